From an optimization exercise on the open Yosys and OpenROAD flow, aimed at small area; shortcuts taken in it are not production practice. Only simulation tests tie the RTL to the original design; equivalence was not proved. Runs are listed by start time; runs that overlapped did not see each other's results, and the first one shown may already differ from the original design. Not every run is shown, and edits may drop behaviour that the tests do not exercise. Power is estimated from default activity; no workload was simulated.

$ cat flow/design.v
`timescale      1ns/1ns
module buf0 (
	input	[0:0]	D,
	input		CLK,
	input		CE,
	output	[0:0]	Q
);
reg	[639:0]	sr;
always @(posedge CLK) begin
	if (CE)
		sr <= {sr[638:0], D};
end
assign Q = sr[639];
endmodule
`timescale 1 ps / 1 ps
module line_buffer (
	clken,
	clock,
	shiftin,
	shiftout,
	taps0x,
	taps1x,
	taps2x);
	input	  clken;
	input	  clock;
	input	[0:0]  shiftin;
	output	[0:0]  shiftout;
	output	[0:0]  taps0x;
	output	[0:0]  taps1x;
	output	[0:0]  taps2x;
buf0 l0 (
.D(shiftin),       
.CLK(clock),   
.CE(clken),     
.Q(taps0x)       
);
buf0 l1 (
.D(taps0x),       
.CLK(clock),   
.CE(clken),     
.Q(taps1x)       
);
buf0 l2 (
.D(taps1x),       
.CLK(clock),   
.CE(clken),     
.Q(taps2x)       
);
assign shiftout = taps2x;
endmodule
`timescale      1ns/1ns
module  RGB2Ycbcr(
        input                   s_rst_n                 ,       
        input                   sclk                    ,       
        input           [7:0]   rgb_r                   ,
        input           [7:0]   rgb_g                   ,
        input           [7:0]   rgb_b                   ,
        input                   vsync_i                 ,
        input                   hsync_i                 ,
        input           [7:0]   data_1_up               ,
        input           [7:0]   data_1_down             ,
        input           [7:0]   data_2_up               ,
        input           [7:0]   data_2_down             ,
        output  reg             vsync_o                 ,       
        output  reg             hsync_o                 ,       
        output  wire    [7:0]   data_o                  
);
localparam              cb_up   =       8'd255   ;
localparam              cb_down =       8'd180   ;
localparam              cr_up   =       8'd128   ;
localparam              cr_down =       8'd80    ;
reg             [15:0]          Y_sum           ;
reg             [15:0]          Cb_sum          ;
reg             [15:0]          Cr_sum          ;
reg             [7:0]           Y_data          ;
reg             [7:0]           Cb_data         ;
reg             [7:0]           Cr_data         ;
reg                             vsync_i_r0      ;
reg                             hsync_i_r0      ;
reg             [7:0]           state           ;
always  @(posedge sclk or negedge s_rst_n) begin
        if(s_rst_n == 1'b0)
                Y_sum <= 16'd0;
        else
                Y_sum <= 8'd77 * rgb_r + 8'd150 * rgb_g + 8'd29 * rgb_b; 
end
always  @(posedge sclk or negedge s_rst_n) begin
        if(s_rst_n == 1'b0)
                Cb_sum <= 16'd0;
        else
                Cb_sum <= -8'd43 * rgb_r - 8'd85 * rgb_g + 8'd128 * rgb_b; 
end
always  @(posedge sclk or negedge s_rst_n) begin
        if(s_rst_n == 1'b0)
                Cr_sum <= 16'd0;
        else
                Cr_sum <= 8'd128 * rgb_r - 8'd107 * rgb_g - 8'd21 * rgb_b; 
end
always  @(posedge sclk or negedge s_rst_n) begin
        if(s_rst_n == 1'b0)
                Y_data <= 8'd0;
        else
                Y_data <=  Y_sum[15:8];
end
always  @(posedge sclk or negedge s_rst_n) begin
        if(s_rst_n == 1'b0)
                Cb_data <= 8'd0;
        else
                Cb_data <=  Cb_sum[15:8] + 8'd128;
end
always  @(posedge sclk or negedge s_rst_n) begin
        if(s_rst_n == 1'b0)
                Cr_data <= 8'd0;
        else
                Cr_data <=  Cr_sum[15:8] +8'd128;
end
always  @(posedge sclk ) begin
        hsync_i_r0 <= hsync_i;
        hsync_o <= hsync_i_r0;
end
always  @(posedge sclk ) begin
        vsync_i_r0 <= vsync_i;
        vsync_o <= vsync_i_r0;
end
 assign  data_o = (Cb_data > cb_down && Cb_data < cb_up 
 		&& Cr_data > cr_down && Cr_data < cr_up) ? 8'hff : 8'h00 ;  
endmodule
`timescale      1ns/1ns
module Cor_alg (
	input						sclk		, 
	input						s_rst_n		,
	input						vsync_i		,
	input						hsync_i		,
	input						data_en_i	,
	input			[15:0]		Cor_data_i	,
	output	reg					vsync_o		,
	output	reg					hsync_o		,
	output	reg					data_en_o	,
	output	wire	[15:0]		Cor_data_o
);
reg							line1_1			;
reg							line1_2			;
reg							line1_3			;
reg							line2_1			; 
reg							line2_2			;
reg							line2_3			;
reg							line3_1			; 
reg							line3_2			;
reg							line3_3			;
reg							data_flag		;
reg							data_en_r0		;
reg							data_en_r1		;
reg							data_en_r2		;
reg                     	vsync_i_r0      ;
reg                     	vsync_i_r1      ;
reg                     	vsync_i_r2      ;
reg                     	hsync_i_r0      ;
reg                     	hsync_i_r1      ;
reg                     	hsync_i_r2      ;
wire						line1			;
wire						line2			;
wire						line3			;
line_buffer	cor_buffer_inst (
	.clock 			( sclk 			),
	.clken			( data_en_i		),
	.shiftin 		( Cor_data_i[0]	),
	.shiftout 		( 		 		),
	.taps0x 		( line1 		),
	.taps1x 		( line2 		),
	.taps2x 		( line3 		)
	);
always @ (posedge sclk ) begin
		line1_1	<= line1;
		line1_2 <= line1_1;
		line1_3 <= line1_2;
end
always @ (posedge sclk ) begin
		line2_1	<= line2;
		line2_2 <= line2_1;
		line2_3 <= line2_2;
end
always @ (posedge sclk ) begin
		line3_1	<= line3;
		line3_2 <= line3_1;
		line3_3 <= line3_2;
end
always @ (posedge sclk or negedge s_rst_n) begin
	if(s_rst_n == 1'b0)
		data_flag <= 1'b0;	
	else if((line1_1 ==1'b1 || line1_2 ==1'b1 || line1_3 ==1'b1  ||
			 line2_1 ==1'b1 || line2_2 ==1'b1 || line2_3 ==1'b1  ||
			 line3_1 ==1'b1 || line3_2 ==1'b1 || line3_3 ==1'b1 ) && data_en_r2) 
		data_flag <= 1'b1;
	else 
	    data_flag <= 1'b0;   
end
always @ (posedge sclk ) begin	
        data_en_r0 <= data_en_i;
		data_en_r1 <= data_en_r0;
		data_en_r2 <= data_en_r1;
		data_en_o <= data_en_r2;
end
always  @(posedge sclk ) begin
        hsync_i_r0 <= hsync_i;
        hsync_i_r1 <= hsync_i_r0;
        hsync_i_r2 <= hsync_i_r1;
        hsync_o <= hsync_i_r2;
end
always  @(posedge sclk ) begin
        vsync_i_r0 <= vsync_i;
        vsync_i_r1 <= vsync_i_r0;
        vsync_i_r2 <= vsync_i_r1;
        vsync_o <= vsync_i_r2;
end
assign Cor_data_o = data_flag == 1'b1 ? 16'hffff : 16'd0;
endmodule
`timescale      1ns/1ns
module Exp_alg (
	input						sclk		, 
	input						s_rst_n		,
	input						vsync_i		,
	input						hsync_i		,
	input						data_en_i	,
	input			[15:0]		Exp_data_i	,
	output	reg					vsync_o		,
	output	reg					hsync_o		,
	output	reg					data_en_o	,
	output	wire	[15:0]		Exp_data_o
);
reg							line1_1			;
reg							line1_2			;
reg							line1_3			;
reg							line2_1			; 
reg							line2_2			;
reg							line2_3			;
reg							line3_1			; 
reg							line3_2			;
reg							line3_3			;
reg							data_flag		;
reg							data_en_r0		;
reg							data_en_r1		;
reg							data_en_r2		;
reg                     	vsync_i_r0      ;
reg                     	vsync_i_r1      ;
reg                     	vsync_i_r2      ;
reg                     	hsync_i_r0      ;
reg                     	hsync_i_r1      ;
reg                     	hsync_i_r2      ;
wire						line1			;
wire						line2			;
wire						line3			;
line_buffer	exp_buffer_inst (
	.clock 			( sclk 			),
	.clken			( data_en_i		),
	.shiftin 		( Exp_data_i[0]	),
	.shiftout 		( 		 		),
	.taps0x 		( line1 		),
	.taps1x 		( line2 		),
	.taps2x 		( line3 		)
	);
always @ (posedge sclk ) begin
		line1_1	<= line1;
		line1_2 <= line1_1;
		line1_3 <= line1_2;
end
always @ (posedge sclk ) begin
		line2_1	<= line2;
		line2_2 <= line2_1;
		line2_3 <= line2_2;
end
always @ (posedge sclk ) begin
		line3_1	<= line3;
		line3_2 <= line3_1;
		line3_3 <= line3_2;
end
always @ (posedge sclk or negedge s_rst_n) begin
	if(s_rst_n == 1'b0)
		data_flag <= 1'b0;	
	else if((line1_1 ==1'b0 || line1_2 ==1'b0 || line1_3 ==1'b0  ||
			 line2_1 ==1'b0 || line2_2 ==1'b0 || line2_3 ==1'b0  ||
			 line3_1 ==1'b0 || line3_2 ==1'b0 || line3_3 ==1'b0 ) && data_en_r2) 
		data_flag <= 1'b0;
	else 
	    data_flag <= 1'b1;   
end
always @ (posedge sclk ) begin	
        data_en_r0 <= data_en_i;
		data_en_r1 <= data_en_r0;
		data_en_r2 <= data_en_r1;
		data_en_o <= data_en_r2;
end
always  @(posedge sclk ) begin
        hsync_i_r0 <= hsync_i;
        hsync_i_r1 <= hsync_i_r0;
        hsync_i_r2 <= hsync_i_r1;
        hsync_o <= hsync_i_r2;
end
always  @(posedge sclk ) begin
        vsync_i_r0 <= vsync_i;
        vsync_i_r1 <= vsync_i_r0;
        vsync_i_r2 <= vsync_i_r1;
        vsync_o <= vsync_i_r2;
end
assign Exp_data_o = data_flag == 1'b0 ? 16'h0 : 16'hffff;
endmodule
`timescale      1ns/1ns
module Boundary_extraction (
	input					sclk			, 
	input					s_rst_n			,
	input					vsync_i			,
	input					hsync_i			,
	input					data_en_i		,
	input					bound_data_i	,
	output wire [15:0] valid_num,
	output	wire	[31:0]	x_coor			,
	output	wire	[31:0]	y_coor			,
	output	wire			coor_valid_flag	
);
reg 						data_en_i_pos	;
reg 						data_en_i_r1	;
reg 						vsync_i_pos		;
reg 						vsync_i_neg		;
reg 						vsync_i_r1		;
reg 			[15:0]		valid_num_cnt	;
reg 						valid_flag		;
reg				[31:0]		x_coor_all		;
reg				[31:0]		y_coor_all		;
reg 			[9:0]		row_cnt			;
reg 			[9:0]		col_cnt			;
always @ (posedge sclk) begin	
	data_en_i_r1 <= data_en_i;
end
always @ (posedge sclk or negedge s_rst_n) begin
	if(s_rst_n == 1'b0)
		data_en_i_pos <= 1'b0;
	else if (~data_en_i_r1 && data_en_i)
	    data_en_i_pos <= 1'b1;    
	else	
        data_en_i_pos <= 1'b0;
end
always @ (posedge sclk) begin	
	vsync_i_r1 <= vsync_i;
end
always @ (posedge sclk or negedge s_rst_n) begin
	if(s_rst_n == 1'b0)
		vsync_i_pos <= 1'b0;
	else if (~vsync_i_r1 && vsync_i)
	    vsync_i_pos <= 1'b1;    
	else	
        vsync_i_pos <= 1'b0;
end
always @ (posedge sclk or negedge s_rst_n) begin
	if(s_rst_n == 1'b0)
		vsync_i_neg <= 1'b0;
	else if (vsync_i_r1 && ~vsync_i)
	    vsync_i_neg <= 1'b1;    
	else	
        vsync_i_neg <= 1'b0;
end
always @ (posedge sclk or negedge s_rst_n) begin
	if(s_rst_n == 1'b0)
		row_cnt <= 10'd0;
	else if (vsync_i_neg == 1'b1)        	
		row_cnt <= 10'd0; 	
	else if (data_en_i_pos == 1'b1 )
		row_cnt <= row_cnt + 1'b1;   
end
 always @ (posedge sclk or negedge s_rst_n) begin
 	if(s_rst_n == 1'b0)
 		col_cnt <= 10'd0;
 	else if (data_en_i == 1'b1)
 		col_cnt <= col_cnt + 1'b1;
 	else	
         col_cnt <= 10'd0;
 end
always @ (posedge sclk or negedge s_rst_n) begin
	if(s_rst_n == 1'b0)
		valid_num_cnt <= 16'd0;
	else if (vsync_i_neg == 1'b1)
		valid_num_cnt <= 16'd0;   
	else if (data_en_i == 1'b1 && bound_data_i == 1'b1)
		valid_num_cnt <= valid_num_cnt + 1'b1;   
end
always @ (posedge sclk or negedge s_rst_n) begin
	if(s_rst_n == 1'b0)
		valid_flag <= 1'b0;
	else if (vsync_i_neg == 1'b1)
		valid_flag <= 1'b0;	        
	else if (valid_num_cnt >= 16'd1500)
		valid_flag <= 1'b1;      
end
always @ (posedge sclk or negedge s_rst_n) begin
	if(s_rst_n == 1'b0)
		x_coor_all <= 32'd0;
	else if (data_en_i == 1'b1 && bound_data_i == 1'b1)
	    x_coor_all <=  x_coor_all +  col_cnt;  
	else if (vsync_i_neg == 1'b1)
	    x_coor_all <= 32'd0;    	   
end
always @ (posedge sclk or negedge s_rst_n) begin
	if(s_rst_n == 1'b0)
		y_coor_all <= 32'd0;
	else if (data_en_i == 1'b1 && bound_data_i == 1'b1)
	    y_coor_all <=  y_coor_all +  row_cnt;  
	else if (vsync_i_neg == 1'b1)
	    y_coor_all <= 32'd0;    	   
end
assign x_coor =  (vsync_i == 1'b1 ) ? x_coor_all : 32'd0;
assign y_coor =  (vsync_i == 1'b1 ) ? y_coor_all : 32'd0;
assign valid_num =  (vsync_i == 1'b1 ) ? valid_num_cnt : 16'd0;
assign coor_valid_flag = vsync_i && valid_flag;
endmodule
`timescale      1ns/1ns
module  algo_top(
        input                   sclk                    ,       
        input                   s_rst_n                 ,   
        input                   vsync_i                 ,       
        input                   hsync_i                 ,       
	    input	[15 : 0]		data_i		            ,	
        input                   [1 : 0]sel              ,
        input                   data_en                 ,       
        output  reg             vsync_o                 ,       
        output  reg             hsync_o                 ,       
        output  [15 : 0] rgb565 ,
	    output  wire    [15 : 0]   valid_num            ,
        output  wire    [31 : 0]   x_coor               ,
        output  wire    [31 : 0]   y_coor               ,
        output  wire            coor_valid_flag        
);
reg     [17:0] rgb_data_o;
assign rgb565 ={rgb_data_o[17 : 13], rgb_data_o[11 : 6], rgb_data_o[5 : 1]};
localparam              RGB             = 2'b00         ;
localparam              YCBCR           = 2'b01         ;
localparam              CORRO           = 2'b10         ;
localparam              EXP             = 2'b11         ;
reg             [1:0]           state                   ;
reg             [17:0]          rgb_data_i0             ;
wire            [7:0]           rgb_r                   ;
wire            [7:0]           rgb_g                   ;
wire            [7:0]           rgb_b                   ;
wire		[7:0]           Ycbcr_data_o            ;
wire            [15:0]          Cor_data_o              ;
wire            [15:0]          Exp_data_o              ;
wire                            cor_vsync_o             ;
wire                            cor_hsync_o             ;
wire                            exp_vsync_o             ;
wire                            exp_hsync_o             ;
wire                            ycbcr_vsync_o           ;
wire                            ycbcr_hsync_o           ;
wire            [7:0]           data_1_up               ;
wire            [7:0]           data_1_down             ;
wire            [7:0]           data_2_up               ;
wire            [7:0]           data_2_down             ;
wire                            cor_data_en_o           ;
wire                            exp_data_en_o           ;
always  @(posedge sclk or negedge s_rst_n) begin
        if(s_rst_n == 1'b0)
                state <= RGB;
        else state <= sel;
end
always  @(posedge sclk ) begin
          rgb_data_i0 <= {data_i[15 : 11], 1'b0, data_i[10 : 5], data_i[4 : 0], 1'b0};              
end
always  @(posedge sclk ) begin
        if(state == RGB) begin
                rgb_data_o <= rgb_data_i0;
                vsync_o <= vsync_i; 
                hsync_o <= hsync_i; 
                end
        else if(state == YCBCR) begin
                rgb_data_o <= {Ycbcr_data_o,Ycbcr_data_o,Ycbcr_data_o[1:0]};
                vsync_o <= ycbcr_vsync_o;
                hsync_o <= ycbcr_hsync_o;
                end
        else if(state == CORRO) begin
                rgb_data_o <= {Cor_data_o,Cor_data_o[1:0]}; 
                vsync_o <= cor_vsync_o;
                hsync_o <= cor_hsync_o;
                end
        else if(state == EXP) begin
                rgb_data_o <= {Exp_data_o,Exp_data_o[1:0]}; 
                vsync_o <= exp_vsync_o;
                hsync_o <= exp_hsync_o;
                end                
end
assign  rgb_r = {data_i[15 : 11], 3'b0};
assign  rgb_g = {data_i[10 : 5] , 2'b0};
assign  rgb_b = {data_i[4 : 0]  , 3'b0};
RGB2Ycbcr       RGB2Ycbcr_inst(
        .s_rst_n                (s_rst_n                ),
        .sclk                   (sclk                   ),
        .rgb_r                  (rgb_r                  ),
        .rgb_g                  (rgb_g                  ),
        .rgb_b                  (rgb_b                  ),
        .vsync_i                (vsync_i                ),
        .hsync_i                (hsync_i                ),
        .data_1_up              (8'b0              ),
        .data_1_down            (8'b0            ),
        .data_2_up              (8'b0              ),
        .data_2_down            (8'b0            ),
        .vsync_o                (ycbcr_vsync_o          ),
        .hsync_o                (ycbcr_hsync_o          ),
        .data_o                 (Ycbcr_data_o           )
);
Cor_alg 			Cor_alg_inst(
        .sclk                   (sclk                   ), 
        .s_rst_n                (s_rst_n                ),
        .vsync_i                (ycbcr_vsync_o          ),
        .hsync_i                (ycbcr_hsync_o          ),
        .data_en_i              (data_en                ),
        .Cor_data_i             ({Ycbcr_data_o,Ycbcr_data_o}  ),
        .vsync_o                (cor_vsync_o            ),
        .hsync_o                (cor_hsync_o            ),
        .data_en_o              (cor_data_en_o          ),
        .Cor_data_o             (Cor_data_o             )
);
Exp_alg                         Exp_alg_inst(
        .sclk                   (sclk                   ), 
        .s_rst_n                (s_rst_n                ),
        .vsync_i                (cor_vsync_o            ),
        .hsync_i                (cor_hsync_o            ),
        .data_en_i              (cor_data_en_o          ),
        .Exp_data_i             (Cor_data_o             ),
        .vsync_o                (exp_vsync_o            ),
        .hsync_o                (exp_hsync_o            ),
        .data_en_o              (exp_data_en_o          ),
        .Exp_data_o             (Exp_data_o             )
);
Boundary_extraction             Boundary_extraction_inst(
        .sclk                   (sclk                   ), 
        .s_rst_n                (s_rst_n                ),
        .vsync_i                (cor_vsync_o            ),
        .hsync_i                (cor_hsync_o            ),
        .data_en_i              (cor_data_en_o          ),
        .bound_data_i           (Cor_data_o[0:0]        ),
        .valid_num              (valid_num              ),
        .x_coor                 (x_coor                 ),
        .y_coor                 (y_coor                 ),
        .coor_valid_flag        (coor_valid_flag        )
);
endmodule
$ cat flow/run.sh
#!/bin/bash
# synth_recipe.tcl (not shown) runs the flow's synth.tcl, then flattens the netlist and writes it again
# the make line also repeats each setting of config.mk as NAME=value (left out here)
make -C /OpenROAD-flow-scripts/flow DESIGN_CONFIG=/design/flow/config.mk WORK_HOME=/design/flow/orfs CLKGATE_MAP_FILE= SYNTH_SCRIPT=/design/flow/synth_recipe.tcl finish
$ cat flow/config.mk
export PLATFORM = sky130hd
export DESIGN_NAME = algo_top
export DESIGN_NICKNAME = algo_top
export VERILOG_FILES = /design/flow/design.v
export SDC_FILE = /design/flow/constraint.sdc
export NUM_CORES = 4
export LEC_CHECK = 0
export CAP_MARGIN = 20
export CORE_MARGIN = 2
export CORE_UTILIZATION = 40
export SLEW_MARGIN = 20
$ cat flow/constraint.sdc
create_clock -name core_clock -period 10.0 [get_ports {sclk}]
set_input_delay 2.0000 -clock core_clock [delete_from_list [all_inputs] [get_ports {sclk}]]
set_output_delay 2.0000 -clock core_clock [all_outputs]
set_load 0.01 [all_outputs]
==> qor.json, run 1 <==
{
  "outcome": {"value": "timing/DRC/antenna clean"},
  "clock_power_share": {"value": 0.396},
  "die_width": {"value": 570.4, "unit": "microns"},
  "grt_max_degree": {"value": 228},
  "final_critical_path_required_period": {"value": 6861, "unit": "ps"},
  "dieHeight": {"value": 570.4, "unit": "microns"},
  "synth_most_common_cell": {"value": "sky130_fd_sc_hd__edfxtp_1"},
  "rows": {"value": 207},
  "totalWireLength": {"value": 167400, "unit": "microns"},
  "gr-usage-all-layers": {"value": 0.1012},
  "cts_tree": {"value": "done"},
  "ys_seq_elements": {"value": 4058},
  "cts_hold_repair.buffers": {"value": 0},
  "grt_pass1_vias": {"value": 45140},
  "rsz0062_at_grt": {"value": "false"},
  "worst_hold_path_type": {"value": "flip-flop to flip-flop"},
  "worst_skew_pair.late_latency": {"value": 890, "unit": "ps"},
  "die_area": {"value": 325300, "unit": "sq um"},
  "power.share.combinational": {"value": 0.043},
  "seqPwrFrac": {"value": 0.560},
  "path_delay_family": {"value": "adder cells"},
  "syn-mean-instance-area": {"value": 25.11, "unit": "sq um"},
  "critical-path-max-stage-delay": {"value": 780, "unit": "ps"},
  "yosysUniqueCellTypes": {"value": 71},
  "max-slew-margin-rel": {"value": 0.2091},
  "yosys.area.top_type_share": {"value": 0.9029},
  "cp-start-kind": {"value": "input pin"},
  "cp_num_cells": {"value": 17},
  "power_leakage": {"value": 0.05069, "unit": "uW"},
  "synth_top_cells_by_area": {"value": "sky130_fd_sc_hd__edfxtp_1 90%, sky130_fd_sc_hd__dfrtp_1 2.7%, sky130_fd_sc_hd__ha_1 1.3%, sky130_fd_sc_hd__dfxtp_1 0.95%, sky130_fd_sc_hd__fa_1 0.56%"},
  "floorplan.io_pins": {"value": 122},
  "report.final.slew_viol_count": {"value": 0},
  "drive_above_1_share": {"value": 0.1041},
  "grt_antenna_before_repair": {"value": 5},
  "dp_hpwl": {"value": 80400, "unit": "microns"},
  "totalPowerFinal": {"value": 35780, "unit": "uW"},
  "drt_iter0_markers": {"value": 4151},
  "crit_fanout": {"value": 5},
  "worst_r2r_path_depth": {"value": 4},
  "clock_tree.root_cell": {"value": "sky130_fd_sc_hd__clkbuf_16"},
  "synth.top_cells.by_count": {"value": "3,858 x sky130_fd_sc_hd__edfxtp_1, 139 x sky130_fd_sc_hd__dfrtp_1, 133 x sky130_fd_sc_hd__ha_1, 107 x sky130_fd_sc_hd__inv_1, 94 x sky130_fd_sc_hd__and2_1"},
  "synthesis.instances": {"value": 5109},
  "cts.repair.resized": {"value": 0},
  "initial_util": {"value": 0.4028},
  "power.internal": {"value": 28400, "unit": "uW"},
  "cts.sinks": {"value": 4058},
  "core-area": {"value": 318600, "unit": "sq um"},
  "worst_ir_drop_vdd": {"value": 172.8, "unit": "uV"},
  "postRouteAntennaNets": {"value": 0},
  "synthToLayoutAreaGrowth": {"value": 15.11, "unit": "%"},
  "power_switching_share": {"value": 0.2061},
  "final.setup.worst_slack": {"value": 3139, "unit": "ps"},
  "critical_path.slowest_cell": {"value": "sky130_fd_sc_hd__a2111oi_0"},
  "final_report_setup_violation_count": {"value": 0},
  "crit_buf_inv": {"value": 2},
  "crit_arrival": {"value": 7620, "unit": "ps"},
  "dr.pass1.iters": {"value": 5},
  "critical_path.reg2reg.startpoint": {"value": "Cor_alg_inst.data_en_o"},
  "crit_path_end": {"value": "RGB2Ycbcr_inst.Cb_sum[15]"},
  "final_min_period_over_clock_period": {"value": 0.6861},
  "num_vias": {"value": 45990},
  "grt_pass1_wl": {"value": 265000, "unit": "microns"},
  "startpoint": {"value": "data_i[8]"},
  "cp-end-kind": {"value": "flip-flop"},
  "cp_cell_sequence": {"value": "clkdlybuf4s50_1 -> ha_1 -> ha_1 -> fa_1 -> inv_1 -> fa_1 -> nor2b_1 -> o21ai_0 -> a21boi_0 -> o41a_1 -> nor4_1 -> a2111oi_0 -> fa_1 -> ha_1 -> a21o_1 -> a31o_2 -> xnor2_1"},
  "fmax": {"value": 145.8, "unit": "MHz"},
  "most_frequently_used_flop_master_after_synthesis": {"value": "sky130_fd_sc_hd__edfxtp_1"},
  "portBuffers": {"value": 121},
  "post_drt_via_cell_ratio": {"value": 4.538},
  "gpl.final_weighted_congestion": {"value": 0.7371},
  "worst-slew-pin-transition": {"value": 1186, "unit": "ps"},
  "cts_made_buffers": {"value": 389},
  "pre_cts_ws": {"value": 2178, "unit": "ps"},
  "crit-reg2reg-capture": {"value": "Exp_alg_inst.exp_buffer_inst.l0.sr[91]"},
  "globalRouteOverflowTotal": {"value": 0},
  "netlist_area": {"value": 128300, "unit": "sq um"},
  "setup_slack_of_the_most_critical_reg_to_reg_path": {"value": 6040, "unit": "ps"},
  "power_switching": {"value": 7372, "unit": "uW"},
  "synth-seq-area-share": {"value": 0.9395},
  "cts-htree-levels": {"value": 5},
  "clock_path_buffers": {"value": 4},
  "path_class": {"value": "input pin to flip-flop"},
  "finalClockSkew": {"value": 59.55, "unit": "ps"},
  "synth_async_sr_flop_share": {"value": 0.03425},
  "reported_max_cap_violation_count": {"value": 0},
  "synth_enable_flop_cells": {"value": 3858},
  "postCtsSetupBuffers": {"value": 0},
  "final-hold-violation-count": {"value": 0},
  "final_nets": {"value": 5833},
  "drc_errors": {"value": 0},
  "power_density_over_the_cells": {"value": 242.2, "unit": "nW/um^2"},
  "clock_pin_slew_of_the_registers_on_the_worst_case_setup_and_hold_paths": {"value": 60, "unit": "ps"},
  "synthDominantAreaCellType": {"value": "sky130_fd_sc_hd__edfxtp_1"},
  "cp_data_required_time": {"value": 10760, "unit": "ps"},
  "synth-warning-count": {"value": 6},
  "route.detailed.wl_per_inst": {"value": 16.52, "unit": "microns"}
}
-- worst min path at each step --
| stage | start | to | slack [ps] | depth (start not counted) |
|---|---|---|---|---|
| 2_1_floorplan | Cor_alg_inst.data_en_r0 | Cor_alg_inst.data_en_r1 | 310 | 0 |
| 3_3_place_gp | Cor_alg_inst.vsync_i_r2 | Cor_alg_inst.vsync_o | 310 | 0 |
| 3_5_place_dp | Exp_alg_inst.hsync_i_r0 | Exp_alg_inst.hsync_i_r1 | 310 | 0 |
| 4_1_cts | Exp_alg_inst.hsync_i_r0 | Exp_alg_inst.hsync_i_r1 | 280 | 0 |
| 5_1_grt | Exp_alg_inst.hsync_i_r0 | Exp_alg_inst.hsync_i_r1 | 280 | 0 |
| 6_report | Exp_alg_inst.hsync_i_r0 | Exp_alg_inst.hsync_i_r1 | 290 | 0 |
-- logic make-up (layout without fill, tap and decap cells) --
group,count (synthesis),in the layout,synth area share
AO/OA/AOI/OAI,214,214,0.01170
XOR/XNOR,83,83,0.005665
adder cells (fa/ha/maj),169,169,0.01859
buffers and inverters,146,973,0.004417
flip-flops,4058,4058,0.9395
multiplexers,30,30,0.002535
other,1,19,0.00002923
AND/OR/NAND/NOR,408,408,0.01754
-- sequential cells by signal (all words and copies together), names as in the netlist, 16 cells and up --
name,cells
Cor_alg_inst.cor_buffer_inst.l0.sr,640
Boundary_extraction_inst.y_coor_all,32
Cor_alg_inst.cor_buffer_inst.l2.sr,640
Cor_alg_inst.cor_buffer_inst.l1.sr,640
Boundary_extraction_inst.x_coor_all,32
rgb_data_i0,16
Exp_alg_inst.exp_buffer_inst.l2.sr,640
Boundary_extraction_inst.valid_num_cnt,16
Exp_alg_inst.exp_buffer_inst.l1.sr,640
rgb_data_o,16
Exp_alg_inst.exp_buffer_inst.l0.sr,640
-- layer usage --
metal | part of all wire | GRT usage | wire length, microns
met1 | 0.52 | 0.1644 | 87340
met4 | 0.030 | 0.03538 | 4955
met2 | 0.41 | 0.1343 | 68640
met3 | 0.039 | 0.01960 | 6467
met5 | 0 | 0 | 0
-- power groups by stage --
stage | sequential (uW) | combinational [uW] | clock, uW
finish | 20000 | 1550 | 14200
global route | 20100 | 1770 | 15300
CTS | 20100 | 1580 | 14700
detailed placement | 20400 | 1570 | 0
global placement | 20400 | 1520 | 0
floorplan | 20500 | 916 | 0
-- cell usage in the layout (no fill, tap or decap), types with 25 or more instances in the layout --
master                            instances
sky130_fd_sc_hd__dfrtp_1                139
sky130_fd_sc_hd__nand3_1                 44
sky130_fd_sc_hd__clkdlybuf4s50_1        119
sky130_fd_sc_hd__a21oi_1                 37
sky130_fd_sc_hd__a21o_1                  38
sky130_fd_sc_hd__clkbuf_16              395
sky130_fd_sc_hd__buf_4                   25
sky130_fd_sc_hd__o21ai_0                 31
sky130_fd_sc_hd__mux2i_1                 28
sky130_fd_sc_hd__nor3_1                  26
sky130_fd_sc_hd__dfxtp_1                 59
sky130_fd_sc_hd__clkinv_1                87
sky130_fd_sc_hd__inv_1                  107
sky130_fd_sc_hd__and2_1                  94
sky130_fd_sc_hd__clkinv_2                71
sky130_fd_sc_hd__xnor2_1                 46
sky130_fd_sc_hd__ha_1                   133
sky130_fd_sc_hd__bufinv_16               31
sky130_fd_sc_hd__fa_1                    36
sky130_fd_sc_hd__clkbuf_1                68
sky130_fd_sc_hd__nand2_1                 80
sky130_fd_sc_hd__xor2_1                  36
sky130_fd_sc_hd__edfxtp_1              3858
sky130_fd_sc_hd__nor2_1                  55
-- per-stage QoR --
step                std cells  instance area (sq um)  setup TNS, ps  hold WS (ps)  utilization
floorplan                5126                 128400       -8191580         309.6            -
global placement         9427                 135200              0         311.5       0.4243
detailed placement       9427                 135200              0         313.5       0.4243
CTS                     10130                 147600              0         278.3       0.4634
global route            10130                 147700              0         276.4       0.4637
finish                  10130                 147700              0         288.9       0.4637
-- cell type report --
| class | count | area (sq um) |
|---|---|---|
| clock inverters | 237 | 2270 |
| flip-flops and latches | 4058 | 120600 |
| inverters | 107 | 401.6 |
| clock buffers | 466 | 10180 |
| multi-input cells | 922 | 7292 |
| well taps | 4180 | 5230 |
| repair buffers | 163 | 1772 |
| fillers | 25740 | 170900 |
| diodes | 1 | 2.502 |
==> inputs of run 2 (changes only) <==
==> flow/design.v (replaced) <==
`timescale      1ns/1ns
module buf0 #(
	parameter W     = 2,
	parameter DEPTH = 640
) (
	input	[W-1:0]	D,
	input		CLK,
	input		CE,
	output	[W-1:0]	Q
);
reg	[W*DEPTH-1:0]	sr;
always @(posedge CLK) begin
	if (CE)
		sr <= {sr[W*DEPTH-W-1:0], D};
end
assign Q = sr[W*DEPTH-1 -: W];
endmodule
`timescale      1ns/1ns
module line_buffer (
	input	clken,
	input	clock,
	input	shiftin,
	output	vor
);
wire	[1:0]	head;
wire	[1:0]	nxt;
assign nxt[1] = ~shiftin & (head[1] ^ head[0]);
assign nxt[0] =  shiftin | (head[1] & ~head[0]);
buf0 #(.W(2), .DEPTH(640)) ring (
	.D	(nxt	),
	.CLK	(clock	),
	.CE	(clken	),
	.Q	(head	)
);
assign vor = head[1] | head[0];
endmodule
`timescale      1ns/1ns
module RGB2Ycbcr (
	input	[15:0]	pix,
	output		mask
);
wire	[4:0]	R = pix[15:11];
wire	[5:0]	G = pix[10:5];
wire	[4:0]	B = pix[4:0];
wire	signed	[14:0]	r15 = {10'd0, R};
wire	signed	[14:0]	g15 = {9'd0, G};
wire	signed	[14:0]	b15 = {10'd0, B};
wire	signed	[14:0]	cb  = (b15 <<< 8) - r15 * 15'sd86 - g15 * 15'sd85;
wire	signed	[14:0]	cr  = g15 * 15'sd107 + b15 * 15'sd42 - (r15 <<< 8);
assign mask = (cb >= 15'sd3392) && (cr >= 15'sd1) && (cr <= 15'sd3008);
endmodule
`timescale      1ns/1ns
module Cor_alg (
	input		sclk,
	input		s_rst_n,
	input		en0,
	input		en3,
	input		x,
	output	reg	flag
);
wire	v;
reg	v1, v2, v3;
line_buffer cor_buffer_inst (
	.clken		(en0	),
	.clock		(sclk	),
	.shiftin	(x	),
	.vor		(v	)
);
always @(posedge sclk) begin
	v1 <= v;
	v2 <= v1;
	v3 <= v2;
end
always @(posedge sclk or negedge s_rst_n) begin
	if (s_rst_n == 1'b0)
		flag <= 1'b0;
	else
		flag <= en3 & (v1 | v2 | v3);
end
endmodule
`timescale      1ns/1ns
module Exp_alg (
	input		sclk,
	input		s_rst_n,
	input		en0,
	input		en3,
	input		x,
	output	reg	flag
);
wire	z;
reg	z1, z2, z3;
line_buffer exp_buffer_inst (
	.clken		(en0	),
	.clock		(sclk	),
	.shiftin	(~x	),
	.vor		(z	)
);
always @(posedge sclk) begin
	z1 <= z;
	z2 <= z1;
	z3 <= z2;
end
always @(posedge sclk or negedge s_rst_n) begin
	if (s_rst_n == 1'b0)
		flag <= 1'b0;
	else
		flag <= ~(en3 & (z1 | z2 | z3));
end
endmodule
`timescale      1ns/1ns
module Boundary_extraction (
	input			sclk,
	input			s_rst_n,
	input			vsync_i,
	input			vsync_i_r1,
	input			data_en_i,
	input			data_en_i_r1,
	input			bound_data_i,
	output	wire	[15:0]	valid_num,
	output	wire	[31:0]	x_coor,
	output	wire	[31:0]	y_coor,
	output	wire		coor_valid_flag
);
reg			data_en_i_pos;
reg			vsync_i_neg;
reg	[15:0]		valid_num_cnt;
reg			valid_flag;
reg	[26:0]		x_coor_all;
reg	[26:0]		y_coor_all;
reg	[8:0]		row_cnt;
reg	[9:0]		col_cnt;
wire	hit = data_en_i & bound_data_i;
always @(posedge sclk or negedge s_rst_n) begin
	if (s_rst_n == 1'b0) begin
		data_en_i_pos <= 1'b0;
		vsync_i_neg   <= 1'b0;
	end else begin
		data_en_i_pos <= ~data_en_i_r1 & data_en_i;
		vsync_i_neg   <= vsync_i_r1 & ~vsync_i;
	end
end
always @(posedge sclk or negedge s_rst_n) begin
	if (s_rst_n == 1'b0)
		row_cnt <= 9'd0;
	else if (vsync_i_neg)
		row_cnt <= 9'd0;
	else if (data_en_i_pos)
		row_cnt <= row_cnt + 1'b1;
end
always @(posedge sclk or negedge s_rst_n) begin
	if (s_rst_n == 1'b0)
		col_cnt <= 10'd0;
	else if (data_en_i)
		col_cnt <= col_cnt + 1'b1;
	else
		col_cnt <= 10'd0;
end
always @(posedge sclk or negedge s_rst_n) begin
	if (s_rst_n == 1'b0)
		valid_num_cnt <= 16'd0;
	else if (vsync_i_neg)
		valid_num_cnt <= 16'd0;
	else if (hit)
		valid_num_cnt <= valid_num_cnt + 1'b1;
end
always @(posedge sclk or negedge s_rst_n) begin
	if (s_rst_n == 1'b0)
		valid_flag <= 1'b0;
	else if (vsync_i_neg)
		valid_flag <= 1'b0;
	else if (valid_num_cnt >= 16'd1500)
		valid_flag <= 1'b1;
end
always @(posedge sclk or negedge s_rst_n) begin
	if (s_rst_n == 1'b0)
		x_coor_all <= 27'd0;
	else if (hit)
		x_coor_all <= x_coor_all + col_cnt;
	else if (vsync_i_neg)
		x_coor_all <= 27'd0;
end
always @(posedge sclk or negedge s_rst_n) begin
	if (s_rst_n == 1'b0)
		y_coor_all <= 27'd0;
	else if (hit)
		y_coor_all <= y_coor_all + row_cnt;
	else if (vsync_i_neg)
		y_coor_all <= 27'd0;
end
assign x_coor    = vsync_i ? {5'd0, x_coor_all} : 32'd0;
assign y_coor    = vsync_i ? {5'd0, y_coor_all} : 32'd0;
assign valid_num = vsync_i ? valid_num_cnt : 16'd0;
assign coor_valid_flag = vsync_i & valid_flag;
endmodule
`timescale      1ns/1ns
module  algo_top(
        input                   sclk                    ,
        input                   s_rst_n                 ,
        input                   vsync_i                 ,
        input                   hsync_i                 ,
        input   [15 : 0]        data_i                  ,
        input   [1 : 0]         sel                     ,
        input                   data_en                 ,
        output  reg             vsync_o                 ,
        output  reg             hsync_o                 ,
        output  wire [15 : 0]   rgb565                  ,
        output  wire    [15 : 0]   valid_num            ,
        output  wire    [31 : 0]   x_coor               ,
        output  wire    [31 : 0]   y_coor               ,
        output  wire            coor_valid_flag
);
reg     [1:0]   state;
reg     [15:0]  out_r;           
assign  rgb565 = out_r;
reg     [15:0]  pix_r;           
reg             mask_r;          
reg     [10:1]  vd;              
reg     [10:1]  hd;              
reg     [7:1]   ed;              
wire            mask;
wire            cor_flag;
wire            exp_flag;
always @(posedge sclk or negedge s_rst_n) begin
        if (s_rst_n == 1'b0)
                state <= 2'b00;
        else
                state <= sel;
end
always @(posedge sclk) begin
        pix_r  <= data_i;
        mask_r <= mask;
        vd     <= {vd[9:1], vsync_i};
        hd     <= {hd[9:1], hsync_i};
        ed     <= {ed[6:1], data_en};
end
RGB2Ycbcr RGB2Ycbcr_inst (
        .pix    (pix_r  ),
        .mask   (mask   )
);
Cor_alg Cor_alg_inst (
        .sclk   (sclk           ),
        .s_rst_n(s_rst_n        ),
        .en0    (data_en        ),
        .en3    (ed[3]          ),
        .x      (mask_r         ),
        .flag   (cor_flag       )
);
Exp_alg Exp_alg_inst (
        .sclk   (sclk           ),
        .s_rst_n(s_rst_n        ),
        .en0    (ed[4]          ),
        .en3    (ed[7]          ),
        .x      (cor_flag       ),
        .flag   (exp_flag       )
);
Boundary_extraction Boundary_extraction_inst (
        .sclk           (sclk           ),
        .s_rst_n        (s_rst_n        ),
        .vsync_i        (vd[6]          ),
        .vsync_i_r1     (vd[7]          ),
        .data_en_i      (ed[4]          ),
        .data_en_i_r1   (ed[5]          ),
        .bound_data_i   (cor_flag       ),
        .valid_num      (valid_num      ),
        .x_coor         (x_coor         ),
        .y_coor         (y_coor         ),
        .coor_valid_flag(coor_valid_flag)
);
wire    bit_sel = (state == 2'b01) ? mask_r :
                  (state == 2'b10) ? cor_flag : exp_flag;
always @(posedge sclk) begin
        case (state)
        2'b00: begin out_r <= pix_r;         vsync_o <= vsync_i; hsync_o <= hsync_i; end
        2'b01: begin out_r <= {16{bit_sel}}; vsync_o <= vd[2];   hsync_o <= hd[2];   end
        2'b10: begin out_r <= {16{bit_sel}}; vsync_o <= vd[6];   hsync_o <= hd[6];   end
        default: begin out_r <= {16{bit_sel}}; vsync_o <= vd[10]; hsync_o <= hd[10]; end
        endcase
end
endmodule
==> run 2 against run 1 <==
Effect of this change:
- sequential share of layout area is 2.2 points lower
- clock skew is 20 ps higher
- sequential power is 33% lower
- largest cell class unchanged
==> qor.json, run 2 <==
{
  "outcome": {"value": "timing/DRC/antenna clean"},
  "sequential_cell_area": {"value": 80640, "unit": "sq um", "change": "-33%"},
  "final_min_period_over_clock_period": {"value": 0.5422, "change": "-0.1439"},
  "cp_data_required_time": {"value": 10760, "unit": "ps", "change": "about the same"},
  "dr.pass1.iters": {"value": 5, "change": "unchanged"},
  "fmax": {"value": 184.4, "unit": "MHz", "change": "+27%"},
  "drt_iter0_markers": {"value": 2783, "change": "-33%"},
  "rows": {"value": 171, "change": "-17%"},
  "gpl.final_weighted_congestion": {"value": 0.7652, "change": "+3.8%"},
  "reported_max_cap_violation_count": {"value": 0, "change": "unchanged"},
  "post_drt_via_cell_ratio": {"value": 4.551, "change": "+0.28%"},
  "power_density_over_the_cells": {"value": 245.3, "unit": "nW/um^2", "change": "+1.3%"},
  "report.final.slew_viol_count": {"value": 0, "change": "unchanged"},
  "die_area": {"value": 223000, "unit": "sq um", "change": "-31%"},
  "path_delay_family": {"value": "adder cells"},
  "gr-usage-all-layers": {"value": 0.1029, "change": "+0.001687"},
  "worst_r2r_path_depth": {"value": 19, "change": "+15"},
  "max-slew-margin-rel": {"value": 0.2586, "change": "+0.04949"},
  "final_report_setup_violation_count": {"value": 0, "change": "unchanged"},
  "min_delay_path_depth": {"value": 0, "change": "unchanged"},
  "globalRouteOverflowTotal": {"value": 0, "change": "unchanged"},
  "cts_hold_repair.buffers": {"value": 0, "change": "unchanged"},
  "worst_hold_path_type": {"value": "flip-flop to flip-flop"},
  "floorplan.io_pins": {"value": 122, "change": "unchanged"},
  "postCtsSetupBuffers": {"value": 0, "change": "unchanged"},
  "route.detailed.wl_per_inst": {"value": 16.17, "unit": "microns", "change": "-2.1%"},
  "synth_async_sr_flop_share": {"value": 0.03524, "change": "+0.0009890"},
  "clock_pin_slew_of_the_registers_on_the_worst_case_setup_and_hold_paths": {"value": 60, "unit": "ps", "change": "about the same"},
  "syn-mean-instance-area": {"value": 23.79, "unit": "sq um", "change": "-5.3%"},
  "final-hold-violation-count": {"value": 0, "change": "unchanged"},
  "drive_above_1_share": {"value": 0.1039, "change": "-0.0002107"},
  "portBuffers": {"value": 111, "change": "-8.3%"},
  "place_inst": {"value": 6647, "change": "-29%"},
  "synthesis.instances": {"value": 3686, "change": "-28%"},
  "postRouteAntennaNets": {"value": 0, "change": "unchanged"},
  "setup_slack_of_the_most_critical_reg_to_reg_path": {"value": 4580, "unit": "ps", "change": "-1460 ps"},
  "cts.repair.resized": {"value": 0, "change": "unchanged"},
  "ys_seq_elements": {"value": 2724, "change": "-33%"},
  "synth.top_cells.by_count": {"value": "2,560 x sky130_fd_sc_hd__edfxtp_1, 141 x sky130_fd_sc_hd__ha_1, 104 x sky130_fd_sc_hd__inv_1, 96 x sky130_fd_sc_hd__dfrtp_1, 85 x sky130_fd_sc_hd__and2_1"},
  "seqPwrFrac": {"value": 0.538, "change": "-0.022"},
  "number_of_filler_instances_in_the_final_layout": {"value": 17610, "change": "-32%"},
  "cts_made_buffers": {"value": 290, "change": "-25%"},
  "crit_fanout": {"value": 5, "change": "unchanged"},
  "crit_buf_inv": {"value": 2, "change": "unchanged"},
  "synth_most_common_cell": {"value": "sky130_fd_sc_hd__edfxtp_1"},
  "worst_ir_drop_vdd": {"value": 147.0, "unit": "uV", "change": "-15%"},
  "totalWireLength": {"value": 115600, "unit": "microns", "change": "-31%"},
  "synth-seq-area-share": {"value": 0.9197, "change": "-0.01985"},
  "crit-reg2reg-capture": {"value": "mask_r"},
  "critical_path.slowest_cell": {"value": "sky130_fd_sc_hd__fa_1"},
  "dp_hpwl": {"value": 54500, "unit": "microns", "change": "-32%"},
  "cp_cell_sequence": {"value": "ha_1 -> ha_1 -> inv_1 -> fa_1 -> inv_1 -> fa_1 -> a21o_1 -> a21oi_1 -> xnor2_1 -> fa_1 -> ha_1 -> a2111o_1 -> o22ai_2 -> nand2b_1 -> a21o_1 -> a2111oi_2 -> a21oi_1 -> o2111a_1 -> nor4_2"},
  "most_common_library_cell_in_the_layout_ignoring_fill_and_taps": {"value": "sky130_fd_sc_hd__edfxtp_1"},
  "die_width": {"value": 472.2, "unit": "microns", "change": "-17%"},
  "cp-end-kind": {"value": "flip-flop"},
  "path_class": {"value": "flip-flop to flip-flop"},
  "worst-slew-pin-transition": {"value": 1112, "unit": "ps", "change": "-74.23 ps"},
  "dieHeight": {"value": 472.2, "unit": "microns", "change": "-17%"},
  "cts-htree-levels": {"value": 5, "change": "unchanged"},
  "power_leakage": {"value": 0.03553, "unit": "uW", "change": "-30%"},
  "grt_antenna_before_repair": {"value": 1, "change": "-4"},
  "finish.utilization": {"value": 0.4665, "change": "+0.002812"},
  "yosysUniqueCellTypes": {"value": 61, "change": "-14%"},
  "clock_tree.root_cell": {"value": "sky130_fd_sc_hd__clkbuf_16"},
  "power_switching_share": {"value": 0.2098, "change": "+0.003707"},
  "final.setup.worst_slack": {"value": 4578, "unit": "ps", "change": "+1439 ps"},
  "grt_pass1_wl": {"value": 184100, "unit": "microns", "change": "-31%"},
  "final_cell_mix": {"value": "2,560 x sky130_fd_sc_hd__edfxtp_1, 295 x sky130_fd_sc_hd__clkbuf_16, 141 x sky130_fd_sc_hd__ha_1, 109 x sky130_fd_sc_hd__clkdlybuf4s50_1, 104 x sky130_fd_sc_hd__inv_1"},
  "tns": {"value": 0, "unit": "ps", "change": "unchanged"},
  "holdCritStartpoint": {"value": "ed[3]"},
  "cp-start-kind": {"value": "flip-flop"},
  "critical-path-max-stage-delay": {"value": 500, "unit": "ps", "change": "-280 ps"},
  "pre_cts_ws": {"value": 4637, "unit": "ps", "change": "+2459 ps"},
  "clock_path_buffers": {"value": 4, "change": "unchanged"},
  "core-area": {"value": 217600, "unit": "sq um", "change": "-32%"},
  "most_frequently_used_flop_master_after_synthesis": {"value": "sky130_fd_sc_hd__edfxtp_1"},
  "crit_arrival": {"value": 6190, "unit": "ps", "change": "-1430 ps"},
  "multi_input_area": {"value": 6545, "unit": "sq um", "change": "-10%"},
  "reg_top3": {"value": "Cor_alg_inst.cor_buffer_inst.ring.sr: 1280 flops, Exp_alg_inst.exp_buffer_inst.ring.sr: 1280 flops"},
  "drc_errors": {"value": 0, "change": "unchanged"},
  "clock_power_share": {"value": 0.405, "change": "+0.009"},
  "yosys.area.top_type_share": {"value": 0.8767, "change": "-0.02615"},
  "critical_path.reg2reg.startpoint": {"value": "pix_r[8]"},
  "synth_enable_flop_cells": {"value": 2560, "change": "-34%"},
  "netlist_area": {"value": 87680, "unit": "sq um", "change": "-32%"},
  "power.share.combinational": {"value": 0.057, "change": "+0.014"},
  "finalClockSkew": {"value": 79.67, "unit": "ps", "change": "+20.12 ps"},
  "grt_max_degree": {"value": 222, "change": "-2.6%"},
  "rsz0062_at_grt": {"value": "false"},
  "power_switching": {"value": 5222, "unit": "uW", "change": "-29%"},
  "postLayoutCellArea": {"value": 101500, "unit": "sq um", "change": "-31%"},
  "power.internal": {"value": 19670, "unit": "uW", "change": "-31%"},
  "worst_skew_pair.late_latency": {"value": 910, "unit": "ps", "change": "+20 ps"},
  "final_critical_path_required_period": {"value": 5422, "unit": "ps", "change": "-1439 ps"},
  "cp_num_cells": {"value": 19, "change": "+2"},
  "cts.sinks": {"value": 2724, "change": "-33%"},
  "initial_util": {"value": 0.4030, "change": "about the same"},
  "synthToLayoutAreaGrowth": {"value": 15.76, "unit": "%"},
  "finalNonFillerCells": {"value": 7147, "change": "-29%"},
  "dpl-instance-area": {"value": 92570, "unit": "sq um", "change": "-32%"},
  "synth-warning-count": {"value": 5, "change": "-1"},
  "worstHoldEndpoint": {"value": "ed[4]"},
  "synth_top_cells_by_area": {"value": "sky130_fd_sc_hd__edfxtp_1 88%, sky130_fd_sc_hd__dfrtp_1 2.7%, sky130_fd_sc_hd__ha_1 2.0%, sky130_fd_sc_hd__dfxtp_1 1.6%, sky130_fd_sc_hd__fa_1 0.66%"},
  "synthDominantAreaCellType": {"value": "sky130_fd_sc_hd__edfxtp_1"},
  "cts_tree": {"value": "done"},
  "num_vias": {"value": 32520, "change": "-29%"},
  "final_nets": {"value": 4279, "change": "-27%"},
  "grt_pass1_vias": {"value": 32230, "change": "-29%"}
}
run 2: changes by cell type in the layout (fill, tap and decap cells not counted), sizes merged, moves of 27 or more:
cell    previous run  this run
clkinv           177       112
o21ai             32        59
dfrtp            139        96
edfxtp          3858      2560
clkbuf           466       350
run 2: cell type report:
type,count,share of cell area
timing repair buffer,136,0.01429
inverter,104,0.003846
tap,2854,0.03518
clock buffer,350,0.07496
clock inverter,147,0.01267
multi-input combinational,830,0.06448
antenna,2,0.00004931
sequential,2724,0.7945
run 2: cell families after synthesis:
group | after synthesis | share of synthesized area
flops | 2724 | 0.9197
simple gates | 339 | 0.02098
compound gates | 203 | 0.01463
fa+ha+maj | 171 | 0.02686
buf+inv | 141 | 0.006464
xor+xnor | 81 | 0.008091
mux | 26 | 0.003268
other cells | 1 | 0.00004277
run 2: per-layer routing:
| layer | global-route usage | vias to the layer above | wire [microns] |
|---|---|---|---|
| li1 | - | 15170 | - |
| met1 | 0.1620 | 16590 | 59710 |
| met2 | 0.1352 | 459 | 47840 |
| met3 | 0.02464 | 307 | 4294 |
| met4 | 0.04329 | 0 | 3747 |
| met5 | 0 | - | 0 |
run 2: per-stage QoR:
step	hold WS, ps	total power [uW]
6_report	323.2	24890
5_1_grt	324.3	25910
4_1_cts	325.8	25270
3_5_place_dp	312.8	15020
3_3_place_gp	310.9	14980
2_1_floorplan	309.6	14610
run 2: worst max-delay path by stage:
stage               slack (ps)      start                                       to
floorplan                -1540      ed[4]  Boundary_extraction_inst.x_coor_all[23]
global placement          4700   pix_r[8]                                   mask_r
detailed placement        4640  pix_r[10]                                   mask_r
CTS                       4610  pix_r[10]                                   mask_r
global route              4200  pix_r[10]                                   mask_r
finish                    4580   pix_r[8]                                   mask_r
run 2: power by group through the flow:
stage / Clock (uW) / Combinational (uW) / Sequential [uW]
2_1_floorplan: 0 / 926 / 13700
3_3_place_gp: 0 / 1360 / 13600
3_5_place_dp: 0 / 1400 / 13600
4_1_cts: 10400 / 1410 / 13400
5_1_grt: 10900 / 1570 / 13500
6_report: 10100 / 1420 / 13400
==> inputs of run 3 (changes only) <==
--- a/flow/config.mk
+++ b/flow/config.mk
@@ -10,2 +10,4 @@
 export CORE_UTILIZATION = 40
+export CTS_BUF_LIST = sky130_fd_sc_hd__clkbuf_4 sky130_fd_sc_hd__clkbuf_8
+export CTS_CLUSTER_SIZE = 20
 export SLEW_MARGIN = 20
==> run 3 against run 2 <==
Effect of this change:
- global-route usage increased by 0.19 points
- largest power group unchanged
- clock power decreased by 11%
- sequential power about the same
==> qor.json, run 3 <==
{
  "power.share.combinational": {"value": 0.059, "change": "+0.002"},
  "clock_pin_slew_of_the_registers_on_the_worst_case_setup_and_hold_paths": {"value": 60, "unit": "ps", "change": "about the same"},
  "cts_tree": {"value": "done"},
  "synth_top_cells_by_area": {"value": "sky130_fd_sc_hd__edfxtp_1 88%, sky130_fd_sc_hd__dfrtp_1 2.7%, sky130_fd_sc_hd__ha_1 2.0%, sky130_fd_sc_hd__dfxtp_1 1.6%, sky130_fd_sc_hd__fa_1 0.66%"},
  "yosysUniqueCellTypes": {"value": 61, "change": "unchanged"},
  "netlist_area": {"value": 87680, "unit": "sq um", "change": "unchanged"},
  "dr.pass1.iters": {"value": 6, "change": "+1"},
  "power.internal": {"value": 18610, "unit": "uW", "change": "-5.4%"},
  "cp_data_required_time": {"value": 10890, "unit": "ps", "change": "+130 ps"},
  "final_critical_path_required_period": {"value": 5416, "unit": "ps", "change": "-6.480 ps"},
  "portBuffers": {"value": 111, "change": "unchanged"},
  "most_frequently_used_flop_master_after_synthesis": {"value": "sky130_fd_sc_hd__edfxtp_1"},
  "cts_hold_repair.buffers": {"value": 0, "change": "unchanged"},
  "gr-usage-all-layers": {"value": 0.1048, "change": "+0.001923"},
  "synthDominantAreaCellType": {"value": "sky130_fd_sc_hd__edfxtp_1"},
  "drive_above_1_share": {"value": 0.1538, "change": "+0.04987"},
  "max-slew-margin-rel": {"value": 0.2372, "change": "-0.02140"},
  "globalRouteOverflowTotal": {"value": 0, "change": "unchanged"},
  "grt_max_degree": {"value": 222, "change": "unchanged"},
  "crit_fanout": {"value": 5, "change": "unchanged"},
  "cts_made_buffers": {"value": 428, "change": "+48%"},
  "synth-seq-area-share": {"value": 0.9197, "change": "unchanged"},
  "fmax": {"value": 184.6, "unit": "MHz", "change": "+0.12%"},
  "grt_pass1_wl": {"value": 188000, "unit": "microns", "change": "+2.1%"},
  "rsz0062_at_grt": {"value": "false"},
  "synthToLayoutAreaGrowth": {"value": 14.92, "unit": "%"},
  "final-hold-violation-count": {"value": 0, "change": "unchanged"},
  "most_common_library_cell_in_the_layout_ignoring_fill_and_taps": {"value": "sky130_fd_sc_hd__edfxtp_1"},
  "cp-start-kind": {"value": "flip-flop"},
  "power_switching": {"value": 5162, "unit": "uW", "change": "-1.1%"},
  "clock_power_share": {"value": 0.377, "change": "-0.028"},
  "die_width": {"value": 472.2, "unit": "microns", "change": "unchanged"},
  "crit_arrival": {"value": 6310, "unit": "ps", "change": "+120 ps"},
  "drt_iter0_markers": {"value": 2948, "change": "+5.9%"},
  "synth_simple_gate_area_share": {"value": 0.02098, "change": "unchanged"},
  "rows": {"value": 171, "change": "unchanged"},
  "dp_hpwl": {"value": 54500, "unit": "microns", "change": "unchanged"},
  "core-area": {"value": 217600, "unit": "sq um", "change": "unchanged"},
  "totalPowerFinal": {"value": 23770, "unit": "uW", "change": "-4.5%"},
  "dpl-instance-area": {"value": 92570, "unit": "sq um", "change": "unchanged"},
  "drc_errors": {"value": 0, "change": "unchanged"},
  "seqPwrFrac": {"value": 0.564, "change": "+0.026"},
  "worst_hold_path_type": {"value": "flip-flop to flip-flop"},
  "worst_ir_drop_vdd": {"value": 135.1, "unit": "uV", "change": "-8.1%"},
  "synth_adder_area_share": {"value": 0.02686, "change": "unchanged"},
  "report.final.slew_viol_count": {"value": 0, "change": "unchanged"},
  "path_class": {"value": "flip-flop to flip-flop"},
  "synthesis.instances": {"value": 3686, "change": "unchanged"},
  "cp-end-kind": {"value": "flip-flop"},
  "clock_path_buffers": {"value": 4, "change": "unchanged"},
  "postLayoutCellArea": {"value": 100800, "unit": "sq um", "change": "-0.72%"},
  "postRouteAntennaNets": {"value": 0, "change": "unchanged"},
  "final_min_period_over_clock_period": {"value": 0.5416, "change": "-0.0006480"},
  "finalClockSkew": {"value": 88.84, "unit": "ps", "change": "+9.178 ps"},
  "synth.top_cells.by_count": {"value": "2,560 x sky130_fd_sc_hd__edfxtp_1, 141 x sky130_fd_sc_hd__ha_1, 104 x sky130_fd_sc_hd__inv_1, 96 x sky130_fd_sc_hd__dfrtp_1, 85 x sky130_fd_sc_hd__and2_1"},
  "power_leakage": {"value": 0.03550, "unit": "uW", "change": "about the same"},
  "route.detailed.wl_per_inst": {"value": 15.90, "unit": "microns", "change": "-1.7%"},
  "power_density_over_the_cells": {"value": 235.9, "unit": "nW/um^2", "change": "-3.8%"},
  "postCtsSetupBuffers": {"value": 0, "change": "unchanged"},
  "outcome": {"value": "timing/DRC/antenna clean"},
  "synth-warning-count": {"value": 5, "change": "unchanged"},
  "die_area": {"value": 223000, "unit": "sq um", "change": "unchanged"},
  "cts.repair.resized": {"value": 0, "change": "unchanged"},
  "final_report_setup_violation_count": {"value": 0, "change": "unchanged"},
  "synth_enable_flop_cells": {"value": 2560, "change": "unchanged"},
  "yosys-mux-area-fraction": {"value": 0.003268, "change": "unchanged"},
  "number_of_filler_instances_in_the_final_layout": {"value": 17750, "change": "+0.78%"},
  "syn-mean-instance-area": {"value": 23.79, "unit": "sq um", "change": "unchanged"},
  "synth_compound_area_frac": {"value": 0.01463, "change": "unchanged"},
  "ys_seq_elements": {"value": 2724, "change": "unchanged"},
  "worst-slew-pin-transition": {"value": 1144, "unit": "ps", "change": "+32.09 ps"},
  "grt_antenna_before_repair": {"value": 3, "change": "+2"},
  "synth_most_common_cell": {"value": "sky130_fd_sc_hd__edfxtp_1"},
  "finish.utilization": {"value": 0.4631, "change": "-0.003370"},
  "floorplan.io_pins": {"value": 122, "change": "unchanged"},
  "cts-htree-levels": {"value": 5, "change": "unchanged"},
  "num_vias": {"value": 33230, "change": "+2.2%"},
  "final_nets": {"value": 4417, "change": "+3.2%"},
  "final_cell_mix": {"value": "2,560 x sky130_fd_sc_hd__edfxtp_1, 438 x sky130_fd_sc_hd__clkbuf_8, 141 x sky130_fd_sc_hd__ha_1, 140 x sky130_fd_sc_hd__clkbuf_4, 109 x sky130_fd_sc_hd__clkdlybuf4s50_1"},
  "clock_tree.root_cell": {"value": "sky130_fd_sc_hd__clkbuf_8"},
  "power_switching_share": {"value": 0.2172, "change": "+0.007417"},
  "initial_util": {"value": 0.4030, "change": "unchanged"},
  "reg_top3": {"value": "Cor_alg_inst.cor_buffer_inst.ring.sr: 1280 flops, Exp_alg_inst.exp_buffer_inst.ring.sr: 1280 flops"},
  "cts.sinks": {"value": 2724, "change": "unchanged"},
  "gpl.final_weighted_congestion": {"value": 0.7652, "change": "unchanged"},
  "grt_pass1_vias": {"value": 33640, "change": "+4.4%"},
  "reported_max_cap_violation_count": {"value": 0, "change": "unchanged"},
  "post_synth_xor_area_fraction": {"value": 0.008091, "change": "unchanged"},
  "post_drt_via_cell_ratio": {"value": 4.486, "change": "-1.4%"},
  "synth_top_family_by_area": {"value": "adder cells"},
  "totalWireLength": {"value": 117800, "unit": "microns", "change": "+1.9%"},
  "synth_async_sr_flop_share": {"value": 0.03524, "change": "unchanged"},
  "dieHeight": {"value": 472.2, "unit": "microns", "change": "unchanged"},
  "worst_skew_pair.late_latency": {"value": 1050, "unit": "ps", "change": "+140 ps"},
  "yosys.area.top_type_share": {"value": 0.8767, "change": "unchanged"}
}
==> run 3: cell counts after synthesis <==
No cell type changed its count.
==> run 3: path summary, 6_finish.rpt <==
path | endpoint | cells after the start | from | slack (ps)
setup / recovery | mask_r | 19 | pix_r[10] | 4580
hold / removal | hd[5] | 0 | hd[4] | 320
setup reg to reg | mask_r | 19 | pix_r[10] | 4580
hold reg to reg | hd[5] | 0 | hd[4] | 320
max in group asynchronous | Boundary_extraction_inst.col_cnt[4] | 2 | s_rst_n | 7780
min in group asynchronous | Boundary_extraction_inst.y_coor_all[23] | 1 | s_rst_n | 1010
==> run 3: per-layer routing <==
| layer | up-vias | part of all wire | global-route usage |
|---|---|---|---|
| met2 | 554 | 0.41 | 0.1366 |
| met3 | 324 | 0.042 | 0.02663 |
| met4 | 0 | 0.032 | 0.04970 |
| met1 | 16850 | 0.51 | 0.1627 |
| li1 | 15510 | - | - |
| met5 | - | 0 | 0 |
==> run 3: cell type report <==
| cell class | count | area [sq um] | area share |
|---|---|---|---|
| clock buffers | 578 | 7079 | 0.07026 |
| multi-input cells | 830 | 6545 | 0.06495 |
| clock inverters | 179 | 1080 | 0.01072 |
| inverters | 104 | 390.4 | 0.003874 |
| diodes | 3 | 7.507 | 0.00007450 |
| well taps | 2854 | 3571 | 0.03544 |
| flip-flops and latches | 2724 | 80640 | 0.8003 |
| repair buffers | 136 | 1450 | 0.01439 |
==> run 3: metrics by stage <==
step | TNS, ps | instances | hold slack [ps] | setup WS (ps)
detailed placement | 0 | 6647 | 312.8 | 4637
global route | 0 | 7407 | 331.3 | 4196
global placement | 0 | 6647 | 310.9 | 4705
floorplan | -86700 | 3695 | 309.6 | -1540
finish | 0 | 7408 | 323.6 | 4584
CTS | 0 | 7404 | 328.5 | 4606
==> run 3: power by group through the flow <==
stage	registers (uW)	clock network, uW	logic [uW]
CTS	13400	9350	1410
finish	13400	8960	1410
detailed placement	13600	0	1400
global route	13500	9820	1570
floorplan	13700	0	926
global placement	13600	0	1360
==> run 3: cell families (layout without fill, tap and decap cells) <==
group,count (synthesis),in the layout
DFF,2724,2724
and+or+nand+nor,339,339
AOI/OAI and AO/OA,203,203
adders and majority gates,171,171
buffers and inverters,141,997
xor gates and xnor gates,81,81
muxes,26,26
other,1,13
==> run 3: critical path: stages (launching register included) <==
cell and delay, ps:
sky130_fd_sc_hd__dfxtp_1 440, sky130_fd_sc_hd__ha_1 340, sky130_fd_sc_hd__ha_1 350, sky130_fd_sc_hd__inv_1 70, sky130_fd_sc_hd__fa_1 500, sky130_fd_sc_hd__inv_1 70
sky130_fd_sc_hd__fa_1 460, sky130_fd_sc_hd__a21o_1 200, sky130_fd_sc_hd__a21oi_1 240, sky130_fd_sc_hd__xnor2_1 170, sky130_fd_sc_hd__fa_1 440, sky130_fd_sc_hd__ha_1 260
sky130_fd_sc_hd__a2111o_1 330, sky130_fd_sc_hd__o22ai_2 250, sky130_fd_sc_hd__nand2b_1 80, sky130_fd_sc_hd__a21o_1 200, sky130_fd_sc_hd__a2111oi_2 350, sky130_fd_sc_hd__a21oi_1 90
sky130_fd_sc_hd__o2111a_1 280, sky130_fd_sc_hd__nor4_2 190
==> inputs of run 4 (changes only) <==
--- a/flow/config.mk
+++ b/flow/config.mk
@@ -9,5 +9,5 @@
 export CORE_MARGIN = 2
-export CORE_UTILIZATION = 40
-export CTS_BUF_LIST = sky130_fd_sc_hd__clkbuf_4 sky130_fd_sc_hd__clkbuf_8
-export CTS_CLUSTER_SIZE = 20
+export CORE_UTILIZATION = 60
+export CTS_BUF_LIST = sky130_fd_sc_hd__clkbuf_8
+export CTS_CLUSTER_SIZE = 30
 export SLEW_MARGIN = 20
==> run 4 against run 3 <==
Effect of this change:
- still clean
- sequential power about the same
- cell count down 13%
- critical path depth unchanged
- global-route usage up 5.2 points
- non-clock buffer count up 1
- register-to-register slack worse by 70 ps
- sequential share of layout area up 1.5 points
==> qor.json, run 4 <==
{
  "outcome": {"value": "timing/DRC/antenna clean"},
  "path_delay_family": {"value": "adder cells"},
  "num_vias": {"value": 33310, "change": "+0.23%"},
  "clock_power_share": {"value": 0.358, "change": "-0.019"},
  "finalNonFillerCells": {"value": 6451, "change": "-13%"},
  "setup_slack_of_the_most_critical_reg_to_reg_path": {"value": 4520, "unit": "ps", "change": "-70 ps"},
  "grt_pass1_vias": {"value": 33500, "change": "-0.41%"},
  "dr.pass1.iters": {"value": 5, "change": "-1"},
  "report.final.slew_viol_count": {"value": 0, "change": "unchanged"},
  "worstHoldEndpoint": {"value": "hd[9]"},
  "final_nets": {"value": 4408, "change": "-0.20%"},
  "grt_pass1_wl": {"value": 184400, "unit": "microns", "change": "-1.9%"},
  "rows": {"value": 140, "change": "-18%"},
  "tns": {"value": 0, "unit": "ps", "change": "unchanged"},
  "globalRouteOverflowTotal": {"value": 0, "change": "unchanged"},
  "postCtsSetupBuffers": {"value": 0, "change": "unchanged"},
  "final_critical_path_required_period": {"value": 5483, "unit": "ps", "change": "+66.67 ps"},
  "synth-warning-count": {"value": 5, "change": "unchanged"},
  "cts_hold_repair.buffers": {"value": 0, "change": "unchanged"},
  "synthToLayoutAreaGrowth": {"value": 12.88, "unit": "%"},
  "final_report_setup_violation_count": {"value": 0, "change": "unchanged"},
  "synth_async_sr_flop_share": {"value": 0.03524, "change": "unchanged"},
  "synth_most_common_cell": {"value": "sky130_fd_sc_hd__edfxtp_1"},
  "reported_max_cap_violation_count": {"value": 0, "change": "unchanged"},
  "clock_tree.root_cell": {"value": "sky130_fd_sc_hd__clkbuf_8"},
  "worst-slew-pin-transition": {"value": 1152, "unit": "ps", "change": "+7.441 ps"},
  "die_area": {"value": 149200, "unit": "sq um", "change": "-33%"},
  "seqPwrFrac": {"value": 0.580, "change": "+0.016"},
  "die_width": {"value": 386.3, "unit": "microns", "change": "-18%"},
  "cts_made_buffers": {"value": 418, "change": "-2.3%"},
  "postRouteAntennaNets": {"value": 0, "change": "unchanged"},
  "final-hold-violation-count": {"value": 0, "change": "unchanged"},
  "min_delay_path_depth": {"value": 0, "change": "unchanged"},
  "crit_arrival": {"value": 6340, "unit": "ps", "change": "+30 ps"},
  "critical_path.reg2reg.startpoint": {"value": "pix_r[10]"},
  "power.share.combinational": {"value": 0.062, "change": "+0.003"},
  "synth_top_cells_by_area": {"value": "sky130_fd_sc_hd__edfxtp_1 88%, sky130_fd_sc_hd__dfrtp_1 2.7%, sky130_fd_sc_hd__ha_1 2.0%, sky130_fd_sc_hd__dfxtp_1 1.6%, sky130_fd_sc_hd__fa_1 0.66%"},
  "final_cell_mix": {"value": "2,560 x sky130_fd_sc_hd__edfxtp_1, 441 x sky130_fd_sc_hd__clkbuf_8, 252 x sky130_fd_sc_hd__inv_1, 141 x sky130_fd_sc_hd__ha_1, 109 x sky130_fd_sc_hd__clkdlybuf4s50_1"},
  "dpl-instance-area": {"value": 91380, "unit": "sq um", "change": "-1.3%"},
  "finish.utilization": {"value": 0.6807, "change": "+0.2176"},
  "most_frequently_used_flop_master_after_synthesis": {"value": "sky130_fd_sc_hd__edfxtp_1"},
  "drc_errors": {"value": 0, "change": "unchanged"},
  "synthDominantAreaCellType": {"value": "sky130_fd_sc_hd__edfxtp_1"},
  "postLayoutCellArea": {"value": 98970, "unit": "sq um", "change": "-1.8%"},
  "path_class": {"value": "flip-flop to flip-flop"},
  "cts.sinks": {"value": 2724, "change": "unchanged"},
  "worst_r2r_path_depth": {"value": 19, "change": "unchanged"},
  "dp_hpwl": {"value": 53970, "unit": "microns", "change": "-0.96%"},
  "gr-usage-all-layers": {"value": 0.1572, "change": "+0.05240"},
  "drt_iter0_markers": {"value": 2544, "change": "-14%"},
  "cp-end-kind": {"value": "flip-flop"},
  "totalWireLength": {"value": 116300, "unit": "microns", "change": "-1.3%"},
  "final_min_period_over_clock_period": {"value": 0.5483, "change": "+0.006667"},
  "crit_buf_inv": {"value": 2, "change": "unchanged"},
  "critical_path.slowest_cell": {"value": "sky130_fd_sc_hd__fa_1"},
  "max-slew-margin-rel": {"value": 0.2322, "change": "-0.004960"},
  "startpoint": {"value": "pix_r[10]"},
  "crit_fanout": {"value": 5, "change": "unchanged"},
  "cts.repair.resized": {"value": 0, "change": "unchanged"},
  "power_leakage": {"value": 0.03558, "unit": "uW", "change": "+0.22%"},
  "power_switching": {"value": 5087, "unit": "uW", "change": "-1.5%"},
  "yosysUniqueCellTypes": {"value": 61, "change": "unchanged"},
  "yosys.area.top_type_share": {"value": 0.8767, "change": "unchanged"},
  "cp-start-kind": {"value": "flip-flop"},
  "core-area": {"value": 145400, "unit": "sq um", "change": "-33%"},
  "grt_antenna_before_repair": {"value": 5, "change": "+2"},
  "fmax": {"value": 182.4, "unit": "MHz", "change": "-1.2%"},
  "synth_enable_flop_cells": {"value": 2560, "change": "unchanged"},
  "worst_skew_pair.late_latency": {"value": 1020, "unit": "ps", "change": "-30 ps"},
  "syn-mean-instance-area": {"value": 23.79, "unit": "sq um", "change": "unchanged"},
  "post_drt_via_cell_ratio": {"value": 5.164, "change": "+15%"},
  "worst_hold_path_type": {"value": "flip-flop to flip-flop"},
  "finalClockSkew": {"value": 69.92, "unit": "ps", "change": "-18.92 ps"},
  "dieHeight": {"value": 386.3, "unit": "microns", "change": "-18%"},
  "cp_cell_sequence": {"value": "ha_1 -> ha_1 -> inv_1 -> fa_1 -> inv_1 -> fa_1 -> a21o_1 -> a21oi_1 -> xnor2_1 -> fa_1 -> ha_1 -> o21a_1 -> o22ai_2 -> or2_2 -> nor3b_1 -> a2111oi_2 -> a21oi_1 -> o2111a_1 -> nor4_2"},
  "power_switching_share": {"value": 0.2202, "change": "+0.003010"},
  "reg_top3": {"value": "Cor_alg_inst.cor_buffer_inst.ring.sr: 1280 flops, Exp_alg_inst.exp_buffer_inst.ring.sr: 1280 flops"},
  "most_common_library_cell_in_the_layout_ignoring_fill_and_taps": {"value": "sky130_fd_sc_hd__edfxtp_1"},
  "power_density_over_the_cells": {"value": 233.4, "unit": "nW/um^2", "change": "-1.1%"},
  "route.detailed.wl_per_inst": {"value": 18.02, "unit": "microns", "change": "+13%"},
  "initial_util": {"value": 0.6031, "change": "+0.2001"},
  "cp_data_required_time": {"value": 10850, "unit": "ps", "change": "-40 ps"},
  "holdCritStartpoint": {"value": "hd[8]"},
  "ys_seq_elements": {"value": 2724, "change": "unchanged"},
  "grt_max_degree": {"value": 228, "change": "+2.7%"},
  "worst_ir_drop_vdd": {"value": 147.0, "unit": "uV", "change": "+8.9%"},
  "synth.top_cells.by_count": {"value": "2,560 x sky130_fd_sc_hd__edfxtp_1, 141 x sky130_fd_sc_hd__ha_1, 104 x sky130_fd_sc_hd__inv_1, 96 x sky130_fd_sc_hd__dfrtp_1, 85 x sky130_fd_sc_hd__and2_1"},
  "drive_above_1_share": {"value": 0.1233, "change": "-0.03047"},
  "power.internal": {"value": 18010, "unit": "uW", "change": "-3.2%"},
  "netlist_area": {"value": 87680, "unit": "sq um", "change": "unchanged"},
  "final.hold.worst_slack": {"value": 324.2, "unit": "ps", "change": "+0.5710 ps"},
  "portBuffers": {"value": 111, "change": "unchanged"},
  "critical-path-max-stage-delay": {"value": 510, "unit": "ps", "change": "about the same"},
  "synthesis.instances": {"value": 3686, "change": "unchanged"},
  "cts_tree": {"value": "done"},
  "crit-reg2reg-capture": {"value": "mask_r"},
  "clock_path_buffers": {"value": 4, "change": "unchanged"},
  "cts-htree-levels": {"value": 5, "change": "unchanged"},
  "rsz0062_at_grt": {"value": "false"},
  "clock_pin_slew_of_the_registers_on_the_worst_case_setup_and_hold_paths": {"value": 70, "unit": "ps", "change": "about the same"},
  "floorplan.io_pins": {"value": 122, "change": "unchanged"},
  "place_inst": {"value": 5709, "change": "-14%"},
  "synth-seq-area-share": {"value": 0.9197, "change": "unchanged"},
  "gpl.final_weighted_congestion": {"value": 0.8052, "change": "+5.2%"}
}
==> run 4: cell counts after synthesis <==
Identical to the previous run, type by type.
==> run 4: cell type report <==
class                           count  area [sq um]
Timing Repair Buffer              137          1489
Sequential cell                  2724         80640
Fill cell                        9014         46420
Antenna cell                        2         5.005
Clock buffer                      441          6070
Tap cell                         1917          2399
Clock inverter                    296          1430
Inverter                          104         390.4
Multi-Input combinational cell    830          6545
==> run 4: kinds of logic after synthesis <==
family,share of synthesized area
AO/OA/AOI/OAI,0.01463
XOR/XNOR,0.008091
adder cells (fa/ha/maj),0.02686
buffers and inverters,0.006464
flip-flops,0.9197
multiplexers,0.003268
other,0.00004277
AND/OR/NAND/NOR,0.02098
==> run 4: per-stage QoR <==
step / power, uW / worst slack, ps
6_report: 23100 / 4517
5_1_grt: 24150 / 4172
4_1_cts: 23450 / 4510
3_5_place_dp: 15040 / 4539
3_3_place_gp: 15000 / 4638
2_1_floorplan: 14610 / -1540
==> run 4: worst reg2reg max path: cells and delay by family, from the launching register on <==
kind | cells | cell delay, ps
DFF | 1 | 460
xor gates and xnor gates | 1 | 180
adders and majority gates | 6 | 2540
buffers and inverters | 2 | 140
AOI/OAI and AO/OA | 7 | 1400
and+or+nand+nor | 3 | 670
==> run 4: power groups by stage <==
stage / Clock (uW) / Combinational, uW / Sequential, uW
floorplan: 0 / 926 / 13700
global placement: 0 / 1370 / 13600
detailed placement: 0 / 1420 / 13600
CTS: 8600 / 1430 / 13400
global route: 9090 / 1600 / 13500
finish: 8270 / 1430 / 13400
==> run 4: layer usage <==
metal	routed length, microns	track usage	vias up
met5	13	0	-
met4	2242	0.05469	2
met3	6458	0.04563	227
met2	47240	0.1960	761
met1	60310	0.2638	16830
li1	-	-	15490
==> run 4: worst max path at each step <==
| stage | endpoint | slack (ps) | cells after the start |
|---|---|---|---|
| global placement | mask_r | 4640 | 19 |
| global route | mask_r | 4170 | 19 |
| CTS | mask_r | 4510 | 19 |
| floorplan | Boundary_extraction_inst.x_coor_all[23] | -1540 | 5 |
| finish | mask_r | 4520 | 19 |
| detailed placement | mask_r | 4540 | 19 |
==> inputs of run 5 (changes only) <==
==> flow/design.v (replaced) <==
`timescale      1ns/1ns
module buf0 #(
	parameter W     = 2,
	parameter DEPTH = 640
) (
	input		CLK,
	input		en,
	input		en_n,
	input	[W-1:0]	D,
	output	[W-1:0]	Q0,
	output	[W-1:0]	Q1
);
reg	[W*DEPTH-1:0]	sr;
wire	[W*DEPTH-1:0]	prev = {sr[W*DEPTH-W-1:0], D};
always @(posedge CLK) begin
	sr <= ~((prev | {W*DEPTH{en_n}}) & (sr | {W*DEPTH{en}}));
end
assign Q0 = sr[W*DEPTH-1 -: W];
assign Q1 = sr[W*DEPTH-W-1 -: W];
endmodule
`timescale      1ns/1ns
module line_buffer (
	input	clock,
	input	clken,
	input	clken_n,
	input	p,
	input	shiftin,
	output	vor,
	output	vor_next
);
wire	[1:0]	q0, q1;
wire	[1:0]	head = q0 ^ {p, p};
reg	[1:0]	aged;
wire	[1:0]	nxt = shiftin ? 2'b01 : aged;
always @(*) begin
	case (head)
	2'b01:   aged = 2'b10;
	2'b10:   aged = 2'b11;
	default: aged = 2'b00;
	endcase
end
buf0 #(.W(2), .DEPTH(640)) ring (
	.CLK	(clock		),
	.en	(clken		),
	.en_n	(clken_n	),
	.D	(nxt ^ {p, p}	),
	.Q0	(q0		),
	.Q1	(q1		)
);
assign vor      = |(q0 ^ {p, p});
assign vor_next = |(q1 ^ {p, p});
endmodule
`timescale      1ns/1ns
module RGB2Ycbcr (
	input	[15:0]	pix,
	output		mask
);
wire	[4:0]	R = pix[15:11];
wire	[5:0]	G = pix[10:5];
wire	[4:0]	B = pix[4:0];
wire	[8:0]	a = {3'b0, B, 1'b0} + {4'b0, B} - {4'b0, R} - {3'b0, G} - 9'd40;
wire	[8:0]	t = {1'b0, G, 2'b0} + {3'b0, G} + {3'b0, B, 1'b0} - {1'b0, R, 3'b0} - {2'b0, R, 2'b0} - 9'd1;
assign mask = ~a[8] && (t <= 9'd140);
endmodule
`timescale      1ns/1ns
module Cor_alg (
	input		sclk,
	input		p,
	input		en1,
	input		en1_n,
	input		en3,
	input		x1,
	output	reg	flag
);
wire	vh, vn;
wire	v = en1 ? vn : vh;
reg	v1, v2, v3;
line_buffer cor_buffer_inst (
	.clock		(sclk	),
	.clken		(en1	),
	.clken_n	(en1_n	),
	.p		(p	),
	.shiftin	(x1	),
	.vor		(vh	),
	.vor_next	(vn	)
);
always @(posedge sclk) begin
	v1 <= v;
	v2 <= v1;
	v3 <= v2;
end
always @(posedge sclk) begin
	flag <= en3 & (v1 | v2 | v3);
end
endmodule
`timescale      1ns/1ns
module Exp_alg (
	input		sclk,
	input		p,
	input		en0,
	input		en0_n,
	input		en3,
	input		x,
	output	reg	flag
);
wire	z;
reg	z1, z2, z3;
line_buffer exp_buffer_inst (
	.clock		(sclk	),
	.clken		(en0	),
	.clken_n	(en0_n	),
	.p		(p	),
	.shiftin	(~x	),
	.vor		(z	),
	.vor_next	(	)
);
always @(posedge sclk) begin
	z1 <= z;
	z2 <= z1;
	z3 <= z2;
end
always @(posedge sclk) begin
	flag <= ~(en3 & (z1 | z2 | z3));
end
endmodule
`timescale      1ns/1ns
module Boundary_extraction (
	input			sclk,
	input			vsync_i,
	input			vsync_i_nx,
	input			data_en_i,
	input			data_en_i_r1,
	input			bound_data_i,
	output	wire	[15:0]	valid_num,
	output	wire	[31:0]	x_coor,
	output	wire	[31:0]	y_coor,
	output	wire		coor_valid_flag
);
reg			data_en_i_pos;
reg	[15:0]		valid_num_cnt;
reg			valid_flag;
reg	[26:0]		x_coor_all;
reg	[26:0]		y_coor_all;
reg	[8:0]		row_cnt;
reg	[9:0]		col_cnt;
wire	hit = data_en_i & bound_data_i;
wire	clr = vsync_i & ~vsync_i_nx;
always @(posedge sclk) begin
	data_en_i_pos <= ~data_en_i_r1 & data_en_i;
end
always @(posedge sclk) begin
	row_cnt       <= (row_cnt + data_en_i_pos) & {9{~clr}};
	col_cnt       <= (col_cnt + 1'b1) & {10{data_en_i}};
	valid_num_cnt <= (valid_num_cnt + hit) & {16{~clr}};
	valid_flag    <= (valid_flag | (valid_num_cnt >= 16'd1500)) & ~clr;
	x_coor_all    <= (x_coor_all + (col_cnt & {10{hit}})) & {27{~clr}};
	y_coor_all    <= (y_coor_all + (row_cnt & {9{hit}})) & {27{~clr}};
end
assign x_coor    = {5'd0, x_coor_all};
assign y_coor    = {5'd0, y_coor_all};
assign valid_num = valid_num_cnt;
assign coor_valid_flag = valid_flag;
endmodule
`timescale      1ns/1ns
module  algo_top(
        input                   sclk                    ,
        input                   s_rst_n                 ,
        input                   vsync_i                 ,
        input                   hsync_i                 ,
        input   [15 : 0]        data_i                  ,
        input   [1 : 0]         sel                     ,
        input                   data_en                 ,
        output  reg             vsync_o                 ,
        output  reg             hsync_o                 ,
        output  wire [15 : 0]   rgb565                  ,
        output  wire    [15 : 0]   valid_num            ,
        output  wire    [31 : 0]   x_coor               ,
        output  wire    [31 : 0]   y_coor               ,
        output  wire            coor_valid_flag
);
reg     [1:0]   state;
reg     [15:0]  out_r;           
assign  rgb565 = out_r;
reg     [15:0]  pix_r;           
reg             mask_r;          
reg             mask_r2;         
reg             ed1_n;           
reg             ed4_n;           
reg             pol;             
reg     [10:1]  vd;              
reg     [10:1]  hd;              
reg     [7:1]   ed;              
wire            mask;
wire            cor_flag;
wire            exp_flag;
always @(posedge sclk) begin
        state <= sel;
end
always @(posedge sclk) begin
        pix_r  <= data_i;
        mask_r <= mask;
        mask_r2 <= mask_r;
        ed1_n  <= ~data_en;
        ed4_n  <= ~ed[3];
        vd     <= {vd[9:1], vsync_i};
        hd     <= {hd[9:1], hsync_i};
        ed     <= {ed[6:1], data_en};
end
always @(posedge sclk or negedge s_rst_n) begin
        if (s_rst_n == 1'b0)
                pol <= 1'b0;
        else
                pol <= ~pol;
end
RGB2Ycbcr RGB2Ycbcr_inst (
        .pix    (pix_r  ),
        .mask   (mask   )
);
Cor_alg Cor_alg_inst (
        .sclk   (sclk           ),
        .p      (pol            ),
        .en1    (ed[1]          ),
        .en1_n  (ed1_n          ),
        .en3    (ed[3]          ),
        .x1     (mask_r2        ),
        .flag   (cor_flag       )
);
Exp_alg Exp_alg_inst (
        .sclk   (sclk           ),
        .p      (pol            ),
        .en0    (ed[4]          ),
        .en0_n  (ed4_n          ),
        .en3    (ed[7]          ),
        .x      (cor_flag       ),
        .flag   (exp_flag       )
);
Boundary_extraction Boundary_extraction_inst (
        .sclk           (sclk           ),
        .vsync_i        (vd[6]          ),
        .vsync_i_nx     (vd[5]          ),
        .data_en_i      (ed[4]          ),
        .data_en_i_r1   (ed[5]          ),
        .bound_data_i   (cor_flag       ),
        .valid_num      (valid_num      ),
        .x_coor         (x_coor         ),
        .y_coor         (y_coor         ),
        .coor_valid_flag(coor_valid_flag)
);
wire    bit_sel = (state == 2'b01) ? mask_r :
                  (state == 2'b10) ? cor_flag : exp_flag;
always @(posedge sclk) begin
        case (state)
        2'b00: begin out_r <= pix_r;         vsync_o <= vsync_i; hsync_o <= hsync_i; end
        2'b01: begin out_r <= {16{bit_sel}}; vsync_o <= vd[2];   hsync_o <= hd[2];   end
        2'b10: begin out_r <= {16{bit_sel}}; vsync_o <= vd[6];   hsync_o <= hd[6];   end
        default: begin out_r <= {16{bit_sel}}; vsync_o <= vd[10]; hsync_o <= hd[10]; end
        endcase
end
endmodule
==> flow/flow/run.sh (new file) <==
#!/bin/bash
# Own flow: the standard layout (standard.sh, unchanged synthesis,
# floorplan, power grid, placement and routing) with two settings passed
# to ORFS through its own variables:
#  - port buffers made of the smallest buffer cell (every input and
#    output port still gets its own buffer).
# Each tool's full output is in the ORFS logs under orfs/logs/; make's own
# output goes to standard.log in this folder.
set -euo pipefail
export CTS_ARGS="-sink_clustering_enable -repair_clock_nets -dont_use_dummy_load -sink_clustering_size 18 -sink_clustering_max_diameter 60 -buf_list sky130_fd_sc_hd__clkbuf_8"
export BUFFER_PORTS_ARGS="-buffer_cell sky130_fd_sc_hd__buf_1"
bash standard.sh > standard.log 2>&1
==> flow/standard.sh (new file) <==
#!/bin/bash
# synth_recipe.tcl (not shown) runs the flow's synth.tcl, then flattens the netlist and writes it again
# the make line also repeats each setting of config.mk as NAME=value (left out here)
make -C /OpenROAD-flow-scripts/flow DESIGN_CONFIG=/design/flow/config.mk WORK_HOME=/design/flow/orfs CLKGATE_MAP_FILE= SYNTH_SCRIPT=/design/flow/synth_recipe.tcl "${@:-finish}"
--- a/flow/config.mk
+++ b/flow/config.mk
@@ -9,5 +9,6 @@
 export CORE_MARGIN = 2
-export CORE_UTILIZATION = 60
+export CORE_UTILIZATION = 70
 export CTS_BUF_LIST = sky130_fd_sc_hd__clkbuf_8
-export CTS_CLUSTER_SIZE = 30
+export CTS_CLUSTER_DIAMETER = 60
+export CTS_CLUSTER_SIZE = 20
 export SLEW_MARGIN = 20
removed: flow/run.sh
==> run 5 against run 4 <==
Effect of this change:
- cell count is 18% higher
- die area is 24% lower
- flip-flop and latch count is 3 higher
- clock power is 46% lower
- sequential share of layout area is 13 points lower
- total power is 16% lower
- fmax is 39% higher
- largest cell class unchanged
- highest routed layer is now met4
==> qor.json, run 5 <==
{
  "power_leakage": {"value": 0.02995, "unit": "uW", "change": "-16%"},
  "die_area": {"value": 112800, "unit": "sq um", "change": "-24%"},
  "cp-start-kind": {"value": "flip-flop"},
  "grt_antenna_before_repair": {"value": 1, "change": "-4"},
  "final_critical_path_required_period": {"value": 3932, "unit": "ps", "change": "-1551 ps"},
  "totalWireLength": {"value": 110600, "unit": "microns", "change": "-4.8%"},
  "crit_fanout": {"value": 267, "change": "+262"},
  "worst-slew-pin-transition": {"value": 1136, "unit": "ps", "change": "-15.67 ps"},
  "worst_ir_drop_vdd": {"value": 183.0, "unit": "uV", "change": "+24%"},
  "globalRouteOverflowTotal": {"value": 0, "change": "unchanged"},
  "final.hold.worst_slack": {"value": 334.3, "unit": "ps", "change": "+10.12 ps"},
  "cp-end-kind": {"value": "flip-flop"},
  "synth_async_sr_flop_share": {"value": 0.0003667, "change": "-0.03488"},
  "place_inst": {"value": 7452, "change": "+31%"},
  "final_cell_mix": {"value": "2,722 x sky130_fd_sc_hd__dfxtp_1, 2,560 x sky130_fd_sc_hd__o22ai_1, 171 x sky130_fd_sc_hd__clkbuf_8, 111 x sky130_fd_sc_hd__buf_1, 77 x sky130_fd_sc_hd__nor2_1"},
  "clock_path_buffers": {"value": 3, "change": "-1"},
  "synth-warning-count": {"value": 6, "change": "+1"},
  "drc_errors": {"value": 0, "change": "unchanged"},
  "clock_pin_slew_of_the_registers_on_the_worst_case_setup_and_hold_paths": {"value": 100, "unit": "ps", "change": "+30 ps"},
  "final-hold-violation-count": {"value": 0, "change": "unchanged"},
  "post_drt_via_cell_ratio": {"value": 6.062, "change": "+17%"},
  "grt_pass1_wl": {"value": 195100, "unit": "microns", "change": "+5.8%"},
  "finalNonFillerCells": {"value": 7625, "change": "+18%"},
  "cts.repair.resized": {"value": 0, "change": "unchanged"},
  "syn-mean-instance-area": {"value": 11.89, "unit": "sq um", "change": "-50%"},
  "final_nets": {"value": 6314, "change": "+43%"},
  "postRouteAntennaNets": {"value": 0, "change": "unchanged"},
  "finish.utilization": {"value": 0.7325, "change": "+0.05176"},
  "report.final.slew_viol_count": {"value": 0, "change": "unchanged"},
  "initial_util": {"value": 0.7074, "change": "+0.1043"},
  "grt_max_degree": {"value": 268, "change": "+18%"},
  "synth_enable_flop_cells": {"value": 0, "change": "-100%"},
  "finalClockSkew": {"value": 59.15, "unit": "ps", "change": "-10.77 ps"},
  "yosysUniqueCellTypes": {"value": 56, "change": "-8.2%"},
  "cts_tree": {"value": "done"},
  "setup_slack_of_the_most_critical_reg_to_reg_path": {"value": 6070, "unit": "ps", "change": "+1550 ps"},
  "critPathMostFrequentCell": {"value": "sky130_fd_sc_hd__buf_4"},
  "die_width": {"value": 335.9, "unit": "microns", "change": "-13%"},
  "synthDominantAreaCellType": {"value": "sky130_fd_sc_hd__dfxtp_1"},
  "path_class": {"value": "flip-flop to flip-flop"},
  "drt_iter0_markers": {"value": 2659, "change": "+4.5%"},
  "reported_max_cap_violation_count": {"value": 0, "change": "unchanged"},
  "floorplan.io_pins": {"value": 122, "change": "unchanged"},
  "rsz0062_at_grt": {"value": "false"},
  "final.setup.worst_slack": {"value": 6068, "unit": "ps", "change": "+1551 ps"},
  "num_vias": {"value": 46220, "change": "+39%"},
  "outcome": {"value": "timing/DRC/antenna clean"},
  "core-area": {"value": 109000, "unit": "sq um", "change": "-25%"},
  "cts_hold_repair.buffers": {"value": 0, "change": "unchanged"},
  "reg_top3": {"value": "Cor_alg_inst.cor_buffer_inst.ring.sr: 1280 flops, Exp_alg_inst.exp_buffer_inst.ring.sr: 1280 flops"},
  "final_report_setup_violation_count": {"value": 0, "change": "unchanged"},
  "tns": {"value": 0, "unit": "ps", "change": "unchanged"},
  "synthToLayoutAreaGrowth": {"value": 3.547, "unit": "%"},
  "yosys.area.top_type_share": {"value": 0.7077, "change": "-0.1690"},
  "cts-htree-levels": {"value": 4, "change": "-1"},
  "dp_hpwl": {"value": 60200, "unit": "microns", "change": "+12%"},
  "fmax": {"value": 254.3, "unit": "MHz", "change": "+39%"},
  "netlist_area": {"value": 77110, "unit": "sq um", "change": "-12%"},
  "postCtsSetupBuffers": {"value": 0, "change": "unchanged"},
  "most_frequently_used_flop_master_after_synthesis": {"value": "sky130_fd_sc_hd__dfxtp_1"},
  "dr.pass1.iters": {"value": 6, "change": "+1"},
  "synth-seq-area-share": {"value": 0.7080, "change": "-0.2116"},
  "route.detailed.wl_per_inst": {"value": 14.51, "unit": "microns", "change": "-19%"},
  "synth_top_cells_by_area": {"value": "sky130_fd_sc_hd__dfxtp_1 71%, sky130_fd_sc_hd__o22ai_1 21%, sky130_fd_sc_hd__clkbuf_1 2.7%, sky130_fd_sc_hd__ha_1 0.99%, sky130_fd_sc_hd__xnor2_1 0.58%"},
  "rows": {"value": 121, "change": "-14%"},
  "clock_tree.root_cell": {"value": "sky130_fd_sc_hd__clkbuf_8"},
  "final_min_period_over_clock_period": {"value": 0.3932, "change": "-0.1551"},
  "cts.sinks": {"value": 2727, "change": "+0.11%"},
  "power_density_over_the_cells": {"value": 243.4, "unit": "nW/um^2", "change": "+4.3%"},
  "grt_pass1_vias": {"value": 43440, "change": "+30%"},
  "worst_skew_pair.late_latency": {"value": 850, "unit": "ps", "change": "-170 ps"},
  "gr-usage-all-layers": {"value": 0.1940, "change": "+0.03676"},
  "critical_path.slowest_cell": {"value": "sky130_fd_sc_hd__buf_4"},
  "crit_arrival": {"value": 4610, "unit": "ps", "change": "-1730 ps"},
  "portBuffers": {"value": 111, "change": "unchanged"},
  "synthesis.instances": {"value": 6483, "change": "+76%"},
  "pre_cts_ws": {"value": 6143, "unit": "ps", "change": "+1604 ps"},
  "cts_made_buffers": {"value": 171, "change": "-59%"},
  "max-slew-margin-rel": {"value": 0.2427, "change": "+0.01045"},
  "ys_seq_elements": {"value": 2727, "change": "+0.11%"},
  "worst_hold_path_type": {"value": "flip-flop to flip-flop"},
  "critical-path-max-stage-delay": {"value": 890, "unit": "ps", "change": "+380 ps"},
  "drive_above_1_share": {"value": 0.03688, "change": "-0.08647"},
  "synth.top_cells.by_count": {"value": "2,726 x sky130_fd_sc_hd__dfxtp_1, 2,560 x sky130_fd_sc_hd__o22ai_1, 549 x sky130_fd_sc_hd__clkbuf_1, 78 x sky130_fd_sc_hd__nor2_1, 61 x sky130_fd_sc_hd__ha_1"},
  "most_common_library_cell_in_the_layout_ignoring_fill_and_taps": {"value": "sky130_fd_sc_hd__dfxtp_1"},
  "gpl.final_weighted_congestion": {"value": 0.7912, "change": "-1.7%"},
  "cp_cell_sequence": {"value": "buf_4 -> buf_12 -> buf_4 -> o22ai_1"},
  "cp_data_required_time": {"value": 10670, "unit": "ps", "change": "-180 ps"},
  "dieHeight": {"value": 335.9, "unit": "microns", "change": "-13%"},
  "synth_most_common_cell": {"value": "sky130_fd_sc_hd__dfxtp_1"}
}
==> run 5: cell types whose count changed after synthesis, moves of 68 or more <==
cell / previous run / this run
sky130_fd_sc_hd__and2_1: 85 / 17
sky130_fd_sc_hd__o22ai_1: 1 / 2560
sky130_fd_sc_hd__dfrtp_1: 96 / 1
sky130_fd_sc_hd__clkbuf_1: 25 / 549
sky130_fd_sc_hd__edfxtp_1: 2560 / 0
sky130_fd_sc_hd__dfxtp_1: 68 / 2726
sky130_fd_sc_hd__ha_1: 141 / 61
==> run 5: cells by family after synthesis <==
kind of cell / after synthesis / synth area share
AND/OR/NAND/NOR: 251 / 0.01666
multiplexers: 6 / 0.001120
AO/OA/AOI/OAI: 2688 / 0.2186
other: 1 / 0.00004863
XOR/XNOR: 74 / 0.008405
adder cells (fa/ha/maj): 79 / 0.01457
flip-flops: 2727 / 0.7080
buffers and inverters: 657 / 0.03257
==> run 5: final timing paths <==
path | from | end | cells past startpoint
setup / recovery | ed[4] | Exp_alg_inst.exp_buffer_inst.ring.sr[766] | 4
hold / removal | hd[1] | hd[2] | 0
min in group asynchronous | s_rst_n | pol | 1
setup reg to reg | ed[4] | Exp_alg_inst.exp_buffer_inst.ring.sr[766] | 4
hold reg to reg | hd[1] | hd[2] | 0
max in group asynchronous | s_rst_n | pol | 1
==> run 5: area by class of cell <==
class	instances	area [sq um]
sequential	2727	54610
inverter	57	214.0
fill	7682	29160
clock buffer	171	2354
timing repair buffer	147	848.3
tap	1414	1769
multi-input combinational	3108	20050
antenna	1	2.502
==> run 5: stage by stage <==
step	cell area (sq um)	total power [uW]
finish	79850	19430
global route	79850	20440
CTS	79810	19650
detailed placement	77460	15210
global placement	77460	15070
floorplan	77140	14760
==> run 5: power by group <==
part           total, uW  switching [uW]  internal, uW  leakage, uW
Sequential         13400             868         12500       0.0230
Clock               4480            2940          1540      0.00123
Combinational       1560             722           836      0.00574
==> run 5: critical path: cells and delay by family (launching register included) <==
kind            cells  cell delay, ps
buf+inv             3            2450
flops               1             880
compound gates      1             210
==> run 5: metal layers <==
layer,global-route usage,vias up,wire length [microns],part of all wire
li1,-,24100,-,-
met1,0.2685,21620,57260,0.52
met2,0.3180,324,48340,0.44
met3,0.03108,182,2877,0.026
met4,0.05410,0,2144,0.019
met5,0,-,0,0
==> inputs of run 6 (changes only) <==
==> flow/config.mk (replaced) <==
export PLATFORM = sky130hd
export DESIGN_NAME = algo_top
export DESIGN_NICKNAME = algo_top
export VERILOG_FILES = /design/flow/design.v
export SDC_FILE = /design/flow/constraint.sdc
export NUM_CORES = 4
export LEC_CHECK = 0
export CAP_MARGIN = 0
export CORE_MARGIN = 2
export CORE_UTILIZATION = 75
export SLEW_MARGIN = 0
==> run 6 against run 5 <==
Effect of this change:
- still clean on timing, DRC and antenna
- total power grew 0.12%
- sequential share of layout area grew 0.078 points
- synthesized cell count is the same
- cell area shrank 0.11%
- clock power is essentially flat
- first-iteration DRC count shrank 3.7%
- global-route usage grew 1.4 points
- flip-flop and latch count is the same
- critical endpoint is now Exp_alg_inst.exp_buffer_inst.ring.sr[510]
==> qor.json, run 6 <==
{
  "outcome": {"value": "timing/DRC/antenna clean"},
  "cts_tree": {"value": "done"},
  "yosysUniqueCellTypes": {"value": 56, "change": "unchanged"},
  "grt_max_degree": {"value": 296, "change": "+10%"},
  "final_cell_mix": {"value": "2,722 x sky130_fd_sc_hd__dfxtp_1, 2,560 x sky130_fd_sc_hd__o22ai_1, 171 x sky130_fd_sc_hd__clkbuf_8, 111 x sky130_fd_sc_hd__buf_1, 78 x sky130_fd_sc_hd__nor2_1"},
  "crit_buf_inv": {"value": 3, "change": "unchanged"},
  "core-area": {"value": 101900, "unit": "sq um", "change": "-6.5%"},
  "finish.utilization": {"value": 0.7828, "change": "+0.05027"},
  "die_area": {"value": 105400, "unit": "sq um", "change": "-6.6%"},
  "postCtsSetupBuffers": {"value": 0, "change": "unchanged"},
  "totalPowerFinal": {"value": 19460, "unit": "uW", "change": "+0.12%"},
  "reported_max_cap_violation_count": {"value": 0, "change": "unchanged"},
  "die_width": {"value": 324.6, "unit": "microns", "change": "-3.4%"},
  "synthesis.instances": {"value": 6483, "change": "unchanged"},
  "rsz0062_at_grt": {"value": "false"},
  "worst_ir_drop_vdd": {"value": 198.6, "unit": "uV", "change": "+8.5%"},
  "drive_above_1_share": {"value": 0.03594, "change": "-0.0009372"},
  "crit_fanout": {"value": 295, "change": "+10%"},
  "grt_antenna_before_repair": {"value": 2, "change": "+1"},
  "max-slew-margin-rel": {"value": 0.1534, "change": "-0.08929"},
  "holdCritStartpoint": {"value": "hd[1]"},
  "tns": {"value": 0, "unit": "ps", "change": "unchanged"},
  "clock_path_buffers": {"value": 3, "change": "unchanged"},
  "path_class": {"value": "flip-flop to flip-flop"},
  "cp-end-kind": {"value": "flip-flop"},
  "cp_cell_sequence": {"value": "buf_4 -> buf_12 -> buf_12 -> o22ai_1"},
  "path_delay_family": {"value": "buffers and inverters"},
  "synthDominantAreaCellType": {"value": "sky130_fd_sc_hd__dfxtp_1"},
  "rows": {"value": 117, "change": "-3.3%"},
  "reg_top3": {"value": "Cor_alg_inst.cor_buffer_inst.ring.sr: 1280 flops, Exp_alg_inst.exp_buffer_inst.ring.sr: 1280 flops"},
  "most_common_library_cell_in_the_layout_ignoring_fill_and_taps": {"value": "sky130_fd_sc_hd__dfxtp_1"},
  "cts.sinks": {"value": 2727, "change": "unchanged"},
  "number_of_filler_instances_in_the_final_layout": {"value": 6557, "change": "-15%"},
  "gpl.final_weighted_congestion": {"value": 0.7962, "change": "+0.63%"},
  "netlist_area": {"value": 77110, "unit": "sq um", "change": "unchanged"},
  "power_density_over_the_cells": {"value": 243.9, "unit": "nW/um^2", "change": "+0.23%"},
  "dieHeight": {"value": 324.6, "unit": "microns", "change": "-3.4%"},
  "synth_enable_flop_cells": {"value": 0, "change": "unchanged"},
  "route.detailed.wl_per_inst": {"value": 14.79, "unit": "microns", "change": "+1.9%"},
  "initial_util": {"value": 0.7568, "change": "+0.04941"},
  "critPathMostFrequentCell": {"value": "sky130_fd_sc_hd__buf_12"},
  "totalWireLength": {"value": 112000, "unit": "microns", "change": "+1.3%"},
  "yosys.area.top_type_share": {"value": 0.7077, "change": "unchanged"},
  "most_frequently_used_flop_master_after_synthesis": {"value": "sky130_fd_sc_hd__dfxtp_1"},
  "critical_path.slowest_cell": {"value": "sky130_fd_sc_hd__dfxtp_4"},
  "clock_pin_slew_of_the_registers_on_the_worst_case_setup_and_hold_paths": {"value": 100, "unit": "ps", "change": "about the same"},
  "crit_arrival": {"value": 4750, "unit": "ps", "change": "+140 ps"},
  "syn-mean-instance-area": {"value": 11.89, "unit": "sq um", "change": "unchanged"},
  "worst-slew-pin-transition": {"value": 1261, "unit": "ps", "change": "+125.5 ps"},
  "drc_errors": {"value": 0, "change": "unchanged"},
  "synth-seq-area-share": {"value": 0.7080, "change": "unchanged"},
  "post_drt_via_cell_ratio": {"value": 6.134, "change": "+1.2%"},
  "drt_iter0_markers": {"value": 2561, "change": "-3.7%"},
  "dp_hpwl": {"value": 61980, "unit": "microns", "change": "+3.0%"},
  "cp_data_required_time": {"value": 10670, "unit": "ps", "change": "about the same"},
  "globalRouteOverflowTotal": {"value": 0, "change": "unchanged"},
  "synth_top_cells_by_area": {"value": "sky130_fd_sc_hd__dfxtp_1 71%, sky130_fd_sc_hd__o22ai_1 21%, sky130_fd_sc_hd__clkbuf_1 2.7%, sky130_fd_sc_hd__ha_1 0.99%, sky130_fd_sc_hd__xnor2_1 0.58%"},
  "synthToLayoutAreaGrowth": {"value": 3.429, "unit": "%"},
  "critical_path.reg2reg.startpoint": {"value": "ed[4]"},
  "final_critical_path_required_period": {"value": 4074, "unit": "ps", "change": "+142.5 ps"},
  "num_vias": {"value": 46470, "change": "+0.54%"},
  "power_leakage": {"value": 0.02992, "unit": "uW", "change": "about the same"},
  "dr.pass1.iters": {"value": 7, "change": "+1"},
  "final_min_period_over_clock_period": {"value": 0.4074, "change": "+0.01425"},
  "floorplan.io_pins": {"value": 122, "change": "unchanged"},
  "clock_tree.root_cell": {"value": "sky130_fd_sc_hd__clkbuf_8"},
  "gr-usage-all-layers": {"value": 0.2083, "change": "+0.01431"},
  "synth.top_cells.by_count": {"value": "2,726 x sky130_fd_sc_hd__dfxtp_1, 2,560 x sky130_fd_sc_hd__o22ai_1, 549 x sky130_fd_sc_hd__clkbuf_1, 78 x sky130_fd_sc_hd__nor2_1, 61 x sky130_fd_sc_hd__ha_1"},
  "grt_pass1_vias": {"value": 43900, "change": "+1.1%"},
  "report.final.slew_viol_count": {"value": 0, "change": "unchanged"},
  "ys_seq_elements": {"value": 2727, "change": "unchanged"},
  "grt_pass1_wl": {"value": 197300, "unit": "microns", "change": "+1.1%"},
  "final_report_setup_violation_count": {"value": 0, "change": "unchanged"},
  "worst_hold_path_type": {"value": "flip-flop to flip-flop"},
  "synth_most_common_cell": {"value": "sky130_fd_sc_hd__dfxtp_1"},
  "postRouteAntennaNets": {"value": 0, "change": "unchanged"},
  "worst_skew_pair.late_latency": {"value": 860, "unit": "ps", "change": "about the same"},
  "fmax": {"value": 245.4, "unit": "MHz", "change": "-3.5%"},
  "final-hold-violation-count": {"value": 0, "change": "unchanged"},
  "cts-htree-levels": {"value": 4, "change": "unchanged"},
  "startpoint": {"value": "ed[4]"},
  "finalClockSkew": {"value": 43.90, "unit": "ps", "change": "-15.25 ps"},
  "cp-start-kind": {"value": "flip-flop"},
  "cts_hold_repair.buffers": {"value": 0, "change": "unchanged"},
  "synth-warning-count": {"value": 6, "change": "unchanged"},
  "critical-path-max-stage-delay": {"value": 850, "unit": "ps", "change": "-40 ps"},
  "synth_async_sr_flop_share": {"value": 0.0003667, "change": "unchanged"},
  "cts.repair.resized": {"value": 0, "change": "unchanged"},
  "portBuffers": {"value": 111, "change": "unchanged"},
  "cts_made_buffers": {"value": 171, "change": "unchanged"},
  "final_nets": {"value": 6309, "change": "-0.079%"}
}
-- run 6: worst register-to-register path: stages (launching register included) --
cell	delay, ps
sky130_fd_sc_hd__dfxtp_4	850
sky130_fd_sc_hd__buf_4	850
sky130_fd_sc_hd__buf_12	790
sky130_fd_sc_hd__buf_12	990
sky130_fd_sc_hd__o22ai_1	440
-- run 6: final cells by class --
| cell class | instances | area, sq um | area share |
|---|---|---|---|
| flip-flops and latches | 2727 | 54610 | 0.6848 |
| repair buffers | 142 | 812.0 | 0.01018 |
| diodes | 3 | 7.507 | 0.00009413 |
| well taps | 1368 | 1712 | 0.02146 |
| multi-input cells | 3108 | 20040 | 0.2513 |
| inverters | 57 | 214.0 | 0.002683 |
| clock buffers | 171 | 2354 | 0.02951 |
-- run 6: worst paths after layout --
kind | slack (ps) | cells past startpoint | to
worst max-delay path | 5930 | 4 | Exp_alg_inst.exp_buffer_inst.ring.sr[510]
worst min-delay path | 340 | 0 | hd[2]
worst max register to register | 5930 | 4 | Exp_alg_inst.exp_buffer_inst.ring.sr[510]
worst min register to register | 340 | 0 | hd[2]
max in group asynchronous | 8990 | 1 | pol
min in group asynchronous | 910 | 1 | pol
-- run 6: report_power, final --
part	switching, uW	internal [uW]	leakage, uW
Sequential	881	12500	0.0230
Combinational	730	834	0.00572
Clock	2940	1540	0.00123
Total	4550	14900	0.0299
-- run 6: kinds of logic after synthesis --
logic type,synth area share
flops,0.7080
xor+xnor,0.008405
fa+ha+maj,0.01457
buf+inv,0.03257
other cells,0.00004863
simple gates,0.01666
compound gates,0.2186
mux,0.001120
-- run 6: per-layer routing --
metal | part of all wire | GRT usage
met1 | 0.50 | 0.2815
met5 | 0 | 0
met2 | 0.46 | 0.3524
met3 | 0.025 | 0.03145
met4 | 0.018 | 0.05586
-- run 6: per-stage QoR --
stage	instances	worst slack, ps	hold slack, ps	cell area, sq um
floorplan	6492	6685	309.6	77140
finish	7576	5926	335.7	79750
CTS	7573	6072	329.4	79750
global placement	7402	6150	311.5	77390
detailed placement	7402	6073	312.1	77390
global route	7575	5615	340.5	79750
==> inputs of run 7 (changes only) <==
--- a/flow/design.v
+++ b/flow/design.v
@@ -57,8 +57,242 @@
 );
-wire	[4:0]	R = pix[15:11];
-wire	[5:0]	G = pix[10:5];
-wire	[4:0]	B = pix[4:0];
-wire	[8:0]	a = {3'b0, B, 1'b0} + {4'b0, B} - {4'b0, R} - {3'b0, G} - 9'd40;
-wire	[8:0]	t = {1'b0, G, 2'b0} + {3'b0, G} + {3'b0, B, 1'b0} - {1'b0, R, 3'b0} - {2'b0, R, 2'b0} - 9'd1;
-assign mask = ~a[8] && (t <= 9'd140);
+  wire new_n18, new_n19, new_n20, new_n21, new_n22, new_n23, new_n24,
+    new_n25, new_n26, new_n27, new_n28, new_n29, new_n30, new_n31, new_n32,
+    new_n33, new_n34, new_n35, new_n36, new_n37, new_n38, new_n39, new_n40,
+    new_n41, new_n42, new_n43, new_n44, new_n45, new_n46, new_n47, new_n48,
+    new_n49, new_n50, new_n51, new_n52, new_n53, new_n54, new_n55, new_n56,
+    new_n57, new_n58, new_n59, new_n60, new_n61, new_n62, new_n63, new_n64,
+    new_n65, new_n66, new_n67, new_n68, new_n69, new_n70, new_n71, new_n72,
+    new_n73, new_n74, new_n75, new_n76, new_n77, new_n78, new_n79, new_n80,
+    new_n81, new_n82, new_n83, new_n84, new_n85, new_n86, new_n87, new_n88,
+    new_n89, new_n90, new_n91, new_n92, new_n93, new_n94, new_n95, new_n96,
+    new_n97, new_n98, new_n99, new_n100, new_n101, new_n102, new_n103,
+    new_n104, new_n105, new_n106, new_n107, new_n108, new_n109, new_n110,
+    new_n111, new_n112, new_n113, new_n114, new_n115, new_n116, new_n117,
+    new_n118, new_n119, new_n120, new_n121, new_n122, new_n123, new_n124,
+    new_n125, new_n126, new_n127, new_n128, new_n129, new_n130, new_n131,
+    new_n132, new_n133, new_n134, new_n135, new_n136, new_n137, new_n138,
+    new_n139, new_n140, new_n141, new_n142, new_n143, new_n144, new_n145,
+    new_n146, new_n147, new_n148, new_n149, new_n150, new_n151, new_n152,
+    new_n153, new_n154, new_n155, new_n156, new_n157, new_n158, new_n159,
+    new_n160, new_n161, new_n162, new_n163, new_n164, new_n165, new_n166,
+    new_n167, new_n168, new_n169, new_n170, new_n171, new_n172, new_n173,
+    new_n174, new_n175, new_n176, new_n177, new_n178, new_n179, new_n180,
+    new_n181, new_n182, new_n183, new_n184, new_n185, new_n186, new_n187,
+    new_n188, new_n189, new_n190, new_n191, new_n192, new_n193, new_n194,
+    new_n195, new_n196, new_n197, new_n198, new_n199, new_n200, new_n201,
+    new_n202, new_n203, new_n204, new_n205, new_n206, new_n207, new_n208,
+    new_n209, new_n210, new_n211, new_n212, new_n213, new_n214, new_n215,
+    new_n216, new_n217, new_n218, new_n219, new_n220, new_n221, new_n222,
+    new_n223, new_n224, new_n225, new_n226, new_n227;
+  assign new_n18 = ~pix[3] & ~pix[13];
+  assign new_n19 = pix[3] & pix[13];
+  assign new_n20 = ~new_n18 & ~new_n19;
+  assign new_n21 = ~pix[11] & pix[12];
+  assign new_n22 = ~pix[1] & ~pix[12];
+  assign new_n23 = pix[1] & pix[12];
+  assign new_n24 = ~new_n22 & ~new_n23;
+  assign new_n25 = pix[11] & new_n24;
+  assign new_n26 = ~new_n21 & ~new_n25;
+  assign new_n27 = ~pix[2] & ~pix[6];
+  assign new_n28 = pix[11] & new_n22;
+  assign new_n29 = ~new_n27 & ~new_n28;
+  assign new_n30 = new_n26 & new_n29;
+  assign new_n31 = pix[2] & pix[6];
+  assign new_n32 = ~new_n21 & new_n31;
+  assign new_n33 = ~new_n22 & new_n32;
+  assign new_n34 = pix[12] & ~new_n31;
+  assign new_n35 = ~pix[11] & new_n34;
+  assign new_n36 = new_n27 & new_n28;
+  assign new_n37 = ~new_n35 & ~new_n36;
+  assign new_n38 = ~new_n33 & new_n37;
+  assign new_n39 = ~new_n30 & new_n38;
+  assign new_n40 = new_n20 & new_n39;
+  assign new_n41 = ~new_n20 & ~new_n39;
+  assign new_n42 = ~new_n40 & ~new_n41;
+  assign new_n43 = ~pix[7] & ~pix[9];
+  assign new_n44 = pix[7] & pix[9];
+  assign new_n45 = ~new_n43 & ~new_n44;
+  assign new_n46 = ~new_n42 & new_n45;
+  assign new_n47 = new_n42 & ~new_n45;
+  assign new_n48 = ~new_n46 & ~new_n47;
+  assign new_n49 = ~new_n27 & ~new_n31;
+  assign new_n50 = ~new_n26 & new_n49;
+  assign new_n51 = new_n26 & ~new_n49;
+  assign new_n52 = ~new_n50 & ~new_n51;
+  assign new_n53 = ~pix[8] & new_n52;
+  assign new_n54 = ~new_n48 & ~new_n53;
+  assign new_n55 = ~pix[0] & ~pix[6];
+  assign new_n56 = pix[1] & ~pix[11];
+  assign new_n57 = ~pix[1] & pix[11];
+  assign new_n58 = ~new_n56 & ~new_n57;
+  assign new_n59 = ~new_n55 & ~new_n58;
+  assign new_n60 = pix[7] & new_n59;
+  assign new_n61 = ~pix[5] & ~new_n60;
+  assign new_n62 = pix[0] & pix[6];
+  assign new_n63 = ~pix[7] & ~new_n62;
+  assign new_n64 = new_n58 & new_n63;
+  assign new_n65 = ~new_n61 & ~new_n64;
+  assign new_n66 = ~new_n54 & ~new_n65;
+  assign new_n67 = ~pix[5] & ~pix[7];
+  assign new_n68 = new_n55 & new_n58;
+  assign new_n69 = new_n67 & new_n68;
+  assign new_n70 = ~new_n48 & ~new_n69;
+  assign new_n71 = pix[8] & ~new_n52;
+  assign new_n72 = ~new_n62 & ~new_n71;
+  assign new_n73 = pix[5] & new_n60;
+  assign new_n74 = ~new_n71 & ~new_n73;
+  assign new_n75 = ~new_n53 & ~new_n74;
+  assign new_n76 = ~new_n72 & new_n75;
+  assign new_n77 = ~new_n70 & ~new_n76;
+  assign new_n78 = ~new_n66 & ~new_n77;
+  assign new_n79 = pix[4] & ~pix[8];
+  assign new_n80 = pix[12] & pix[13];
+  assign new_n81 = ~pix[12] & ~pix[13];
+  assign new_n82 = ~new_n80 & ~new_n81;
+  assign new_n83 = ~new_n20 & new_n82;
+  assign new_n84 = pix[14] & ~new_n83;
+  assign new_n85 = ~pix[14] & new_n83;
+  assign new_n86 = ~new_n84 & ~new_n85;
+  assign new_n87 = ~new_n79 & new_n86;
+  assign new_n88 = new_n79 & ~new_n86;
+  assign new_n89 = ~new_n87 & ~new_n88;
+  assign new_n90 = ~pix[10] & new_n89;
+  assign new_n91 = ~new_n21 & ~new_n40;
+  assign new_n92 = ~new_n34 & ~new_n91;
+  assign new_n93 = ~pix[12] & new_n27;
+  assign new_n94 = pix[12] & new_n20;
+  assign new_n95 = ~new_n93 & ~new_n94;
+  assign new_n96 = ~new_n39 & new_n95;
+  assign new_n97 = ~new_n92 & ~new_n96;
+  assign new_n98 = ~new_n43 & ~new_n46;
+  assign new_n99 = ~new_n97 & new_n98;
+  assign new_n100 = new_n90 & ~new_n99;
+  assign new_n101 = new_n97 & ~new_n98;
+  assign new_n102 = ~pix[14] & ~pix[15];
+  assign new_n103 = ~new_n80 & ~new_n102;
+  assign new_n104 = pix[8] & ~new_n86;
+  assign new_n105 = ~pix[13] & ~pix[14];
+  assign new_n106 = pix[4] & new_n105;
+  assign new_n107 = ~new_n83 & new_n106;
+  assign new_n108 = ~new_n104 & ~new_n107;
+  assign new_n109 = pix[9] & ~new_n108;
+  assign new_n110 = ~pix[9] & new_n108;
+  assign new_n111 = ~new_n109 & ~new_n110;
+  assign new_n112 = new_n103 & new_n111;
+  assign new_n113 = ~new_n103 & ~new_n111;
+  assign new_n114 = ~new_n112 & ~new_n113;
+  assign new_n115 = ~new_n101 & ~new_n114;
+  assign new_n116 = pix[10] & ~new_n89;
+  assign new_n117 = ~new_n115 & ~new_n116;
+  assign new_n118 = ~new_n100 & ~new_n117;
+  assign new_n119 = ~new_n59 & new_n67;
+  assign new_n120 = ~new_n65 & new_n68;
+  assign new_n121 = ~new_n119 & ~new_n120;
+  assign new_n122 = ~new_n74 & new_n121;
+  assign new_n123 = new_n54 & new_n122;
+  assign new_n124 = ~new_n118 & ~new_n123;
+  assign new_n125 = ~new_n78 & new_n124;
+  assign new_n126 = ~new_n99 & new_n114;
+  assign new_n127 = new_n90 & ~new_n115;
+  assign new_n128 = ~new_n126 & ~new_n127;
+  assign new_n129 = ~new_n125 & new_n128;
+  assign new_n130 = ~pix[14] & ~new_n108;
+  assign new_n131 = ~pix[15] & new_n130;
+  assign new_n132 = ~pix[10] & new_n108;
+  assign new_n133 = ~new_n80 & ~new_n132;
+  assign new_n134 = pix[14] & ~new_n133;
+  assign new_n135 = ~pix[9] & ~pix[10];
+  assign new_n136 = ~new_n130 & ~new_n135;
+  assign new_n137 = ~new_n134 & new_n136;
+  assign new_n138 = ~new_n131 & ~new_n137;
+  assign new_n139 = ~new_n129 & new_n138;
+  assign new_n140 = ~pix[15] & ~new_n128;
+  assign new_n141 = new_n53 & ~new_n82;
+  assign new_n142 = ~new_n121 & new_n141;
+  assign new_n143 = new_n48 & new_n142;
+  assign new_n144 = ~new_n138 & ~new_n143;
+  assign new_n145 = ~new_n124 & new_n144;
+  assign new_n146 = ~new_n140 & new_n145;
+  assign new_n147 = ~pix[0] & ~new_n22;
+  assign new_n148 = ~pix[13] & ~new_n147;
+  assign new_n149 = ~pix[1] & ~new_n148;
+  assign new_n150 = ~pix[2] & pix[14];
+  assign new_n151 = ~new_n23 & ~new_n147;
+  assign new_n152 = ~pix[2] & ~pix[13];
+  assign new_n153 = new_n151 & new_n152;
+  assign new_n154 = ~pix[3] & ~pix[14];
+  assign new_n155 = pix[3] & pix[14];
+  assign new_n156 = ~new_n154 & ~new_n155;
+  assign new_n157 = pix[2] & pix[13];
+  assign new_n158 = ~new_n151 & new_n157;
+  assign new_n159 = ~new_n156 & ~new_n158;
+  assign new_n160 = ~new_n153 & new_n159;
+  assign new_n161 = ~pix[1] & ~new_n160;
+  assign new_n162 = pix[1] & new_n160;
+  assign new_n163 = ~new_n152 & ~new_n157;
+  assign new_n164 = new_n156 & ~new_n163;
+  assign new_n165 = ~new_n162 & ~new_n164;
+  assign new_n166 = ~new_n161 & new_n165;
+  assign new_n167 = pix[3] & new_n166;
+  assign new_n168 = ~new_n150 & ~new_n167;
+  assign new_n169 = ~new_n149 & ~new_n168;
+  assign new_n170 = pix[2] & ~pix[14];
+  assign new_n171 = ~new_n150 & ~new_n170;
+  assign new_n172 = new_n149 & new_n171;
+  assign new_n173 = ~pix[15] & ~new_n172;
+  assign new_n174 = ~new_n169 & new_n173;
+  assign new_n175 = pix[9] & ~new_n174;
+  assign new_n176 = pix[4] & ~pix[10];
+  assign new_n177 = ~pix[3] & ~new_n162;
+  assign new_n178 = new_n170 & ~new_n177;
+  assign new_n179 = new_n149 & new_n150;
+  assign new_n180 = pix[3] & pix[4];
+  assign new_n181 = ~pix[15] & new_n180;
+  assign new_n182 = ~new_n179 & new_n181;
+  assign new_n183 = ~new_n178 & ~new_n182;
+  assign new_n184 = new_n176 & ~new_n183;
+  assign new_n185 = ~pix[3] & pix[9];
+  assign new_n186 = new_n184 & ~new_n185;
+  assign new_n187 = ~new_n151 & new_n163;
+  assign new_n188 = new_n151 & ~new_n163;
+  assign new_n189 = ~new_n187 & ~new_n188;
+  assign new_n190 = ~pix[5] & ~pix[11];
+  assign new_n191 = ~pix[0] & new_n190;
+  assign new_n192 = pix[6] & ~new_n191;
+  assign new_n193 = pix[5] & pix[11];
+  assign new_n194 = pix[0] & new_n193;
+  assign new_n195 = ~new_n192 & ~new_n194;
+  assign new_n196 = new_n24 & ~new_n195;
+  assign new_n197 = pix[6] & new_n193;
+  assign new_n198 = ~pix[6] & new_n190;
+  assign new_n199 = ~pix[0] & ~new_n24;
+  assign new_n200 = ~new_n198 & new_n199;
+  assign new_n201 = ~new_n197 & ~new_n200;
+  assign new_n202 = ~new_n196 & new_n201;
+  assign new_n203 = new_n189 & new_n202;
+  assign new_n204 = pix[7] & ~new_n203;
+  assign new_n205 = ~new_n189 & ~new_n202;
+  assign new_n206 = ~new_n204 & ~new_n205;
+  assign new_n207 = ~pix[8] & new_n166;
+  assign new_n208 = new_n206 & new_n207;
+  assign new_n209 = ~new_n186 & ~new_n208;
+  assign new_n210 = ~new_n175 & ~new_n209;
+  assign new_n211 = pix[4] & ~pix[9];
+  assign new_n212 = new_n174 & new_n211;
+  assign new_n213 = ~new_n184 & ~new_n212;
+  assign new_n214 = pix[8] & ~new_n166;
+  assign new_n215 = ~new_n206 & new_n214;
+  assign new_n216 = ~new_n213 & ~new_n215;
+  assign new_n217 = ~new_n210 & ~new_n216;
+  assign new_n218 = ~new_n131 & ~new_n183;
+  assign new_n219 = ~new_n176 & ~new_n218;
+  assign new_n220 = pix[13] & pix[14];
+  assign new_n221 = ~pix[15] & ~new_n220;
+  assign new_n222 = ~new_n105 & ~new_n220;
+  assign new_n223 = ~new_n135 & ~new_n222;
+  assign new_n224 = ~new_n221 & ~new_n223;
+  assign new_n225 = ~new_n219 & ~new_n224;
+  assign new_n226 = ~new_n217 & new_n225;
+  assign new_n227 = ~new_n146 & new_n226;
+  assign mask = ~new_n139 & new_n227;
 endmodule
--- a/flow/config.mk
+++ b/flow/config.mk
@@ -7,5 +7,8 @@
 export LEC_CHECK = 0
-export CAP_MARGIN = 0
+export CAP_MARGIN = 20
 export CORE_MARGIN = 2
-export CORE_UTILIZATION = 75
-export SLEW_MARGIN = 0
+export CORE_UTILIZATION = 70
+export CTS_BUF_LIST = sky130_fd_sc_hd__clkbuf_8
+export CTS_CLUSTER_DIAMETER = 60
+export CTS_CLUSTER_SIZE = 20
+export SLEW_MARGIN = 20
==> run 7 against run 6 <==
Effect of this change:
- still clean
- flip-flop and latch count unchanged
- cell count up 0.24%
- synthesized cell count down 0.31%
- fmax up 16%
- clock skew up 3.8 ps
- total power down 0.60%
- count of clock-buffer cells in the layout unchanged
- area after synthesis down 0.54%
- cell area down 0.48%
- non-clock buffer count unchanged
- worst hold slack worse by 3.7 ps
- critical path depth up 6
==> qor.json, run 7 <==
{
  "rsz0062_at_grt": {"value": "false"},
  "route.detailed.wl_per_inst": {"value": 14.66, "unit": "microns", "change": "-0.87%"},
  "cts.sinks": {"value": 2727, "change": "unchanged"},
  "cp_data_required_time": {"value": 10710, "unit": "ps", "change": "+40 ps"},
  "floorplan.io_pins": {"value": 122, "change": "unchanged"},
  "ys_seq_elements": {"value": 2727, "change": "unchanged"},
  "power_switching_share": {"value": 0.2321, "change": "-0.001814"},
  "power.share.combinational": {"value": 0.076, "change": "-0.004"},
  "worst-slew-pin-transition": {"value": 1222, "unit": "ps", "change": "-39.86 ps"},
  "cp-end-kind": {"value": "flip-flop"},
  "cts_hold_repair.buffers": {"value": 0, "change": "unchanged"},
  "netlist_area": {"value": 76700, "unit": "sq um", "change": "-0.54%"},
  "initial_util": {"value": 0.7056, "change": "-0.05125"},
  "final_critical_path_required_period": {"value": 3506, "unit": "ps", "change": "-568.3 ps"},
  "tns": {"value": 0, "unit": "ps", "change": "unchanged"},
  "worstHoldEndpoint": {"value": "vd[2]"},
  "synth-warning-count": {"value": 6, "change": "unchanged"},
  "die_area": {"value": 112200, "unit": "sq um", "change": "+6.5%"},
  "power_leakage": {"value": 0.02961, "unit": "uW", "change": "-1.0%"},
  "synth_top_cells_by_area": {"value": "sky130_fd_sc_hd__dfxtp_1 71%, sky130_fd_sc_hd__o22ai_1 21%, sky130_fd_sc_hd__clkbuf_1 2.7%, sky130_fd_sc_hd__ha_1 0.65%, sky130_fd_sc_hd__xnor2_1 0.42%"},
  "crit-reg2reg-capture": {"value": "Boundary_extraction_inst.x_coor_all[23]"},
  "cts_made_buffers": {"value": 171, "change": "unchanged"},
  "worst_r2r_path_depth": {"value": 10, "change": "+6"},
  "synthDominantAreaCellType": {"value": "sky130_fd_sc_hd__dfxtp_1"},
  "final_cell_mix": {"value": "2,722 x sky130_fd_sc_hd__dfxtp_1, 2,561 x sky130_fd_sc_hd__o22ai_1, 171 x sky130_fd_sc_hd__clkbuf_8, 111 x sky130_fd_sc_hd__buf_1, 77 x sky130_fd_sc_hd__nor2_1"},
  "die_width": {"value": 335.0, "unit": "microns", "change": "+3.2%"},
  "worst_skew_pair.late_latency": {"value": 870, "unit": "ps", "change": "about the same"},
  "grt_pass1_vias": {"value": 42910, "change": "-2.2%"},
  "gr-usage-all-layers": {"value": 0.1932, "change": "-0.01507"},
  "postCtsSetupBuffers": {"value": 0, "change": "unchanged"},
  "globalRouteOverflowTotal": {"value": 0, "change": "unchanged"},
  "final-hold-violation-count": {"value": 0, "change": "unchanged"},
  "cp-start-kind": {"value": "flip-flop"},
  "power_density_over_the_cells": {"value": 243.6, "unit": "nW/um^2", "change": "-0.13%"},
  "worst_hold_path_type": {"value": "flip-flop to flip-flop"},
  "yosysUniqueCellTypes": {"value": 64, "change": "+14%"},
  "synth_async_sr_flop_share": {"value": 0.0003667, "change": "unchanged"},
  "clock_pin_slew_of_the_registers_on_the_worst_case_setup_and_hold_paths": {"value": 110, "unit": "ps", "change": "about the same"},
  "core-area": {"value": 108700, "unit": "sq um", "change": "+6.7%"},
  "synthToLayoutAreaGrowth": {"value": 3.491, "unit": "%", "change": "about the same"},
  "grt_max_degree": {"value": 287, "change": "-3.0%"},
  "synth_enable_flop_cells": {"value": 0, "change": "unchanged"},
  "synth_most_common_cell": {"value": "sky130_fd_sc_hd__dfxtp_1"},
  "grt_antenna_before_repair": {"value": 1, "change": "-1"},
  "postRouteAntennaNets": {"value": 0, "change": "unchanged"},
  "final_min_period_over_clock_period": {"value": 0.3506, "change": "-0.05683"},
  "syn-mean-instance-area": {"value": 11.87, "unit": "sq um", "change": "-0.23%"},
  "cts_tree": {"value": "done"},
  "synth.top_cells.by_count": {"value": "2,726 x sky130_fd_sc_hd__dfxtp_1, 2,561 x sky130_fd_sc_hd__o22ai_1, 558 x sky130_fd_sc_hd__clkbuf_1, 77 x sky130_fd_sc_hd__nor2_1, 47 x sky130_fd_sc_hd__a21oi_1"},
  "final_nets": {"value": 6246, "change": "-1.0%"},
  "finalClockSkew": {"value": 47.74, "unit": "ps", "change": "+3.833 ps"},
  "rows": {"value": 121, "change": "+3.4%"},
  "dr.pass1.iters": {"value": 5, "change": "-2"},
  "drt_iter0_markers": {"value": 2519, "change": "-1.6%"},
  "final_report_setup_violation_count": {"value": 0, "change": "unchanged"},
  "crit_fanout": {"value": 23, "change": "-92%"},
  "power.internal": {"value": 14850, "unit": "uW", "change": "-0.37%"},
  "holdCritStartpoint": {"value": "vd[1]"},
  "fmax": {"value": 285.2, "unit": "MHz", "change": "+16%"},
  "power_switching": {"value": 4487, "unit": "uW", "change": "-1.4%"},
  "max-slew-margin-rel": {"value": 0.1856, "change": "+0.03222"},
  "crit_arrival": {"value": 4210, "unit": "ps", "change": "-540 ps"},
  "grt_pass1_wl": {"value": 193200, "unit": "microns", "change": "-2.1%"},
  "critical_path.reg2reg.startpoint": {"value": "Cor_alg_inst.flag"},
  "clock_path_buffers": {"value": 3, "change": "unchanged"},
  "cts.repair.resized": {"value": 0, "change": "unchanged"},
  "most_common_library_cell_in_the_layout_ignoring_fill_and_taps": {"value": "sky130_fd_sc_hd__dfxtp_1"},
  "yosys.area.top_type_share": {"value": 0.7115, "change": "+0.003822"},
  "gpl.final_weighted_congestion": {"value": 0.7993, "change": "+0.39%"},
  "cts-htree-levels": {"value": 4, "change": "unchanged"},
  "totalWireLength": {"value": 111300, "unit": "microns", "change": "-0.63%"},
  "reported_max_cap_violation_count": {"value": 0, "change": "unchanged"},
  "portBuffers": {"value": 111, "change": "unchanged"},
  "most_frequently_used_flop_master_after_synthesis": {"value": "sky130_fd_sc_hd__dfxtp_1"},
  "report.final.slew_viol_count": {"value": 0, "change": "unchanged"},
  "drive_above_1_share": {"value": 0.03642, "change": "+0.0004808"},
  "synth-seq-area-share": {"value": 0.7119, "change": "+0.003823"},
  "min_delay_path_depth": {"value": 0, "change": "unchanged"},
  "final.hold.worst_slack": {"value": 332.0, "unit": "ps", "change": "-3.651 ps"},
  "reg_top3": {"value": "Cor_alg_inst.cor_buffer_inst.ring.sr: 1280 flops, Exp_alg_inst.exp_buffer_inst.ring.sr: 1280 flops"},
  "clock_power_share": {"value": 0.232, "change": "+0.002"},
  "synthesis.instances": {"value": 6463, "change": "-0.31%"},
  "setup_slack_of_the_most_critical_reg_to_reg_path": {"value": 6490, "unit": "ps", "change": "+570 ps"},
  "post_drt_via_cell_ratio": {"value": 6.080, "change": "-0.88%"},
  "dp_hpwl": {"value": 60280, "unit": "microns", "change": "-2.7%"},
  "worst_ir_drop_vdd": {"value": 174.0, "unit": "uV", "change": "-12%"},
  "dieHeight": {"value": 335.0, "unit": "microns", "change": "+3.2%"},
  "path_class": {"value": "flip-flop to flip-flop"},
  "drc_errors": {"value": 0, "change": "unchanged"},
  "seqPwrFrac": {"value": 0.693, "change": "+0.004"},
  "num_vias": {"value": 46170, "change": "-0.65%"},
  "number_of_filler_instances_in_the_final_layout": {"value": 7693, "change": "+17%"},
  "outcome": {"value": "timing/DRC/antenna clean"},
  "clock_tree.root_cell": {"value": "sky130_fd_sc_hd__clkbuf_8"}
}
-- run 7: cells by family (layout without fill, tap and decap cells) --
kind of cell	count (synthesis)	count (layout)	synth area share
AOI/OAI and AO/OA	2700	2700	0.2203
xor gates and xnor gates	71	71	0.008483
adders and majority gates	48	48	0.007977
buffers and inverters	639	345	0.03204
DFF	2727	2727	0.7119
muxes	6	6	0.001126
other	1	12	0.00004889
and+or+nand+nor	271	271	0.01814
-- run 7: area by class of cell --
type	count	area (sq um)	area share
Multi-Input combinational cell	3106	19690	0.2480
Inverter	32	120.1	0.001513
Sequential cell	2727	54610	0.6880
Clock buffer	171	2354	0.02965
Tap cell	1414	1769	0.02229
Timing Repair Buffer	142	827.0	0.01042
Antenna cell	2	5.005	0.00006305
-- run 7: metrics by stage --
stage,setup WS [ps],power (uW),instances,instance area (sq um),util
finish,6494,19340,7594,79370,0.7302
global route,6121,20310,7593,79370,0.7302
CTS,6423,19540,7591,79330,0.7298
detailed placement,6452,15110,7420,76980,0.7081
global placement,6540,14970,7420,76980,0.7081
floorplan,6785,14680,6472,76730,-
-- run 7: metal layers --
metal,GRT usage,up-vias,part of all wire
li1,-,24060,-
met1,0.2708,21670,0.52
met2,0.3139,279,0.44
met3,0.03036,172,0.023
met4,0.05286,0,0.018
met5,0,-,0
-- run 7: worst max path at each step --
stage / from / slack [ps] / end
after floorplan: ed[4] / 6780 / Boundary_extraction_inst.y_coor_all[9]
after global placement: Cor_alg_inst.flag / 6540 / Boundary_extraction_inst.x_coor_all[26]
after detailed placement: Cor_alg_inst.flag / 6450 / Boundary_extraction_inst.x_coor_all[23]
after CTS: Boundary_extraction_inst.y_coor_all[9] / 6420 / y_coor[9]
after global routing: Cor_alg_inst.flag / 6120 / Boundary_extraction_inst.x_coor_all[23]
final: Cor_alg_inst.flag / 6490 / Boundary_extraction_inst.x_coor_all[23]
-- run 7: critical path, cell delays in order, from the launching register on --
cell and delay, ps:
sky130_fd_sc_hd__dfxtp_1 720, sky130_fd_sc_hd__and3_1 280, sky130_fd_sc_hd__ha_1 240, sky130_fd_sc_hd__a21o_1 180, sky130_fd_sc_hd__a21oi_1 220, sky130_fd_sc_hd__o21bai_1 110
sky130_fd_sc_hd__a2111o_1 450, sky130_fd_sc_hd__a31oi_1 770, sky130_fd_sc_hd__nor3_1 170, sky130_fd_sc_hd__xnor2_1 190, sky130_fd_sc_hd__nor2_1 50
-- run 7: power groups by stage --
stage	combinational [uW]	clock, uW	sequential [uW]
2_1_floorplan	1280	0	13400
6_report	1460	4480	13400
3_3_place_gp	1370	0	13600
4_1_cts	1470	4670	13400
5_1_grt	1650	5040	13600
3_5_place_dp	1470	0	13600
==> inputs of run 8 (changes only) <==
--- a/flow/flow/run.sh
+++ b/flow/flow/run.sh
@@ -9,3 +9,3 @@
 set -euo pipefail
-export CTS_ARGS="-sink_clustering_enable -repair_clock_nets -dont_use_dummy_load -sink_clustering_size 18 -sink_clustering_max_diameter 60 -buf_list sky130_fd_sc_hd__clkbuf_8"
+export CTS_ARGS="-sink_clustering_enable -repair_clock_nets -dont_use_dummy_load -sink_clustering_size 30 -sink_clustering_max_diameter 45 -buf_list sky130_fd_sc_hd__clkbuf_8 -sink_clustering_buffer sky130_fd_sc_hd__clkbuf_16"
 export BUFFER_PORTS_ARGS="-buffer_cell sky130_fd_sc_hd__buf_1"
==> run 8 against run 7 <==
Effect of this change:
- clock power rose by 34%
- critical path type is now flip-flop to primary output
- worst hold slack gained 2.5 ps
- critical endpoint is now x_coor[10]
- non-clock buffer count unchanged
- still clean on timing, DRC and antenna
- global-route usage grew 0.43 points
==> qor.json, run 8 <==
{
  "worst_ir_drop_vdd": {"value": 170.2, "unit": "uV", "change": "-2.1%"},
  "place_inst": {"value": 7420, "change": "unchanged"},
  "rows": {"value": 121, "change": "unchanged"},
  "clock_path_buffers": {"value": 3, "change": "unchanged"},
  "route.detailed.wl_per_inst": {"value": 14.92, "unit": "microns", "change": "+1.8%"},
  "rsz0062_at_grt": {"value": "false"},
  "pre_cts_ws": {"value": 6452, "unit": "ps", "change": "unchanged"},
  "reg_top3": {"value": "Cor_alg_inst.cor_buffer_inst.ring.sr: 1280 flops, Exp_alg_inst.exp_buffer_inst.ring.sr: 1280 flops"},
  "crit_buf_inv": {"value": 1, "change": "+1"},
  "final.setup.worst_slack": {"value": 6488, "unit": "ps", "change": "-5.580 ps"},
  "grt_antenna_before_repair": {"value": 2, "change": "+1"},
  "most_frequently_used_flop_master_after_synthesis": {"value": "sky130_fd_sc_hd__dfxtp_1"},
  "cp_cell_sequence": {"value": "buf_1"},
  "clock_tree.root_cell": {"value": "sky130_fd_sc_hd__clkbuf_8"},
  "final_nets": {"value": 6248, "change": "+0.032%"},
  "finalClockSkew": {"value": 66.65, "unit": "ps", "change": "+18.92 ps"},
  "critical_path.reg2reg.startpoint": {"value": "Cor_alg_inst.flag"},
  "drt_iter0_markers": {"value": 2629, "change": "+4.4%"},
  "synthDominantAreaCellType": {"value": "sky130_fd_sc_hd__dfxtp_1"},
  "cp-end-kind": {"value": "primary output"},
  "dpl-instance-area": {"value": 76980, "unit": "sq um", "change": "unchanged"},
  "synth_enable_flop_cells": {"value": 0, "change": "unchanged"},
  "synth.top_cells.by_count": {"value": "2,726 x sky130_fd_sc_hd__dfxtp_1, 2,561 x sky130_fd_sc_hd__o22ai_1, 558 x sky130_fd_sc_hd__clkbuf_1, 77 x sky130_fd_sc_hd__nor2_1, 47 x sky130_fd_sc_hd__a21oi_1"},
  "worst_skew_pair.late_latency": {"value": 940, "unit": "ps", "change": "+70 ps"},
  "grt_pass1_wl": {"value": 196600, "unit": "microns", "change": "+1.8%"},
  "cp_data_required_time": {"value": 8000, "unit": "ps", "change": "-2710 ps"},
  "max-slew-margin-rel": {"value": 0.1647, "change": "-0.02095"},
  "worst_hold_path_type": {"value": "flip-flop to flip-flop"},
  "totalWireLength": {"value": 113400, "unit": "microns", "change": "+1.8%"},
  "power_leakage": {"value": 0.03042, "unit": "uW", "change": "+2.7%"},
  "holdCritStartpoint": {"value": "vd[4]"},
  "synth_most_common_cell": {"value": "sky130_fd_sc_hd__dfxtp_1"},
  "postCtsSetupBuffers": {"value": 0, "change": "unchanged"},
  "ys_seq_elements": {"value": 2727, "change": "unchanged"},
  "clock_pin_slew_of_the_registers_on_the_worst_case_setup_and_hold_paths": {"value": 90, "unit": "ps", "change": "-20 ps"},
  "critical-path-max-stage-delay": {"value": 430, "unit": "ps", "change": "-340 ps"},
  "initial_util": {"value": 0.7056, "change": "unchanged"},
  "finalNonFillerCells": {"value": 7597, "change": "+0.040%"},
  "dp_hpwl": {"value": 60280, "unit": "microns", "change": "unchanged"},
  "number_of_filler_instances_in_the_final_layout": {"value": 7446, "change": "-3.2%"},
  "gpl.final_weighted_congestion": {"value": 0.7993, "change": "unchanged"},
  "crit_fanout": {"value": 6, "change": "-74%"},
  "yosysUniqueCellTypes": {"value": 64, "change": "unchanged"},
  "cts_hold_repair.buffers": {"value": 0, "change": "unchanged"},
  "num_vias": {"value": 46440, "change": "+0.57%"},
  "synthToLayoutAreaGrowth": {"value": 5.811, "unit": "%"},
  "path_delay_family": {"value": "flip-flops"},
  "synthesis.instances": {"value": 6463, "change": "unchanged"},
  "tns": {"value": 0, "unit": "ps", "change": "unchanged"},
  "synth-seq-area-share": {"value": 0.7119, "change": "unchanged"},
  "final_report_setup_violation_count": {"value": 0, "change": "unchanged"},
  "cts_tree": {"value": "done"},
  "power_density_over_the_cells": {"value": 257.4, "unit": "nW/um^2", "change": "+5.7%"},
  "synth_top_cells_by_area": {"value": "sky130_fd_sc_hd__dfxtp_1 71%, sky130_fd_sc_hd__o22ai_1 21%, sky130_fd_sc_hd__clkbuf_1 2.7%, sky130_fd_sc_hd__ha_1 0.65%, sky130_fd_sc_hd__xnor2_1 0.42%"},
  "syn-mean-instance-area": {"value": 11.87, "unit": "sq um", "change": "unchanged"},
  "worst-slew-pin-transition": {"value": 1253, "unit": "ps", "change": "+31.42 ps"},
  "cts.sinks": {"value": 2727, "change": "unchanged"},
  "fmax": {"value": 284.8, "unit": "MHz", "change": "-0.16%"},
  "crit_arrival": {"value": 1510, "unit": "ps", "change": "-2700 ps"},
  "gr-usage-all-layers": {"value": 0.1975, "change": "+0.004272"},
  "grt_pass1_vias": {"value": 43470, "change": "+1.3%"},
  "final-hold-violation-count": {"value": 0, "change": "unchanged"},
  "startpoint": {"value": "Boundary_extraction_inst.x_coor_all[10]"},
  "cts-htree-levels": {"value": 4, "change": "unchanged"},
  "cts.repair.resized": {"value": 0, "change": "unchanged"},
  "drive_above_1_share": {"value": 0.03673, "change": "+0.0003118"},
  "final_min_period_over_clock_period": {"value": 0.3512, "change": "+0.0005580"},
  "drc_errors": {"value": 0, "change": "unchanged"},
  "most_common_library_cell_in_the_layout_ignoring_fill_and_taps": {"value": "sky130_fd_sc_hd__dfxtp_1"},
  "dr.pass1.iters": {"value": 5, "change": "unchanged"},
  "core-area": {"value": 108700, "unit": "sq um", "change": "unchanged"},
  "final_critical_path_required_period": {"value": 3512, "unit": "ps", "change": "+5.580 ps"},
  "floorplan.io_pins": {"value": 122, "change": "unchanged"},
  "dieHeight": {"value": 335.0, "unit": "microns", "change": "unchanged"},
  "finish.utilization": {"value": 0.7466, "change": "+0.01637"},
  "synth_async_sr_flop_share": {"value": 0.0003667, "change": "unchanged"},
  "netlist_area": {"value": 76700, "unit": "sq um", "change": "unchanged"},
  "grt_max_degree": {"value": 287, "change": "unchanged"},
  "die_width": {"value": 335.0, "unit": "microns", "change": "unchanged"},
  "cp-start-kind": {"value": "flip-flop"},
  "globalRouteOverflowTotal": {"value": 0, "change": "unchanged"},
  "post_drt_via_cell_ratio": {"value": 6.113, "change": "+0.53%"},
  "final_cell_mix": {"value": "2,722 x sky130_fd_sc_hd__dfxtp_1, 2,561 x sky130_fd_sc_hd__o22ai_1, 156 x sky130_fd_sc_hd__clkbuf_16, 111 x sky130_fd_sc_hd__buf_1, 77 x sky130_fd_sc_hd__nor2_1"},
  "portBuffers": {"value": 111, "change": "unchanged"},
  "postRouteAntennaNets": {"value": 0, "change": "unchanged"},
  "die_area": {"value": 112200, "unit": "sq um", "change": "unchanged"},
  "synth-warning-count": {"value": 6, "change": "unchanged"},
  "outcome": {"value": "timing/DRC/antenna clean"},
  "yosys.area.top_type_share": {"value": 0.7115, "change": "unchanged"},
  "report.final.slew_viol_count": {"value": 0, "change": "unchanged"},
  "cts_made_buffers": {"value": 173, "change": "+1.2%"},
  "path_class": {"value": "flip-flop to primary output"},
  "postLayoutCellArea": {"value": 81150, "unit": "sq um", "change": "+2.2%"},
  "reported_max_cap_violation_count": {"value": 0, "change": "unchanged"},
  "critical_path.slowest_cell": {"value": "sky130_fd_sc_hd__dfxtp_1"}
}
## run 8: cell counts after synthesis
No cell type changed its count.
## run 8: through the flow
stage / hold slack (ps) / total power (uW)
floorplan: 309.6 / 14680
global placement: 312.3 / 14970
detailed placement: 313.6 / 15110
CTS: 336.1 / 21100
global route: 344.5 / 21870
finish: 334.5 / 20890
## run 8: final cells by class
cell class | instances | area [sq um] | share of cell area
multi-input combinational | 3106 | 19690 | 0.2426
antenna | 3 | 7.507 | 0.00009251
inverter | 32 | 120.1 | 0.001480
tap | 1414 | 1769 | 0.02180
sequential | 2727 | 54610 | 0.6730
timing repair buffer | 142 | 819.5 | 0.01010
clock buffer | 173 | 4138 | 0.05099
## run 8: logic make-up (layout without fill, tap and decap cells)
group / after synthesis / in the layout / synth area share
flip-flops: 2727 / 2727 / 0.7119
AO/OA/AOI/OAI: 2700 / 2700 / 0.2203
buffers and inverters: 639 / 347 / 0.03204
AND/OR/NAND/NOR: 271 / 271 / 0.01814
XOR/XNOR: 71 / 71 / 0.008483
adder cells (fa/ha/maj): 48 / 48 / 0.007977
multiplexers: 6 / 6 / 0.001126
other: 1 / 13 / 0.00004889
## run 8: final timing paths
check,slack [ps],cells past startpoint,endpoint
max in group asynchronous,9030,1,pol
worst max-delay path,6490,1,x_coor[10]
worst min-delay path,330,0,vd[5]
min in group asynchronous,860,1,pol
worst max register to register,6510,10,Boundary_extraction_inst.x_coor_all[23]
worst min register to register,330,0,vd[5]
## run 8: per-layer routing
metal  up-vias  GRT usage  share of wire
met5         -          0              0
met3       168    0.03042          0.024
met1     21850     0.2715           0.51
met4         0    0.05438          0.019
li1      24100          -              -
met2       317     0.3271           0.45
## run 8: report_power, final
| part | switching (uW) | internal [uW] | total [uW] | leakage (uW) |
|---|---|---|---|---|
| registers | 884 | 12500 | 13400 | 0.0230 |
| clock network | 3130 | 2880 | 6010 | 0.00204 |
| logic | 679 | 789 | 1470 | 0.00540 |
==> inputs of run 9 (changes only) <==
--- a/flow/flow/run.sh
+++ b/flow/flow/run.sh
@@ -9,3 +9,3 @@
 set -euo pipefail
-export CTS_ARGS="-sink_clustering_enable -repair_clock_nets -dont_use_dummy_load -sink_clustering_size 30 -sink_clustering_max_diameter 45 -buf_list sky130_fd_sc_hd__clkbuf_8 -sink_clustering_buffer sky130_fd_sc_hd__clkbuf_16"
+export CTS_ARGS="-sink_clustering_enable -repair_clock_nets -dont_use_dummy_load -sink_clustering_size 20 -sink_clustering_max_diameter 50 -buf_list sky130_fd_sc_hd__clkbuf_8"
 export BUFFER_PORTS_ARGS="-buffer_cell sky130_fd_sc_hd__buf_1"
==> run 9 against run 8 <==
Effect of this change:
- register-to-register slack lost 40 ps
- worst hold slack got worse by 21 ps
- combinational power about the same
- first-iteration DRC count down 4.4%
- sequential share of layout area grew 1.5 points
- wire length is 1.8% lower
- core utilization decreased by 1.7 points
- clock skew shrank 7.9 ps
- critical path type is now flip-flop to flip-flop
==> qor.json, run 9 <==
{
  "outcome": {"value": "timing/DRC/antenna clean"},
  "clock_pin_slew_of_the_registers_on_the_worst_case_setup_and_hold_paths": {"value": 110, "unit": "ps", "change": "+20 ps"},
  "pre_cts_ws": {"value": 6452, "unit": "ps", "change": "unchanged"},
  "cts_hold_repair.buffers": {"value": 0, "change": "unchanged"},
  "dp_hpwl": {"value": 60280, "unit": "microns", "change": "unchanged"},
  "num_vias": {"value": 46240, "change": "-0.43%"},
  "dieHeight": {"value": 335.0, "unit": "microns", "change": "unchanged"},
  "cts_tree": {"value": "done"},
  "final_nets": {"value": 6245, "change": "-0.048%"},
  "grt_max_degree": {"value": 287, "change": "unchanged"},
  "cts-htree-levels": {"value": 4, "change": "unchanged"},
  "worst_hold_path_type": {"value": "flip-flop to flip-flop"},
  "finalClockSkew": {"value": 58.78, "unit": "ps", "change": "-7.874 ps"},
  "yosysUniqueCellTypes": {"value": 64, "change": "unchanged"},
  "cp-end-kind": {"value": "flip-flop"},
  "max-slew-margin-rel": {"value": 0.1616, "change": "-0.003044"},
  "crit_fanout": {"value": 23, "change": "+17"},
  "synthDominantAreaCellType": {"value": "sky130_fd_sc_hd__dfxtp_1"},
  "worst_ir_drop_vdd": {"value": 161.7, "unit": "uV", "change": "-5.0%"},
  "synth-seq-area-share": {"value": 0.7119, "change": "unchanged"},
  "final-hold-violation-count": {"value": 0, "change": "unchanged"},
  "fmax": {"value": 283.3, "unit": "MHz", "change": "-0.52%"},
  "die_width": {"value": 335.0, "unit": "microns", "change": "unchanged"},
  "crit_arrival": {"value": 4220, "unit": "ps", "change": "+2710 ps"},
  "route.detailed.wl_per_inst": {"value": 14.67, "unit": "microns", "change": "-1.7%"},
  "postRouteAntennaNets": {"value": 0, "change": "unchanged"},
  "grt_antenna_before_repair": {"value": 1, "change": "-1"},
  "globalRouteMet1Util": {"value": 0.2717, "change": "about the same"},
  "worst-slew-pin-transition": {"value": 1258, "unit": "ps", "change": "+4.566 ps"},
  "synth_async_sr_flop_share": {"value": 0.0003667, "change": "unchanged"},
  "final_cell_mix": {"value": "2,722 x sky130_fd_sc_hd__dfxtp_1, 2,561 x sky130_fd_sc_hd__o22ai_1, 171 x sky130_fd_sc_hd__clkbuf_8, 111 x sky130_fd_sc_hd__buf_1, 77 x sky130_fd_sc_hd__nor2_1"},
  "grt_busiest_layer": {"value": "met2"},
  "drt_iter0_markers": {"value": 2513, "change": "-4.4%"},
  "synth_most_common_cell": {"value": "sky130_fd_sc_hd__dfxtp_1"},
  "totalWireLength": {"value": 111400, "unit": "microns", "change": "-1.8%"},
  "cts_made_buffers": {"value": 171, "change": "-1.2%"},
  "synth_top_cells_by_area": {"value": "sky130_fd_sc_hd__dfxtp_1 71%, sky130_fd_sc_hd__o22ai_1 21%, sky130_fd_sc_hd__clkbuf_1 2.7%, sky130_fd_sc_hd__ha_1 0.65%, sky130_fd_sc_hd__xnor2_1 0.42%"},
  "drive_above_1_share": {"value": 0.03626, "change": "-0.0004678"},
  "power_density_over_the_cells": {"value": 243.6, "unit": "nW/um^2", "change": "-5.4%"},
  "globalRouteOverflowTotal": {"value": 0, "change": "unchanged"},
  "tns": {"value": 0, "unit": "ps", "change": "unchanged"},
  "cp-start-kind": {"value": "flip-flop"},
  "initial_util": {"value": 0.7056, "change": "unchanged"},
  "worst_r2r_path_depth": {"value": 10, "change": "unchanged"},
  "worst_skew_pair.late_latency": {"value": 860, "unit": "ps", "change": "-80 ps"},
  "die_area": {"value": 112200, "unit": "sq um", "change": "unchanged"},
  "clock_path_buffers": {"value": 3, "change": "unchanged"},
  "cp_cell_sequence": {"value": "and3_1 -> ha_1 -> a21o_1 -> a21oi_1 -> o21bai_1 -> a2111o_1 -> a31oi_1 -> nor3_1 -> xnor2_1 -> nor2_1"},
  "reg_top3": {"value": "Cor_alg_inst.cor_buffer_inst.ring.sr: 1280 flops, Exp_alg_inst.exp_buffer_inst.ring.sr: 1280 flops"},
  "syn-mean-instance-area": {"value": 11.87, "unit": "sq um", "change": "unchanged"},
  "critical_path.slowest_cell": {"value": "sky130_fd_sc_hd__a31oi_1"},
  "grt_util_met2": {"value": 0.3154, "change": "-0.01172"},
  "cp_num_cells": {"value": 10, "change": "+9"},
  "cts.repair.resized": {"value": 0, "change": "unchanged"},
  "final.setup.worst_slack": {"value": 6470, "unit": "ps", "change": "-18.48 ps"},
  "cts.sinks": {"value": 2727, "change": "unchanged"},
  "crit_buf_inv": {"value": 0, "change": "-1"},
  "portBuffers": {"value": 111, "change": "unchanged"},
  "yosys.area.top_type_share": {"value": 0.7115, "change": "unchanged"},
  "path_class": {"value": "flip-flop to flip-flop"},
  "netlist_area": {"value": 76700, "unit": "sq um", "change": "unchanged"},
  "final_report_setup_violation_count": {"value": 0, "change": "unchanged"},
  "synth-warning-count": {"value": 6, "change": "unchanged"},
  "dr.pass1.iters": {"value": 5, "change": "unchanged"},
  "clock_tree.root_cell": {"value": "sky130_fd_sc_hd__clkbuf_8"},
  "rsz0062_at_grt": {"value": "false"},
  "report.final.slew_viol_count": {"value": 0, "change": "unchanged"},
  "min_delay_path_depth": {"value": 0, "change": "unchanged"},
  "final_critical_path_required_period": {"value": 3530, "unit": "ps", "change": "+18.48 ps"},
  "post_drt_via_cell_ratio": {"value": 6.090, "change": "-0.37%"},
  "most_common_library_cell_in_the_layout_ignoring_fill_and_taps": {"value": "sky130_fd_sc_hd__dfxtp_1"},
  "floorplan.io_pins": {"value": 122, "change": "unchanged"},
  "gr-usage-all-layers": {"value": 0.1939, "change": "-0.003564"},
  "postCtsSetupBuffers": {"value": 0, "change": "unchanged"},
  "ys_seq_elements": {"value": 2727, "change": "unchanged"},
  "synthToLayoutAreaGrowth": {"value": 3.457, "unit": "%"},
  "cp_data_required_time": {"value": 10690, "unit": "ps", "change": "+2690 ps"},
  "grt_pass1_vias": {"value": 43040, "change": "-0.98%"},
  "synthesis.instances": {"value": 6463, "change": "unchanged"},
  "core-area": {"value": 108700, "unit": "sq um", "change": "unchanged"},
  "path_delay_family": {"value": "compound AO/OA/AOI/OAI gates"},
  "power_leakage": {"value": 0.02960, "unit": "uW", "change": "-2.7%"},
  "gpl.final_weighted_congestion": {"value": 0.7993, "change": "unchanged"},
  "synth.top_cells.by_count": {"value": "2,726 x sky130_fd_sc_hd__dfxtp_1, 2,561 x sky130_fd_sc_hd__o22ai_1, 558 x sky130_fd_sc_hd__clkbuf_1, 77 x sky130_fd_sc_hd__nor2_1, 47 x sky130_fd_sc_hd__a21oi_1"},
  "drc_errors": {"value": 0, "change": "unchanged"},
  "synth_enable_flop_cells": {"value": 0, "change": "unchanged"},
  "final_min_period_over_clock_period": {"value": 0.3530, "change": "+0.001848"},
  "reported_max_cap_violation_count": {"value": 0, "change": "unchanged"},
  "groute.layer.met3.usage": {"value": 0.03030, "change": "-0.0001157"},
  "most_frequently_used_flop_master_after_synthesis": {"value": "sky130_fd_sc_hd__dfxtp_1"},
  "critical-path-max-stage-delay": {"value": 790, "unit": "ps", "change": "+360 ps"},
  "rows": {"value": 121, "change": "unchanged"},
  "grt_pass1_wl": {"value": 193900, "unit": "microns", "change": "-1.4%"}
}
run 9: cell counts after synthesis:
No cell type changed its count.
run 9: per-layer routing:
metal / part of all wire / wire length (microns)
met1: 0.52 / 57440
met2: 0.44 / 49160
met5: 0 / 0
met3: 0.026 / 2878
met4: 0.017 / 1913
run 9: cells by family after synthesis:
kind of cell	Yosys count	share of synthesized area
fa+ha+maj	48	0.007977
xor+xnor	71	0.008483
buf+inv	639	0.03204
simple gates	271	0.01814
compound gates	2700	0.2203
mux	6	0.001126
flops	2727	0.7119
other cells	1	0.00004889
run 9: power breakdown:
part | switching (uW) | leakage, uW | total, uW | internal, uW
logic | 672 | 0.00540 | 1460 | 788
registers | 875 | 0.0230 | 13400 | 12500
clock network | 2930 | 0.00123 | 4470 | 1540
total | 4480 | 0.0296 | 19300 | 14800
run 9: path summary, 6_finish.rpt:
| path | start | end | slack, ps |
|---|---|---|---|
| worst max-delay path | Cor_alg_inst.flag | Boundary_extraction_inst.x_coor_all[23] | 6470 |
| worst min-delay path | hd[7] | hd[8] | 310 |
| worst max register to register | Cor_alg_inst.flag | Boundary_extraction_inst.x_coor_all[23] | 6470 |
| worst min register to register | hd[7] | hd[8] | 310 |
| max in group asynchronous | s_rst_n | pol | 8970 |
| min in group asynchronous | s_rst_n | pol | 920 |
run 9: cell type report:
type	count	area, sq um
well taps	1414	1769
inverters	32	120.1
fillers	7683	29350
diodes	1	2.502
flip-flops and latches	2727	54610
repair buffers	141	803.3
clock buffers	171	2354
multi-input cells	3106	19690
run 9: worst reg2reg max path, stage by stage, from the launching register on:
cell                       delay [ps]
sky130_fd_sc_hd__dfxtp_1          710
sky130_fd_sc_hd__and3_1           290
sky130_fd_sc_hd__ha_1             240
sky130_fd_sc_hd__a21o_1           180
sky130_fd_sc_hd__a21oi_1          220
sky130_fd_sc_hd__o21bai_1         110
sky130_fd_sc_hd__a2111o_1         450
sky130_fd_sc_hd__a31oi_1          790
sky130_fd_sc_hd__nor3_1           170
sky130_fd_sc_hd__xnor2_1          190
sky130_fd_sc_hd__nor2_1            50
run 9: through the flow:
| stage | hold slack [ps] | utilization | instance area, sq um | std cells | power (uW) |
|---|---|---|---|---|---|
| 6_report | 314.0 | 0.7300 | 79350 | 7592 | 19330 |
| 5_1_grt | 331.7 | 0.7300 | 79350 | 7592 | 20310 |
| 4_1_cts | 316.7 | 0.7298 | 79330 | 7591 | 19540 |
| 3_5_place_dp | 313.6 | 0.7081 | 76980 | 7420 | 15110 |
| 3_3_place_gp | 312.3 | 0.7081 | 76980 | 7420 | 14970 |
| 2_1_floorplan | 309.6 | - | 76730 | 6472 | 14680 |
==> inputs of run 10 (changes only) <==
==> flow/config.mk (replaced) <==
export PLATFORM = sky130hd
export DESIGN_NAME = algo_top
export DESIGN_NICKNAME = algo_top
export VERILOG_FILES = /design/flow/design.v
export SDC_FILE = /design/flow/constraint.sdc
export NUM_CORES = 4
export LEC_CHECK = 0
export CAP_MARGIN = 0
export CORE_MARGIN = 2
export CORE_UTILIZATION = 75
export PLACE_DENSITY = 0.9
export SLEW_MARGIN = 0
==> run 10 against run 9 <==
Effect of this change:
- flip-flop and latch count unchanged
- largest power group unchanged
- die area down 6.6%
- sequential power about the same
==> qor.json, run 10 <==
{
  "postRouteAntennaNets": {"value": 0, "change": "unchanged"},
  "floorplan.io_pins": {"value": 122, "change": "unchanged"},
  "dieHeight": {"value": 323.8, "unit": "microns", "change": "-3.3%"},
  "synth_most_common_cell": {"value": "sky130_fd_sc_hd__dfxtp_1"},
  "synth_enable_flop_cells": {"value": 0, "change": "unchanged"},
  "cts.sinks": {"value": 2727, "change": "unchanged"},
  "cts_made_buffers": {"value": 166, "change": "-2.9%"},
  "die_area": {"value": 104800, "unit": "sq um", "change": "-6.6%"},
  "final.setup.worst_slack": {"value": 5593, "unit": "ps", "change": "-876.4 ps"},
  "critPathMostFrequentCell": {"value": "sky130_fd_sc_hd__buf_4"},
  "synthToLayoutAreaGrowth": {"value": 3.286, "unit": "%"},
  "cts-htree-levels": {"value": 4, "change": "unchanged"},
  "dp_hpwl": {"value": 68440, "unit": "microns", "change": "+14%"},
  "worst-slew-pin-transition": {"value": 1237, "unit": "ps", "change": "-20.98 ps"},
  "clock_pin_slew_of_the_registers_on_the_worst_case_setup_and_hold_paths": {"value": 110, "unit": "ps", "change": "about the same"},
  "synth-seq-area-share": {"value": 0.7119, "change": "unchanged"},
  "synth_async_sr_flop_share": {"value": 0.0003667, "change": "unchanged"},
  "power_leakage": {"value": 0.02957, "unit": "uW", "change": "about the same"},
  "final_report_setup_violation_count": {"value": 0, "change": "unchanged"},
  "most_common_library_cell_in_the_layout_ignoring_fill_and_taps": {"value": "sky130_fd_sc_hd__dfxtp_1"},
  "crit_fanout": {"value": 293, "change": "+1200%"},
  "postCtsSetupBuffers": {"value": 0, "change": "unchanged"},
  "pre_cts_ws": {"value": 5775, "unit": "ps", "change": "-677.6 ps"},
  "final_cell_mix": {"value": "2,722 x sky130_fd_sc_hd__dfxtp_1, 2,561 x sky130_fd_sc_hd__o22ai_1, 166 x sky130_fd_sc_hd__clkbuf_8, 111 x sky130_fd_sc_hd__buf_1, 77 x sky130_fd_sc_hd__nor2_1"},
  "drt_iter0_markers": {"value": 3200, "change": "+27%"},
  "cp_cell_sequence": {"value": "buf_12 -> buf_4 -> buf_4 -> o22ai_1"},
  "critical-path-max-stage-delay": {"value": 1020, "unit": "ps", "change": "+230 ps"},
  "route.detailed.wl_per_inst": {"value": 16.20, "unit": "microns", "change": "+10%"},
  "report.final.slew_viol_count": {"value": 0, "change": "unchanged"},
  "reported_max_cap_violation_count": {"value": 0, "change": "unchanged"},
  "synth-warning-count": {"value": 6, "change": "unchanged"},
  "cp-start-kind": {"value": "flip-flop"},
  "cts_tree": {"value": "done"},
  "initial_util": {"value": 0.7549, "change": "+0.04936"},
  "yosys.area.top_type_share": {"value": 0.7115, "change": "unchanged"},
  "ys_seq_elements": {"value": 2727, "change": "unchanged"},
  "critical_path.slowest_cell": {"value": "sky130_fd_sc_hd__buf_4"},
  "die_width": {"value": 323.8, "unit": "microns", "change": "-3.3%"},
  "finalClockSkew": {"value": 73.71, "unit": "ps", "change": "+14.93 ps"},
  "grt_pass1_wl": {"value": 209100, "unit": "microns", "change": "+7.9%"},
  "drc_errors": {"value": 0, "change": "unchanged"},
  "crit_arrival": {"value": 5110, "unit": "ps", "change": "+890 ps"},
  "gpl.final_weighted_congestion": {"value": 0.8164, "change": "+2.1%"},
  "synthesis.instances": {"value": 6463, "change": "unchanged"},
  "gr-usage-all-layers": {"value": 0.2288, "change": "+0.03486"},
  "grt_max_degree": {"value": 294, "change": "+2.4%"},
  "rsz0062_at_grt": {"value": "false"},
  "cp_data_required_time": {"value": 10710, "unit": "ps", "change": "+20 ps"},
  "num_vias": {"value": 47250, "change": "+2.2%"},
  "dr.pass1.iters": {"value": 7, "change": "+2"},
  "worst_hold_path_type": {"value": "flip-flop to flip-flop"},
  "rows": {"value": 117, "change": "-3.3%"},
  "dpl-instance-area": {"value": 76920, "unit": "sq um", "change": "about the same"},
  "synth_top_cells_by_area": {"value": "sky130_fd_sc_hd__dfxtp_1 71%, sky130_fd_sc_hd__o22ai_1 21%, sky130_fd_sc_hd__clkbuf_1 2.7%, sky130_fd_sc_hd__ha_1 0.65%, sky130_fd_sc_hd__xnor2_1 0.42%"},
  "cts.repair.resized": {"value": 0, "change": "unchanged"},
  "globalRouteOverflowTotal": {"value": 0, "change": "unchanged"},
  "core-area": {"value": 101600, "unit": "sq um", "change": "-6.5%"},
  "worst_skew_pair.late_latency": {"value": 860, "unit": "ps", "change": "about the same"},
  "grt_antenna_before_repair": {"value": 1, "change": "unchanged"},
  "clock_tree.root_cell": {"value": "sky130_fd_sc_hd__clkbuf_8"},
  "power_density_over_the_cells": {"value": 245.3, "unit": "nW/um^2", "change": "+0.70%"},
  "worst_ir_drop_vdd": {"value": 188.3, "unit": "uV", "change": "+16%"},
  "final-hold-violation-count": {"value": 0, "change": "unchanged"},
  "netlist_area": {"value": 76700, "unit": "sq um", "change": "unchanged"},
  "path_class": {"value": "flip-flop to flip-flop"},
  "final.hold.worst_slack": {"value": 314.3, "unit": "ps", "change": "+0.2970 ps"},
  "fmax": {"value": 226.9, "unit": "MHz", "change": "-20%"},
  "tns": {"value": 0, "unit": "ps", "change": "unchanged"},
  "max-slew-margin-rel": {"value": 0.1756, "change": "+0.01399"},
  "yosysUniqueCellTypes": {"value": 64, "change": "unchanged"},
  "clock_path_buffers": {"value": 3, "change": "unchanged"},
  "final_critical_path_required_period": {"value": 4407, "unit": "ps", "change": "+876.4 ps"},
  "outcome": {"value": "timing/DRC/antenna clean"},
  "reg_top3": {"value": "Cor_alg_inst.cor_buffer_inst.ring.sr: 1280 flops, Exp_alg_inst.exp_buffer_inst.ring.sr: 1280 flops"},
  "worst_r2r_path_depth": {"value": 4, "change": "-6"},
  "portBuffers": {"value": 111, "change": "unchanged"},
  "syn-mean-instance-area": {"value": 11.87, "unit": "sq um", "change": "unchanged"},
  "cp-end-kind": {"value": "flip-flop"},
  "totalWireLength": {"value": 122300, "unit": "microns", "change": "+9.8%"},
  "postLayoutCellArea": {"value": 79220, "unit": "sq um", "change": "-0.17%"},
  "final_nets": {"value": 6247, "change": "+0.032%"},
  "most_frequently_used_flop_master_after_synthesis": {"value": "sky130_fd_sc_hd__dfxtp_1"},
  "drive_above_1_share": {"value": 0.03641, "change": "+0.0001501"},
  "cts_hold_repair.buffers": {"value": 0, "change": "unchanged"},
  "synthDominantAreaCellType": {"value": "sky130_fd_sc_hd__dfxtp_1"},
  "grt_pass1_vias": {"value": 44640, "change": "+3.7%"},
  "post_drt_via_cell_ratio": {"value": 6.257, "change": "+2.7%"},
  "min_delay_path_depth": {"value": 0, "change": "unchanged"},
  "totalPowerFinal": {"value": 19430, "unit": "uW", "change": "+0.54%"},
  "final_min_period_over_clock_period": {"value": 0.4407, "change": "+0.08764"},
  "synth.top_cells.by_count": {"value": "2,726 x sky130_fd_sc_hd__dfxtp_1, 2,561 x sky130_fd_sc_hd__o22ai_1, 558 x sky130_fd_sc_hd__clkbuf_1, 77 x sky130_fd_sc_hd__nor2_1, 47 x sky130_fd_sc_hd__a21oi_1"}
}
-- run 10: changes by cell type in the layout (fill, tap and decap cells not counted) --
| cell | previous run | this run |
|---|---|---|
| sky130_fd_sc_hd__buf_12 | 12 | 8 |
| sky130_fd_sc_hd__buf_4 | 15 | 29 |
| sky130_fd_sc_hd__diode_2 | 1 | 4 |
| sky130_fd_sc_hd__o21ai_1 | 10 | 11 |
| sky130_fd_sc_hd__o21ai_2 | 1 | 0 |
| sky130_fd_sc_hd__buf_6 | 3 | 0 |
| sky130_fd_sc_hd__clkbuf_8 | 171 | 166 |
-- run 10: final cells by class --
class | instances | area (sq um)
Multi-Input combinational cell | 3106 | 19680
Clock buffer | 166 | 2285
Tap cell | 1368 | 1712
Fill cell | 5960 | 22380
Inverter | 32 | 120.1
Antenna cell | 4 | 10.01
Sequential cell | 2727 | 54610
Timing Repair Buffer | 148 | 794.5
-- run 10: kinds of logic after synthesis --
| group | after synthesis | synth area share |
|---|---|---|
| AOI/OAI and AO/OA | 2700 | 0.2203 |
| and+or+nand+nor | 271 | 0.01814 |
| buffers and inverters | 639 | 0.03204 |
| xor gates and xnor gates | 71 | 0.008483 |
| other | 1 | 0.00004889 |
| adders and majority gates | 48 | 0.007977 |
| muxes | 6 | 0.001126 |
| DFF | 2727 | 0.7119 |
-- run 10: per-stage QoR --
step                  util  instances
floorplan                -       6472
global placement    0.7571       7381
detailed placement  0.7571       7381
CTS                 0.7796       7547
global route        0.7797       7551
finish              0.7797       7551
-- run 10: metal layers --
metal	global-route usage	part of all wire	vias to the layer above
met4	0.06317	0.018	0
met1	0.3232	0.47	22480
met2	0.3708	0.48	585
met3	0.03415	0.031	170
met5	0	0	-
li1	-	-	24020
-- run 10: path summary, 6_finish.rpt --
check,startpoint,endpoint,slack (ps)
worst min-delay path,vd[4],vd[5],310
worst max register to register,ed[4],Exp_alg_inst.exp_buffer_inst.ring.sr[772],5590
min in group asynchronous,s_rst_n,pol,860
worst max-delay path,ed[4],Exp_alg_inst.exp_buffer_inst.ring.sr[772],5590
max in group asynchronous,s_rst_n,pol,9040
worst min register to register,vd[4],vd[5],310
-- run 10: where the power goes --
part	switching (uW)	internal, uW
logic	711	787
clock network	2980	1500
registers	938	12500
-- run 10: worst max-delay path: cells and delay by family, from the launching register on --
| kind | cells | cell delay [ps] |
|---|---|---|
| buf+inv | 3 | 2650 |
| flops | 1 | 990 |
| compound gates | 1 | 240 |
==> inputs of run 11 (changes only) <==
--- a/flow/config.mk
+++ b/flow/config.mk
@@ -7,6 +7,6 @@
 export LEC_CHECK = 0
-export CAP_MARGIN = 0
+export CAP_MARGIN = 20
 export CORE_MARGIN = 2
-export CORE_UTILIZATION = 75
-export PLACE_DENSITY = 0.9
-export SLEW_MARGIN = 0
+export CORE_UTILIZATION = 70
+export PLACE_DENSITY = 0.8
+export SLEW_MARGIN = 20
==> run 11 against run 10 <==
Effect of this change:
- sequential share of layout area is 0.11 points lower
- sequential power hardly changed
- worst hold slack worse by 1.8 ps
- wire length is 8.4% lower
- global-route usage is 3.2 points lower
- cell count is 0.62% higher
- synthesized cell count stayed put
- cell area is 0.16% higher
- area after synthesis stayed put
- largest cell class unchanged
- critical path depth is 7 higher
- critical path type unchanged
==> qor.json, run 11 <==
{
  "outcome": {"value": "timing/DRC/antenna clean"},
  "reg_top3": {"value": "Cor_alg_inst.cor_buffer_inst.ring.sr: 1280 flops, Exp_alg_inst.exp_buffer_inst.ring.sr: 1280 flops"},
  "power.share.combinational": {"value": 0.076, "change": "about the same"},
  "crit-reg2reg-capture": {"value": "Boundary_extraction_inst.y_coor_all[17]"},
  "cp_data_required_time": {"value": 10660, "unit": "ps", "change": "-50 ps"},
  "final.setup.worst_slack": {"value": 5843, "unit": "ps", "change": "+249.2 ps"},
  "ys_seq_elements": {"value": 2727, "change": "unchanged"},
  "reported_max_cap_violation_count": {"value": 0, "change": "unchanged"},
  "cts_tree": {"value": "done"},
  "synthDominantAreaCellType": {"value": "sky130_fd_sc_hd__dfxtp_1"},
  "power.internal": {"value": 14810, "unit": "uW", "change": "about the same"},
  "initial_util": {"value": 0.7056, "change": "-0.04936"},
  "portBuffers": {"value": 111, "change": "unchanged"},
  "seqPwrFrac": {"value": 0.695, "change": "+0.002"},
  "finalClockSkew": {"value": 50.53, "unit": "ps", "change": "-23.17 ps"},
  "crit_fanout": {"value": 84, "change": "-71%"},
  "clock_path_buffers": {"value": 3, "change": "unchanged"},
  "postLayoutCellArea": {"value": 79340, "unit": "sq um", "change": "+0.16%"},
  "worst_skew_pair.late_latency": {"value": 840, "unit": "ps", "change": "-20 ps"},
  "dp_hpwl": {"value": 62180, "unit": "microns", "change": "-9.2%"},
  "post_drt_via_cell_ratio": {"value": 6.067, "change": "-3.0%"},
  "netlist_area": {"value": 76700, "unit": "sq um", "change": "unchanged"},
  "cts_made_buffers": {"value": 166, "change": "unchanged"},
  "crit_path_end": {"value": "Boundary_extraction_inst.y_coor_all[17]"},
  "yosys.area.top_type_share": {"value": 0.7115, "change": "unchanged"},
  "critical_path.reg2reg.startpoint": {"value": "ed[4]"},
  "synthToLayoutAreaGrowth": {"value": 3.447, "unit": "%"},
  "path_class": {"value": "flip-flop to flip-flop"},
  "pre_cts_ws": {"value": 5916, "unit": "ps", "change": "+141.1 ps"},
  "synth_async_sr_flop_share": {"value": 0.0003667, "change": "unchanged"},
  "dpl-instance-area": {"value": 76980, "unit": "sq um", "change": "about the same"},
  "rsz0062_at_grt": {"value": "false"},
  "synth_most_common_cell": {"value": "sky130_fd_sc_hd__dfxtp_1"},
  "number_of_filler_instances_in_the_final_layout": {"value": 7410, "change": "+24%"},
  "gpl.final_weighted_congestion": {"value": 0.7497, "change": "-8.2%"},
  "synth-warning-count": {"value": 6, "change": "unchanged"},
  "drc_errors": {"value": 0, "change": "unchanged"},
  "floorplan.io_pins": {"value": 122, "change": "unchanged"},
  "final.hold.worst_slack": {"value": 312.4, "unit": "ps", "change": "-1.816 ps"},
  "synth_top_cells_by_area": {"value": "sky130_fd_sc_hd__dfxtp_1 71%, sky130_fd_sc_hd__o22ai_1 21%, sky130_fd_sc_hd__clkbuf_1 2.7%, sky130_fd_sc_hd__ha_1 0.65%, sky130_fd_sc_hd__xnor2_1 0.42%"},
  "setup_slack_of_the_most_critical_reg_to_reg_path": {"value": 5840, "unit": "ps", "change": "+250 ps"},
  "synthesis.instances": {"value": 6463, "change": "unchanged"},
  "final-hold-violation-count": {"value": 0, "change": "unchanged"},
  "report.final.slew_viol_count": {"value": 0, "change": "unchanged"},
  "grt_pass1_wl": {"value": 196400, "unit": "microns", "change": "-6.1%"},
  "power_switching_share": {"value": 0.2327, "change": "-0.005336"},
  "power_leakage": {"value": 0.02960, "unit": "uW", "change": "about the same"},
  "final_nets": {"value": 6247, "change": "unchanged"},
  "cts_hold_repair.buffers": {"value": 0, "change": "unchanged"},
  "route.detailed.wl_per_inst": {"value": 14.74, "unit": "microns", "change": "-9.0%"},
  "final_report_setup_violation_count": {"value": 0, "change": "unchanged"},
  "worst_ir_drop_vdd": {"value": 171.9, "unit": "uV", "change": "-8.7%"},
  "clock_pin_slew_of_the_registers_on_the_worst_case_setup_and_hold_paths": {"value": 110, "unit": "ps", "change": "about the same"},
  "max-slew-margin-rel": {"value": 0.2212, "change": "+0.04560"},
  "worst_r2r_path_depth": {"value": 11, "change": "+7"},
  "power_density_over_the_cells": {"value": 243.2, "unit": "nW/um^2", "change": "-0.86%"},
  "die_width": {"value": 335.0, "unit": "microns", "change": "+3.5%"},
  "syn-mean-instance-area": {"value": 11.87, "unit": "sq um", "change": "unchanged"},
  "tns": {"value": 0, "unit": "ps", "change": "unchanged"},
  "startpoint": {"value": "ed[4]"},
  "dieHeight": {"value": 335.0, "unit": "microns", "change": "+3.5%"},
  "synth_enable_flop_cells": {"value": 0, "change": "unchanged"},
  "num_vias": {"value": 46100, "change": "-2.4%"},
  "power_switching": {"value": 4489, "unit": "uW", "change": "-2.9%"},
  "globalRouteOverflowTotal": {"value": 0, "change": "unchanged"},
  "cts.sinks": {"value": 2727, "change": "unchanged"},
  "final_critical_path_required_period": {"value": 4157, "unit": "ps", "change": "-249.2 ps"},
  "final_cell_mix": {"value": "2,722 x sky130_fd_sc_hd__dfxtp_1, 2,561 x sky130_fd_sc_hd__o22ai_1, 166 x sky130_fd_sc_hd__clkbuf_8, 111 x sky130_fd_sc_hd__buf_1, 77 x sky130_fd_sc_hd__nor2_1"},
  "worst_hold_path_type": {"value": "flip-flop to flip-flop"},
  "cp-end-kind": {"value": "flip-flop"},
  "postCtsSetupBuffers": {"value": 0, "change": "unchanged"},
  "clock_tree.root_cell": {"value": "sky130_fd_sc_hd__clkbuf_8"},
  "most_frequently_used_flop_master_after_synthesis": {"value": "sky130_fd_sc_hd__dfxtp_1"},
  "crit_arrival": {"value": 4810, "unit": "ps", "change": "-300 ps"},
  "drt_iter0_markers": {"value": 2527, "change": "-21%"},
  "postRouteAntennaNets": {"value": 0, "change": "unchanged"},
  "most_common_library_cell_in_the_layout_ignoring_fill_and_taps": {"value": "sky130_fd_sc_hd__dfxtp_1"},
  "final_min_period_over_clock_period": {"value": 0.4157, "change": "-0.02492"},
  "grt_max_degree": {"value": 294, "change": "unchanged"},
  "rows": {"value": 121, "change": "+3.4%"},
  "worst-slew-pin-transition": {"value": 1168, "unit": "ps", "change": "-68.40 ps"},
  "core-area": {"value": 108700, "unit": "sq um", "change": "+7.0%"},
  "dr.pass1.iters": {"value": 5, "change": "-2"},
  "cts.repair.resized": {"value": 0, "change": "unchanged"},
  "cp-start-kind": {"value": "flip-flop"},
  "cts-htree-levels": {"value": 4, "change": "unchanged"},
  "synth-seq-area-share": {"value": 0.7119, "change": "unchanged"},
  "yosysUniqueCellTypes": {"value": 64, "change": "unchanged"},
  "grt_pass1_vias": {"value": 43760, "change": "-2.0%"},
  "synth.top_cells.by_count": {"value": "2,726 x sky130_fd_sc_hd__dfxtp_1, 2,561 x sky130_fd_sc_hd__o22ai_1, 558 x sky130_fd_sc_hd__clkbuf_1, 77 x sky130_fd_sc_hd__nor2_1, 47 x sky130_fd_sc_hd__a21oi_1"},
  "totalWireLength": {"value": 112000, "unit": "microns", "change": "-8.4%"},
  "gr-usage-all-layers": {"value": 0.1965, "change": "-0.03230"},
  "die_area": {"value": 112200, "unit": "sq um", "change": "+7.0%"},
  "fmax": {"value": 240.5, "unit": "MHz", "change": "+6.0%"},
  "clock_power_share": {"value": 0.229, "change": "about the same"},
  "grt_antenna_before_repair": {"value": 3, "change": "+2"},
  "drive_above_1_share": {"value": 0.03658, "change": "+0.0001618"}
}
==> run 11: cell count changes in the layout (fill, tap and decap cells not counted), sizes merged <==
cell / delta
diode: +1
==> run 11: final cells by class <==
cell class              instances  area, sq um  share of cell area
inverters                      32        120.1            0.001514
well taps                    1414         1769             0.02230
clock buffers                 166         2285             0.02880
repair buffers                148        854.6             0.01077
flip-flops and latches       2727        54610              0.6883
diodes                          5        12.51           0.0001577
multi-input cells            3106        19690              0.2481
==> run 11: how the worst min path moves through the flow <==
stage,start,end,slack (ps),cells past startpoint
4_1_cts,ed[2],ed[3],310,0
5_1_grt,ed[2],ed[3],320,0
6_report,ed[2],ed[3],310,0
3_5_place_dp,hd[8],hd[9],310,0
2_1_floorplan,ed[2],ed[3],310,0
3_3_place_gp,vd[7],vd[8],310,0
==> run 11: per-stage QoR <==
stage                     power, uW  instances    util
after floorplan               14680       6472       -
after global placement        14960       7425  0.7081
after detailed placement      15110       7425  0.7081
after CTS                     19480       7591  0.7292
after global routing          20250       7598  0.7299
final                         19300       7598  0.7299
==> run 11: critical path: stages, from the launching register on <==
cell	delay, ps
sky130_fd_sc_hd__dfxtp_4	700
sky130_fd_sc_hd__buf_4	680
sky130_fd_sc_hd__and3_1	320
sky130_fd_sc_hd__ha_1	250
sky130_fd_sc_hd__a21o_1	180
sky130_fd_sc_hd__a21oi_1	220
sky130_fd_sc_hd__o21bai_1	110
sky130_fd_sc_hd__a2111o_1	450
sky130_fd_sc_hd__a31o_2	260
sky130_fd_sc_hd__a21oi_2	520
sky130_fd_sc_hd__or3_1	210
sky130_fd_sc_hd__a21oi_1	60
==> run 11: kinds of logic after synthesis <==
kind of cell / share of synthesized area
flip-flops: 0.7119
AO/OA/AOI/OAI: 0.2203
buffers and inverters: 0.03204
AND/OR/NAND/NOR: 0.01814
XOR/XNOR: 0.008483
adder cells (fa/ha/maj): 0.007977
multiplexers: 0.001126
other: 0.00004889
==> run 11: routing by layer <==
metal | wire length [microns] | global-route usage | part of all wire
met4 | 2079 | 0.05429 | 0.019
met2 | 50150 | 0.3274 | 0.45
met1 | 56710 | 0.2676 | 0.51
met5 | 11 | 0 | 0.000098
met3 | 3070 | 0.03123 | 0.027
==> run 11: power by group through the flow <==
stage / registers [uW] / clock network [uW] / logic (uW)
after floorplan: 13400 / 0 / 1280
after global routing: 13600 / 4970 / 1660
after detailed placement: 13600 / 0 / 1470
final: 13400 / 4420 / 1470
after CTS: 13400 / 4590 / 1470
after global placement: 13600 / 0 / 1360
==> inputs of run 12 (changes only) <==
--- a/flow/flow/run.sh
+++ b/flow/flow/run.sh
@@ -4,6 +4,2 @@
 # to ORFS through its own variables:
-#  - port buffers made of the smallest buffer cell (every input and
-#    output port still gets its own buffer).
-# Each tool's full output is in the ORFS logs under orfs/logs/; make's own
-# output goes to standard.log in this folder.
 set -euo pipefail
--- a/flow/config.mk
+++ b/flow/config.mk
@@ -7,6 +7,6 @@
 export LEC_CHECK = 0
-export CAP_MARGIN = 20
+export CAP_MARGIN = 0
 export CORE_MARGIN = 2
-export CORE_UTILIZATION = 70
-export PLACE_DENSITY = 0.8
-export SLEW_MARGIN = 20
+export CORE_UTILIZATION = 75
+export PLACE_DENSITY = 0.9
+export SLEW_MARGIN = 0
==> run 12 against run 11 <==
Effect of this change:
- total power rose by 0.71%
- critical endpoint is now Exp_alg_inst.exp_buffer_inst.ring.sr[772]
- fmax fell by 5.7%
- synthesized cell count did not move
- wire length rose by 9.2%
- sequential share of layout area rose by 0.11 points
- cell count fell by 0.62%
- clock power rose by 1%
- largest cell class unchanged
- sequential power barely moved
- non-clock buffer count did not move
- count of clock-buffer cells in the layout did not move
- still clean
- combinational power barely moved
==> qor.json, run 12 <==
{
  "outcome": {"value": "timing/DRC/antenna clean"},
  "crit_buf_inv": {"value": 3, "change": "+2"},
  "clock_path_buffers": {"value": 3, "change": "unchanged"},
  "syn-mean-instance-area": {"value": 11.87, "unit": "sq um", "change": "unchanged"},
  "synth_async_sr_flop_share": {"value": 0.0003667, "change": "unchanged"},
  "power.share.combinational": {"value": 0.077, "change": "about the same"},
  "netlist_area": {"value": 76700, "unit": "sq um", "change": "unchanged"},
  "grt_pass1_wl": {"value": 209100, "unit": "microns", "change": "+6.4%"},
  "max-slew-margin-rel": {"value": 0.1756, "change": "-0.04560"},
  "crit_arrival": {"value": 5110, "unit": "ps", "change": "+300 ps"},
  "drc_errors": {"value": 0, "change": "unchanged"},
  "dr.pass1.iters": {"value": 7, "change": "+2"},
  "path_class": {"value": "flip-flop to flip-flop"},
  "cp-end-kind": {"value": "flip-flop"},
  "yosys.area.top_type_share": {"value": 0.7115, "change": "unchanged"},
  "dieHeight": {"value": 323.8, "unit": "microns", "change": "-3.3%"},
  "most_frequently_used_flop_master_after_synthesis": {"value": "sky130_fd_sc_hd__dfxtp_1"},
  "power_density_over_the_cells": {"value": 245.3, "unit": "nW/um^2", "change": "+0.87%"},
  "report.final.slew_viol_count": {"value": 0, "change": "unchanged"},
  "tns": {"value": 0, "unit": "ps", "change": "unchanged"},
  "grt_max_degree": {"value": 294, "change": "unchanged"},
  "gr-usage-all-layers": {"value": 0.2288, "change": "+0.03230"},
  "cts_tree": {"value": "done"},
  "holdCritStartpoint": {"value": "vd[4]"},
  "worst_skew_pair.late_latency": {"value": 860, "unit": "ps", "change": "+20 ps"},
  "cts.sinks": {"value": 2727, "change": "unchanged"},
  "dpl-instance-area": {"value": 76920, "unit": "sq um", "change": "about the same"},
  "core-area": {"value": 101600, "unit": "sq um", "change": "-6.5%"},
  "fmax": {"value": 226.9, "unit": "MHz", "change": "-5.7%"},
  "yosysUniqueCellTypes": {"value": 64, "change": "unchanged"},
  "die_width": {"value": 323.8, "unit": "microns", "change": "-3.3%"},
  "post_drt_via_cell_ratio": {"value": 6.257, "change": "+3.1%"},
  "cts_made_buffers": {"value": 166, "change": "unchanged"},
  "cp_cell_sequence": {"value": "buf_12 -> buf_4 -> buf_4 -> o22ai_1"},
  "final_cell_mix": {"value": "2,722 x sky130_fd_sc_hd__dfxtp_1, 2,561 x sky130_fd_sc_hd__o22ai_1, 166 x sky130_fd_sc_hd__clkbuf_8, 111 x sky130_fd_sc_hd__buf_1, 77 x sky130_fd_sc_hd__nor2_1"},
  "gpl.final_weighted_congestion": {"value": 0.8164, "change": "+8.9%"},
  "clock_tree.root_cell": {"value": "sky130_fd_sc_hd__clkbuf_8"},
  "most_common_library_cell_in_the_layout_ignoring_fill_and_taps": {"value": "sky130_fd_sc_hd__dfxtp_1"},
  "synthesis.instances": {"value": 6463, "change": "unchanged"},
  "cp-start-kind": {"value": "flip-flop"},
  "totalPowerFinal": {"value": 19430, "unit": "uW", "change": "+0.71%"},
  "portBuffers": {"value": 111, "change": "unchanged"},
  "final_report_setup_violation_count": {"value": 0, "change": "unchanged"},
  "path_delay_family": {"value": "buffers and inverters"},
  "reported_max_cap_violation_count": {"value": 0, "change": "unchanged"},
  "power_leakage": {"value": 0.02957, "unit": "uW", "change": "about the same"},
  "final_critical_path_required_period": {"value": 4407, "unit": "ps", "change": "+249.2 ps"},
  "final_nets": {"value": 6247, "change": "unchanged"},
  "grt_antenna_before_repair": {"value": 1, "change": "-2"},
  "synthDominantAreaCellType": {"value": "sky130_fd_sc_hd__dfxtp_1"},
  "synth_top_cells_by_area": {"value": "sky130_fd_sc_hd__dfxtp_1 71%, sky130_fd_sc_hd__o22ai_1 21%, sky130_fd_sc_hd__clkbuf_1 2.7%, sky130_fd_sc_hd__ha_1 0.65%, sky130_fd_sc_hd__xnor2_1 0.42%"},
  "final-hold-violation-count": {"value": 0, "change": "unchanged"},
  "worst_ir_drop_vdd": {"value": 188.3, "unit": "uV", "change": "+9.5%"},
  "setup_slack_of_the_most_critical_reg_to_reg_path": {"value": 5590, "unit": "ps", "change": "-250 ps"},
  "drive_above_1_share": {"value": 0.03641, "change": "-0.0001618"},
  "power.internal": {"value": 14810, "unit": "uW", "change": "about the same"},
  "power_switching": {"value": 4625, "unit": "uW", "change": "+3.0%"},
  "seqPwrFrac": {"value": 0.693, "change": "-0.002"},
  "crit-reg2reg-capture": {"value": "Exp_alg_inst.exp_buffer_inst.ring.sr[772]"},
  "clock_power_share": {"value": 0.230, "change": "about the same"},
  "initial_util": {"value": 0.7549, "change": "+0.04936"},
  "route.detailed.wl_per_inst": {"value": 16.20, "unit": "microns", "change": "+9.9%"},
  "drt_iter0_markers": {"value": 3200, "change": "+27%"},
  "postLayoutCellArea": {"value": 79220, "unit": "sq um", "change": "-0.16%"},
  "globalRouteOverflowTotal": {"value": 0, "change": "unchanged"},
  "postRouteAntennaNets": {"value": 0, "change": "unchanged"},
  "critical_path.reg2reg.startpoint": {"value": "ed[4]"},
  "rows": {"value": 117, "change": "-3.3%"},
  "clock_pin_slew_of_the_registers_on_the_worst_case_setup_and_hold_paths": {"value": 110, "unit": "ps", "change": "about the same"},
  "cts_hold_repair.buffers": {"value": 0, "change": "unchanged"},
  "power_switching_share": {"value": 0.2380, "change": "+0.005336"},
  "worst_hold_path_type": {"value": "flip-flop to flip-flop"},
  "totalWireLength": {"value": 122300, "unit": "microns", "change": "+9.2%"},
  "crit_fanout": {"value": 293, "change": "+250%"},
  "synth_most_common_cell": {"value": "sky130_fd_sc_hd__dfxtp_1"},
  "rsz0062_at_grt": {"value": "false"},
  "finalClockSkew": {"value": 73.71, "unit": "ps", "change": "+23.17 ps"},
  "min_delay_path_depth": {"value": 0, "change": "unchanged"},
  "synth.top_cells.by_count": {"value": "2,726 x sky130_fd_sc_hd__dfxtp_1, 2,561 x sky130_fd_sc_hd__o22ai_1, 558 x sky130_fd_sc_hd__clkbuf_1, 77 x sky130_fd_sc_hd__nor2_1, 47 x sky130_fd_sc_hd__a21oi_1"},
  "critical-path-max-stage-delay": {"value": 1020, "unit": "ps", "change": "+320 ps"},
  "synth-seq-area-share": {"value": 0.7119, "change": "unchanged"},
  "synth-warning-count": {"value": 6, "change": "unchanged"},
  "reg_top3": {"value": "Cor_alg_inst.cor_buffer_inst.ring.sr: 1280 flops, Exp_alg_inst.exp_buffer_inst.ring.sr: 1280 flops"},
  "worst_r2r_path_depth": {"value": 4, "change": "-7"},
  "worst-slew-pin-transition": {"value": 1237, "unit": "ps", "change": "+68.40 ps"},
  "floorplan.io_pins": {"value": 122, "change": "unchanged"},
  "die_area": {"value": 104800, "unit": "sq um", "change": "-6.6%"},
  "critical_path.slowest_cell": {"value": "sky130_fd_sc_hd__buf_4"},
  "cts-htree-levels": {"value": 4, "change": "unchanged"},
  "worstHoldEndpoint": {"value": "vd[5]"},
  "number_of_filler_instances_in_the_final_layout": {"value": 5960, "change": "-20%"},
  "cp_data_required_time": {"value": 10710, "unit": "ps", "change": "+50 ps"},
  "synthToLayoutAreaGrowth": {"value": 3.286, "unit": "%"},
  "final_min_period_over_clock_period": {"value": 0.4407, "change": "+0.02492"},
  "num_vias": {"value": 47250, "change": "+2.5%"},
  "ys_seq_elements": {"value": 2727, "change": "unchanged"},
  "critPathMostFrequentCell": {"value": "sky130_fd_sc_hd__buf_4"},
  "synth_enable_flop_cells": {"value": 0, "change": "unchanged"},
  "grt_pass1_vias": {"value": 44640, "change": "+2.0%"},
  "cts.repair.resized": {"value": 0, "change": "unchanged"},
  "dp_hpwl": {"value": 68440, "unit": "microns", "change": "+10%"},
  "postCtsSetupBuffers": {"value": 0, "change": "unchanged"}
}
-- run 12: cell counts after synthesis --
Identical to the previous run, type by type.
-- run 12: kinds of logic after synthesis --
logic type | synth area share
other | 0.00004889
xor gates and xnor gates | 0.008483
DFF | 0.7119
and+or+nand+nor | 0.01814
buffers and inverters | 0.03204
adders and majority gates | 0.007977
AOI/OAI and AO/OA | 0.2203
muxes | 0.001126
-- run 12: worst max path at each step --
stage | from | end | slack (ps) | depth (start not counted)
3_5_place_dp | ed[4] | Exp_alg_inst.exp_buffer_inst.ring.sr[936] | 5770 | 4
4_1_cts | ed[4] | Exp_alg_inst.exp_buffer_inst.ring.sr[772] | 5740 | 4
6_report | ed[4] | Exp_alg_inst.exp_buffer_inst.ring.sr[772] | 5590 | 4
5_1_grt | ed[4] | Exp_alg_inst.exp_buffer_inst.ring.sr[772] | 5170 | 4
3_3_place_gp | ed[4] | Exp_alg_inst.exp_buffer_inst.ring.sr[958] | 5920 | 4
2_1_floorplan | ed[4] | Boundary_extraction_inst.y_coor_all[9] | 6780 | 14
-- run 12: metrics by stage --
step / utilization / instances / hold WS [ps] / setup WS [ps]
after detailed placement: 0.7571 / 7381 / 312.8 / 5775
final: 0.7797 / 7551 / 314.3 / 5593
after global routing: 0.7797 / 7551 / 315.8 / 5170
after floorplan: - / 6472 / 309.6 / 6785
after CTS: 0.7796 / 7547 / 329.1 / 5739
after global placement: 0.7571 / 7381 / 309.8 / 5920
-- run 12: final cells by class --
type                       instances  area (sq um)  share of cell area
antenna                            4         10.01           0.0001264
clock buffer                     166          2285             0.02884
inverter                          32         120.1            0.001516
multi-input combinational       3106         19680              0.2485
sequential                      2727         54610              0.6894
tap                             1368          1712             0.02161
timing repair buffer             148         794.5             0.01003
-- run 12: layer usage --
layer | track usage | share of wire | vias up | wire [microns]
met3 | 0.03415 | 0.031 | 170 | 3776
met1 | 0.3232 | 0.47 | 22480 | 57950
met2 | 0.3708 | 0.48 | 585 | 58450
met5 | 0 | 0 | - | 0
li1 | - | - | 24020 | -
met4 | 0.06317 | 0.018 | 0 | 2151
-- run 12: power by group through the flow --
stage / clock, uW / sequential, uW / combinational, uW
floorplan: 0 / 13400 / 1280
global placement: 0 / 13600 / 1360
global route: 4960 / 13700 / 1670
detailed placement: 0 / 13700 / 1490
finish: 4470 / 13500 / 1500
CTS: 4580 / 13500 / 1500
-- run 12: worst reg2reg max path: stages (launching register included) --
cell and delay (ps):
sky130_fd_sc_hd__dfxtp_4 990, sky130_fd_sc_hd__buf_12 770, sky130_fd_sc_hd__buf_4 1140, sky130_fd_sc_hd__buf_4 1070
sky130_fd_sc_hd__o22ai_1 280

==> port drivers added, routing unchanged <==
Ports are ideal in the flow. The routed layouts listed here were re-timed in OpenROAD. Step 1 assumes that a clkbuf_16 drives the clock port and a buf_2 every other input. Step 2 moves the port delays by t, midway between the first and last clock arrival at a register: inputs arrive t later, outputs are due t later. That takes back most of the time a late clock gives input paths. a / b / c = ideal ports / drivers / drivers and shift; a / b = the first two.
run | shift t [ns] | setup WS [ns] | hold WS [ns] | worst register clock-pin slew, ns
run 1 | 0.954 | 3.139 / 3.202 / 2.248 | 0.289 / 0.289 / 0.289 | 0.07 / 0.07
run 2 | 0.954 | 4.578 / 4.578 / 4.578 | 0.323 / 0.323 / 0.323 | 0.08 / 0.08
run 3 | 1.081 | 4.584 / 4.584 / 4.584 | 0.324 / 0.324 / 0.324 | 0.07 / 0.07
run 4 | 1.044 | 4.517 / 4.517 / 4.517 | 0.324 / 0.324 / 0.324 | 0.07 / 0.07
run 5 | 0.892 | 6.068 / 6.068 / 6.068 | 0.334 / 0.334 / 0.334 | 0.11 / 0.11
run 6 | 0.908 | 5.926 / 5.926 / 5.926 | 0.336 / 0.336 / 0.336 | 0.11 / 0.11
run 7 | 0.907 | 6.494 / 6.451 / 6.494 | 0.332 / 0.332 / 0.332 | 0.11 / 0.11
run 8 | 0.962 | 6.488 / 6.423 / 6.507 | 0.335 / 0.335 / 0.335 | 0.09 / 0.09
run 9 | 0.895 | 6.470 / 6.470 / 6.470 | 0.314 / 0.314 / 0.314 | 0.11 / 0.11
run 10 | 0.908 | 5.593 / 5.593 / 5.593 | 0.314 / 0.314 / 0.314 | 0.12 / 0.12
run 11 | 0.897 | 5.843 / 5.843 / 5.843 | 0.312 / 0.312 / 0.312 | 0.11 / 0.11
run 12 | 0.908 | 5.593 / 5.593 / 5.593 | 0.314 / 0.314 / 0.314 | 0.12 / 0.12
After both steps setup and hold are still met in every run listed. The setup slack of run 1, which loses most, moves by +0.063 ns with the drivers and by -0.891 ns with both steps.
